What follows belongs to an exercise in optimizing a design on an open flow for small area; a production flow would make more cautious choices.
At most, simulation tests tie the RTL to the original design; equivalence was not proved.
The runs stand in the order in which they began. Some may have run side by side, so a run need not build on the results above it, and the first need not be the original design.
The series may have gaps, and a smaller design here may also do less where the tests do not look.
The RTL of runs 3 to 6 was laid out without a check of its function.
Power figures rest on the tool's default switching activity, not on a simulated workload.

**flow/config.mk**
```make
export PLATFORM = sky130hd
export DESIGN_NAME = uart_module
export DESIGN_NICKNAME = uart_module
export VERILOG_FILES = /design/flow/design.v
export SDC_FILE = /design/flow/constraint.sdc
export NUM_CORES = 4
export LEC_CHECK = 0
export CAP_MARGIN = 20
export CORE_MARGIN = 2
export CORE_UTILIZATION = 40
export SLEW_MARGIN = 20
```
**flow/run.sh**
```bash
#!/bin/bash
# synth_recipe.tcl (not shown) runs the flow's synth.tcl, then flattens the netlist and writes it again
# the make line also repeats each setting of config.mk as NAME=value (left out here)
make -C /OpenROAD-flow-scripts/flow DESIGN_CONFIG=/design/flow/config.mk WORK_HOME=/design/flow/orfs CLKGATE_MAP_FILE= SYNTH_SCRIPT=/design/flow/synth_recipe.tcl finish
```
**flow/design.v**
```verilog
module counter #(
    parameter logic [19:0] RST_VALUE = 20'd500_000
)(
    input logic clk,
    input logic rst_n,
    input logic enable,
    output logic [19:0] value,
    output logic overflow
);
logic [19:0] value_nxt;
logic overflow_nxt;
always_ff @(posedge clk or negedge rst_n) begin
    if (!rst_n) begin
        value <= 20'b0;
        overflow <= 1'b0;
    end else begin
        value <= value_nxt;
        overflow <= overflow_nxt;
    end
end
always_comb begin
    value_nxt = value;
    overflow_nxt = 1'b0;
    if (enable) begin
        if(value < RST_VALUE) begin
            value_nxt = value + 1;
        end
        else begin
            value_nxt = 20'b0;
            overflow_nxt = 1'b1;
        end
    end
end
endmodule
module fifo #(
    parameter int DATA_WIDTH = 8,
    parameter int ADDR_WIDTH = 4  
)(
    input  logic clk,
    input  logic rst_n,
    input  logic wr,
    input  logic [DATA_WIDTH-1:0] w_data,
    input  logic rd,
    output logic [DATA_WIDTH-1:0] r_data,
    output logic full,
    output logic empty
);
    logic [DATA_WIDTH-1:0] mem [0:(2**ADDR_WIDTH)-1];
    logic [ADDR_WIDTH:0] wr_ptr, wr_ptr_nxt;
    logic [ADDR_WIDTH:0] rd_ptr, rd_ptr_nxt;
    always_ff @(posedge clk, negedge rst_n) begin
        if (!rst_n) begin
            wr_ptr <= '0;
            rd_ptr <= '0;
        end
        else begin
            wr_ptr <= wr_ptr_nxt;
            rd_ptr <= rd_ptr_nxt;
        end
    end
    always_ff @(posedge clk) begin
        if (wr && !full) begin
            mem[wr_ptr[ADDR_WIDTH-1:0]] <= w_data;
        end
    end
    always_comb begin
        wr_ptr_nxt = wr_ptr;
        rd_ptr_nxt = rd_ptr;
        if (wr && !full) begin
            wr_ptr_nxt = wr_ptr + 1'b1;
        end
        if (rd && !empty) begin
            rd_ptr_nxt = rd_ptr + 1'b1;
        end
    end
    assign r_data = mem[rd_ptr[ADDR_WIDTH-1:0]];
    assign empty = (wr_ptr == rd_ptr);
    assign full  = (wr_ptr[ADDR_WIDTH-1:0] == rd_ptr[ADDR_WIDTH-1:0]) &&
                   (wr_ptr[ADDR_WIDTH]     != rd_ptr[ADDR_WIDTH]);
endmodule
module uart_rx #(
    parameter DBIT = 8,  
    parameter SB_TICK = 16  
) (
    input logic clk,
    input logic rst_n,
    input logic rx,
    input logic s_tick,
    output logic rx_done_tick,
    output logic [7:0] dout
);
typedef enum logic [1:0] {
    IDLE,
    START,
    DATA,
    STOP
} state_t;
state_t state, state_nxt;
logic [3:0] s, s_nxt;
logic [2:0] n, n_nxt;
logic [7:0] b, b_nxt;
always_ff @(posedge clk, negedge rst_n) begin
    if (!rst_n) begin
        state <= IDLE;
        s <= 4'b0;
        n <= 3'b0;
        b <= 8'b0;
    end else begin
        state <= state_nxt;
        s <= s_nxt;
        n <= n_nxt;
        b <= b_nxt;
    end
end
always_comb begin
    state_nxt = state;
    s_nxt = s;
    n_nxt = n;
    b_nxt = b;
    case (state)
        IDLE: begin
            if (~rx) begin
                state_nxt = START;
                s_nxt = 0;
            end
        end
        START: begin
            if (s_tick) begin
                if (s == 7) begin
                    state_nxt = DATA;
                    s_nxt = 0;
                    n_nxt = 0;
                end else begin
                    s_nxt = s + 1;
                end
            end
        end
        DATA: begin
            if (s_tick) begin
                if (s == 15) begin
                    s_nxt = 0;
                    b_nxt = {rx, b[7:1]};
                    if (n == (DBIT - 1))
                        state_nxt = STOP;
                    else
                        n_nxt = n + 1;
                end else begin
                    s_nxt = s + 1;
                end
            end
        end
        STOP: begin
            if (s_tick) begin
                if (s == (SB_TICK - 1)) begin
                    state_nxt = IDLE;
                end else begin
                    s_nxt = s + 1;
                end
            end
        end
    endcase
end
always_comb begin
    rx_done_tick = 1'b0;
    dout = b;
    case (state)
        IDLE: ;
        START: ;
        DATA: ;
        STOP: begin
            rx_done_tick = (s_tick && (s == (SB_TICK - 1)));
        end
    endcase
end
endmodule
module uart_tx #(
    parameter DBIT = 8,  
    parameter SB_TICK = 16  
) (
    input logic clk,
    input logic rst_n,
    input logic tx_start,
    input logic s_tick,
    input logic [7:0] din,
    output logic tx_done_tick,
    output logic tx
);
typedef enum logic [1:0] {
    IDLE,
    START,
    DATA,
    STOP
} state_t;
state_t state, state_nxt;
logic [3:0] s, s_nxt;
logic [2:0] n, n_nxt;
logic [7:0] b, b_nxt;
always_ff @(posedge clk, negedge rst_n)
    if (!rst_n) begin
        state <= IDLE;
        s <= 0;
        n <= 0;
        b <= 0;
    end else begin
        state <= state_nxt;
        s <= s_nxt;
        n <= n_nxt;
        b <= b_nxt;
    end
always_comb begin
    state_nxt = state;
    s_nxt = s;
    n_nxt = n;
    b_nxt = b;
    case (state)
        IDLE: begin
            if (tx_start) begin
                state_nxt = START;
                s_nxt = 0;
                b_nxt = din;
            end
        end
        START: begin
            if (s_tick) begin
                if (s == 15) begin
                    state_nxt = DATA;
                    s_nxt = 0;
                    n_nxt = 0;
                end else begin
                    s_nxt = s + 1;
                end
            end
        end
        DATA: begin
            if (s_tick) begin
                if (s == 15) begin
                    s_nxt = 0;
                    b_nxt = b >> 1;
                    if (n == (DBIT - 1)) begin
                        state_nxt = STOP;
                    end else begin
                        n_nxt = n + 1;
                    end
                end else begin
                    s_nxt = s + 1;
                end
            end
        end
        STOP: begin
            if (s_tick) begin
                if (s == (SB_TICK - 1)) begin
                    state_nxt = IDLE;
                end else begin
                    s_nxt = s + 1;
                end
            end
        end
    endcase
end
always_comb begin
    tx_done_tick = 1'b0;
    case (state)
        IDLE: begin
            tx = 1'b1;
        end
        START: begin
            tx = 1'b0;
        end
        DATA: begin
            tx = b[0];
        end
        STOP: begin
            tx = 1'b1;
            if (s_tick) begin
                if (s == (SB_TICK - 1)) begin
                    tx_done_tick = 1'b1;
                end
            end
        end
    endcase
end
endmodule
module uart_module #(
    parameter int BIT_TICKS = 54
)(
    input logic clk,
    input logic rst_n,
    input logic rx,
    input logic rd_uart,
    input logic [7:0] w_data,
    input logic wr_uart,
    output logic tx,
    output logic [7:0] r_data,
    output logic rx_empty,
    output logic tx_full
);
wire logic [7:0] dout;
wire logic rx_done_tick;
wire logic tx_done_tick;
wire logic [7:0] din;
wire logic s_tick_ov;
wire logic tx_fifo_empty;
counter #(.RST_VALUE(BIT_TICKS)) u_baud_rate_generator (
    .clk(clk),
    .rst_n(rst_n),
    .enable(1'b1),
    .overflow(s_tick_ov),
    .value()
);
uart_rx u_reciever (
    .clk(clk),
    .rst_n(rst_n),
    .rx(rx),
    .s_tick(s_tick_ov),
    .dout(dout),
    .rx_done_tick(rx_done_tick)
);
fifo u_reciever_fifo (
    .clk(clk),
    .rst_n(rst_n),
    .w_data(dout),
    .wr(rx_done_tick),
    .r_data(r_data),
    .rd(rd_uart),
    .empty(rx_empty),
    .full()
);
uart_tx u_tranciever (
    .clk(clk),
    .rst_n(rst_n),
    .tx(tx),
    .din(din),
    .s_tick(s_tick_ov),
    .tx_done_tick(tx_done_tick),
    .tx_start(!tx_fifo_empty)
);
fifo u_tranciever_fifo(
    .clk(clk),
    .rst_n(rst_n),
    .w_data(w_data),
    .wr(wr_uart),
    .rd(tx_done_tick),
    .empty(tx_fifo_empty),
    .full(tx_full),
    .r_data(din)
);
endmodule
```
**flow/constraint.sdc**
```tcl
create_clock -name core_clock -period 10.0 [get_ports {clk}]
set_input_delay 2.0000 -clock core_clock [delete_from_list [all_inputs] [get_ports {clk}]]
set_output_delay 2.0000 -clock core_clock [all_outputs]
set_load 0.01 [all_outputs]
```
==> results.txt, run 1 <==
Status
The flow ran to the end and the layout has no timing, DRC or antenna violations.

Worst setup path
The signal on the critical path passes through buf_4 -> mux4_2 -> nor2b_1 -> a211oi_1 -> a21oi_1 -> clkdlybuf4s50_1. The critical path endpoint is r_data[6]. The worst register-to-register path has a setup slack of 6.94 ns. STA puts the critical path data arrival time at 3.23 ns. The worst setup path is of the reg -> out kind. The critical path crosses 6 cells after its start point. STA puts the critical path data required time at about 8.0 ns. Grouping stages by cell kind, the critical path spends the most delay in buffers and inverters. Along the worst path, the maximum fanout reaches 24.

In this run the worst setup path begins at u_reciever_fifo.rd_ptr[0]. The worst register-to-register path ends at u_reciever_fifo.mem[11][1]. On the worst path, the slowest cell contributes a delay of 0.59 ns.

The critical path contains buffers and inverters numbering 2 combined. The launching point of the worst reg2reg path is u_reciever_fifo.rd_ptr[3]. STA classifies the critical path startpoint as a register. Counting cells, the worst reg-to-reg path comes to 5. The capturing element type of the critical path is an output pin. The worst-path cell with the longest stage delay is sky130_fd_sc_hd__dfrtp_2.

Layout
The cell area after layout is ~15000 µm². The final core area utilization is 46.1%. The net count of the finished layout is 869. The antenna cell count is 0. The top cell types in the final layout, fill and taps aside, are 256 x sky130_fd_sc_hd__edfxtp_1, 73 x sky130_fd_sc_hd__dfrtp_1, 56 x sky130_fd_sc_hd__mux4_2, 38 x sky130_fd_sc_hd__mux2i_1, 37 x sky130_fd_sc_hd__clkbuf_16.

The layout has 2900 filler cells. The most common library cell in the layout ignoring fill and taps is sky130_fd_sc_hd__edfxtp_1. The layout overhead on the synthesized area is 13.7%. The multi-input combinational cells in the finished layout cover a total of ~3800 µm².

Across the whole layout, storage elements account for 9570 µm². The number of non-filler instances in the completed layout is between 1k and 1.5k. The share of final-layout standard cells stronger than drive strength 1 is roughly 17%.

Timing
Setup violations remaining at the end of the flow were counted as 0. The final hold violation count came to 0. The part of the cycle the worst path needs is 52.3%. The max-slew violation count was 0. The transition at the pin with the smallest max-transition slack is 1.03 ns. The clock arrives with ~0.021 ns of skew. In this run the tightest slew margin relative to its limit is 31.4%.

The fmax is 0.191 GHz. Setup repair after global routing left no endpoint under its margin. The final-layout setup total negative slack is 0 ns. Subtracting the final worst setup slack from the clock period gives 5.23 ns.

Route
Dividing the detail-routed wire length by the instance count gives ~20 µm. The number of vias after detailed routing is between 6k and 7k. For this run, the detailed router's first-pass iteration total came to 4. For this block, the routed nets add up to around 25000 µm of wire.

In the routed design, unresolved DRC markers number 0. For this block, the initial DRC count from the detailed router was about 470. The residual antenna-violating net count after detailed routing is 0. Dividing the detail-routed via count by the number of cells gives ~5.2.

Floorplan
The effective utilization at floorplan is 40.6%. In this run the standard cell core region covers 33500 µm². Pin placement for this block handled 24 I/O pins. The floorplan has 67 rows. The die covers 35500 µm². The die extent in x is around 190 µm.

The floorplan step set the die height to 188 µm.

Synth
Yosys mapped a number of flops with a built-in enable equal to between 200 and 300. The share of synthesized registers carrying an async set or reset is 22.7%. Counting flops and latches in the post-synthesis netlist gives 331. After synthesis, flip-flops and latches occupy between 70% and 80% of the total area. After technology mapping, the gate count stands at 782. For this run, the leading register cell type out of synthesis is sky130_fd_sc_hd__edfxtp_1. The post-synthesis instance area is approximately 14000 µm². The synthesized area divided by synthesized cell count is 17.4 µm². During synthesis, Yosys emitted a total of 4 warnings. In this run, distinct cell masters in the synthesized netlist total 51.

Power
The completed layout was analyzed and its total power is 4.06 mW. Across the VDD grid, the largest voltage drop is 0.146 mV. The ratio of total power to cell area is 263 nW/µm². The static leakage power is 5.40 nW.

Clocking
The total CTS buffers is 37. TritonCTS built the clock tree. The post-cts hold buffer count is 0. Clock latency on the worst-skew pair, taken at its later pin, is 0.52 ns. CTS saw 331 sinks. The CTS root buffer is sky130_fd_sc_hd__clkbuf_16. The number of buffers between clock root and the deepest sink is 3. The number of levels in the clock H-tree is 2.

The number of resized instances in the post-cts repair step is 0. In this run the post-CTS setup repair buffer count came out at 0. The clock slew seen by the registers of the worst setup and hold paths is 0.05 ns.

Global routing
The number of global-route vias before repair was 6870. Summed over all layers, the global routing overflow is 0. The initial antenna violation count came to 0. Across every metal layer, demand over resource in global routing totals 14.7%. The first global-routing pass estimated 40000 µm of wire. The pin count of the biggest net entering global routing is 76.

Worst hold path
The path category of the worst min-delay check is reg -> reg.

Place
In this run the cell area measured after placement is around 14000 µm². Buffers placed on the I/O ports in this run total 23. Including well taps, the total number of placed cells is around 1.2k.

The detailed-placement wirelength estimate is 15500 µm. The placer's final routability congestion estimate is 0.751.

Run
The number of max-capacitance violations reported is 0.
==> per-stage QoR <==
stage / hold slack [ns] / worst slack, ns
after floorplan: 0.425 / 6.34
after global placement: 0.453 / 5.22
after detailed placement: 0.457 / 5.23
after CTS: 0.464 / 4.68
after global routing: 0.483 / 4.51
final: 0.457 / 4.77
==> layer usage <==
layer / wire length, µm / part of all wire [%] / global-route usage, %
met4: 577 / 2.3 / 4.81
met1: 11200 / 44 / 20.0
met3: 1200 / 4.7 / 2.78
met2: 12500 / 49 / 23.9
met5: 0 / 0 / 0
==> worst min path at each step <==
stage	start	to	slack, ns	cells after the start
after CTS	u_baud_rate_generator.value[0]	u_baud_rate_generator.value[0]	0.46	1
after global routing	u_baud_rate_generator.value[0]	u_baud_rate_generator.value[0]	0.48	1
after detailed placement	u_baud_rate_generator.value[0]	u_baud_rate_generator.value[0]	0.46	1
after global placement	u_baud_rate_generator.value[0]	u_baud_rate_generator.value[0]	0.45	1
final	u_baud_rate_generator.value[0]	u_baud_rate_generator.value[0]	0.46	1
after floorplan	u_baud_rate_generator.value[0]	u_baud_rate_generator.value[0]	0.43	1
==> kinds of logic after synthesis <==
kind of cell             synth area share, %
flip-flops                              70.3
AND/OR/NAND/NOR                         5.24
multiplexers                            13.3
AO/OA/AOI/OAI                           4.39
buffers and inverters                   2.19
XOR/XNOR                                1.93
adder cells (fa/ha/maj)                 2.58
other                                 0.0276
==> report_power, final <==
group | switching (mW) | internal, mW
combinational | 0.467 | 0.446
sequential | 0.169 | 1.69
clock | 0.522 | 0.765
==> worst reg2reg max path, cell delays in order (launching register included) <==
cell and delay (ns):
sky130_fd_sc_hd__dfrtp_1 0.86, sky130_fd_sc_hd__xor2_1 0.23, sky130_fd_sc_hd__nor4_2 0.11, sky130_fd_sc_hd__a211oi_4 0.41, sky130_fd_sc_hd__nand2_1 0.22, sky130_fd_sc_hd__nor2_1 0.83
==> layout make-up <==
| cell class | count | share of cell area (%) |
|---|---|---|
| Timing Repair Buffer | 30 | 1.81 |
| Clock buffer | 48 | 6.51 |
| Tap cell | 448 | 3.63 |
| Inverter | 22 | 0.534 |
| Sequential cell | 331 | 61.9 |
| Multi-Input combinational cell | 406 | 24.6 |
| Clock inverter | 19 | 1.02 |
==> cell usage after synthesis (4+ instances only) <==
master	number	area, µm²
sky130_fd_sc_hd__xor2_1	10	87.6
sky130_fd_sc_hd__and3_1	18	113
sky130_fd_sc_hd__o21ai_0	18	90.1
sky130_fd_sc_hd__a21o_1	5	37.5
sky130_fd_sc_hd__a211oi_1	8	60.1
sky130_fd_sc_hd__edfxtp_1	256	7690
sky130_fd_sc_hd__a22o_1	5	43.8
sky130_fd_sc_hd__nor2_1	35	131
sky130_fd_sc_hd__nand3_1	13	65.1
sky130_fd_sc_hd__nand2_1	23	86.3
sky130_fd_sc_hd__xnor2_1	20	175
sky130_fd_sc_hd__dfrtp_1	75	1880
sky130_fd_sc_hd__mux2i_1	38	380
sky130_fd_sc_hd__buf_4	5	37.5
sky130_fd_sc_hd__mux2_2	15	169
sky130_fd_sc_hd__nor3_1	12	60.1
sky130_fd_sc_hd__o221ai_1	6	52.6
sky130_fd_sc_hd__inv_1	22	82.6
sky130_fd_sc_hd__nand4_1	8	50.1
sky130_fd_sc_hd__a21oi_1	21	105
sky130_fd_sc_hd__mux4_2	56	1260
sky130_fd_sc_hd__ha_1	28	350
sky130_fd_sc_hd__clkbuf_1	11	41.3
sky130_fd_sc_hd__buf_6	6	67.6
sky130_fd_sc_hd__buf_2	13	65.1
sky130_fd_sc_hd__nor2b_1	14	87.6
sky130_fd_sc_hd__a32o_1	4	40.0
==> registers in the layout, summed over array words and instances, names as in the netlist <==
name / count
u_reciever_fifo.rd_ptr: 5
u_tranciever.b: 8
u_tranciever.s: 4
u_tranciever_fifo.wr_ptr: 5
u_tranciever.n: 3
u_reciever.n: 3
u_reciever.state: 2
u_tranciever_fifo.mem: 128
u_tranciever_fifo.rd_ptr: 5
u_reciever_fifo.mem: 128
u_reciever.s: 4
u_baud_rate_generator.value: 20
u_reciever.b: 8
u_tranciever.state: 2
u_reciever_fifo.wr_ptr: 5
u_baud_rate_generator.overflow: 1
==> run 2, diff against run 1 <==
==> flow/design.v (replaced) <==
module counter #(
    parameter int BIT_TICKS = 54
)(
    input  logic clk,
    input  logic rst_n,
    output logic tick
);
logic [5:0] u;
assign tick = (u == 6'(BIT_TICKS + 1));
always_ff @(posedge clk or negedge rst_n) begin
    if (!rst_n)
        u <= 6'd0;
    else if (tick)
        u <= 6'd1;
    else
        u <= u + 6'd1;
end
endmodule
module fifo (
    input  logic       clk,
    input  logic       rst_n,
    input  logic       wr,
    input  logic [7:0] w_data,
    input  logic       rd,
    output logic [7:0] r_data,
    output logic       full,
    output logic       empty
);
logic [7:0] mem [0:15];
logic [4:0] p;
assign empty = p[4];
assign full  = ~p[4] & (&p[3:0]);
wire push = wr & ~full;
wire pop  = rd & ~empty;
always_ff @(posedge clk) begin
    if (push) begin
        mem[0] <= w_data;
        for (int i = 1; i < 16; i++)
            mem[i] <= mem[i-1];
    end
end
always_ff @(posedge clk or negedge rst_n) begin
    if (!rst_n)
        p <= 5'b11111;
    else if (push & ~pop)
        p <= p + 5'd1;
    else if (pop & ~push)
        p <= p - 5'd1;
end
assign r_data = mem[p[3:0]];
endmodule
module uart_rx (
    input  logic       clk,
    input  logic       rst_n,
    input  logic       rx,
    input  logic       s_tick,
    output logic       rx_done_tick,
    output logic [7:0] dout
);
localparam logic [1:0] IDLE = 2'd0, START = 2'd1, DATA = 2'd2, STOP = 2'd3;
logic [1:0] state;
logic [3:0] s;
logic [7:0] b;
wire last = s_tick & (&s);
always_ff @(posedge clk or negedge rst_n) begin
    if (!rst_n)
        state <= IDLE;
    else case (state)
        IDLE:  if (~rx) state <= START;
        START: if (last) state <= DATA;
        DATA:  if (last & b[0]) state <= STOP;
        STOP:  if (last) state <= IDLE;
    endcase
end
always_ff @(posedge clk) begin
    if (state == IDLE)
        s <= 4'd8;
    else if (s_tick)
        s <= s + 4'd1;
end
always_ff @(posedge clk) begin
    if (state == IDLE)
        b <= 8'h80;
    else if (state == DATA && last)
        b <= {rx, b[7:1]};
end
assign rx_done_tick = (state == STOP) & last;
assign dout = b;
endmodule
module uart_tx (
    input  logic       clk,
    input  logic       rst_n,
    input  logic       tx_start,
    input  logic       s_tick,
    input  logic [7:0] din,
    output logic       tx_done_tick,
    output logic       tx
);
localparam logic [1:0] IDLE = 2'd0, START = 2'd1, DATA = 2'd2, STOP = 2'd3;
logic [1:0] state;
logic [6:0] ns;    
wire last = s_tick & (&ns[3:0]);
always_ff @(posedge clk or negedge rst_n) begin
    if (!rst_n)
        state <= IDLE;
    else case (state)
        IDLE:  if (tx_start) state <= START;
        START: if (last) state <= DATA;
        DATA:  if (last & (&ns[6:4])) state <= STOP;
        STOP:  if (last) state <= IDLE;
    endcase
end
always_ff @(posedge clk) begin
    if (state == IDLE)
        ns <= 7'b111_0000;
    else if (s_tick)
        ns <= ns + 7'd1;
end
always_comb begin
    case (state)
        START:   tx = 1'b0;
        DATA:    tx = din[ns[6:4]];
        default: tx = 1'b1;
    endcase
end
assign tx_done_tick = (state == STOP) & last;
endmodule
module uart_module #(
    parameter int BIT_TICKS = 54
)(
    input logic clk,
    input logic rst_n,
    input logic rx,
    input logic rd_uart,
    input logic [7:0] w_data,
    input logic wr_uart,
    output logic tx,
    output logic [7:0] r_data,
    output logic rx_empty,
    output logic tx_full
);
logic s_tick;
logic [7:0] dout;
logic rx_done_tick;
logic tx_done_tick;
logic [7:0] din;
logic tx_fifo_empty;
counter #(.BIT_TICKS(BIT_TICKS)) u_baud_rate_generator (
    .clk(clk),
    .rst_n(rst_n),
    .tick(s_tick)
);
uart_rx u_reciever (
    .clk(clk),
    .rst_n(rst_n),
    .rx(rx),
    .s_tick(s_tick),
    .dout(dout),
    .rx_done_tick(rx_done_tick)
);
fifo u_reciever_fifo (
    .clk(clk),
    .rst_n(rst_n),
    .w_data(dout),
    .wr(rx_done_tick),
    .r_data(r_data),
    .rd(rd_uart),
    .empty(rx_empty),
    .full()
);
uart_tx u_tranciever (
    .clk(clk),
    .rst_n(rst_n),
    .tx(tx),
    .din(din),
    .s_tick(s_tick),
    .tx_done_tick(tx_done_tick),
    .tx_start(!tx_fifo_empty)
);
fifo u_tranciever_fifo (
    .clk(clk),
    .rst_n(rst_n),
    .w_data(w_data),
    .wr(wr_uart),
    .rd(tx_done_tick),
    .empty(tx_fifo_empty),
    .full(tx_full),
    .r_data(din)
);
endmodule
==> results.txt, run 2 <==
Status
The flow ran to the end and the layout has no timing, DRC or antenna violations.

Route
After detailed routing, the number of vias per cell comes to roughly 5.6. The total DRC errors in the routed layout is 0. After detailed routing, the total wire length is between 20000 and 25000 µm. The detail route stage leaves a number of antenna-violating nets equal to 0. The first routing iteration left 828 violations.

The count of TritonRoute iterations in the first routing pass is 5. The routed layout has 7156 vias. Dividing the detail-routed wire length by the instance count gives 19.3 µm.

Synth
The share of the synthesized area in the top cell type is between 60% and 70%. The count of unique library cells instantiated by Yosys is 72. The most frequent cell after synthesis is sky130_fd_sc_hd__edfxtp_1. Counting instances in the post-synthesis netlist gives the leading cell types as 256 x sky130_fd_sc_hd__edfxtp_1, 47 x sky130_fd_sc_hd__nand2_1, 42 x sky130_fd_sc_hd__nor2_1. In the synthesized netlist the async set-or-reset flop fraction comes to 6.78%. The synthesized area divided by synthesized cell count is 14.5 µm². By area the synthesized netlist is led by sky130_fd_sc_hd__edfxtp_1 62%, sky130_fd_sc_hd__dfxtp_1 3.1%, sky130_fd_sc_hd__mux2i_1 2.7%. The leading register cell type out of synthesis is sky130_fd_sc_hd__edfxtp_1. Of all cell types, the one taking the most synthesized area is sky130_fd_sc_hd__edfxtp_1.

The post-synthesis instance area is 12400 µm². The number of synthesized flops with an enable pin is ~260. After synthesis, flip-flops and latches occupy between 60% and 70% of the total area. The number of flip-flops and latches in the synthesized netlist is between 200 and 300. The Yosys step of the flow raised 5 warnings. The gate count of the mapped netlist is 854.

Layout
The cell area after layout is 14100 µm². The repair_antennas step left the layout with diodes totalling 0. Leaving out fill and tap cells, the most frequent cells in the layout are 256 x sky130_fd_sc_hd__edfxtp_1, 47 x sky130_fd_sc_hd__nand2_1, 42 x sky130_fd_sc_hd__nor2_1, 39 x sky130_fd_sc_hd__a21oi_1, 37 x sky130_fd_sc_hd__o21ai_0. The total of fill cells in the finished design is 2700. The library cell used most frequently in the layout, excluding fill and tap cells, is sky130_fd_sc_hd__edfxtp_1. The number of non-filler instances in the completed layout is 1287. Of the cells placed in the final design, the portion with a size suffix greater than 1 is about an eighth. The layout overhead on the synthesized area is 13.9%. For this run, the post-layout net count is 904. Across the whole layout, storage elements account for approximately 8600 µm². Summing all multi-input logic gate instances after layout gives 3480 µm².

Clocking
The CTS root buffer is sky130_fd_sc_hd__clkbuf_16. The clock drives 295 sinks. The total CTS buffers is 34. The number of levels in the clock H-tree is 2. For the worst-skew pair, the clock arrives at the later sink with an insertion delay of 0.51 ns. Clock-pin slew was measured on the worst setup and hold paths at 0.06 ns. The number of buffers between clock root and the deepest sink is 3. The clock tree from TritonCTS is done.

The number of gates resized after CTS was 0. The post-cts hold buffer count is 0. The number of buffers inserted to repair setup after CTS is 0.

Timing
Measured against its own limit, the worst slew margin works out to 33.5%. The minimum hold slack is 0.433 ns. The final hold violation count is 0. The part of the cycle the worst path needs is 56.5%. Setup repair after global routing left no endpoint under its margin.

For the pin with the worst max-slew slack, the measured transition is 0.997 ns. For the final routed database, the setup TNS stands at 0 ns. The max-slew violation count is 0. For the finished layout, the period the worst path requires is between 5 and 6 ns. The fmax is 0.177 GHz. Across the routed clock network, the largest skew measured is 0.0264 ns.

Setup violations remaining at the end of the flow were counted as 0.

Global routing
Global routing used 15.1% of the available tracks across all layers. The global route total overflow is 0. The pin count of the biggest net entering global routing is 81. The number of global-route vias before repair is just under 7k. The first global-routing pass estimated ~39000 µm of wire. The initial antenna violation count was 0.

Place
The detailed-placement wirelength estimate is 15300 µm. The congestion estimate from routability-driven global placement came to between 0.7 and 0.8. Including well taps, the total number of placed cells is 1229. Summing all placed instances gives a cell area of 12900 µm².

In this run the tool buffered the top-level ports with 23 buffer cells.

Worst hold path
The path category of the worst min-delay check is reg -> reg. The worst min-delay path startpoint is u_reciever_fifo.mem[7][7].

Worst setup path
The origin of the worst setup path is u_tranciever_fifo.p[3]. The capturing element type of the critical path is an output pin. The maximum fanout count along the critical path is 34.

The worst setup path is launched from a register. In this run the critical register-to-register path is launched from u_reciever_fifo.p[1]. The critical path class is reg -> out. The endpoint required time on the critical path is 8.00 ns. Data arrives at the worst endpoint at 3.65 ns.

Power
The analysis attributes to cell leakage a power of about 5 nW. The design draws 3.91 mW. The ratio of total power to cell area is 277 nW/µm². The peak supply drop is 0.204 mV.

Floorplan
The total area inside the core boundary comes to 30600 µm². The area enclosed by the die boundary is 32400 µm². From bottom edge to top edge, the die measures 180 µm.

Once the floorplan was initialized, standard cells occupied 40.5% of the core. The die extent in x is 180 µm. The number of top-level pins is 24. The site row count is 64.

Run
The number of max-capacitance violations reported is 0.
-- run 2: worst max-delay path, stage by stage, from the launching register on --
cell and delay, ns:
sky130_fd_sc_hd__dfstp_2 0.77, sky130_fd_sc_hd__buf_4 0.44, sky130_fd_sc_hd__and2b_1 0.31, sky130_fd_sc_hd__a22oi_1 0.12, sky130_fd_sc_hd__a2111oi_0 0.44, sky130_fd_sc_hd__a211oi_1 0.12
sky130_fd_sc_hd__o22a_2 0.25, sky130_fd_sc_hd__o22ai_2 0.13, sky130_fd_sc_hd__clkdlybuf4s50_1 0.56
-- run 2: path summary, 6_finish.rpt --
kind / endpoint / slack (ns) / cells after the start
max: tx / 4.35 / 8
min: u_reciever_fifo.mem[8][7] / 0.43 / 0
max reg2reg: u_reciever_fifo.p[4] / 6.06 / 11
min reg2reg: u_reciever_fifo.mem[8][7] / 0.43 / 0
max in group asynchronous: u_tranciever.state[1] / 7.35 / 1
min in group asynchronous: u_baud_rate_generator.u[3] / 2.05 / 1
-- run 2: kinds of logic (layout without fill, tap and decap cells) --
group,after synthesis,after routing,synth area share [%]
AOI/OAI and AO/OA,180,180,9.93
xor gates and xnor gates,20,20,1.41
adders and majority gates,22,22,2.34
buffers and inverters,69,106,2.87
DFF,295,295,69.2
muxes,62,62,5.84
and+or+nand+nor,206,206,8.37
-- run 2: power by group --
group / internal [mW] / total [mW] / switching [mW]
Clock: 0.871 / 1.35 / 0.475
Sequential: 1.45 / 1.64 / 0.187
Combinational: 0.395 / 0.921 / 0.526
Total: 2.72 / 3.91 / 1.19
-- run 2: final cells by class --
type	count	area share [%]
Inverter	17	0.452
Sequential cell	295	60.8
Clock inverter	17	2.22
Tap cell	396	3.51
Clock buffer	41	6.36
Multi-Input combinational cell	490	24.6
Timing Repair Buffer	31	2.06
-- run 2: layer usage --
metal / vias up / track usage [%] / part of all wire [%]
met5: - / 0 / 0
met4: 0 / 4.65 / 2.2
met3: 39 / 2.53 / 5.1
met2: 206 / 21.5 / 44
met1: 3570 / 23.4 / 49
li1: 3341 / - / -
-- run 2: per-stage QoR --
stage | setup slack, ns | util [%]
after detailed placement | 4.86 | 42.2
after global routing | 4.13 | 46.2
after CTS | 4.33 | 46.2
after floorplan | 0.242 | -
after global placement | 4.93 | 42.2
final | 4.35 | 46.2
==> run 3, diff against run 2 <==
--- a/flow/design.v
+++ b/flow/design.v
@@ -47,7 +47,50 @@
     else if (pop & ~push)
         p <= p - 5'd1;
 end
-assign r_data = mem[p[3:0]];
+logic [15:0] sel;
+always_comb begin
+    for (int i = 0; i < 16; i++)
+        sel[i] = (p[3:0] == 4'(i));
+    r_data = '0;
+    for (int i = 0; i < 16; i++)
+        r_data = r_data | (mem[i] & {8{sel[i]}});
+end
+endmodule
+module fifo_tx (
+    input  logic       clk,
+    input  logic       rst_n,
+    input  logic       wr,
+    input  logic [7:0] w_data,
+    input  logic       rd,
+    output logic [7:0] head,
+    output logic       full,
+    output logic       empty
+);
+logic [7:0]  mem [0:15];
+logic [15:0] v;
+logic [15:0] m;
+assign full  = &v;
+assign empty = ~|v;
+assign head  = mem[0];
+always_comb begin
+    m[0] = ~v[0] | rd;
+    for (int i = 1; i < 16; i++)
+        m[i] = ~v[i] | m[i-1];
+end
+always_ff @(posedge clk) begin
+    for (int i = 0; i < 15; i++)
+        if (m[i]) mem[i] <= mem[i+1];
+    if (m[15]) mem[15] <= w_data;
+end
+always_ff @(posedge clk or negedge rst_n) begin
+    if (!rst_n)
+        v <= '0;
+    else begin
+        for (int i = 0; i < 15; i++)
+            if (m[i]) v[i] <= v[i+1];
+        if (m[15]) v[15] <= wr & ~full;
+    end
+end
 endmodule
 module uart_rx (
     input  logic       clk,
@@ -177,7 +220,7 @@
     .tx_done_tick(tx_done_tick),
     .tx_start(!tx_fifo_empty)
 );
-fifo u_tranciever_fifo (
+fifo_tx u_tranciever_fifo (
     .clk(clk),
     .rst_n(rst_n),
     .w_data(w_data),
@@ -185,6 +228,6 @@
     .rd(tx_done_tick),
     .empty(tx_fifo_empty),
     .full(tx_full),
-    .r_data(din)
-);
-endmodule
+    .head(din)
+);
+endmodule
--- a/flow/config.mk
+++ b/flow/config.mk
@@ -8,4 +8,5 @@
 export CAP_MARGIN = 20
 export CORE_MARGIN = 2
 export CORE_UTILIZATION = 40
+export CTS_BUF_LIST = sky130_fd_sc_hd__clkbuf_4
 export SLEW_MARGIN = 20
==> results.txt, run 3 <==
Global routing
For this run, the total global-route usage over all layers was measured as 13.2%. The pin count of the biggest net entering global routing is 75. The global route total overflow is 0. The initial antenna violation count is 1. The first global-routing pass estimated 31800 µm of wire. The number of global-route vias before repair was 6202.

Synth
During synthesis, Yosys emitted a total of 7 warnings. The number of synthesized flops with an enable pin is between 200 and 300. The synthesized design contains 306 register bits. The synthesized area divided by synthesized cell count is around 17 µm².

The share of the synthesized area in the top cell type is 66.1%. The gate count of the mapped netlist is 691. The most frequent cell after synthesis is sky130_fd_sc_hd__edfxtp_1. The portion of the post-synthesis area used by sequential elements is 76.1%.

The commonest cells after synthesis are 256 x sky130_fd_sc_hd__edfxtp_1, 30 x sky130_fd_sc_hd__mux2i_1, 30 x sky130_fd_sc_hd__nand2_1. The count of unique library cells instantiated by Yosys is 75. In the synthesized netlist the async set-or-reset flop fraction comes to between 10% and 20%. The leading area contributor after synthesis is sky130_fd_sc_hd__edfxtp_1. In this run the cell area of the synthesized design comes to 11600 µm². Ranked by total cell area, the synthesized netlist is headed by sky130_fd_sc_hd__edfxtp_1 66%, sky130_fd_sc_hd__dfrtp_1 5.6%, sky130_fd_sc_hd__dfxtp_1 3.3%. For this run, the leading register cell type out of synthesis is sky130_fd_sc_hd__edfxtp_1.

Clocking
The post-cts hold buffer count is 0. The tree is rooted in a sky130_fd_sc_hd__clkbuf_4. The clock tree from TritonCTS is done. The total clock sinks is 306.

The later-pin clock latency in the skew report is 0.67 ns. The number of buffers inserted to repair setup after CTS is 0. The total CTS buffers is 78.

Clock-pin slew was measured on the worst setup and hold paths at 0.07 ns. The number of buffers between clock root and the deepest sink is 3. In this run, post-CTS repair resized a total of 0 instances. The clock tree synthesis step divided the H-tree into 3 levels.

Route
The residual antenna-violating net count after detailed routing is 0. The detail-routed via count per cell is approximately 5.1. The initial detailed-routing violation count is 487. The total DRC errors in the routed layout is 0.

The average wire per standard cell is ~16 µm. The count of TritonRoute iterations in the first routing pass is 5. Detailed routing inserted a total of about 6k vias. The post-detailed-routing wire length is 19700 µm.

Worst setup path
The critical path arrival is 3.74 ns. The setup path with the least slack is of type reg -> out. The worst setup path is launched from a register.

The capturing element type of the critical path is an output pin. For the worst setup path, the data required time is 8.00 ns. Along the worst path, the maximum fanout reaches 51.

Floorplan
The initial utilization of the core area, before any placement, comes to between 40% and 50%. The site row count is 62. During I/O placement, the number of pins put on the boundary was 24. The floorplan step defined a die boundary enclosing 30400 µm².

The die extent in x is ~170 µm. The area of the core region is 28600 µm². The floorplan die height is 174 µm.

Worst hold path
The tightest min-delay check is of the reg -> reg type.

Power
Summing internal, switching and leakage power gives 2.98 mW. Power spread over the standard cell area amounts to 225 nW/µm². The static leakage power is 4.84 nW. The peak supply drop is a little over 0.09 mV.

Layout
The top cell types in the final layout, fill and taps aside, are 256 x sky130_fd_sc_hd__edfxtp_1, 116 x sky130_fd_sc_hd__clkbuf_4, 30 x sky130_fd_sc_hd__nand2_1, 30 x sky130_fd_sc_hd__mux2i_1, 26 x sky130_fd_sc_hd__dfrtp_1. The share of final-layout standard cells stronger than drive strength 1 is slightly above 20%. Leaving out fill and tap cells, the most frequent cell in the layout is sky130_fd_sc_hd__edfxtp_1. In the final design database the tool counted 794 nets.

The area growth from synthesis to layout is 13.9%.

Timing
The fmax is 0.174 GHz. The worst pin sits at a relative slew slack of 34.0%. The part of the cycle the worst path needs is between 50% and 60%. At the pin with the least slew margin, the transition time is 0.991 ns.

Setup violations remaining at the end of the flow were counted as 0. The clock skew is 0.0289 ns. The final hold violation count was 0.

Setup repair after global routing left no endpoint under its margin. Summed over all failing endpoints, the final setup total negative slack is 0 ns. The max-slew violation count is 0.

Counting I/O delays and the setup requirement, the final critical path takes 5.74 ns.

Place
Once detailed placement completed, the half-perimeter wirelength came to between 10000 and 15000 µm. The congestion estimate from routability-driven global placement came to 0.791. Buffers placed on the I/O ports in this run total 23.

Run
The number of max-capacitance violations reported is 0.

Status
The flow ran to the end and the layout has no timing, DRC or antenna violations.
==> run 3: cell count changes after synthesis, sizes merged, moves of 16 or more <==
cell,previous run,this run
dfrtp,10,26
nor2,42,24
buf,40,20
o21ai,39,17
nand2,48,30
a21oi,39,11
==> run 3: per-layer routing <==
layer | vias to the layer above | share of wire, % | GRT usage [%]
met5 | - | 0 | 0
met4 | 0 | 2.0 | 6.62
met3 | 30 | 4.7 | 3.43
met2 | 149 | 46 | 19.7
met1 | 3038 | 47 | 17.8
li1 | 2881 | - | -
==> run 3: final cells by class <==
| cell class | instances | area, µm² |
|---|---|---|
| diodes | 1 | 2.50 |
| clock buffers | 116 | 871 |
| clock inverters | 20 | 185 |
| fillers | 2477 | 15400 |
| inverters | 16 | 60.1 |
| multi-input cells | 336 | 2540 |
| flip-flops and latches | 306 | 8850 |
| well taps | 384 | 480 |
| repair buffers | 26 | 253 |
==> run 3: stage by stage <==
stage               cell area, µm²  utilization (%)  instances  setup slack [ns]  hold slack (ns)
finish                       13200             46.3       1205              4.26            0.409
global route                 13200             46.3       1205              4.03            0.415
CTS                          13200             46.3       1204              4.23            0.411
detailed placement           12200             42.6       1068              4.99            0.405
global placement             12200             42.6       1068              5.08            0.400
floorplan                    11600                -        691              3.84            0.400
==> run 3: where the power goes <==
group / switching [mW] / internal, mW / total, mW / leakage [nW]
sequential: 0.0932 / 1.40 / 1.50 / 3.01
combinational: 0.204 / 0.171 / 0.375 / 1.22
clock: 0.476 / 0.632 / 1.11 / 0.619
total: 0.773 / 2.21 / 2.98 / 4.84
==> run 3: worst max-delay path, stage by stage (launching register included) <==
cell and delay (ns):
sky130_fd_sc_hd__dfstp_2 1.16, sky130_fd_sc_hd__nor2b_1 0.70, sky130_fd_sc_hd__a21oi_1 0.15, sky130_fd_sc_hd__a221oi_1 0.34
sky130_fd_sc_hd__a2111o_1 0.16, sky130_fd_sc_hd__clkdlybuf4s50_1 0.53
==> run 3: logic make-up after synthesis <==
family                   share of synthesized area [%]
flip-flops                                        76.1
AND/OR/NAND/NOR                                   7.92
AO/OA/AOI/OAI                                     5.69
multiplexers                                      5.20
buffers and inverters                             2.11
adder cells (fa/ha/maj)                           1.89
XOR/XNOR                                          1.05
==> run 3: path summary, 6_finish.rpt <==
check,start,end,slack (ns),cells after the start
hold reg to reg,u_tranciever_fifo.mem[2][2],u_tranciever_fifo.mem[1][2],0.41,0
setup reg to reg,u_baud_rate_generator.u[0],u_reciever_fifo.p[4],5.79,10
min in group asynchronous,rst_n,u_tranciever_fifo.v[7],1.75,2
hold / removal,u_tranciever_fifo.mem[2][2],u_tranciever_fifo.mem[1][2],0.41,0
setup / recovery,u_reciever_fifo.p[3],r_data[3],4.26,5
max in group asynchronous,rst_n,u_tranciever_fifo.v[9],7.93,2
==> run 4, diff against run 3 <==
--- a/flow/config.mk
+++ b/flow/config.mk
@@ -8,5 +8,4 @@
 export CAP_MARGIN = 20
 export CORE_MARGIN = 2
 export CORE_UTILIZATION = 40
-export CTS_BUF_LIST = sky130_fd_sc_hd__clkbuf_4
 export SLEW_MARGIN = 20
==> results.txt, run 4 <==
Status
The flow ran to the end and the layout has no timing, DRC or antenna violations.

Timing
For the pin with the worst max-slew slack, the measured transition is 0.988 ns. Of the available clock period, the critical path in the final layout requires between 50 and 60%. The final hold violation count is 0. The setup violation total in the final timing report is 0. The final critical delay including setup and external delays is 5.57 ns. The worst max-slew margin expressed relative to the limit is 34.1%. The max-slew violation count is 0. The clock skew is roughly 0.011 ns. The final-layout setup total negative slack is 0 ns. Static timing analysis puts the maximum clock frequency at roughly 0.18 GHz. Setup repair after global routing left no endpoint under its margin.

Floorplan
The area enclosed by the die boundary is 30400 µm². 24 I/O pins were placed. Measured along the y axis, the die boundary spans 174 µm. The effective utilization at floorplan is 40.6%. The floorplan has slightly above 60 rows. The die extent in x is 174 µm.

The area of the core region is 28600 µm².

Synth
The largest family of logic cells by synthesized area is simple AND/OR/NAND/NOR gates. Yosys instantiated no cell more often than sky130_fd_sc_hd__edfxtp_1. The commonest cells after synthesis are 256 x sky130_fd_sc_hd__edfxtp_1, 30 x sky130_fd_sc_hd__mux2i_1, 30 x sky130_fd_sc_hd__nand2_1. The cell area that synthesis handed to floorplanning was roughly 12000 µm².

Summed over all instances, the cell type with the most area after synthesis is sky130_fd_sc_hd__edfxtp_1. Among all flip-flop cells after synthesis, the most frequent one is sky130_fd_sc_hd__edfxtp_1. The area fraction in and, or, nand and nor cells after synthesis is 7.92%. The gate count of the mapped netlist is 691. The portion of synthesized area spent on multiplexers is 5.20%.

The share of the synthesized area in the top cell type is 66.1%. The synthesized area divided by synthesized cell count is 16.8 µm². The number of flip-flops and latches in the synthesized netlist is 306. Summing the areas of all xor and xnor instances in the mapped netlist gives 1.05% of the synthesized area. The synthesized netlist devotes 1.89% of its cell area to adder and majority cells.

The count of unique library cells instantiated by Yosys is 75. The Yosys step of the flow raised 7 warnings. Ranked by total cell area, the synthesized netlist is headed by sky130_fd_sc_hd__edfxtp_1 66%, sky130_fd_sc_hd__dfrtp_1 5.6%, sky130_fd_sc_hd__dfxtp_1 3.3%. For this run, asynchronously set or reset flops after synthesis account for 10.1%. Yosys mapped a number of flops with a built-in enable equal to roughly 260. Summing the areas of all compound-gate instances in the mapped netlist gives 5.69% of the synthesized area. Sequential elements use 76.1% of the synthesized area.

Layout
The most common library cell in the layout ignoring fill and taps is sky130_fd_sc_hd__edfxtp_1. After routing the design area is 13300 µm². The number of non-filler instances in the completed layout is 1124. The layout overhead on the synthesized area is 14.3%. Fill cells in the final layout number 2391. The number of antenna diodes in the final layout is 0. In the final layout, the share of cells above drive strength 1 is 12.6%. In the layout the commonest cells are 256 x sky130_fd_sc_hd__edfxtp_1, 35 x sky130_fd_sc_hd__clkbuf_16, 30 x sky130_fd_sc_hd__nand2_1, 30 x sky130_fd_sc_hd__mux2i_1, 26 x sky130_fd_sc_hd__dfrtp_1. The net count of the finished layout is 746. Summing all multi-input logic gate instances after layout gives 2540 µm². The area taken by flip-flops and latches is 8850 µm².

Route
The initial detailed-routing violation count is between 300 and 400. Dividing the detail-routed wire length by the instance count gives 17.1 µm. The detail-routed via count per cell is approximately 5.2.

The first detailed-routing pass ran for 4 iterations. After detailed routing, the number of remaining DRC violations is 0. The number of vias after detailed routing is around 5.8k. The residual antenna-violating net count after detailed routing is 0. The post-detailed-routing wire length is 19200 µm.

Global routing
The initial antenna violation count is 0. Entering global routing, the biggest net connects 75 pins. The global route total overflow is 0. The all-layer global routing usage is 12.5%. The number of global-route vias before repair is approximately 5.7k. The first global-routing pass estimated 30900 µm of wire.

Worst setup path
The critical path arrival is around 3.6 ns. The dominant delay contributor by cell family on the critical path is flip-flops. The endpoint required time on the critical path is about 8 ns. The worst-path cell with the longest stage delay is sky130_fd_sc_hd__dfstp_2.

The signal on the critical path passes through nor2b_1 -> a21oi_1 -> a221oi_1 -> a2111o_1 -> clkdlybuf4s50_1. The worst setup path is captured at an output pin. The worst setup path is launched from a register. The count of buffering cells on the critical path with inverters included is 1.

Of all nets on the critical path, the largest fanout is 51. The delay of the slowest cell on the worst path is 1.16 ns. The critical path is of the reg -> out type.

Power
The part of the total power dissipated in sequential elements is 48.7%. In this run switching power makes up 24.8% of total power. The static leakage power is 4.77 nW. The ratio of total power to cell area is 232 nW/µm². Per report_power, the combinational group accounts for between 10% and 20% of the total. Summed over all nets, the switching power comes to 0.764 mW. The internal portion of the total power is 2.31 mW. The power share of the clock group is 39.2%. VDD sags by at most 0.156 mV.

Clocking
The clock slew seen by the registers of the worst setup and hold paths is 0.06 ns. CTS saw 306 sinks. The post-cts hold buffer count is 0.

The total CTS buffers is 30. The later pin in the worst-skew pair is clocked with a latency of 0.55 ns. The clock tree from TritonCTS is done. In this run the number of H-tree levels came out at 1. The CTS root buffer is sky130_fd_sc_hd__clkbuf_16. The number of resized instances in the post-cts repair step is 0. The clock passes through at most 3 buffers. The number of buffers inserted to repair setup after CTS is 0.

Run
Across the run, the number of max-cap violations was 0.

Place
The placer's final routability congestion estimate is about 0.79. The total instance count after detailed placement is 1068. The instance area after placement is approximately 12000 µm².

The count of buffers from port buffering is 23. Once detailed placement completed, the half-perimeter wirelength came to about 12000 µm.

Worst hold path
In this run the worst hold path is classified as reg -> reg.
## run 4: changes by cell type in the layout (fill, tap and decap cells not counted)
cell,previous run,this run
sky130_fd_sc_hd__clkbuf_16,0,35
sky130_fd_sc_hd__inv_2,1,0
sky130_fd_sc_hd__clkbuf_8,0,1
sky130_fd_sc_hd__inv_4,0,3
sky130_fd_sc_hd__clkinv_1,13,5
sky130_fd_sc_hd__clkbuf_4,116,0
sky130_fd_sc_hd__clkbuf_1,0,1
sky130_fd_sc_hd__clkinv_2,1,5
sky130_fd_sc_hd__diode_2,1,0
sky130_fd_sc_hd__clkinv_8,0,1
## run 4: worst paths after layout
check                                                  from                          end  slack [ns]  cells after the start
worst max register to register   u_baud_rate_generator.u[0]         u_reciever_fifo.p[4]        5.77                     10
min in group asynchronous                             rst_n       u_tranciever_fifo.v[1]        1.87                      2
worst max-delay path                   u_reciever_fifo.p[3]                    r_data[3]        4.43                      5
worst min register to register  u_tranciever_fifo.mem[3][1]  u_tranciever_fifo.mem[2][1]        0.42                      0
worst min-delay path            u_tranciever_fifo.mem[3][1]  u_tranciever_fifo.mem[2][1]        0.42                      0
max in group asynchronous                             rst_n         u_reciever_fifo.p[3]        7.80                      2
## run 4: area by class of cell
cell class,instances,share of cell area [%]
Sequential cell,306,66.6
Multi-Input combinational cell,336,19.1
Clock buffer,37,6.73
Tap cell,384,3.62
Timing Repair Buffer,26,1.90
Clock inverter,19,1.55
Inverter,16,0.452
## run 4: power by group through the flow
stage | Sequential [mW] | Clock (mW) | Combinational (mW)
after CTS | 1.50 | 1.23 | 0.376
after global placement | 1.52 | 0 | 0.361
final | 1.50 | 1.21 | 0.373
after global routing | 1.51 | 1.29 | 0.411
after detailed placement | 1.52 | 0 | 0.374
after floorplan | 1.45 | 0 | 0.321
## run 4: logic make-up (layout without fill, tap and decap cells)
| group | count (synthesis) | in the layout |
|---|---|---|
| buf+inv | 49 | 98 |
| fa+ha+maj | 17 | 17 |
| xor+xnor | 14 | 14 |
| compound gates | 91 | 91 |
| flops | 306 | 306 |
| mux | 50 | 50 |
| simple gates | 164 | 164 |
## run 4: worst reg2reg max path, stage by stage (launching register included)
cell                        delay, ns
sky130_fd_sc_hd__dfrtp_1         0.40
sky130_fd_sc_hd__ha_1            0.35
sky130_fd_sc_hd__nand4_1         0.24
sky130_fd_sc_hd__nor2_1          0.37
sky130_fd_sc_hd__o311a_4         0.94
sky130_fd_sc_hd__ha_1            0.41
sky130_fd_sc_hd__inv_1           0.15
sky130_fd_sc_hd__fa_1            0.49
sky130_fd_sc_hd__a21o_1          0.23
sky130_fd_sc_hd__a2111oi_0       0.42
sky130_fd_sc_hd__o31ai_1         0.15
## run 4: routing by layer
layer	vias to the layer above	part of all wire (%)	track usage, %
met5	-	0	0
met4	0	1.8	3.57
met3	28	4.4	2.08
met2	127	46	19.6
met1	2919	48	18.2
li1	2731	-	-
## run 4: metrics by stage
step / setup slack (ns) / hold slack [ns] / util (%) / power, mW
detailed placement: 4.99 / 0.405 / 42.6 / 1.90
global route: 4.20 / 0.416 / 46.4 / 3.21
finish: 4.43 / 0.416 / 46.4 / 3.08
global placement: 5.08 / 0.400 / 42.6 / 1.88
floorplan: 3.84 / 0.400 / - / 1.77
CTS: 4.41 / 0.416 / 46.4 / 3.11
==> run 5, diff against run 4 <==
--- a/flow/config.mk
+++ b/flow/config.mk
@@ -7,5 +7,8 @@
 export LEC_CHECK = 0
 export CAP_MARGIN = 20
 export CORE_MARGIN = 2
-export CORE_UTILIZATION = 40
+export CORE_UTILIZATION = 70
+export CTS_BUF_LIST = sky130_fd_sc_hd__clkbuf_8
+export CTS_CLUSTER_DIAMETER = 50
+export CTS_CLUSTER_SIZE = 20
 export SLEW_MARGIN = 20
==> results.txt, run 5 <==
Worst setup path
The capturing point of the worst reg2reg path is u_reciever_fifo.p[4]. The startpoint type of the worst setup path is a register. The launching point of the worst reg2reg path is u_baud_rate_generator.u[0]. The critical path arrival is 3.62 ns.

The path depth of the worst reg2reg path is 10. For the worst setup path, the data required time is 8.00 ns. Of all nets on the critical path, the largest fanout is 51. Across all register-to-register paths, the minimum setup slack is 5.92 ns.

The critical path class is reg -> out. The capturing element type of the critical path is an output pin.

Global routing
The initial antenna violation count was 0. The pin count of the biggest net entering global routing is 70. The number of global-route vias before repair is between 5k and 6k. The all-layer global routing usage is 21.2%.

The first global-routing pass estimated 29800 µm of wire. For this run the aggregate overflow at the end of global routing stands at 0.

Place
Detailed placement ended at an HPWL of 11800 µm. The placer's final routability congestion estimate is 0.839. The total instance count after detailed placement is approximately 910.

At the placement stage, the worst setup path has a slack of 5.04 ns. The instance area after placement is 12000 µm². The count of buffers from port buffering is 23.

Clocking
The number of buffers inserted to repair setup after CTS is 0. Clock latency on the worst-skew pair, taken at its later pin, is 0.56 ns. The CTS root buffer is sky130_fd_sc_hd__clkbuf_8.

The number of levels in the clock H-tree is 1. The clock slew seen by the registers of the worst setup and hold paths is 0.11 ns. The clock tree from TritonCTS is done. The total CTS buffers is 25. Buffers inserted to repair hold after CTS numbered 0. The total clock sinks is 306. The number of buffers between clock root and the deepest sink is 3. The number of resized instances in the post-cts repair step is 0.

Synth
Synthesis inferred 306 register bits. Counting flops with an async set or reset pin after synthesis yields a share of just over 10%. The synthesized design contains between 200 and 300 enable-type register cells. For this run, the number of Yosys warnings is 7. After synthesis, the largest family of logic cells by area is simple AND/OR/NAND/NOR gates. Summed over its instances, the top area cell type makes up 66.1% of the synthesized netlist area. The portion of the post-synthesis area used by sequential elements is about three quarters. The count of unique library cells instantiated by Yosys is 75.

The synthesized netlist devotes 5.69% of its cell area to compound gates. By area the synthesized netlist is led by sky130_fd_sc_hd__edfxtp_1 66%, sky130_fd_sc_hd__dfrtp_1 5.6%, sky130_fd_sc_hd__dfxtp_1 3.3%. The cell count after synthesis came out at a little under 700. In the synthesized netlist the dominant register cell turns out to be sky130_fd_sc_hd__edfxtp_1. The biggest area contributor in the post-synthesis netlist is sky130_fd_sc_hd__edfxtp_1. The post-synthesis instance area is 11600 µm². The synthesized area divided by synthesized cell count is 16.8 µm². The synthesized netlist devotes 1.89% of its cell area to adder and majority cells. Summing the areas of all and, or, nand and nor instances in the mapped netlist gives 7.92% of the synthesized area. By count the netlist is led by 256 x sky130_fd_sc_hd__edfxtp_1, 30 x sky130_fd_sc_hd__mux2i_1, 30 x sky130_fd_sc_hd__nand2_1. The most frequent cell after synthesis is sky130_fd_sc_hd__edfxtp_1.

The portion of netlist area occupied by mux cells is 5.20%. The share of the synthesized netlist area taken by xor and xnor gates is under 10%.

Timing
Setup violations remaining at the end of the flow were counted as 0. The final critical delay including setup and external delays is 5.62 ns. Setup repair after global routing left no endpoint under its margin.

The final hold violation count is 0. After routing, the total negative slack on setup checks comes to 0 ns. The minimum hold slack is 0.413 ns. The part of the cycle the worst path needs is 56.2%.

The max-slew violation count was 0. The final critical-path setup slack is 4.38 ns. The fmax is approximately 0.18 GHz. The clock skew is approximately 0.026 ns. For the pin with the worst max-slew slack, the measured transition is slightly below 1 ns. The worst max-slew margin expressed relative to the limit is 35.8%.

Route
The count of nets left with antenna violations once routing finished came out at 0. The total DRC errors in the routed layout is 0. In the routed layout, each cell is associated on average with a via count of between 6 and 7. Before antenna repair, the detailed router went through 5 iterations. In the final routed layout, each cell accounts on average for between 15 and 20 µm. The first routing iteration left 511 violations. The number of vias after detailed routing is 5853. The post-detailed-routing wire length is 18200 µm.

Layout
Leaving out fill and tap cells, the most frequent cells in the layout are 256 x sky130_fd_sc_hd__edfxtp_1, 30 x sky130_fd_sc_hd__nand2_1, 30 x sky130_fd_sc_hd__mux2i_1, 26 x sky130_fd_sc_hd__dfrtp_1, 25 x sky130_fd_sc_hd__clkbuf_8. The final layout contains roughly 740 nets. The cell area after layout is 12500 µm². The total of fill cells in the finished design is 915. The most common library cell in the layout ignoring fill and taps is sky130_fd_sc_hd__edfxtp_1.

The layout overhead on the synthesized area is 7.87%. The final core area utilization is 76.4%. The repair_antennas step left the layout with diodes totalling 0. Cells with a size suffix above 1 make up 11.6% of the layout. The number of non-filler instances in the completed layout is 950.

Worst hold path
The path category of the worst min-delay check is reg -> reg. The count of cells along the worst hold path is 0. The startpoint identified for the worst hold timing path is u_tranciever_fifo.mem[14][5].

The path with the worst hold slack has its endpoint at u_tranciever_fifo.mem[13][5].

Power
VDD sags by at most 0.209 mV. In this run the static leakage power is 4.51 nW. The total power is around 2.6 mW.

The ratio of total power to cell area is between 200 and 250 nW/µm². The power share of the clock group is 27.9%. Registers are responsible for 56.6% of the overall power. Per report_power, the combinational group accounts for about 16% of the total. The internal power contribution is 1.87 mW. In this run switching power makes up 28.1% of total power.

Summed over all nets, the switching power comes to approximately 0.73 mW.

Run
Across the run, the number of max-cap violations was 0.

Floorplan
Measured along the y axis, the die boundary spans approximately 130 µm. The effective utilization at floorplan is between 70 and 80%. Measured along the x axis, the die boundary spans between 100 and 150 µm. The initialized floorplan defines 47 standard-cell rows. The die covers ~18000 µm². In this run the count of I/O pins placed on the die edge is 24.

The core region is ~16000 µm².

Status
The run finished with no timing, DRC or antenna violations.
==> run 5: worst max-delay path, cell delays in order, from the launching register on <==
cell and delay (ns):
sky130_fd_sc_hd__dfstp_2 1.18, sky130_fd_sc_hd__nor2b_1 0.69, sky130_fd_sc_hd__a311o_1 0.27, sky130_fd_sc_hd__a211oi_1 0.05, sky130_fd_sc_hd__o21ai_0 0.28, sky130_fd_sc_hd__clkdlybuf4s50_1 0.59
==> run 5: power by group through the flow <==
| stage | logic [mW] | registers (mW) | clock network, mW |
|---|---|---|---|
| 6_report | 0.402 | 1.47 | 0.723 |
| 4_1_cts | 0.402 | 1.47 | 0.746 |
| 3_3_place_gp | 0.388 | 1.49 | 0 |
| 3_5_place_dp | 0.399 | 1.50 | 0 |
| 5_1_grt | 0.443 | 1.48 | 0.790 |
| 2_1_floorplan | 0.321 | 1.45 | 0 |
==> run 5: cell type report <==
class                           instances  area, µm²  share of cell area [%]
Tap cell                              220        275                    2.20
Sequential cell                       306       8850                    70.6
Clock buffer                           25        344                    2.74
Inverter                               16       60.1                   0.479
Clock inverter                         20        209                    1.67
Timing Repair Buffer                   27        260                    2.08
Multi-Input combinational cell        336       2540                    20.3
==> run 5: how the worst max path moves through the flow <==
stage	start	to	depth (start not counted)
6_report	u_reciever_fifo.p[3]	r_data[5]	5
5_1_grt	u_reciever_fifo.p[3]	r_data[3]	5
4_1_cts	u_reciever_fifo.p[3]	r_data[5]	5
3_5_place_dp	u_reciever_fifo.p[3]	r_data[5]	5
3_3_place_gp	u_reciever_fifo.p[3]	r_data[5]	5
2_1_floorplan	u_baud_rate_generator.u[0]	u_reciever_fifo.p[4]	11
==> run 5: cell families (layout without fill, tap and decap cells) <==
group                      count (synthesis)  count (layout)
DFF                                      306             306
and+or+nand+nor                          164             164
AOI/OAI and AO/OA                         91              91
muxes                                     50              50
buffers and inverters                     49              88
adders and majority gates                 17              17
xor gates and xnor gates                  14              14
==> run 5: per-layer routing <==
layer  global-route usage (%)  routed length, µm  vias up
met4                     4.36                234        0
met3                     4.21               1100       21
met1                     33.7               8470     2922
met5                        0                  0        -
met2                     31.5               8360      190
li1                         -                  -     2720
==> run 6, diff against run 5 <==
--- a/flow/config.mk
+++ b/flow/config.mk
@@ -8,7 +8,7 @@
 export CAP_MARGIN = 20
 export CORE_MARGIN = 2
 export CORE_UTILIZATION = 70
-export CTS_BUF_LIST = sky130_fd_sc_hd__clkbuf_8
-export CTS_CLUSTER_DIAMETER = 50
-export CTS_CLUSTER_SIZE = 20
+export CTS_BUF_LIST = sky130_fd_sc_hd__clkbuf_4
+export CTS_CLUSTER_DIAMETER = 40
+export CTS_CLUSTER_SIZE = 12
 export SLEW_MARGIN = 20
==> results.txt, run 6 <==
Floorplan
The area of the core region is about 16000 µm². In this run the horizontal extent of the chip is 133 µm. Pin placement for this block handled 24 I/O pins. The effective utilization at floorplan is 70.9%.

The site row count is between 40 and 50. The die is 133 µm tall. The floorplan step defined a die boundary enclosing 17700 µm².

Timing
The max-slew violation count is 0. The worst path needs 5.65 ns of the cycle, external delays included. Based on the critical path, the design can be clocked at up to 0.177 GHz. The worst max-slew margin expressed relative to the limit is 35.9%. The part of the cycle the worst path needs is between 50% and 60%. The final hold violation count is 0.

The clock skew is 0.0526 ns. On the final layout, the worst hold slack is 0.414 ns. Across all setup checks in the final design, the least slack found is about 4.3 ns. For the pin with the worst max-slew slack, the measured transition is ~0.96 ns. Setup repair after global routing left no endpoint under its margin. Setup total negative slack on the finished layout was measured at 0 ns. The setup violation total in the final timing report is 0.

Route
For this block, the routed nets add up to between 15000 and 20000 µm of wire. The residual antenna-violating net count after detailed routing is 0. The count of TritonRoute iterations in the first routing pass is 5. The average wire per standard cell is ~19 µm. The number of vias after detailed routing is 5854.

The total DRC errors in the routed layout is 0. Using the TritonRoute via totals, the vias-per-cell ratio works out to between 6 and 7. After the first detailed-routing iteration, the DRC count stood at 449.

Synth
The most used flip-flop cell after synthesis is sky130_fd_sc_hd__edfxtp_1. The post-synthesis instance area is 11600 µm². After Yosys synthesis, XOR and XNOR cells account for 1.05% of the synthesized area.

Summing the sequential cell areas from Yosys gives roughly 76% of the chip area. Yosys mapped a number of flops with a built-in enable equal to about 260. The portion of synthesized area spent on multiplexers is under 10%. Summing the areas of all compound-gate instances in the mapped netlist gives 5.69% of the synthesized area. The total number of yosys warnings is 7. By area the synthesized netlist is led by sky130_fd_sc_hd__edfxtp_1 66%, sky130_fd_sc_hd__dfrtp_1 5.6%, sky130_fd_sc_hd__dfxtp_1 3.3%.

The leading area contributor after synthesis is sky130_fd_sc_hd__edfxtp_1. In this run the biggest area consumer among cell types represents approximately 66% of the synthesized area. The synthesized area divided by synthesized cell count is around 17 µm². Of the total synthesized cell area, the portion taken by AND, OR, NAND and NOR gates is 7.92%. The most frequent cell after synthesis is sky130_fd_sc_hd__edfxtp_1. By area, the combinational part of the netlist is dominated by simple AND/OR/NAND/NOR gates. In the synthesized netlist, the cells that appear most often are 256 x sky130_fd_sc_hd__edfxtp_1, 30 x sky130_fd_sc_hd__mux2i_1, 30 x sky130_fd_sc_hd__nand2_1.

The gate count of the mapped netlist is approximately 700. The share of synthesized registers carrying an async set or reset is between 10% and 20%. After synthesis, the netlist uses 75 different library cells.

The number of flip-flops and latches in the synthesized netlist is about 310. The post-synthesis adder-cell area fraction is 1.89%.

Layout
The layout has roughly 950 filler cells. The net count of the finished layout is 753. In the layout the commonest cells are 256 x sky130_fd_sc_hd__edfxtp_1, 46 x sky130_fd_sc_hd__clkbuf_4, 30 x sky130_fd_sc_hd__nand2_1, 30 x sky130_fd_sc_hd__mux2i_1, 26 x sky130_fd_sc_hd__dfrtp_1. The count of cells in the finished layout, fillers not included, comes to 968. Leaving out fill and tap cells, the most frequent cell in the layout is sky130_fd_sc_hd__edfxtp_1. The layout overhead on the synthesized area is 7.15%. The share of final-layout standard cells stronger than drive strength 1 is 14.1%. The final core area utilization is 75.9%.

Place
Counting tap cells, the placed design contains a total of 905 instances. Detailed placement finished with a half-perimeter wire length of 11800 µm. The placer's final routability congestion estimate is 0.839. The count of buffers from port buffering is 23. The setup slack at placement is 5.04 ns.

Clocking
The number of buffers between clock root and the deepest sink is 3. The number of levels in the clock H-tree is 2. TritonCTS built the clock tree.

The root buffer cell chosen for the clock tree is sky130_fd_sc_hd__clkbuf_4. The number of resized instances in the post-cts repair step is 0. For this design, the sink count on the clock tree is 306. The number of buffers inserted to repair setup after CTS is 0. The clock reaches the later pin of the worst-skew pair after around 0.65 ns. The total CTS buffers is 36. The clock slew seen by the registers of the worst setup and hold paths is around 0.11 ns. The post-cts hold buffer count is 0.

Run
Max-cap violations in this run came to 0.

Power
The peak supply drop is approximately 0.2 mV. For this design the static power due to leakage is between 4 and 5 nW. The ratio of total power to cell area is 202 nW/µm².

Worst setup path
The most critical setup path has its startpoint at u_reciever_fifo.p[3]. The capturing point of the worst reg2reg path is u_reciever_fifo.p[4]. The endpoint required time on the critical path is around 8.0 ns. The path depth of the worst reg2reg path is 10. Grouping stages by cell kind, the critical path spends the most delay in flip-flops. The maximum fanout count along the critical path is 51. The capturing element type of the critical path is an output pin. The count of buffering cells on the critical path with inverters included is 1. The critical path endpoint is r_data[5]. In this run the number of cells on the critical path is 5. Walking the worst path, the cells encountered are nor2b_1 -> a311o_1 -> a211oi_1 -> o21ai_0 -> clkdlybuf4s50_1. The slowest stage of the critical path is the sky130_fd_sc_hd__dfstp_2 cell. The setup check on the worst reg-to-reg path leaves a slack of ~5.9 ns. The largest single stage delay on the critical path is 1.17 ns.

The startpoint type of the worst setup path is a register. The critical path arrival is 3.65 ns. By startpoint and endpoint, the worst setup path is classified as reg -> out. In this run the critical register-to-register path is launched from u_baud_rate_generator.u[0].

Global routing
The initial antenna violation count came to 1. Global routing finished with a remaining overflow of 0. The all-layer global routing usage is between 20% and 30%. The met3 capacity usage during global routing is 3.91%. In the global route stage, met2 resource usage came out at 31.6%.

The number of global-route vias before repair was 5800. Global routing consumed, on the met1 layer, 33.8% of the routing resources. The pin count of the biggest net entering global routing is 70.

The wire length of the first global-routing pass is 29900 µm. The busiest layer in global routing is met1.

Status
The run finished with no timing, DRC or antenna violations.

Worst hold path
The path category of the worst min-delay check is reg -> reg.
-- run 6: how the worst min path moves through the flow --
stage | depth (start not counted) | start | endpoint | slack [ns]
2_1_floorplan | 0 | u_tranciever_fifo.mem[1][0] | u_tranciever_fifo.mem[0][0] | 0.40
3_3_place_gp | 0 | u_tranciever_fifo.mem[4][1] | u_tranciever_fifo.mem[3][1] | 0.40
3_5_place_dp | 0 | u_tranciever_fifo.mem[14][3] | u_tranciever_fifo.mem[13][3] | 0.40
4_1_cts | 0 | u_tranciever_fifo.mem[1][0] | u_tranciever_fifo.mem[0][0] | 0.41
5_1_grt | 0 | u_tranciever_fifo.mem[1][0] | u_tranciever_fifo.mem[0][0] | 0.41
6_report | 0 | u_tranciever_fifo.mem[15][5] | u_tranciever_fifo.mem[14][5] | 0.41
-- run 6: per-layer routing --
metal,share of wire (%),vias to the layer above
met5,0,-
met2,46,188
li1,-,2750
met4,1.9,0
met1,46,2891
met3,6.4,25
-- run 6: cells by family after synthesis --
| group | count (synthesis) |
|---|---|
| AOI/OAI and AO/OA | 91 |
| xor gates and xnor gates | 14 |
| adders and majority gates | 17 |
| buffers and inverters | 49 |
| DFF | 306 |
| muxes | 50 |
| and+or+nand+nor | 164 |
-- run 6: area by class of cell --
cell class	count	area (µm²)	area share, %
flip-flops and latches	306	8850	71.0
clock buffers	46	345	2.77
multi-input cells	336	2540	20.4
well taps	220	275	2.21
inverters	16	60.1	0.482
repair buffers	27	260	2.09
clock inverters	16	121	0.974
diodes	1	2.50	0.0201
-- run 6: report_power, final --
part / switching, mW / internal [mW] / total, mW
sequential: 0.0671 / 1.40 / 1.47
combinational: 0.229 / 0.173 / 0.402
clock: 0.394 / 0.253 / 0.647
total: 0.690 / 1.83 / 2.52
-- run 6: stage by stage --
stage / total power, mW / instance area [µm²]
6_report: 2.52 / 12500
5_1_grt: 2.64 / 12500
4_1_cts: 2.54 / 12500
3_5_place_dp: 1.90 / 12000
3_3_place_gp: 1.88 / 12000
2_1_floorplan: 1.77 / 11600
==> run 7, diff against run 6 <==
--- a/flow/design.v
+++ b/flow/design.v
@@ -28,32 +28,47 @@
 );
 logic [7:0] mem [0:15];
 logic [4:0] p;
+logic [3:0] hp;
+logic       pend;
 assign empty = p[4];
 assign full  = ~p[4] & (&p[3:0]);
 wire push = wr & ~full;
 wire pop  = rd & ~empty;
-always_ff @(posedge clk) begin
-    if (push) begin
-        mem[0] <= w_data;
-        for (int i = 1; i < 16; i++)
-            mem[i] <= mem[i-1];
+wire ins  = pend & ((hp + p[3:0]) == 4'd0);
+always_ff @(posedge clk) begin
+    for (int j = 0; j < 15; j++)
+        mem[j] <= mem[j+1];
+    mem[15] <= ins ? w_data : mem[0];
+end
+always_ff @(posedge clk or negedge rst_n) begin
+    if (!rst_n) begin
+        p    <= 5'b11111;
+        hp   <= 4'd0;
+        pend <= 1'b0;
+    end else begin
+        if (push & ~pop)
+            p <= p + 5'd1;
+        else if (pop & ~push)
+            p <= p - 5'd1;
+        if (!pop)
+            hp <= hp - 4'd1;
+        if (push)
+            pend <= 1'b1;
+        else if (ins)
+            pend <= 1'b0;
     end
 end
-always_ff @(posedge clk or negedge rst_n) begin
-    if (!rst_n)
-        p <= 5'b11111;
-    else if (push & ~pop)
-        p <= p + 5'd1;
-    else if (pop & ~push)
-        p <= p - 5'd1;
-end
+wire        selb = pend & (p == 5'd0);
 logic [15:0] sel;
-always_comb begin
+always_comb
     for (int i = 0; i < 16; i++)
-        sel[i] = (p[3:0] == 4'(i));
-    r_data = '0;
-    for (int i = 0; i < 16; i++)
-        r_data = r_data | (mem[i] & {8{sel[i]}});
+        sel[i] = ~selb & (hp == 4'(i));
+for (genvar j = 0; j < 8; j++) begin : g_col
+    logic [15:0] d;
+    for (genvar i = 0; i < 16; i++) begin : g_bit
+        assign d[i] = mem[i][j];
+    end
+    rd_col u_col (.sel(sel), .d(d), .selb(selb), .b(w_data[j]), .y(r_data[j]));
 end
 endmodule
 module fifo_tx (
@@ -92,6 +107,34 @@
     end
 end
 endmodule
+module rd_col (
+    input  logic [15:0] sel,
+    input  logic [15:0] d,
+    input  logic        selb,
+    input  logic        b,
+    output logic        y
+);
+logic [5:0] t;
+for (genvar g = 0; g < 5; g++) begin : g_aoi
+    aoi222 u (.a0(sel[3*g]),   .b0(d[3*g]),
+              .a1(sel[3*g+1]), .b1(d[3*g+1]),
+              .a2(sel[3*g+2]), .b2(d[3*g+2]), .y(t[g]));
+end
+aoi22 u_last (.a0(sel[15]), .b0(d[15]), .a1(selb), .b1(b), .y(t[5]));
+assign y = ~&t;
+endmodule
+module aoi222 (
+    input  logic a0, b0, a1, b1, a2, b2,
+    output logic y
+);
+assign y = ~((a0 & b0) | (a1 & b1) | (a2 & b2));
+endmodule
+module aoi22 (
+    input  logic a0, b0, a1, b1,
+    output logic y
+);
+assign y = ~((a0 & b0) | (a1 & b1));
+endmodule
 module uart_rx (
     input  logic       clk,
     input  logic       rst_n,
@@ -122,7 +165,7 @@
         s <= s + 4'd1;
 end
 always_ff @(posedge clk) begin
-    if (state == IDLE)
+    if (state == START && last)
         b <= 8'h80;
     else if (state == DATA && last)
         b <= {rx, b[7:1]};
==> flow/flow/run.sh (new file) <==
#!/bin/bash
# Standard layout with two changes: port buffers are buf_1, and the clock
# tree is built from clkbuf_4 with larger sink clusters and no dummy loads.
set -euo pipefail
export BUFFER_PORTS_ARGS="-buffer_cell sky130_fd_sc_hd__buf_1"
export CTS_ARGS="-sink_clustering_enable -repair_clock_nets -dont_use_dummy_load -buf_list sky130_fd_sc_hd__clkbuf_8 -sink_clustering_size 20 -sink_clustering_max_diameter 50"
bash standard.sh > standard_flow.log 2>&1
==> flow/standard.sh (new file) <==
#!/bin/bash
# synth_recipe.tcl (not shown) runs the flow's synth.tcl, then flattens the netlist and writes it again
# the make line also repeats each setting of config.mk as NAME=value (left out here)
make -C /OpenROAD-flow-scripts/flow DESIGN_CONFIG=/design/flow/config.mk WORK_HOME=/design/flow/orfs CLKGATE_MAP_FILE= SYNTH_SCRIPT=/design/flow/synth_recipe.tcl "${@:-finish}"
--- a/flow/config.mk
+++ b/flow/config.mk
@@ -8,7 +8,5 @@
 export CAP_MARGIN = 20
 export CORE_MARGIN = 2
 export CORE_UTILIZATION = 70
-export CTS_BUF_LIST = sky130_fd_sc_hd__clkbuf_4
-export CTS_CLUSTER_DIAMETER = 40
-export CTS_CLUSTER_SIZE = 12
 export SLEW_MARGIN = 20
+export SYNTH_HIERARCHICAL = 1
removed: flow/run.sh
==> results.txt, run 7 <==
Timing
Derived from the worst setup path, the maximum achievable clock frequency is between 0.15 and 0.2 GHz. The max-slew violation count is 0. The setup violation total in the final timing report is 0.

Between clock sinks in the finished design, the worst skew comes to around 0.040 ns. The final hold violation count is 0. The transition at the pin with the smallest max-transition slack is 1.22 ns.

The final-layout setup total negative slack is 0 ns. The worst max-slew margin expressed relative to the limit is 18.1%. Final hold analysis gives a worst-case slack of approximately 0.34 ns. The final critical delay including setup and external delays is approximately 5.2 ns. In the finished design, the share of the clock period the worst path needs comes to 52.4%. Setup repair after global routing left no endpoint under its margin.

Synth
The gate count of the mapped netlist is 642. The total number of yosys warnings is 13. The synthesized area divided by synthesized cell count is approximately 16 µm². The post-synthesis instance area is 10200 µm².

Route
The post-detailed-routing wire length is 16400 µm. After detailed routing, the average wire length per cell comes to 19.0 µm. The first detailed-routing pass took 5 iterations. The residual antenna-violating net count after detailed routing is 0. The total DRC errors in the routed layout is 0.

The detailed router finished its first iteration with 481 violations. The detail-routed via count per cell is 6.11. The number of vias after detailed routing is 5283.

Global routing
The busiest layer in global routing is met2. The global-route met2 utilization is 33.3%. The initial antenna violation count is 0. The pin count of the biggest net entering global routing is 37. Across every metal layer, demand over resource in global routing totals 21.2%. The number of global-route vias before repair is 5316. The global route total overflow is 0. Global routing used 4.51% of the available met3 tracks. The met1 global-route usage is 31.0%.

The first global-routing pass estimated ~26000 µm of wire.

Clocking
The number of resized instances in the post-cts repair step is 0. The total clock sinks is 311. Post-CTS timing repair inserted 0 buffers for setup. The clock tree from TritonCTS is done. The root buffer cell chosen for the clock tree is sky130_fd_sc_hd__clkbuf_8. In this run the number of H-tree levels came out at 1. The number of buffers between clock root and the deepest sink is 3. The later pin in the worst-skew pair is clocked with a latency of 0.53 ns. After clock tree synthesis, the clock-pin slew on the worst setup and hold paths is 0.11 ns.

Clock tree synthesis inserted a total of 22 buffers. In this run, post-CTS hold repair placed 0 buffers.

Worst setup path
At the worst endpoint, the arrival time is 3.24 ns. Tracing the worst setup path back leads to its startpoint at u_reciever_fifo.p[3]. The launching point of the worst reg2reg path is u_baud_rate_generator.u[0]. Walking the worst path, the cells encountered are or4b_1 -> nor3_2 -> buf_4 -> nor3b_1 -> and2_1 -> a222oi_1 -> and4_1 -> nand3_1 -> buf_1. Together, buffers and inverters on the worst path number 2. The delay of the slowest cell on the worst path is 0.54 ns. The slowest stage of the critical path is the sky130_fd_sc_hd__or4b_1 cell. In this run the worst path has a maximum fanout of 15. STA classifies the critical path startpoint as a register. Data on the critical path is required at its endpoint by 8.00 ns.

The critical path class is reg -> out. Broken down by cell family, the worst path's largest delay share belongs to simple AND/OR/NAND/NOR gates. The capturing element type of the critical path is an output pin.

Layout
The number of non-filler instances in the completed layout is 864. Fill cells in the final layout number roughly 880. The share of final-layout standard cells stronger than drive strength 1 is 10.9%. The top cell types in the final layout, fill and taps aside, are 147 x sky130_fd_sc_hd__dfxtp_1, 128 x sky130_fd_sc_hd__edfxtp_1, 40 x sky130_fd_sc_hd__a222oi_1, 31 x sky130_fd_sc_hd__dfrtp_1, 30 x sky130_fd_sc_hd__nand2_1. 0 antenna diodes ended up in the layout. The layout overhead on the synthesized area is 6.09%. The net count of the finished layout is 721.

The area taken by flip-flops and latches is 7690 µm². The most common library cell in the layout ignoring fill and taps is sky130_fd_sc_hd__dfxtp_1. The multi-input logic area is 2430 µm².

Power
For this design the static power due to leakage is 3.89 nW. Of the total power, the share spent switching nets is 25.9%. Power spread over the standard cell area amounts to about 210 nW/µm². Cell internal power was estimated by the tool at between 1.5 and 2 mW. The power share of the clock group is 24.2%. The worst-case IR drop observed on VDD is 0.191 mV. The share of total power dissipated in combinational logic is 13.3%. The switching power is 0.576 mW. Of the total power, registers draw a little over three fifths.

Floorplan
Once the floorplan was initialized, standard cells occupied 71.0% of the core. From bottom edge to top edge, the die measures ~120 µm. The die extent in x is roughly 120 µm.

The site row count is 44. The number of top-level pins is 24. In this run the standard cell core region covers ~14000 µm².

The area enclosed by the die boundary is about 16000 µm².

Place
The congestion estimate from routability-driven global placement came to 0.825. The detailed-placement wirelength estimate is between 10000 and 15000 µm. The total instance count after detailed placement is 842.

The count of buffers from port buffering is 23.

Worst hold path
The worst min-delay path startpoint is u_reciever_fifo.mem[10][1]. The min-delay analysis places its worst path in the category reg -> reg.

Run
The number of max-capacitance violations reported is 0.

Status
The run finished with no timing, DRC or antenna violations.
## run 7: layer usage
metal / wire length [µm] / share of wire (%) / vias up
met2: 7420 / 45 / 135
met5: 0 / 0 / -
li1: - / - / 2495
met4: 281 / 1.7 / 0
met1: 7550 / 46 / 2623
met3: 1120 / 6.8 / 30
## run 7: area by class of cell
type                    count  area share, %
repair buffers             24          0.878
well taps                 184           2.13
flip-flops and latches    311           71.1
clock buffers              22           2.80
inverters                  20          0.693
multi-input cells         303           22.4
## run 7: metrics by stage
stage	utilization [%]	total power, mW	instance area (µm²)	setup slack (ns)
after CTS	75.3	2.23	10800	4.78
after global routing	75.3	2.33	10800	4.57
after global placement	73.2	1.69	10500	5.47
final	75.3	2.23	10800	4.76
after floorplan	-	1.62	10200	5.39
after detailed placement	73.2	1.70	10500	5.37
## run 7: worst paths after layout
kind | endpoint | slack [ns] | depth (start not counted)
setup / recovery | r_data[4] | 4.76 | 9
hold / removal | u_reciever_fifo.mem[9][1] | 0.34 | 0
setup reg to reg | u_reciever_fifo.p[4] | 6.13 | 13
hold reg to reg | u_reciever_fifo.mem[9][1] | 0.34 | 0
max in group asynchronous | u_tranciever_fifo.v[7] | 7.78 | 1
min in group asynchronous | u_tranciever_fifo.v[10] | 1.61 | 1
## run 7: power groups by stage
stage               clock network, mW  registers, mW  logic, mW
detailed placement                  0           1.42      0.288
finish                          0.539           1.39      0.297
global placement                    0           1.41      0.271
CTS                             0.554           1.39      0.290
global route                    0.600           1.40      0.333
floorplan                           0           1.40      0.222
==> run 8, diff against run 7 <==
==> flow/flow/run.sh (replaced) <==
#!/bin/bash
# Standard layout with two changes: port buffers are buf_1, and the clock
# tree is built from clkbuf_4 with larger sink clusters and no dummy loads.
set -euo pipefail
export BUFFER_PORTS_ARGS="-buffer_cell sky130_fd_sc_hd__buf_1"
export CTS_ARGS="-sink_clustering_enable -repair_clock_nets -dont_use_dummy_load -buf_list sky130_fd_sc_hd__clkbuf_4 -sink_clustering_size 12 -sink_clustering_max_diameter 40"
bash standard.sh > standard_flow.log 2>&1
==> results.txt, run 8 <==
Timing
Across all setup checks in the final design, the least slack found is between 4 and 5 ns. The max-slew violation count was 0. The final critical path takes up 53.1% of the cycle. Setup repair after global routing left no endpoint under its margin.

Setup violations remaining at the end of the flow were counted as 0. The fmax is about 0.19 GHz. The final-layout setup total negative slack is 0 ns. The clock skew is 0.0862 ns. Headroom to the max-slew limit came out at around 17%. The final hold violation count is 0.

The transition at the pin with the smallest max-transition slack is 1.24 ns. The final critical delay including setup and external delays is roughly 5.3 ns.

Floorplan
For this design the top-level I/O count stands at 24. The area of the core region is 14400 µm². The floorplan step set the die height to roughly 120 µm.

The effective utilization at floorplan is roughly 70%. The die covers 15600 µm². The die extent in x is 125 µm. After floorplanning, the core was divided into 44 placement rows.

Clocking
In this run the number of H-tree levels came out at 2. Once the clock tree was built, the setup fixing pass inserted 0 buffers. The clock slew seen by the registers of the worst setup and hold paths is 0.11 ns.

The clock tree from TritonCTS is done. In this run, CTS created clock tree buffers numbering 35. CTS placed an instance of sky130_fd_sc_hd__clkbuf_4 at the clock tree root. The number of hold buffers added after CTS was 0.

The number of resized instances in the post-cts repair step is 0. The number of buffers between clock root and the deepest sink is 3. For this design, the sink count on the clock tree is approximately 310. The clock reaches the later pin of the worst-skew pair after 0.64 ns.

Synth
Synthesis produced a netlist whose cell count is 642. The Yosys step of the flow raised 13 warnings. The cell area that synthesis handed to floorplanning was a little over 10000 µm². The average instance in the mapped netlist occupies between 15 and 20 µm².

Run
Max-cap violations in this run came to 0.

Place
Port buffering added 23 buffers. The setup slack at placement is 5.37 ns. The detailed-placement wirelength estimate is 11400 µm.

The instance area after placement is 10500 µm². At the end of routability-driven placement, the weighted congestion stood at around 0.83.

Worst setup path
In this run the critical register-to-register path is launched from u_baud_rate_generator.u[0]. STA classifies the critical path endpoint as an output pin. The path depth of the worst reg2reg path is 13. The critical path class is reg -> out. The setup slack of the most critical reg-to-reg path is 6.10 ns. The startpoint type of the worst setup path is a register. Data on the critical path arrives at its endpoint at between 3 and 4 ns. For the worst setup path, the data required time is 8.00 ns.

The maximum fanout count along the critical path is 15. The worst register-to-register path ends at u_reciever_fifo.p[4].

Layout
With fillers left out, the area of the finished cells amounts to about 11000 µm². The net count of the finished layout is 734. 0 antenna diodes ended up in the layout.

The share of final-layout standard cells stronger than drive strength 1 is about an eighth. The layout has 883 filler cells. For this run, the share of the core covered by cells in the final layout is 75.1%.

The layout overhead on the synthesized area is 5.70%. The most common library cell in the layout ignoring fill and taps is sky130_fd_sc_hd__dfxtp_1. In the layout the commonest cells are 147 x sky130_fd_sc_hd__dfxtp_1, 128 x sky130_fd_sc_hd__edfxtp_1, 40 x sky130_fd_sc_hd__a222oi_1, 35 x sky130_fd_sc_hd__clkbuf_4, 31 x sky130_fd_sc_hd__dfrtp_1.

Worst hold path
The tightest min-delay check is of the reg -> reg type. The count of cells along the worst hold path is 0. The worst hold path begins at u_reciever_fifo.mem[11][4]. The destination of the worst hold path is u_reciever_fifo.mem[10][4].

Global routing
The wire length of the first global-routing pass is about 27000 µm. The all-layer global routing usage is between 20 and 25%. Entering global routing, the biggest net connects 37 pins. The number of global-route vias before repair is about 5.5k. The initial antenna violation count is 0. For this run the aggregate overflow at the end of global routing stands at 0.

Power
For this design the ratio of total power to cell area is roughly 200 nW/µm². The total power is 2.20 mW. VDD sags by at most 0.146 mV. The static leakage power is 3.89 nW.

Route
In the routed layout, each cell is associated on average with a via count of 6.17. The average wire per standard cell is 18.8 µm. Once detail routing completed, the nets flagged for antenna violations numbered 0. The post-detailed-routing wire length is 16500 µm.

The number of vias after detailed routing is ~5.4k. For this block, the initial DRC count from the detailed router was just over 500. The total DRC errors in the routed layout is 0. The count of TritonRoute iterations in the first routing pass is 8.

Status
The flow ran to the end and the layout has no timing, DRC or antenna violations.
run 8: area by class of cell:
type	instances	area, µm²	share of cell area [%]
clock buffers	35	263	2.44
inverters	20	75.1	0.696
multi-input cells	303	2430	22.5
flip-flops and latches	311	7690	71.3
well taps	184	230	2.13
repair buffers	24	95.1	0.882
run 8: where the power goes:
group          total (mW)  leakage [nW]  switching (mW)  internal (mW)
registers            1.39          2.70          0.0476           1.34
clock network       0.513         0.161           0.350          0.163
logic               0.296          1.03           0.187          0.109
run 8: how the worst max path moves through the flow:
stage | start | endpoint | slack, ns | cells after the start
finish | u_reciever_fifo.p[3] | r_data[1] | 4.69 | 9
global route | u_reciever_fifo.p[3] | r_data[1] | 4.49 | 9
CTS | u_reciever_fifo.p[3] | r_data[4] | 4.70 | 9
detailed placement | u_reciever_fifo.p[3] | r_data[1] | 5.37 | 9
global placement | u_reciever_fifo.p[3] | r_data[4] | 5.47 | 9
floorplan | u_reciever_fifo.p[3] | r_data[0] | 5.39 | 7
run 8: per-stage QoR:
| step | cells | hold slack, ns |
|---|---|---|
| finish | 877 | 0.310 |
| global route | 877 | 0.297 |
| CTS | 877 | 0.306 |
| detailed placement | 842 | 0.336 |
| global placement | 842 | 0.331 |
| floorplan | 642 | 0.330 |
run 8: critical path: stages (launching register included):
cell and delay, ns:
sky130_fd_sc_hd__dfstp_2 0.39, sky130_fd_sc_hd__or4b_1 0.54, sky130_fd_sc_hd__nor3_2 0.11, sky130_fd_sc_hd__buf_4 0.29, sky130_fd_sc_hd__nor3b_1 0.13, sky130_fd_sc_hd__and2_1 0.34
sky130_fd_sc_hd__a222oi_1 0.40, sky130_fd_sc_hd__and4_1 0.26, sky130_fd_sc_hd__nand3_1 0.09, sky130_fd_sc_hd__buf_1 0.15
run 8: per-layer routing:
metal | wire length (µm) | track usage, %
met5 | 0 | 0
met4 | 293 | 7.34
met3 | 977 | 5.24
met2 | 7570 | 33.4
met1 | 7690 | 31.3
==> run 9, diff against run 8 <==
==> flow/flow/run.sh (replaced) <==
#!/bin/bash
# Standard layout with two changes: port buffers are buf_1, and the clock
# tree is built from clkbuf_4 with larger sink clusters and no dummy loads.
set -euo pipefail
export BUFFER_PORTS_ARGS="-buffer_cell sky130_fd_sc_hd__buf_1"
export CTS_ARGS="-sink_clustering_enable -repair_clock_nets -dont_use_dummy_load -buf_list \"sky130_fd_sc_hd__clkbuf_2 sky130_fd_sc_hd__clkbuf_4\" -sink_clustering_size 10 -sink_clustering_max_diameter 35"
bash standard.sh > standard_flow.log 2>&1
==> results.txt, run 9 <==
Floorplan
The floorplan step defined a die boundary enclosing 15600 µm². The area of the core region is 14400 µm². The floorplan step set the die width to 125 µm.

Once the floorplan was initialized, standard cells occupied 71.0% of the core. The floorplan step set the die height to 125 µm. The number of top-level pins is 24.

The floorplan has 44 rows.

Place
The total instance count after detailed placement is 842. The placer's final routability congestion estimate is 0.825. Summed over all nets, the half-perimeter wirelength after detailed placement is 11400 µm. The count of buffers from port buffering is 23.

Route
In the final routing, the length of wire on met1 measures 7420 µm. The total DRC errors in the routed layout is 0. After the first detailed-routing iteration, the DRC count stood at about 430. In the detailed route, the total length drawn on met2 is 7520 µm. The average wire per standard cell is 18.7 µm.

In the routed layout, each cell is associated on average with a via count of between 6 and 7. Detailed routing placed a total of 1230 µm of wire on met3. The post-detailed-routing wire length is 16500 µm. The residual antenna-violating net count after detailed routing is 0. The count of TritonRoute iterations in the first routing pass is 7.

The highest layer touched by signal routing is met4. Summing over every cut layer, the via total after detailed routing is between 5k and 6k.

Clocking
The number of clock buffers added by TritonCTS is 42. The CTS root buffer is sky130_fd_sc_hd__clkbuf_4. The H-tree was split into 2 levels.

The number of buffers between clock root and the deepest sink is 3. The total clock sinks is 311. The post-cts hold buffer count is 0.

For the worst-skew pair, the clock arrives at the later sink with an insertion delay of 0.65 ns. Clock-pin slew was measured on the worst setup and hold paths at 0.10 ns. The clock tree from TritonCTS is done. After clock tree synthesis, the setup repair step added 0 buffers.

After clock tree synthesis, the repair step resized 0 gates.

Timing
Setup repair after global routing left no endpoint under its margin. The max-slew violation count is 0. The final-layout setup total negative slack is 0 ns. Across all hold checks on the routed design, the worst slack comes to 0.312 ns. The fmax is about 0.19 GHz. The setup violation total in the final timing report is 0.

The transition at the pin with the smallest max-transition slack is 1.19 ns. The final critical delay including setup and external delays is about 5.3 ns. Measured against its own limit, the worst slew margin works out to 20.2%. After layout, the worst path uses 52.9% of the clock period.

The final hold violation count came to 0. Between clock sinks in the finished design, the worst skew comes to 0.103 ns.

Worst setup path
The maximum fanout count along the critical path is 15. Data on the critical path is required at its endpoint by 8.00 ns. The capturing element type of the critical path is an output pin. The critical path arrival is 3.29 ns.

The worst register-to-register path begins at u_baud_rate_generator.u[0]. The startpoint type of the worst setup path is a register. The critical path is of the reg -> out type.

In this run the worst setup path begins at u_reciever_fifo.p[3].

Layout
The share of final-layout standard cells stronger than drive strength 1 is a little over an eighth. The finished layout holds 884 standard cells, fillers aside. The total of fill cells in the finished design is ~900. The most common library cell in the layout ignoring fill and taps is sky130_fd_sc_hd__dfxtp_1. The top cell types in the final layout, fill and taps aside, are 147 x sky130_fd_sc_hd__dfxtp_1, 128 x sky130_fd_sc_hd__edfxtp_1, 42 x sky130_fd_sc_hd__clkbuf_4, 40 x sky130_fd_sc_hd__a222oi_1, 31 x sky130_fd_sc_hd__dfrtp_1.

The layout overhead on the synthesized area is 6.22%. 0 antenna diodes ended up in the layout. The net count of the finished layout is 741.

Worst hold path
The startpoint identified for the worst hold timing path is u_reciever_fifo.mem[11][4]. The path category of the worst min-delay check is reg -> reg.

Status
The flow ran to the end and the layout has no timing, DRC or antenna violations.

Power
The total power is 2.24 mW. The peak supply drop is ~0.15 mV. The static leakage power is 3.93 nW. The ratio of total power to cell area is between 200 and 250 nW/µm².

Global routing
The first global-routing pass estimated between 20000 and 30000 µm of wire. The initial antenna violation count is 0. The global route total overflow is 0. The number of global-route vias before repair is between 5k and 6k. The pin count of the biggest net entering global routing is 37. Global routing consumed, over all layers together, 21.8% of the routing resources.

Synth
The gate count of the mapped netlist is roughly 640. The synthesized area divided by synthesized cell count is between 15 and 20 µm². For this run, the number of Yosys warnings is 13. The post-synthesis instance area is 10200 µm².

Run
Across the run, the number of max-cap violations was 0.
==> run 9: power by group <==
part	leakage, nW	internal [mW]	switching (mW)
clock network	0.193	0.194	0.361
registers	2.70	1.34	0.0472
logic	1.03	0.109	0.186
total	3.93	1.65	0.594
==> run 9: layout make-up <==
| class | instances | area (µm²) | share of cell area (%) |
|---|---|---|---|
| repair buffers | 24 | 95.1 | 0.877 |
| clock buffers | 42 | 315 | 2.91 |
| flip-flops and latches | 311 | 7690 | 71.0 |
| inverters | 20 | 75.1 | 0.693 |
| well taps | 184 | 230 | 2.12 |
| multi-input cells | 303 | 2430 | 22.4 |
==> run 9: per-layer routing <==
| metal | up-vias | track usage, % |
|---|---|---|
| met5 | - | 0 |
| met4 | 0 | 7.87 |
| met3 | 36 | 5.84 |
| met2 | 152 | 33.0 |
| met1 | 2656 | 30.9 |
| li1 | 2547 | - |
==> run 9: final timing paths <==
| check | to | slack, ns | cells after the start |
|---|---|---|---|
| worst max-delay path | r_data[1] | 4.71 | 9 |
| worst min register to register | u_reciever_fifo.mem[10][4] | 0.31 | 0 |
| worst min-delay path | u_reciever_fifo.mem[10][4] | 0.31 | 0 |
| worst max register to register | u_reciever_fifo.p[4] | 6.10 | 13 |
| min in group asynchronous | u_baud_rate_generator.u[5] | 1.47 | 1 |
| max in group asynchronous | u_tranciever_fifo.v[6] | 7.83 | 1 |
==> run 9: critical path: stages, from the launching register on <==
cell and delay (ns):
sky130_fd_sc_hd__dfstp_2 0.39, sky130_fd_sc_hd__or4b_1 0.54, sky130_fd_sc_hd__nor3_2 0.11, sky130_fd_sc_hd__buf_4 0.28, sky130_fd_sc_hd__nor3b_1 0.13, sky130_fd_sc_hd__and2_1 0.34, sky130_fd_sc_hd__a222oi_1 0.39, sky130_fd_sc_hd__and4_1 0.26
sky130_fd_sc_hd__nand3_1 0.09, sky130_fd_sc_hd__buf_1 0.15
==> run 9: per-stage QoR <==
| step | instance area [µm²] | utilization (%) | worst slack, ns |
|---|---|---|---|
| after floorplan | 10200 | - | 5.39 |
| after global placement | 10500 | 73.2 | 5.47 |
| after detailed placement | 10500 | 73.2 | 5.37 |
| after CTS | 10800 | 75.4 | 4.70 |
| after global routing | 10800 | 75.4 | 4.48 |
| final | 10800 | 75.4 | 4.71 |
==> run 10, diff against run 9 <==
--- a/flow/design.v
+++ b/flow/design.v
@@ -1,19 +1,15 @@
-module counter #(
-    parameter int BIT_TICKS = 54
-)(
+module counter (
     input  logic clk,
     input  logic rst_n,
     output logic tick
 );
 logic [5:0] u;
-assign tick = (u == 6'(BIT_TICKS + 1));
-always_ff @(posedge clk or negedge rst_n) begin
-    if (!rst_n)
-        u <= 6'd0;
-    else if (tick)
-        u <= 6'd1;
+assign tick = (u == 6'd20);
+always_ff @(posedge clk or negedge rst_n) begin
+    if (!rst_n)
+        u <= 6'd52;
     else
-        u <= u + 6'd1;
+        u <= {u[4:0], u[5] ^ u[4] ^ tick};
 end
 endmodule
 module fifo (
@@ -231,7 +227,7 @@
 logic tx_done_tick;
 logic [7:0] din;
 logic tx_fifo_empty;
-counter #(.BIT_TICKS(BIT_TICKS)) u_baud_rate_generator (
+counter u_baud_rate_generator (
     .clk(clk),
     .rst_n(rst_n),
     .tick(s_tick)
==> flow/flow/run.sh (replaced) <==
#!/bin/bash
# Standard layout with two changes: port buffers are buf_1, and the clock
# tree is built from clkbuf_4 with larger sink clusters and no dummy loads.
set -euo pipefail
export BUFFER_PORTS_ARGS="-buffer_cell sky130_fd_sc_hd__buf_1"
export CTS_ARGS="-sink_clustering_enable -repair_clock_nets -dont_use_dummy_load -buf_list sky130_fd_sc_hd__clkbuf_4 -sink_clustering_size 12 -sink_clustering_max_diameter 40"
bash standard.sh > standard_flow.log 2>&1
==> results.txt, run 10 <==
Worst hold path
The worst hold path terminates at u_reciever_fifo.mem[11][7]. The path category of the worst min-delay check is reg -> reg. The worst min-delay path startpoint is u_reciever_fifo.mem[12][7]. The worst hold path was traced through 0 stages.

Global routing
The initial antenna violation count is 1. The pin count of the biggest net entering global routing is 37. The number of global-route vias before repair was 5478. The global route total overflow is 0. The all-layer global routing usage is 22.0%.

The wire length of the first global-routing pass is 27100 µm.

Route
The initial detailed-routing violation count is 448. The count of TritonRoute iterations in the first routing pass is 6. The number of vias after detailed routing is 5288. After detailed routing, the number of vias per cell comes to about 6.1. The total DRC errors in the routed layout is 0. The routed design has 16400 µm of wire. The residual antenna-violating net count after detailed routing is 0. The average wire per standard cell is ~19 µm.

Timing
Setup repair after global routing left no endpoint under its margin. Hold timing on the final database bottoms out at a slack of around 0.33 ns. After routing, the total negative slack on setup checks comes to 0 ns. The part of the cycle the worst path needs is 53.0%. The max-slew violation count is 0. The final critical delay including setup and external delays is approximately 5.3 ns. In this run the tightest slew margin relative to its limit is a little over a fifth. Derived from the worst setup path, the maximum achievable clock frequency is 0.189 GHz. The final hold violation count came to 0. The clock arrives with 0.0538 ns of skew. The transition at the pin with the smallest max-transition slack is 1.16 ns. Setup violations remaining at the end of the flow were counted as 0.

Floorplan
The number of top-level pins is 24. The total area inside the core boundary comes to 14000 µm². Measured along the y axis, the die boundary spans approximately 120 µm. The die covers 15500 µm². From left edge to right edge, the die measures roughly 120 µm. For this configuration, the core starts out at a cell density of ~72%. The site row count is 43.

Layout
The final core area utilization is between 70% and 80%. The number of non-filler instances in the completed layout is 861. From synthesis to final layout, the design area changed by 5.68%. The net count of the finished layout is 721. The multi-input logic area is 2350 µm². The antenna cell count is 0.

The layout has 883 filler cells. The most common library cell in the layout ignoring fill and taps is sky130_fd_sc_hd__dfxtp_1. The sequential cells in the finished layout cover a total of 7700 µm². The post-route netlist has 13.2% of its cells at a drive strength greater than 1. In the layout the commonest cells are 147 x sky130_fd_sc_hd__dfxtp_1, 128 x sky130_fd_sc_hd__edfxtp_1, 40 x sky130_fd_sc_hd__a222oi_1, 36 x sky130_fd_sc_hd__clkbuf_4.

Clocking
In this run, post-CTS hold repair placed 0 buffers. TritonCTS built the clock tree. After clock tree synthesis, the setup repair step added 0 buffers.

The clock slew seen by the registers of the worst setup and hold paths is 0.11 ns. The clock net in this run drives a total of 311 sinks. The number of buffers between clock root and the deepest sink is 3. The number of gates resized after CTS was 0. The total CTS buffers is 36. The tree is rooted in a sky130_fd_sc_hd__clkbuf_4.

The number of levels in the clock H-tree is 2. The later-pin clock latency in the skew report is 0.62 ns.

Worst setup path
The startpoint type of the worst setup path is a register. STA puts the critical path data arrival time at 3.30 ns. The launching point of the worst reg2reg path is u_baud_rate_generator.u[2]. The capturing element type of the critical path is an output pin. Across all register-to-register paths, the minimum setup slack is 6.26 ns. For the worst flop-to-flop path, the logic depth is 11.

The maximum fanout count along the critical path is 15. The endpoint identified for the worst register-to-register timing path is u_reciever_fifo.p[4]. STA puts the critical path data required time at 8.00 ns. The critical path class is reg -> out.

Synth
After synthesis the cells add up to 10100 µm². After synthesis, the mean cell area works out to 16.1 µm². The gate count of the mapped netlist is 629. The total number of yosys warnings is 13.

Power
In this run the static leakage power is 3.85 nW. The ratio of total power to cell area is 205 nW/µm². The peak supply drop is 0.156 mV. The total power is 2.20 mW.

Place
Routability-driven placement finished with a final weighted congestion of ~0.89. Summed over all nets, the half-perimeter wirelength after detailed placement is between 10000 and 15000 µm. The number of placed instances, taps included, is 825. In this run the tool buffered the top-level ports with 23 buffer cells.

Status
The flow ran to the end and the layout has no timing, DRC or antenna violations.

Run
Max-cap violations in this run came to 0.
## run 10: cell count changes in the layout (fill, tap and decap cells not counted), moves of 2 or more
cell / delta
sky130_fd_sc_hd__nand2_1: -2
sky130_fd_sc_hd__dfrtp_1: -3
sky130_fd_sc_hd__nor2_1: -2
sky130_fd_sc_hd__xor2_1: -2
sky130_fd_sc_hd__nand2b_1: +2
sky130_fd_sc_hd__nand3_1: -2
sky130_fd_sc_hd__clkbuf_4: -6
sky130_fd_sc_hd__dfstp_2: +3
## run 10: per-stage QoR
step	instance area, µm²	setup slack (ns)
finish	10700	4.70
global route	10700	4.53
CTS	10700	4.72
detailed placement	10400	5.38
global placement	10400	5.43
floorplan	10100	5.39
## run 10: area by class of cell
type | count | area share (%)
repair buffers | 24 | 0.888
multi-input cells | 291 | 21.9
well taps | 180 | 2.10
inverters | 19 | 0.666
clock buffers | 36 | 2.52
flip-flops and latches | 311 | 71.9
## run 10: report_power, final
part | total [mW] | switching, mW | internal [mW]
registers | 1.39 | 0.0473 | 1.34
clock network | 0.518 | 0.351 | 0.167
logic | 0.289 | 0.180 | 0.108
total | 2.20 | 0.579 | 1.62
## run 10: layer usage
| metal | global-route usage, % | vias to the layer above | share of wire [%] |
|---|---|---|---|
| li1 | - | 2493 | - |
| met1 | 31.1 | 2581 | 44 |
| met2 | 34.0 | 175 | 46 |
| met3 | 5.28 | 37 | 7.2 |
| met4 | 7.47 | 2 | 2.1 |
| met5 | 0 | - | 0.079 |
## run 10: worst max-delay path by stage
stage,startpoint,endpoint
after floorplan,u_reciever_fifo.p[3],r_data[0]
after global placement,u_reciever_fifo.p[3],r_data[4]
after detailed placement,u_reciever_fifo.p[3],r_data[4]
after CTS,u_reciever_fifo.p[3],r_data[4]
after global routing,u_reciever_fifo.p[3],r_data[4]
final,u_reciever_fifo.p[3],r_data[4]
## run 10: worst max-delay path, cell delays in order (launching register included)
cell and delay, ns:
sky130_fd_sc_hd__dfstp_2 0.39, sky130_fd_sc_hd__or4b_1 0.54, sky130_fd_sc_hd__nor3_2 0.12, sky130_fd_sc_hd__buf_4 0.27
sky130_fd_sc_hd__nor3b_1 0.13, sky130_fd_sc_hd__and2_1 0.31, sky130_fd_sc_hd__a222oi_1 0.37, sky130_fd_sc_hd__and4_1 0.25
sky130_fd_sc_hd__nand3_1 0.15, sky130_fd_sc_hd__buf_1 0.17
==> run 11, diff against run 10 <==
==> flow/flow/run.sh (replaced) <==
#!/bin/bash
# Standard layout with three changes: after floorplan every cell gets the
# smallest size of its family (flow/downsize.tcl); port buffers are buf_1;
# the clock tree is built from clkbuf_4 with larger sink clusters and no
# dummy loads.
set -euo pipefail
export POST_FLOORPLAN_TCL="$PWD/flow/downsize.tcl"
export BUFFER_PORTS_ARGS="-buffer_cell sky130_fd_sc_hd__buf_1"
export CTS_ARGS="-sink_clustering_enable -repair_clock_nets -dont_use_dummy_load -buf_list sky130_fd_sc_hd__clkbuf_4 -sink_clustering_size 12 -sink_clustering_max_diameter 40"
bash standard.sh > standard_flow.log 2>&1
==> flow/flow/downsize.tcl (new file) <==
set db [ord::get_db]
set block [ord::get_db_block]
set dont_use {}
if { [info exists ::env(DONT_USE_CELLS)] } {
  set dont_use $::env(DONT_USE_CELLS)
}
array set fam {}
foreach lib [$db getLibs] {
  foreach m [$lib getMasters] {
    set n [$m getName]
    if { [regexp {^(sky130_fd_sc_hd__[a-z0-9]+)_([0-9]+)$} $n -> base sz] } {
      if { [lsearch -exact $dont_use $n] < 0 } {
        lappend fam($base) $m
      }
    }
  }
}
set swapped 0
set saved 0
foreach inst [$block getInsts] {
  set m [$inst getMaster]
  set n [$m getName]
  if { ![regexp {^(sky130_fd_sc_hd__[a-z0-9]+)_([0-9]+)$} $n -> base sz] } {
    continue
  }
  if { ![info exists fam($base)] } {
    continue
  }
  set best $m
  set bw [$m getWidth]
  foreach c $fam($base) {
    if { [$c getWidth] < $bw } {
      set best $c
      set bw [$c getWidth]
    }
  }
  if { $best ne $m } {
    set saved [expr { $saved + [$m getWidth] - $bw }]
    $inst swapMaster $best
    incr swapped
  }
}
puts "downsize: swapped $swapped cells, saved width [expr { $saved / 1000.0 }] um"
==> results.txt, run 11 <==
Status
The run finished with no timing, DRC or antenna violations.

Power
Of the total power, the clock network draws 23.3%. The switching power is 0.583 mW. The share of power burned in combinational logic is 13.2%. IR analysis of the VDD net gives a maximum drop of 0.215 mV. Sequential cells account for between 60 and 70% of the total power.

The switching share of power is 26.5%. Summed over all cells, the static leakage comes to 3.81 nW. The internal power contribution is 1.61 mW. Power spread over the standard cell area amounts to ~210 nW/µm².

Global routing
The initial antenna violation count came to 0. The global route total overflow is 0. The wire length of the first global-routing pass is 26800 µm. The pin count of the biggest net entering global routing is 37.

For this run, the total global-route usage over all layers was measured as 22.1%. The number of global-route vias before repair is 5371.

Route
The routed design has 16500 µm of wire. The count of nets left with antenna violations once routing finished came out at 0. After the first detailed-routing iteration, the DRC count stood at 573.

The total DRC errors in the routed layout is 0. The first detailed-routing pass took 6 iterations. In the final routed layout, each cell accounts on average for 19.2 µm. The number of vias after detailed routing is 5262. Dividing the detail-routed via count by the number of cells gives approximately 6.1.

Synth
Summing every instance area after synthesis gives about 10000 µm². Each instance of the synthesized netlist takes up on average 16.1 µm². The total number of yosys warnings is 13. The gate count of the mapped netlist is 629.

Timing
The final hold violation count is 0. The max-slew violation count is 0. The part of the cycle the worst path needs is 53.8%.

The final critical-path setup slack is 4.62 ns. The setup violation total in the final timing report is 0. For this run, the top clock speed supported by timing is 0.186 GHz.

Setup repair after global routing left no endpoint under its margin. The worst max-slew margin expressed relative to the limit is about 28%. For the final database, setup skew stands at roughly 0.053 ns. For the final routed database, the setup TNS stands at 0 ns. Subtracting the final worst setup slack from the clock period gives 5.38 ns. The transition at the pin with the smallest max-transition slack is about 1.1 ns.

Worst setup path
At the worst endpoint, the required time is roughly 8.0 ns. STA puts the critical path data arrival time at 3.38 ns. The startpoint type of the worst setup path is a register. The maximum fanout count along the critical path is 15.

The capturing element type of the critical path is an output pin. The setup path with the least slack is of type reg -> out.

Floorplan
The die extent in x is roughly 120 µm. The number of top-level pins is 24. The effective utilization at floorplan is 72.4%. The area of the core region is between 10000 and 15000 µm². After floorplanning, the core was divided into 43 placement rows. The die is 124 µm tall.

The area enclosed by the die boundary is 15500 µm².

Clocking
The number of resized instances in the post-cts repair step is 0. The post-cts hold buffer count is 0. For this design, the sink count on the clock tree is 311. TritonCTS built the clock tree. At the later pin of the worst-skew pair, clock insertion delay measures 0.63 ns. The CTS root buffer is sky130_fd_sc_hd__clkbuf_4. Buffers added to address setup during post-CTS repair amount to 0. Counting along the longest clock path gives a buffer depth of 3.

The total CTS buffers is 35. The clock slew seen by the registers of the worst setup and hold paths is 0.12 ns. The clock tree synthesis step divided the H-tree into 2 levels.

Layout
The antenna cell count is 0. The layout overhead on the synthesized area is 4.59%. Fill cells in the final layout number 850. The net count of the finished layout is 720. The most common library cell in the layout ignoring fill and taps is sky130_fd_sc_hd__dfxtp_1.

In the final layout, flip-flops and latches occupy around 7700 µm². The multi-input combinational cells in the finished layout cover a total of 2250 µm². In the layout the commonest cells are 147 x sky130_fd_sc_hd__dfxtp_1, 128 x sky130_fd_sc_hd__edfxtp_1, 40 x sky130_fd_sc_hd__a222oi_1, 35 x sky130_fd_sc_hd__clkbuf_4. Of the cells placed in the final design, the portion with a size suffix greater than 1 is 9.41%.

Worst hold path
The path category of the worst min-delay check is reg -> reg.

Place
At the placement stage, the worst setup path has a slack of 5.37 ns. The placer's final routability congestion estimate is approximately 0.8. The count of buffers added on input and output ports is 23. The detailed-placement wirelength estimate is 11400 µm.

Run
The number of max-capacitance violations reported is 0.
[run 11: cell types whose count changed in the layout (fill, tap and decap cells not counted), sizes merged]
cell    previous run  this run
clkbuf            37        36
[run 11: power groups by stage]
stage	Sequential, mW	Combinational, mW	Clock, mW
CTS	1.39	0.280	0.528
finish	1.39	0.291	0.511
detailed placement	1.42	0.279	0
global placement	1.41	0.260	0
global route	1.40	0.323	0.576
floorplan	1.40	0.222	0
[run 11: cell type report]
class	instances	share of cell area, %
Timing Repair Buffer	24	0.897
Multi-Input combinational cell	291	21.2
Inverter	19	0.673
Tap cell	180	2.12
Sequential cell	311	72.6
Clock buffer	35	2.48
[run 11: path summary, 6_finish.rpt]
check | start | end | slack (ns) | cells past startpoint
max | u_reciever_fifo.p[3] | r_data[2] | 4.62 | 9
min | u_reciever_fifo.mem[15][5] | u_reciever_fifo.mem[14][5] | 0.33 | 0
max reg2reg | u_baud_rate_generator.u[2] | u_reciever_fifo.p[4] | 5.94 | 11
min reg2reg | u_reciever_fifo.mem[15][5] | u_reciever_fifo.mem[14][5] | 0.33 | 0
max in group asynchronous | rst_n | u_baud_rate_generator.u[0] | 7.92 | 1
min in group asynchronous | rst_n | u_reciever_fifo.hp[1] | 1.47 | 1
[run 11: worst max-delay path, cell delays in order (launching register included)]
cell and delay (ns):
sky130_fd_sc_hd__dfstp_2 0.41, sky130_fd_sc_hd__or4b_1 0.51, sky130_fd_sc_hd__nor3_1 0.16, sky130_fd_sc_hd__buf_4 0.30, sky130_fd_sc_hd__nor3b_1 0.12, sky130_fd_sc_hd__and2_1 0.35
sky130_fd_sc_hd__a222oi_1 0.38, sky130_fd_sc_hd__and4_1 0.25, sky130_fd_sc_hd__nand3_1 0.10, sky130_fd_sc_hd__buf_1 0.15
[run 11: metal layers]
metal	vias up	GRT usage (%)	routed length, µm
met5	-	0	0
met4	0	6.01	269
met3	28	6.01	1240
met2	179	33.7	7540
met1	2576	32.1	7450
li1	2479	-	-
[run 11: stage by stage]
| step | hold WS, ns | std cells | area (µm²) | power, mW | util, % |
|---|---|---|---|---|---|
| finish | 0.328 | 860 | 10600 | 2.20 | 75.8 |
| global route | 0.327 | 860 | 10600 | 2.30 | 75.8 |
| CTS | 0.322 | 860 | 10600 | 2.20 | 75.5 |
| detailed placement | 0.336 | 825 | 10300 | 1.70 | 73.6 |
| global placement | 0.332 | 825 | 10300 | 1.67 | 73.6 |
| floorplan | 0.330 | 629 | 10100 | 1.62 | - |
==> run 12, diff against run 11 <==
--- a/flow/flow/run.sh
+++ b/flow/flow/run.sh
@@ -6,5 +6,5 @@
 set -euo pipefail
 export POST_FLOORPLAN_TCL="$PWD/flow/downsize.tcl"
 export BUFFER_PORTS_ARGS="-buffer_cell sky130_fd_sc_hd__buf_1"
-export CTS_ARGS="-sink_clustering_enable -repair_clock_nets -dont_use_dummy_load -buf_list sky130_fd_sc_hd__clkbuf_4 -sink_clustering_size 12 -sink_clustering_max_diameter 40"
+export CTS_ARGS="-sink_clustering_enable -repair_clock_nets -dont_use_dummy_load -buf_list sky130_fd_sc_hd__clkbuf_4 -root_buf sky130_fd_sc_hd__clkbuf_2 -tree_buf sky130_fd_sc_hd__clkbuf_2 -sink_clustering_size 12 -sink_clustering_max_diameter 40"
 bash standard.sh > standard_flow.log 2>&1
==> results.txt, run 12 <==
Global routing
The all-layer global routing usage is between 20 and 25%. The wire length of the first global-routing pass is 26800 µm. The number of global-route vias before repair is 5368. The initial antenna violation count is 0. The pin count of the biggest net entering global routing is 37.

Summed over all layers, the global routing overflow is 0.

Floorplan
The die is 124 µm tall. The area of the core region is 14000 µm². The area enclosed by the die boundary is between 15000 and 20000 µm². Pin placement for this block handled 24 I/O pins. The effective utilization at floorplan is 72.4%. Row generation in the floorplan step produced 43 rows. In this run the horizontal extent of the chip is ~120 µm.

Clocking
In this run, post-CTS hold repair placed 0 buffers. The clock slew seen by the registers of the worst setup and hold paths is 0.11 ns. The clock drives 311 sinks. CTS built an H-tree with a depth of 2. The total CTS buffers is 35. Once the clock tree was built, the setup fixing pass inserted 0 buffers.

The clock tree from TritonCTS is done. The number of resized instances in the post-cts repair step is 0. The number of buffers between clock root and the deepest sink is 3.

CTS placed an instance of sky130_fd_sc_hd__clkbuf_2 at the clock tree root. The clock reaches the later pin of the worst-skew pair after 0.75 ns.

Route
The initial detailed-routing violation count is 578. The total DRC errors in the routed layout is 0. The detail-routed via count per cell is 6.14.

Detailed routing inserted a total of 5280 vias. The residual antenna-violating net count after detailed routing is 0. The count of TritonRoute iterations in the first routing pass is 5. The average wire per standard cell is 19.1 µm. The post-detailed-routing wire length is 16500 µm.

Power
Across the VDD grid, the largest voltage drop is 0.212 mV. For this design the ratio of total power to cell area is between 200 and 250 nW/µm². Summed over all cells, the static leakage comes to 3.81 nW.

Worst setup path
The startpoint type of the worst setup path is a register. The maximum fanout count along the critical path is 15. The endpoint required time on the critical path is 8.00 ns. The setup slack of the most critical reg-to-reg path is 5.97 ns.

STA classifies the critical path endpoint as an output pin. The critical path class is reg -> out. At the worst endpoint, the arrival time is 3.49 ns.

Layout
Relative to the synthesized area, the layout overhead comes to 4.47%. 0 antenna diodes ended up in the layout. Leaving out fill and tap cells, the most frequent cells in the layout are 147 x sky130_fd_sc_hd__dfxtp_1, 128 x sky130_fd_sc_hd__edfxtp_1, 40 x sky130_fd_sc_hd__a222oi_1, 30 x sky130_fd_sc_hd__clkbuf_4. The library cell used most frequently in the layout, excluding fill and tap cells, is sky130_fd_sc_hd__dfxtp_1. In the final layout, the share of cells above drive strength 1 is 9.41%. The net count of the finished layout is 720.

Run
The number of max-capacitance violations reported is 0.

Timing
At the pin with the least slew margin, the transition time is 1.07 ns. The worst pin sits at a relative slew slack of 28.2%. Setup violations remaining at the end of the flow were counted as 0.

The final critical delay including setup and external delays is ~5.5 ns. The fmax is 0.182 GHz. Setup repair after global routing left no endpoint under its margin. The final hold violation count is 0. The final-layout setup total negative slack is 0 ns.

Setup slack on the critical path of the routed design comes to 4.51 ns. The max-slew violation count is 0. The part of the cycle the worst path needs is a little over half. The tightest hold path in the finished design has a slack of 0.326 ns. The clock skew is 0.0761 ns.

Synth
The total number of yosys warnings is 13. Synthesis handed over a netlist of 629 instances. The post-synthesis instance area is a little over 10000 µm². Each instance of the synthesized netlist takes up on average approximately 16 µm².

Place
Detailed placement finished with a half-perimeter wire length of 11400 µm. The count of buffers from port buffering is 23. The setup slack at placement is 5.37 ns. The placer's final routability congestion estimate is slightly above 0.8.

Status
The run finished with no timing, DRC or antenna violations.

Worst hold path
The tightest min-delay check is of the reg -> reg type.
## run 12: power breakdown
| group | internal [mW] | total [mW] | leakage [nW] | switching [mW] |
|---|---|---|---|---|
| Sequential | 1.34 | 1.39 | 2.71 | 0.0516 |
| Clock | 0.150 | 0.498 | 0.159 | 0.348 |
| Combinational | 0.107 | 0.290 | 0.945 | 0.183 |
## run 12: area by class of cell
class	instances	area, µm²
tap	180	225
clock buffer	35	250
multi-input combinational	291	2250
inverter	19	71.3
fill	854	3400
sequential	311	7700
timing repair buffer	24	95.1
## run 12: per-layer routing
metal,wire (µm),share of wire [%],track usage [%]
met5,0,0,0
met4,291,1.8,5.82
met3,1300,7.9,5.84
met2,7490,46,33.7
met1,7370,45,32.2
## run 12: stage by stage
stage	power (mW)	util (%)	instance area, µm²	instances
final	2.18	75.7	10600	860
after global routing	2.29	75.7	10600	860
after CTS	2.18	75.4	10600	860
after detailed placement	1.70	73.6	10300	825
after global placement	1.67	73.6	10300	825
after floorplan	1.62	-	10100	629
## run 12: worst paths after layout
check,start,end,cells past startpoint
max,u_reciever_fifo.p[3],r_data[7],9
min,u_reciever_fifo.mem[15][0],u_reciever_fifo.mem[14][0],0
max reg2reg,u_baud_rate_generator.u[2],u_reciever_fifo.p[4],11
min reg2reg,u_reciever_fifo.mem[15][0],u_reciever_fifo.mem[14][0],0
max in group asynchronous,rst_n,u_baud_rate_generator.u[0],1
min in group asynchronous,rst_n,u_baud_rate_generator.u[3],1
## run 12: critical path, stage by stage (launching register included)
cell and delay [ns]:
sky130_fd_sc_hd__dfstp_2 0.41, sky130_fd_sc_hd__or4b_1 0.51, sky130_fd_sc_hd__nor3_1 0.16, sky130_fd_sc_hd__buf_4 0.29, sky130_fd_sc_hd__nor3b_1 0.12, sky130_fd_sc_hd__and2_1 0.36
sky130_fd_sc_hd__a222oi_1 0.38, sky130_fd_sc_hd__and4_1 0.26, sky130_fd_sc_hd__nand3_1 0.11, sky130_fd_sc_hd__buf_1 0.16
==> run 13, diff against run 12 <==
--- a/flow/design.v
+++ b/flow/design.v
@@ -30,7 +30,7 @@
 assign full  = ~p[4] & (&p[3:0]);
 wire push = wr & ~full;
 wire pop  = rd & ~empty;
-wire ins  = pend & ((hp + p[3:0]) == 4'd0);
+wire ins  = pend & (hp == 4'(-p[3:0]));
 always_ff @(posedge clk) begin
     for (int j = 0; j < 15; j++)
         mem[j] <= mem[j+1];
@@ -46,8 +46,7 @@
             p <= p + 5'd1;
         else if (pop & ~push)
             p <= p - 5'd1;
-        if (!pop)
-            hp <= hp - 4'd1;
+        hp <= hp - {3'b000, ~pop};
         if (push)
             pend <= 1'b1;
         else if (ins)
@@ -116,7 +115,7 @@
               .a1(sel[3*g+1]), .b1(d[3*g+1]),
               .a2(sel[3*g+2]), .b2(d[3*g+2]), .y(t[g]));
 end
-aoi22 u_last (.a0(sel[15]), .b0(d[15]), .a1(selb), .b1(b), .y(t[5]));
+assign t[5] = ~((sel[15] & d[15]) | (selb & b));
 assign y = ~&t;
 endmodule
 module aoi222 (
@@ -124,12 +123,6 @@
     output logic y
 );
 assign y = ~((a0 & b0) | (a1 & b1) | (a2 & b2));
-endmodule
-module aoi22 (
-    input  logic a0, b0, a1, b1,
-    output logic y
-);
-assign y = ~((a0 & b0) | (a1 & b1));
 endmodule
 module uart_rx (
     input  logic       clk,
@@ -157,8 +150,8 @@
 always_ff @(posedge clk) begin
     if (state == IDLE)
         s <= 4'd8;
-    else if (s_tick)
-        s <= s + 4'd1;
+    else
+        s <= s + {3'd0, s_tick};
 end
 always_ff @(posedge clk) begin
     if (state == START && last)
==> results.txt, run 13 <==
Worst setup path
The number of cells on the worst reg-to-reg path is 13. The worst-path cell with the longest stage delay is sky130_fd_sc_hd__nor3_1. The worst setup path is captured at an output pin. The delay of the slowest cell on the worst path is 0.84 ns. The startpoint type of the worst setup path is a register. At the worst endpoint, the required time is 8.00 ns. The cell family contributing the most delay on the critical path is simple AND/OR/NAND/NOR gates. At the worst endpoint, the arrival time is between 3 and 4 ns.

The number of gates on the worst path with buffers counted is 11. Together, buffers and inverters on the worst path number 3. The critical path class is reg -> out. The maximum fanout count along the critical path is 12.

The critical path goes through inv_1 -> ha_1 -> nand2_1 -> nor4_1 -> buf_4 -> nand3b_1 -> nor3_1 -> a222oi_1 -> nand3_1 -> or3_1 -> buf_1.

Timing
The setup violation total in the final timing report is 0. The fmax is 0.173 GHz. The final hold violation count came to 0. Counting I/O delays and the setup requirement, the final critical path takes 5.79 ns.

The final-layout setup total negative slack is 0 ns. For the pin with the worst max-slew slack, the measured transition is 1.04 ns. The clock skew is 0.0513 ns.

The max-slew violation count was 0. The part of the cycle the worst path needs is between 50 and 60%. The worst max-slew margin expressed relative to the limit is 30.1%.

Setup repair after global routing left no endpoint under its margin. The minimum hold slack is just over 0.3 ns.

Layout
The share of final-layout standard cells stronger than drive strength 1 is 8.70%. The area taken by flip-flops and latches is 7700 µm². The multi-input logic area is 2040 µm². The most common library cell in the layout ignoring fill and taps is sky130_fd_sc_hd__dfxtp_1.

From synthesis to final layout, the design area changed by 4.42%. The library cells used most frequently in the layout, excluding fill and tap cells, are 147 x sky130_fd_sc_hd__dfxtp_1, 128 x sky130_fd_sc_hd__edfxtp_1, 40 x sky130_fd_sc_hd__a222oi_1, 31 x sky130_fd_sc_hd__nand2_1, 29 x sky130_fd_sc_hd__clkbuf_4. The total of fill cells in the finished design is between 800 and 900.

The net count of the finished layout is 703.

Clocking
The clock tree from TritonCTS is done. The post-cts hold buffer count is 0. The number of levels in the clock H-tree is 2.

The number of resized instances in the post-cts repair step is 0. Counting every sink on the clock net gives 311. The number of setup buffers added after CTS is 0. Clock tree synthesis selected as its root buffer the cell sky130_fd_sc_hd__clkbuf_2. Clock-pin slew was measured on the worst setup and hold paths at 0.12 ns. The later-pin clock latency in the skew report is around 0.73 ns.

In this run the deepest clock path goes through 3 buffers. The total CTS buffers is 34.

Synth
The post-synthesis instance area is 9950 µm². For this run, the number of Yosys warnings is 13. The gate count of the mapped netlist is 612. In this run the mean area of a mapped cell was 16.3 µm².

Route
The residual antenna-violating net count after detailed routing is 0. In the final routed layout, each cell accounts on average for 20.0 µm. The pre-antenna-repair detailed-routing pass consisted of 5 iterations. Dividing the detail-routed via count by the number of cells gives between 6 and 7.

After detailed routing, the total wire length is 16900 µm. The initial detailed-routing violation count is 624. The routed layout has 5114 vias. The total DRC errors in the routed layout is 0.

Power
The ratio of total power to cell area is around 200 nW/µm². The part of the total power dissipated in sequential elements is roughly two thirds. The clock network is responsible for 23.1% of the overall power.

The internal power contribution is 1.58 mW. The switching power is 0.544 mW. The peak supply drop is 0.136 mV. In this run the static leakage power is 3.90 nW. Net switching is 25.6% of the power.

The share of power burned in combinational logic is 11.6%.

Global routing
Global routing consumed, over all layers together, between 20% and 30% of the routing resources. The global route total overflow is 0. The first global-routing pass estimated 26400 µm of wire.

The number of global-route vias before repair is 5177. The initial antenna violation count is 2. Entering global routing, the biggest net connects 37 pins.

Status
The flow ran to the end and the layout has no timing, DRC or antenna violations.

Worst hold path
The path category of the worst min-delay check is reg -> reg. The worst hold path passes through 0 cells.

Place
The placer's final routability congestion estimate is 0.927. The count of buffers added on input and output ports is 23. The detailed-placement wirelength estimate is between 10000 and 15000 µm.

Floorplan
Once the floorplan was initialized, standard cells occupied 71.7% of the core. After floorplanning, the core was divided into 43 placement rows. The number of top-level pins is 24. The die extent in x is 123 µm. The area enclosed by the die boundary is 15200 µm². The area of the core region is ~14000 µm². Measured along the y axis, the die boundary spans about 120 µm.

Run
The tool flagged a number of max-cap violations equal to 0.
## run 13: cell count changes in the layout (fill, tap and decap cells not counted), moves of 4 or more
cell / previous run / this run
sky130_fd_sc_hd__and2_1: 11 / 3
sky130_fd_sc_hd__and4_1: 11 / 2
sky130_fd_sc_hd__nand3_1: 22 / 16
sky130_fd_sc_hd__a22oi_1: 8 / 2
sky130_fd_sc_hd__a22o_1: 0 / 15
sky130_fd_sc_hd__or3_1: 1 / 11
sky130_fd_sc_hd__nor2_1: 21 / 28
sky130_fd_sc_hd__a21oi_1: 15 / 6
sky130_fd_sc_hd__nor4_4: 4 / 0
## run 13: worst paths after layout
path	endpoint	startpoint	slack, ns
setup / recovery	r_data[3]	u_reciever_fifo.p[0]	4.21
hold / removal	u_reciever_fifo.mem[10][4]	u_reciever_fifo.mem[11][4]	0.31
setup reg to reg	u_reciever_fifo.p[4]	u_baud_rate_generator.u[2]	6.67
hold reg to reg	u_reciever_fifo.mem[10][4]	u_reciever_fifo.mem[11][4]	0.31
max in group asynchronous	u_baud_rate_generator.u[0]	rst_n	8.03
min in group asynchronous	u_reciever_fifo.hp[0]	rst_n	1.38
## run 13: cell type report
| cell class | count | area share, % |
|---|---|---|
| diodes | 1 | 0.0241 |
| clock buffers | 34 | 2.34 |
| inverters | 21 | 0.759 |
| well taps | 180 | 2.17 |
| flip-flops and latches | 311 | 74.1 |
| multi-input cells | 276 | 19.6 |
| repair buffers | 25 | 0.988 |
## run 13: power groups by stage
stage                     Combinational [mW]  Clock (mW)  Sequential (mW)
after floorplan                        0.195           0             1.39
after global placement                 0.220           0             1.41
after detailed placement               0.238           0             1.41
after CTS                              0.242       0.508             1.38
after global routing                   0.273       0.559             1.39
final                                  0.246       0.491             1.39
## run 13: per-layer routing
metal  part of all wire [%]  global-route usage [%]  vias up
met5                      0                       0        -
met2                     45                    35.3      182
li1                       -                       -     2423
met1                     45                    33.5     2484
met3                    8.3                    7.01       25
met4                    1.7                    7.24        0
## run 13: stage by stage
stage / instance area, µm² / setup slack, ns / power, mW / cells / utilization, %
after floorplan: 9950 / 5.27 / 1.59 / 612 / -
after global placement: 10100 / 5.14 / 1.63 / 813 / 73.0
after detailed placement: 10100 / 5.00 / 1.65 / 813 / 73.0
after CTS: 10400 / 4.26 / 2.14 / 847 / 74.8
after global routing: 10400 / 3.96 / 2.22 / 848 / 74.8
final: 10400 / 4.21 / 2.12 / 848 / 74.8
==> run 14, diff against run 13 <==
--- a/flow/design.v
+++ b/flow/design.v
@@ -72,35 +72,86 @@
     input  logic       wr,
     input  logic [7:0] w_data,
     input  logic       rd,
-    output logic [7:0] head,
+    input  logic       clr_head,
+    output logic [7:0] q0,
+    output logic       at_x,
     output logic       full,
     output logic       empty
 );
-logic [7:0]  mem [0:15];
-logic [15:0] v;
-logic [15:0] m;
-assign full  = &v;
-assign empty = ~|v;
-assign head  = mem[0];
+logic [7:0] st [0:15];
+logic [7:0] d  [0:15];
+logic [4:0] p;
+logic [3:0] hp, tp;
+logic       init;
+assign empty = p[4];
+assign full  = ~p[4] & (&p[3:0]);
+assign at_x  = (hp == 4'd0);
+assign q0    = st[0];
+wire push = wr & ~full;
+wire pop  = rd;
+wire clr  = init | (clr_head & (hp == 4'd1));
+logic [15:0] ins;
+wire  [3:0] tq = tp - 4'd1;
+logic [3:0] lo, hi;
 always_comb begin
-    m[0] = ~v[0] | rd;
-    for (int i = 1; i < 16; i++)
-        m[i] = ~v[i] | m[i-1];
-end
-always_ff @(posedge clk) begin
-    for (int i = 0; i < 15; i++)
-        if (m[i]) mem[i] <= mem[i+1];
-    if (m[15]) mem[15] <= w_data;
-end
-always_ff @(posedge clk or negedge rst_n) begin
-    if (!rst_n)
-        v <= '0;
-    else begin
-        for (int i = 0; i < 15; i++)
-            if (m[i]) v[i] <= v[i+1];
-        if (m[15]) v[15] <= wr & ~full;
-    end
-end
+    for (int k = 0; k < 4; k++) begin
+        lo[k] = push & (tq[1:0] == 2'(k));
+        hi[k] = (tq[3:2] == 2'(k));
+    end
+    for (int j = 0; j < 16; j++)
+        ins[j] = lo[j % 4] & hi[j / 4];
+end
+wire [7:0] w_n = ~w_data;
+for (genvar k = 0; k < 8; k++) begin : g_x
+    oai22 u (.a1(st[1][k]), .a2(clr), .b1(~ins[0]), .b2(w_n[k]), .y(d[0][k]));
+end
+for (genvar j = 1; j < 16; j++) begin : g_pos
+    for (genvar k = 0; k < 8; k++) begin : g_bit
+        if (j % 2 == 1) begin : g_inv
+            aoi21 u (.a1(ins[j]), .a2(w_data[k]), .b1(st[(j+1)%16][k]), .y(d[j][k]));
+        end else begin : g_true
+            oai21 u (.a1(~ins[j]), .a2(w_n[k]), .b1(st[j+1][k]), .y(d[j][k]));
+        end
+    end
+end
+always_ff @(posedge clk)
+    for (int j = 0; j < 16; j++)
+        st[j] <= d[j];
+always_ff @(posedge clk or negedge rst_n) begin
+    if (!rst_n) begin
+        p    <= 5'b11111;
+        hp   <= 4'd1;
+        tp   <= 4'd1;
+        init <= 1'b1;
+    end else begin
+        if (push & ~pop)
+            p <= p + 5'd1;
+        else if (pop & ~push)
+            p <= p - 5'd1;
+        hp <= hp - {3'b000, ~pop};
+        tp <= tp - {3'b000, ~push};
+        if (hp == 4'd2)
+            init <= 1'b0;
+    end
+end
+endmodule
+module aoi21 (
+    input  logic a1, a2, b1,
+    output logic y
+);
+assign y = ~((a1 & a2) | b1);
+endmodule
+module oai21 (
+    input  logic a1, a2, b1,
+    output logic y
+);
+assign y = ~((a1 | a2) & b1);
+endmodule
+module oai22 (
+    input  logic a1, a2, b1, b2,
+    output logic y
+);
+assign y = ~((a1 | a2) & (b1 | b2));
 endmodule
 module rd_col (
     input  logic [15:0] sel,
@@ -168,6 +219,8 @@
     input  logic       tx_start,
     input  logic       s_tick,
     input  logic [7:0] din,
+    input  logic       at_x,
+    output logic       stop,
     output logic       tx_done_tick,
     output logic       tx
 );
@@ -181,23 +234,31 @@
     else case (state)
         IDLE:  if (tx_start) state <= START;
         START: if (last) state <= DATA;
-        DATA:  if (last & (&ns[6:4])) state <= STOP;
+        DATA:  if (last & (ns[6:4] == 3'd0)) state <= STOP;
         STOP:  if (last) state <= IDLE;
     endcase
 end
 always_ff @(posedge clk) begin
     if (state == IDLE)
-        ns <= 7'b111_0000;
+        ns <= 7'd0;
     else if (s_tick)
         ns <= ns + 7'd1;
+end
+logic nb, txd;
+always_ff @(posedge clk) begin
+    if (at_x)
+        nb <= din[ns[6:4]];
+    if (last)
+        txd <= nb;
 end
 always_comb begin
     case (state)
         START:   tx = 1'b0;
-        DATA:    tx = din[ns[6:4]];
+        DATA:    tx = txd;
         default: tx = 1'b1;
     endcase
 end
+assign stop = (state == STOP);
 assign tx_done_tick = (state == STOP) & last;
 endmodule
 module uart_module #(
@@ -220,6 +281,8 @@
 logic tx_done_tick;
 logic [7:0] din;
 logic tx_fifo_empty;
+logic at_x;
+logic tx_stop;
 counter u_baud_rate_generator (
     .clk(clk),
     .rst_n(rst_n),
@@ -248,6 +311,8 @@
     .rst_n(rst_n),
     .tx(tx),
     .din(din),
+    .at_x(at_x),
+    .stop(tx_stop),
     .s_tick(s_tick),
     .tx_done_tick(tx_done_tick),
     .tx_start(!tx_fifo_empty)
@@ -258,8 +323,10 @@
     .w_data(w_data),
     .wr(wr_uart),
     .rd(tx_done_tick),
+    .clr_head(tx_stop),
+    .q0(din),
+    .at_x(at_x),
     .empty(tx_fifo_empty),
-    .full(tx_full),
-    .head(din)
-);
-endmodule
+    .full(tx_full)
+);
+endmodule
==> results.txt, run 14 <==
Timing
After layout, the worst path uses between 50% and 60% of the clock period. Setup violations remaining at the end of the flow were counted as 0. The max-slew violation count is 0. Setup repair after global routing left no endpoint under its margin. The smallest clock period supported by the final layout is computed as 5.65 ns. The clock skew is ~0.16 ns.

The fmax is 0.177 GHz. After routing, the total negative slack on setup checks comes to 0 ns. The transition at the pin with the smallest max-transition slack is 1.23 ns. In this run the tightest slew margin relative to its limit is 17.6%.

The final hold violation count came to 0.

Power
The share of power burned in combinational logic is 18.6%. The part of the total power dissipated in sequential elements is 61.5%. The clock network burns 19.9% of the power. The peak supply drop is between 0.15 and 0.2 mV. The total power is 2.58 mW.

The switching power is slightly below 0.8 mW. Dividing total power by cell area gives a power density of 254 nW/µm². For this design the static power due to leakage is 4.12 nW. The internal power of the cells totals about 1.8 mW. The switching share of power is 30.2%.

Worst setup path
For the worst setup path, the data required time is 8.00 ns. The capturing element type of the critical path is an output pin. The critical path class is reg -> out. The capturing point of the worst reg2reg path is u_reciever_fifo.p[4]. Along the worst path, the maximum fanout reaches 12. The setup slack of the most critical reg-to-reg path is approximately 6.6 ns. The delay of the slowest cell on the worst path is 0.95 ns.

Walking the worst path, the cells encountered are inv_1 -> ha_1 -> nand2_1 -> nor4_4 -> nor2_1 -> nand2_1 -> nor3_1 -> a222oi_1 -> nand3_1 -> or3_1 -> buf_1. Data arrives at the worst endpoint at 3.65 ns. The launching point of the worst reg2reg path is u_baud_rate_generator.u[2]. The most numerous cell type found on the critical path is sky130_fd_sc_hd__nand2_1. The largest individual stage delay along the critical path comes from the cell sky130_fd_sc_hd__nor3_1. The path depth of the worst reg2reg path is 13. STA classifies the critical path startpoint as a register.

Route
Before antenna repair, the detailed router went through 8 iterations. The detail-routed via count per cell is approximately 6.1. The average wire per standard cell is just under 20 µm.

The post-detailed-routing wire length is 19700 µm. In this run the remaining antenna-violating nets after routing total 0. In the routed design, unresolved DRC markers number 0. Summing over every cut layer, the via total after detailed routing is 6204. After the first detailed-routing iteration, the DRC count stood at 681.

Layout
The net count of the finished layout is 885. In the final layout, the share of cells above drive strength 1 is 9.39%. The library cells used most frequently in the layout, excluding fill and tap cells, are 275 x sky130_fd_sc_hd__dfxtp_1, 70 x sky130_fd_sc_hd__a21oi_1, 57 x sky130_fd_sc_hd__o21ai_1, 40 x sky130_fd_sc_hd__a222oi_1, 39 x sky130_fd_sc_hd__inv_1. Leaving out fill and tap cells, the most frequent cell in the layout is sky130_fd_sc_hd__dfxtp_1.

The area growth from synthesis to layout is 2.86%. The repair_antennas step left the layout with diodes totalling 0.

Clocking
The clock tree from TritonCTS is done. The total CTS buffers is 36. In this run the clock root is driven by a sky130_fd_sc_hd__clkbuf_2. CTS saw 311 sinks. The H-tree was split into 2 levels. The number of resized instances in the post-cts repair step is 0. The later-pin clock latency in the skew report is roughly 0.8 ns. The number of setup buffers added after CTS is 0.

The clock slew seen by the registers of the worst setup and hold paths is 0.11 ns. Buffers inserted to repair hold after CTS numbered 0. The longest clock path from root to sink contains 3 buffers.

Global routing
The number of global-route vias before repair is 6144. The first global-routing pass estimated 31400 µm of wire. Entering global routing, the biggest net connects 35 pins. The initial antenna violation count is 0. Summed over all layers, the global routing overflow is 0.

Across every metal layer, demand over resource in global routing totals a little over a quarter.

Floorplan
The area enclosed by the die boundary is around 15000 µm². The die is 123 µm wide. The number of top-level pins is 24.

The effective utilization at floorplan is 71.3%. The region available for standard cell placement spans ~14000 µm². The floorplan die height is roughly 120 µm.

The site row count is 43.

Synth
The post-synthesis instance area is 9860 µm². The synthesized area divided by synthesized cell count is 12.5 µm². The gate count of the mapped netlist is 786. The total number of yosys warnings is 15.

Worst hold path
The startpoint identified for the worst hold timing path is u_reciever_fifo.mem[4][0]. For hold timing, the worst endpoint is u_reciever_fifo.mem[3][0]. The tightest min-delay check is of the reg -> reg type.

The count of cells along the worst hold path is 0.

Place
The count of buffers from port buffering is 23. Detailed placement finished with a half-perimeter wire length of 13300 µm. The placer's final routability congestion estimate is 0.866.

Run
The number of max-capacitance violations reported is 0.

Status
The run finished with no timing, DRC or antenna violations.
-- run 14: worst max-delay path, delay by kind of cell (launching register included) --
kind	cells	cell delay [ns]
flip-flops	1	0.59
AND/OR/NAND/NOR	7	1.67
adder cells (fa/ha/maj)	1	0.22
buffers and inverters	2	0.23
AO/OA/AOI/OAI	1	0.26
-- run 14: power groups by stage --
stage | logic [mW] | clock network (mW) | registers [mW]
CTS | 0.475 | 0.526 | 1.58
floorplan | 0.409 | 0 | 1.58
detailed placement | 0.472 | 0 | 1.61
finish | 0.479 | 0.513 | 1.59
global route | 0.537 | 0.574 | 1.61
global placement | 0.441 | 0 | 1.60
-- run 14: worst max path at each step --
stage / start / end / slack (ns) / depth (start not counted)
floorplan: u_reciever_fifo.p[0] / r_data[0] / 5.27 / 9
CTS: u_reciever_fifo.p[0] / r_data[6] / 4.09 / 10
finish: u_reciever_fifo.p[0] / r_data[6] / 4.35 / 11
global route: u_reciever_fifo.p[0] / r_data[6] / 4.20 / 10
global placement: u_reciever_fifo.p[0] / r_data[0] / 5.05 / 10
detailed placement: u_reciever_fifo.p[0] / r_data[6] / 4.83 / 10
-- run 14: area by class of cell --
type	instances	area (µm²)
flip-flops and latches	311	6440
well taps	180	225
fillers	981	3690
inverters	41	154
multi-input cells	425	2940
repair buffers	28	125
clock buffers	36	258
-- run 14: per-stage QoR --
step	hold slack, ns	utilization [%]	setup slack [ns]	area [µm²]	instances
floorplan	0.330	-	5.27	9860	786
global placement	0.336	71.3	5.05	9860	985
detailed placement	0.336	71.3	4.83	9860	985
CTS	0.260	73.2	4.09	10100	1021
global route	0.266	73.3	4.20	10100	1021
finish	0.263	73.3	4.35	10100	1021
-- run 14: metal layers --
| layer | GRT usage, % | routed length, µm |
|---|---|---|
| met2 | 46.5 | 9650 |
| met3 | 4.74 | 1100 |
| met4 | 10.3 | 521 |
| met1 | 33.8 | 8410 |
| met5 | 0 | 0 |
==> run 15, diff against run 14 <==
--- a/flow/design.v
+++ b/flow/design.v
@@ -183,7 +183,7 @@
     output logic       rx_done_tick,
     output logic [7:0] dout
 );
-localparam logic [1:0] IDLE = 2'd0, START = 2'd1, DATA = 2'd2, STOP = 2'd3;
+localparam logic [1:0] IDLE = 2'b00, START = 2'b01, DATA = 2'b11, STOP = 2'b10;
 logic [1:0] state;
 logic [3:0] s;
 logic [7:0] b;
@@ -224,7 +224,7 @@
     output logic       tx_done_tick,
     output logic       tx
 );
-localparam logic [1:0] IDLE = 2'd0, START = 2'd1, DATA = 2'd2, STOP = 2'd3;
+localparam logic [1:0] IDLE = 2'b00, START = 2'b01, DATA = 2'b11, STOP = 2'b10;
 logic [1:0] state;
 logic [6:0] ns;    
 wire last = s_tick & (&ns[3:0]);
==> results.txt, run 15 <==
Status
The run finished with no timing, DRC or antenna violations.

Place
The instance area after placement is a little under 10000 µm². Prior to clock tree synthesis, the placed netlist has a worst setup slack of between 4 and 5 ns. During placement, the flow inserted port buffers numbering 23.

The detailed-placement wirelength estimate is between 10000 and 15000 µm. The placer's final routability congestion estimate is 0.842.

Layout
In the final design database the tool counted approximately 870 nets. In the layout the commonest cells are 275 x sky130_fd_sc_hd__dfxtp_1, 71 x sky130_fd_sc_hd__a21oi_1, 56 x sky130_fd_sc_hd__o21ai_1, 41 x sky130_fd_sc_hd__nand2_1, 40 x sky130_fd_sc_hd__a222oi_1. The layout overhead on the synthesized area is 2.55%. The most common library cell in the layout ignoring fill and taps is sky130_fd_sc_hd__dfxtp_1. Cells with a size suffix above 1 make up 9.09% of the layout. Summing all multi-input logic gate instances after layout gives 2840 µm².

The total of fill cells in the finished design is ~1000. The area taken by flip-flops and latches is 6440 µm². The finished cells cover between 10000 and 15000 µm².

Clocking
The number of resized instances in the post-cts repair step is 0. The total CTS buffers is 34. The H-tree was split into 2 levels. For this design, the CTS-stage hold fixing added 0 buffers. TritonCTS built the clock tree. Clock-pin slew was measured on the worst setup and hold paths at between 0.1 and 0.15 ns. Buffers added to address setup during post-CTS repair amount to 0. For the worst-skew pair, the clock arrives at the later sink with an insertion delay of between 0.7 and 0.8 ns.

The CTS root buffer is sky130_fd_sc_hd__clkbuf_2. The total clock sinks is 311. The number of buffers between clock root and the deepest sink is 3.

Route
Dividing the detail-routed wire length by the instance count gives 19.4 µm. The detailed router finished its first iteration with 640 violations. The post-detailed-routing wire length is 19700 µm. The pre-antenna-repair detailed-routing pass consisted of 6 iterations. The total DRC errors in the routed layout is 0. The number of vias after detailed routing is 6225. The residual antenna-violating net count after detailed routing is 0. The detail-routed via count per cell is approximately 6.1.

Global routing
The first global-routing pass estimated approximately 31000 µm of wire. The initial antenna violation count is 1. Across every metal layer, demand over resource in global routing totals 27.4%. The number of global-route vias before repair was about 6.2k. Global routing finished with a remaining overflow of 0.

The pin count of the biggest net entering global routing is 35.

Power
The analysis attributes to cell leakage a power of slightly above 4 nW. The ratio of total power to cell area is 248 nW/µm². Across the VDD grid, the largest voltage drop is 0.146 mV.

Timing
The final hold violation count is 0. The transition at the pin with the smallest max-transition slack is 1.23 ns. The worst max-slew margin expressed relative to the limit is about 17%. The worst path meets setup with between 4 and 5 ns of slack. The max-slew violation count was 0.

Hold is met by just under 0.3 ns. The final critical delay including setup and external delays is between 5 and 6 ns. The fmax is 0.171 GHz. Setup repair after global routing left no endpoint under its margin. The clock skew is 0.106 ns.

The part of the cycle the worst path needs is 58.4%. The final-layout setup total negative slack is 0 ns. Setup violations remaining at the end of the flow were counted as 0.

Floorplan
The die covers 14900 µm². In this run the horizontal extent of the chip is 122 µm. The effective utilization at floorplan is a little under three quarters. The area of the core region is 13800 µm². The site row count is 43.

The floorplan die height is about 120 µm. During I/O placement, the number of pins put on the boundary was 24.

Worst setup path
Data on the critical path is required at its endpoint by 8.00 ns. The capturing element type of the critical path is an output pin. The critical path arrival is 3.84 ns. The critical path is of the reg -> out type. In this run the worst path has a maximum fanout of 12.

STA classifies the critical path startpoint as a register.

Worst hold path
In this run the worst hold path is classified as reg -> reg.

Run
Across the run, the number of max-cap violations was 0.

Synth
The post-synthesis instance area is 9760 µm². The total number of yosys warnings is 15. The gate count of the mapped netlist is 785. The synthesized area divided by synthesized cell count is about 12 µm².
-- run 15: critical path, cell delays in order, from the launching register on --
cell and delay (ns):
sky130_fd_sc_hd__dfstp_2 0.60, sky130_fd_sc_hd__inv_1 0.09, sky130_fd_sc_hd__ha_1 0.23, sky130_fd_sc_hd__nand2_1 0.06
sky130_fd_sc_hd__nor4_1 0.04, sky130_fd_sc_hd__buf_4 0.17, sky130_fd_sc_hd__or3_1 0.37, sky130_fd_sc_hd__nor3_1 0.85
sky130_fd_sc_hd__a222oi_1 0.33, sky130_fd_sc_hd__nand2_1 0.13, sky130_fd_sc_hd__or3_1 0.13, sky130_fd_sc_hd__buf_1 0.15
-- run 15: worst paths after layout --
| path | startpoint | endpoint | slack (ns) | depth (start not counted) |
|---|---|---|---|---|
| hold / removal | u_reciever_fifo.mem[13][2] | u_reciever_fifo.mem[12][2] | 0.29 | 0 |
| setup reg to reg | u_baud_rate_generator.u[2] | u_reciever_fifo.p[4] | 5.79 | 13 |
| max in group asynchronous | rst_n | u_tranciever.state[0] | 8.07 | 1 |
| min in group asynchronous | rst_n | u_reciever.state[1] | 1.36 | 1 |
| setup / recovery | u_reciever_fifo.p[0] | r_data[3] | 4.16 | 11 |
| hold reg to reg | u_reciever_fifo.mem[13][2] | u_reciever_fifo.mem[12][2] | 0.29 | 0 |
-- run 15: metrics by stage --
stage | utilization (%) | power (mW) | instances
floorplan | - | 1.91 | 785
global placement | 70.8 | 1.96 | 981
detailed placement | 70.8 | 1.99 | 981
CTS | 72.6 | 2.49 | 1015
global route | 72.7 | 2.61 | 1017
finish | 72.7 | 2.48 | 1017
-- run 15: final cells by class --
cell class | instances | share of cell area, %
flip-flops and latches | 311 | 64.3
well taps | 180 | 2.25
clock buffers | 34 | 2.43
repair buffers | 28 | 1.23
diodes | 1 | 0.0250
inverters | 37 | 1.39
multi-input cells | 426 | 28.4
-- run 15: routing by layer --
layer | GRT usage (%) | vias up | wire, µm
li1 | - | 2952 | -
met1 | 37.9 | 2989 | 8780
met5 | 0 | - | 0
met2 | 42.4 | 242 | 8860
met3 | 6.79 | 42 | 1580
met4 | 9.63 | 0 | 472
-- run 15: power breakdown --
group          internal (mW)  switching (mW)  leakage, nW  total, mW
registers               1.44           0.119         2.67       1.55
clock network          0.146           0.355        0.154      0.501
logic                  0.158           0.266         1.20      0.423
==> run 16, diff against run 15 <==
==> flow/flow/run.sh (replaced) <==
#!/bin/bash
# Standard layout with three changes: after floorplan every cell gets the
# smallest size of its family (flow/downsize.tcl); port buffers are buf_1;
# the clock tree is built from clkbuf_4 with larger sink clusters and no
# dummy loads.
set -euo pipefail
export POST_FLOORPLAN_TCL="$PWD/flow/downsize.tcl"
export BUFFER_PORTS_ARGS="-buffer_cell sky130_fd_sc_hd__buf_1"
export CTS_ARGS="-sink_clustering_enable -repair_clock_nets -dont_use_dummy_load -buf_list sky130_fd_sc_hd__clkbuf_4 -root_buf sky130_fd_sc_hd__clkbuf_2 -tree_buf sky130_fd_sc_hd__clkbuf_2 -sink_clustering_size 11 -sink_clustering_max_diameter 35"
bash standard.sh > standard_flow.log 2>&1
==> results.txt, run 16 <==
Status
The run finished with no timing, DRC or antenna violations.

Global routing
The all-layer global routing usage is 27.4%. After global routing, the most crowded layer is met2. The wire length of the first global-routing pass is 31400 µm. The initial antenna violation count came to 1.

Entering global routing, the biggest net connects 35 pins. For this run the aggregate overflow at the end of global routing stands at 0. For met3 alone, demand over resource in global routing was 6.69%.

In the global route stage, met2 resource usage came out at 42.2%. The number of global-route vias before repair came to 6303. For met1 alone, demand over resource in global routing was 37.8%.

Clocking
The number of levels in the clock H-tree is 2. The number of resized instances in the post-cts repair step is 0. Clock-pin slew was measured on the worst setup and hold paths at 0.10 ns.

The number of buffers between clock root and the deepest sink is 3. The total clock sinks is a little over 300. Hold repair after CTS inserted 0 buffers. The later-pin clock latency in the skew report is 0.79 ns. The CTS root buffer is sky130_fd_sc_hd__clkbuf_2. The number of buffers inserted to repair setup after CTS is 0. The clock tree from TritonCTS is done. Counting the buffers created by CTS gives 40.

Floorplan
The site row count is between 40 and 50. The die covers 14900 µm². The number of top-level pins is 24. The floorplan step set the die height to 122 µm.

Once the floorplan was initialized, standard cells occupied between 70% and 80% of the core. The area of the core region is around 14000 µm². The die is around 120 µm wide.

Place
The count of buffers added on input and output ports is 23. The placer's final routability congestion estimate is between 0.8 and 0.9. Including well taps, the total number of placed cells is 981. Detailed placement ended at an HPWL of 13300 µm.

Layout
Leaving out fill and tap cells, the most frequent cell in the layout is sky130_fd_sc_hd__dfxtp_1. The layout overhead on the synthesized area is 3.01%. After the flow finishes, the layout carries non-filler instances totaling 1023. In the layout the commonest cells are 275 x sky130_fd_sc_hd__dfxtp_1, 71 x sky130_fd_sc_hd__a21oi_1, 56 x sky130_fd_sc_hd__o21ai_1, 41 x sky130_fd_sc_hd__nand2_1, 40 x sky130_fd_sc_hd__a222oi_1. The post-route netlist has around a tenth of its cells at a drive strength greater than 1. Counting the fill cells in the layout gives about 1k. The final layout contains between 800 and 900 nets.

Power
The peak supply drop is 0.154 mV. The ratio of total power to cell area is 250 nW/µm². The total power is approximately 2.5 mW. Net switching is 29.7% of the power. For this design the total switching power over the nets is about 0.74 mW. The static leakage power is 4.06 nW. The part of the total power dissipated in sequential elements is 61.9%. Combinational logic is responsible for 16.9% of the overall power. Cell internal power was estimated by the tool at 1.77 mW. Of the total power, the clock network draws 21.3%.

Timing
The transition at the pin with the smallest max-transition slack is between 1 and 1.5 ns. Of the available clock period, the critical path in the final layout requires 58.2%. Setup repair after global routing left no endpoint under its margin. The clock skew is 0.0878 ns. The final hold violation count came to 0. Summed over all failing endpoints, the final setup total negative slack is 0 ns. The max-slew violation count is 0. The routed design could run at a clock period as short as slightly below 6 ns. The setup violation total in the final timing report is 0. For this run, the top clock speed supported by timing is 0.172 GHz. The worst max-slew margin expressed relative to the limit is 20.3%.

Worst setup path
STA classifies the critical path startpoint as a register. The setup slack of the most critical reg-to-reg path is 5.83 ns. The maximum fanout count along the critical path is 12.

The endpoint required time on the critical path is 8.00 ns. For the worst setup path, the data arrival time is around 3.8 ns. STA classifies the critical path endpoint as an output pin. The critical path class is reg -> out.

Route
In the routed design, unresolved DRC markers number 0. For this block, the via count after detailed routing is roughly 6.2k. The initial detailed-routing violation count is 626. Using the TritonRoute via totals, the vias-per-cell ratio works out to approximately 6. After detailed routing, the average wire length per cell comes to 19.2 µm. After detailed routing, the total wire length is ~20000 µm. The detail route stage leaves a number of antenna-violating nets equal to 0.

The count of TritonRoute iterations in the first routing pass is 8.

Worst hold path
The tightest min-delay check is of the reg -> reg type.

Synth
Counting every instance in the synthesized netlist gives slightly below 800. Averaged over all synthesized cells, the footprint is 12.4 µm². During synthesis, Yosys emitted a total of 15 warnings. The post-synthesis instance area is 9760 µm².

Run
The number of max-capacitance violations reported is 0.
run 16: cell types whose count changed in the layout (fill, tap and decap cells not counted):
cell | before | now
sky130_fd_sc_hd__clkbuf_4 | 29 | 35
run 16: per-stage QoR:
| stage | area (µm²) | hold WS (ns) | util, % | setup slack [ns] |
|---|---|---|---|---|
| after floorplan | 9760 | 0.330 | - | 5.27 |
| after global placement | 9750 | 0.332 | 70.8 | 5.09 |
| after detailed placement | 9750 | 0.337 | 70.8 | 4.96 |
| after CTS | 10000 | 0.254 | 72.9 | 4.15 |
| after global routing | 10100 | 0.267 | 73.0 | 3.93 |
| final | 10100 | 0.269 | 73.0 | 4.18 |
run 16: routing by layer:
layer / share of wire, % / wire, µm
met1: 45 / 8890
met2: 45 / 8790
met3: 8.0 / 1570
met4: 2.2 / 424
met5: 0 / 0
run 16: worst paths after layout:
path,startpoint,to,cells after the start
min in group asynchronous,rst_n,u_reciever_fifo.hp[2],1
worst min-delay path,u_reciever_fifo.mem[13][7],u_reciever_fifo.mem[12][7],0
worst max register to register,u_baud_rate_generator.u[2],u_reciever_fifo.p[4],13
max in group asynchronous,rst_n,u_reciever_fifo.pend,1
worst min register to register,u_reciever_fifo.mem[13][7],u_reciever_fifo.mem[12][7],0
worst max-delay path,u_reciever_fifo.p[0],r_data[3],11
run 16: area by class of cell:
class	instances	area [µm²]	share of cell area, %
sequential	311	6440	64.0
multi-input combinational	426	2840	28.3
clock buffer	40	288	2.86
tap	180	225	2.24
inverter	37	139	1.38
timing repair buffer	28	123	1.22
antenna	1	2.50	0.0249
run 16: critical path, stage by stage, from the launching register on:
cell	delay, ns
sky130_fd_sc_hd__dfstp_2	0.59
sky130_fd_sc_hd__inv_1	0.09
sky130_fd_sc_hd__ha_1	0.23
sky130_fd_sc_hd__nand2_1	0.06
sky130_fd_sc_hd__nor4_1	0.04
sky130_fd_sc_hd__buf_4	0.17
sky130_fd_sc_hd__or3_1	0.37
sky130_fd_sc_hd__nor3_1	0.82
sky130_fd_sc_hd__a222oi_1	0.32
sky130_fd_sc_hd__nand2_1	0.13
sky130_fd_sc_hd__or3_1	0.13
sky130_fd_sc_hd__buf_1	0.15
run 16: power by group through the flow:
stage	Sequential (mW)	Clock [mW]	Combinational, mW
after global placement	1.57	0	0.394
after detailed placement	1.57	0	0.415
after CTS	1.55	0.549	0.420
after global routing	1.57	0.600	0.477
final	1.55	0.534	0.423
after floorplan	1.55	0	0.366
==> run 17, diff against run 16 <==
==> flow/flow/run.sh (replaced) <==
#!/bin/bash
# Standard layout with three changes: after floorplan every cell gets the
# smallest size of its family (flow/downsize.tcl); port buffers are buf_1;
# the clock tree is built from clkbuf_4 with larger sink clusters and no
# dummy loads.
set -euo pipefail
export POST_FLOORPLAN_TCL="$PWD/flow/downsize.tcl"
export BUFFER_PORTS_ARGS="-buffer_cell sky130_fd_sc_hd__buf_1"
export CTS_ARGS="-sink_clustering_enable -repair_clock_nets -dont_use_dummy_load -buf_list sky130_fd_sc_hd__clkbuf_4 -root_buf sky130_fd_sc_hd__clkbuf_2 -tree_buf sky130_fd_sc_hd__clkbuf_2 -sink_clustering_size 12 -sink_clustering_max_diameter 40"
bash standard.sh > standard_flow.log 2>&1
--- a/flow/config.mk
+++ b/flow/config.mk
@@ -7,6 +7,6 @@
 export LEC_CHECK = 0
 export CAP_MARGIN = 20
 export CORE_MARGIN = 2
-export CORE_UTILIZATION = 70
+export CORE_UTILIZATION = 80
 export SLEW_MARGIN = 20
 export SYNTH_HIERARCHICAL = 1
==> results.txt, run 17 <==
Status
The flow ran to the end and the layout has no timing, DRC or antenna violations.

Worst setup path
Walking the worst path, the cells encountered are inv_1 -> ha_1 -> nand2_1 -> nor4_1 -> buf_4 -> or3_1 -> nor3_1 -> a222oi_1 -> nand2_1 -> or3_1 -> buf_1. The launching point of the worst reg2reg path is u_baud_rate_generator.u[2]. Among cell families on the critical path, the largest total delay comes from simple AND/OR/NAND/NOR gates. The worst-path cell with the longest stage delay is sky130_fd_sc_hd__nor3_1.

STA classifies the critical path startpoint as a register. Counting buffers and inverters, the worst setup path is 11 cells deep. The critical path arrival is 3.75 ns.

The endpoint required time on the critical path is 8.00 ns. The capturing point of the worst reg2reg path is u_reciever_fifo.p[4]. Counting both buffers and inverters, the worst setup path holds a total of 3. Setup slack on the worst reg-to-reg path comes out at 5.96 ns. For this run, the slowest stage of the critical path takes 0.78 ns. In this run the worst path has a maximum fanout of 12. STA classifies the critical path endpoint as an output pin.

The path depth of the worst reg2reg path is 13. The critical path class is reg -> out. The origin of the worst setup path is u_reciever_fifo.p[0].

Floorplan
The number of top-level pins is 24. The floorplan step defined a die boundary enclosing 13100 µm². The effective utilization at floorplan is about 82%.

The floorplan step defined a core boundary enclosing 12000 µm². The die extent in x is 114 µm. The floorplan die height is roughly 110 µm.

The site row count is 40.

Run
The number of max-capacitance violations reported is 0.

Worst hold path
The tightest min-delay check is of the reg -> reg type. The count of cells along the worst hold path is 0. The destination of the worst hold path is u_reciever_fifo.mem[6][0]. The worst min-delay path startpoint is u_reciever_fifo.mem[7][0].

Clocking
Gates resized during post-CTS repair numbered 0. The CTS root buffer is sky130_fd_sc_hd__clkbuf_2. After clock tree synthesis, the clock-pin slew on the worst setup and hold paths is 0.12 ns.

The later-pin clock latency in the skew report is roughly 0.74 ns. The number of buffers between clock root and the deepest sink is 3. The clock tree from TritonCTS is done.

The total clock sinks is a little over 300. The number of buffers inserted to repair setup after CTS is 0. The number of levels in the clock H-tree is 2. TritonCTS created 35 clock buffers. The post-cts hold buffer count is 0.

Place
Detailed placement finished with a half-perimeter wire length of between 10000 and 15000 µm. During placement, the flow inserted port buffers numbering 23. The total instance count after detailed placement is 946. Routability-driven placement finished with a final weighted congestion of around 0.86.

Layout
After the last flow step, the layout net total stands at just under 900. The share of final-layout standard cells stronger than drive strength 1 is 9.23%. The number of non-filler instances in the completed layout is 981.

The library cells used most frequently in the layout, excluding fill and tap cells, are 275 x sky130_fd_sc_hd__dfxtp_1, 71 x sky130_fd_sc_hd__a21oi_1, 56 x sky130_fd_sc_hd__o21ai_1, 41 x sky130_fd_sc_hd__nand2_1, 40 x sky130_fd_sc_hd__a222oi_1. Compared with the post-synthesis result, the final layout area differs by 2.14%. The repair_antennas step left the layout with diodes totalling 0. The most common library cell in the layout ignoring fill and taps is sky130_fd_sc_hd__dfxtp_1.

Global routing
The first global-routing pass estimated 31400 µm of wire. Entering global routing, the biggest net connects 35 pins. The initial antenna violation count is 0. Global routing used 30.6% of the available tracks across all layers.

The number of global-route vias before repair is 6406. The global route total overflow is 0.

Timing
Setup repair after global routing left no endpoint under its margin. For the finished layout, the period the worst path requires is 5.75 ns. Setup total negative slack on the finished layout was measured at 0 ns. Setup violations remaining at the end of the flow were counted as 0.

At the pin with the least slew margin, the transition time is ~1.1 ns. The final hold violation count is 0. Between clock sinks in the finished design, the worst skew comes to 0.0593 ns. For this run, the top clock speed supported by timing is approximately 0.17 GHz. The part of the cycle the worst path needs is 57.5%. The worst max-slew margin expressed relative to the limit is between 20 and 30%. The max-slew violation count is 0.

Route
The detail-routed via count per cell is around 6.4. After the first detailed-routing iteration, the DRC count stood at 514. After detailed routing, the number of remaining DRC violations is 0.

The post-detailed-routing wire length is 19200 µm. The average wire per standard cell is 19.5 µm. The count of TritonRoute iterations in the first routing pass is 5.

The residual antenna-violating net count after detailed routing is 0. Detailed routing inserted a total of 6296 vias.

Power
Dividing total power by cell area gives a power density of 249 nW/µm². Overall power consumption after layout is estimated at roughly 2.5 mW. The analysis attributes to cell leakage a power of 4.02 nW.

Across the VDD grid, the largest voltage drop is 0.191 mV.

Synth
The synthesized area divided by synthesized cell count is between 10 and 15 µm². In this run the cell area of the synthesized design comes to 9760 µm². For this run, the number of Yosys warnings is 15. The gate count of the mapped netlist is 785.
-- run 17: changes by cell type in the layout (fill, tap and decap cells not counted) --
cell,previous run,this run
sky130_fd_sc_hd__nor3_2,0,2
sky130_fd_sc_hd__buf_2,1,0
sky130_fd_sc_hd__diode_2,1,0
sky130_fd_sc_hd__nor4_2,2,3
sky130_fd_sc_hd__nor3_1,10,8
sky130_fd_sc_hd__nor4_1,6,5
sky130_fd_sc_hd__clkbuf_4,35,30
sky130_fd_sc_hd__buf_4,4,2
-- run 17: through the flow --
step | util (%) | instance area (µm²) | setup WS, ns | hold WS (ns)
finish | 83.3 | 9970 | 4.25 | 0.331
global route | 83.3 | 9970 | 3.97 | 0.308
CTS | 83.2 | 9950 | 4.16 | 0.333
detailed placement | 81.1 | 9700 | 4.94 | 0.337
global placement | 81.1 | 9700 | 5.14 | 0.331
floorplan | - | 9760 | 5.27 | 0.330
-- run 17: how the worst max path moves through the flow --
stage | slack, ns | endpoint
after floorplan | 5.27 | r_data[0]
after global placement | 5.14 | r_data[5]
after detailed placement | 4.94 | r_data[2]
after CTS | 4.16 | r_data[2]
after global routing | 3.97 | r_data[2]
final | 4.25 | r_data[2]
-- run 17: power by group --
part           switching, mW  internal (mW)
logic                  0.267          0.157
clock network          0.349          0.151
registers              0.119           1.44
total                  0.735           1.74
-- run 17: layout make-up --
cell class / instances / area, µm²
clock buffers: 35 / 250
well taps: 147 / 184
repair buffers: 25 / 103
multi-input cells: 426 / 2860
flip-flops and latches: 311 / 6440
inverters: 37 / 139
fillers: 673 / 1990
-- run 17: per-layer routing --
metal	GRT usage [%]	up-vias	routed length, µm
met5	0	-	0
met4	11.5	0	366
li1	-	2951	-
met2	52.1	210	9650
met3	6.35	33	1290
met1	38.9	3102	7860
==> run 18, diff against run 17 <==
--- a/flow/design.v
+++ b/flow/design.v
@@ -85,18 +85,17 @@
 logic       init;
 assign empty = p[4];
 assign full  = ~p[4] & (&p[3:0]);
-assign at_x  = (hp == 4'd0);
+assign at_x  = (hp == 4'd15);
 assign q0    = st[0];
 wire push = wr & ~full;
 wire pop  = rd;
-wire clr  = init | (clr_head & (hp == 4'd1));
+wire clr  = init | (clr_head & (hp == 4'd0));
 logic [15:0] ins;
-wire  [3:0] tq = tp - 4'd1;
 logic [3:0] lo, hi;
 always_comb begin
     for (int k = 0; k < 4; k++) begin
-        lo[k] = push & (tq[1:0] == 2'(k));
-        hi[k] = (tq[3:2] == 2'(k));
+        lo[k] = push & (tp[1:0] == 2'(k));
+        hi[k] = (tp[3:2] == 2'(k));
     end
     for (int j = 0; j < 16; j++)
         ins[j] = lo[j % 4] & hi[j / 4];
@@ -120,8 +119,8 @@
 always_ff @(posedge clk or negedge rst_n) begin
     if (!rst_n) begin
         p    <= 5'b11111;
-        hp   <= 4'd1;
-        tp   <= 4'd1;
+        hp   <= 4'd0;
+        tp   <= 4'd0;
         init <= 1'b1;
     end else begin
         if (push & ~pop)
@@ -130,7 +129,7 @@
             p <= p - 5'd1;
         hp <= hp - {3'b000, ~pop};
         tp <= tp - {3'b000, ~push};
-        if (hp == 4'd2)
+        if (hp == 4'd1)
             init <= 1'b0;
     end
 end
--- a/flow/config.mk
+++ b/flow/config.mk
@@ -7,6 +7,6 @@
 export LEC_CHECK = 0
 export CAP_MARGIN = 20
 export CORE_MARGIN = 2
-export CORE_UTILIZATION = 80
+export CORE_UTILIZATION = 70
 export SLEW_MARGIN = 20
 export SYNTH_HIERARCHICAL = 1
==> results.txt, run 18 <==
Power
IR analysis of the VDD net gives a maximum drop of roughly 0.17 mV. The share of power burned in combinational logic is about 17%. Net switching is around 29% of the power.

The power share of the clock group is 20.9%. The ratio of total power to cell area is between 200 and 250 nW/µm². The switching power is about 0.71 mW. The static leakage power is 4.05 nW.

The internal power contribution is 1.75 mW. Overall power consumption after layout is estimated at roughly 2.5 mW. The part of the total power dissipated in sequential elements is 62.6%.

Worst setup path
Of all nets on the critical path, the largest fanout is 8. The capturing element type of the critical path is an output pin. Walking the worst path, the cells encountered are inv_1 -> ha_1 -> nor4b_1 -> nand2_1 -> nand3_1 -> nor3_1 -> a222oi_1 -> nand2_1 -> or3_1 -> buf_1. Setup slack on the worst reg-to-reg path comes out at 5.99 ns.

The critical path arrival is 3.55 ns. The count of buffering cells on the critical path with inverters included is 2. The worst register-to-register path ends at u_reciever_fifo.p[4]. Counting cells, the worst reg-to-reg path comes to 13. The most numerous cell type found on the critical path is sky130_fd_sc_hd__nand2_1.

The startpoint type of the worst setup path is a register. At the worst endpoint, the required time is approximately 8 ns. The critical path class is reg -> out.

In this design, the stage delay of the slowest critical-path cell is 0.76 ns. For this design, the slowest cell found on the critical path is sky130_fd_sc_hd__nor3_1. The launching point of the worst reg2reg path is u_baud_rate_generator.u[2]. The kind of cell with the highest combined delay along the critical path is simple AND/OR/NAND/NOR gates.

Route
After the first detailed-routing iteration, the DRC count stood at 625. The count of TritonRoute iterations in the first routing pass is 8. The average wire per standard cell is 19.0 µm.

After detailed routing, the number of remaining DRC violations is 0. In this run the remaining antenna-violating nets after routing total 0. The routed design has roughly 19000 µm of wire. The routed layout has between 6k and 7k vias. Dividing the detail-routed via count by the number of cells gives 6.10.

Place
The wire-length estimate of the detail-placed layout is 13400 µm. The total instance count after detailed placement is 975. At the end of routability-driven placement, the weighted congestion stood at 0.914.

The count of buffers from port buffering is 23. The instance area after placement is 9660 µm². The setup slack at placement is 5.24 ns.

Layout
The net count of the finished layout is 869. Leaving out fill and tap cells, the most frequent cell in the layout is sky130_fd_sc_hd__dfxtp_1. Counting the fill cells in the layout gives 993. The finished layout holds 1012 standard cells, fillers aside. The share of final-layout standard cells stronger than drive strength 1 is 8.05%. After routing the design area is roughly 9900 µm².

Cells fill roughly 72% of the core in the end. The top cell types in the final layout, fill and taps aside, are 275 x sky130_fd_sc_hd__dfxtp_1, 73 x sky130_fd_sc_hd__a21oi_1, 56 x sky130_fd_sc_hd__o21ai_1, 45 x sky130_fd_sc_hd__nand2_1, 40 x sky130_fd_sc_hd__a222oi_1. The multi-input logic area is 2790 µm².

The layout overhead on the synthesized area is 2.03%. The number of antenna diodes in the final layout is 0. The sequential cells in the finished layout cover a total of 6430 µm².

Status
The run finished with no timing, DRC or antenna violations.

Floorplan
The die is 122 µm wide. The site row count is 43. The area of the core region is 13700 µm². The effective utilization at floorplan is 70.9%. During I/O placement, the number of pins put on the boundary was 24. The floorplan die height is 122 µm. The floorplan step defined a die boundary enclosing 14900 µm².

Worst hold path
Along the worst hold path, the cell count comes to 0. The worst hold path belongs to the class reg -> reg. The path with the worst hold slack has its endpoint at u_reciever_fifo.mem[9][2]. The startpoint identified for the worst hold timing path is u_reciever_fifo.mem[10][2].

Timing
Based on the critical path, the design can be clocked at up to ~0.18 GHz. Setup repair after global routing left no endpoint under its margin. The worst pin sits at a relative slew slack of 33.9%. The final hold violation count is 0. The part of the cycle the worst path needs is 55.5%.

The minimum hold slack is 0.315 ns. In the final timing run, aggregate negative setup slack is 0 ns. The transition at the pin with the smallest max-transition slack is 0.984 ns.

In the post-route analysis, the smallest setup slack over all paths is 4.45 ns. Setup violations remaining at the end of the flow were counted as 0. The max-slew violation count was 0. After layout, the minimum clock period comes to 5.55 ns. The clock arrives with 0.0657 ns of skew.

Clocking
The number of buffers inserted to repair setup after CTS is 0. TritonCTS built the clock tree. In this run the clock root is driven by a sky130_fd_sc_hd__clkbuf_2. The number of levels in the clock H-tree is 2. The number of buffers between clock root and the deepest sink is 3. Counting the buffers created by CTS gives 37. After clock tree synthesis, the repair step resized 0 gates. The total clock sinks is 311. The later pin in the worst-skew pair is clocked with a latency of around 0.76 ns. Buffers inserted to repair hold after CTS numbered 0. The clock slew seen by the registers of the worst setup and hold paths is 0.11 ns.

Global routing
The global route total overflow is 0. The number of global-route vias before repair is 6278. The first global-routing pass estimated slightly above 30000 µm of wire.

The all-layer global routing usage is 27.2%. Entering global routing, the biggest net connects 35 pins. The initial antenna violation count is 0.

Synth
The gate count of the mapped netlist is 782. The cell area that synthesis handed to floorplanning was 9730 µm². The synthesized area divided by synthesized cell count is 12.4 µm². The total number of yosys warnings is 15.

Run
The number of max-capacitance violations reported is 0.
==> run 18: final cells by class <==
| type | instances | area share (%) |
|---|---|---|
| repair buffers | 23 | 0.882 |
| clock buffers | 37 | 2.67 |
| well taps | 180 | 2.27 |
| inverters | 33 | 1.25 |
| flip-flops and latches | 311 | 64.8 |
| multi-input cells | 428 | 28.1 |
==> run 18: worst reg2reg max path, delay by kind of cell (launching register included) <==
kind / cells / cell delay, ns
and+or+nand+nor: 6 / 2.00
adders and majority gates: 2 / 0.59
DFF: 1 / 0.53
AOI/OAI and AO/OA: 2 / 0.34
muxes: 1 / 0.24
xor gates and xnor gates: 1 / 0.15
buffers and inverters: 1 / 0.11
==> run 18: worst max path at each step <==
stage	start	to	slack [ns]	cells after the start
after global routing	u_reciever_fifo.p[0]	r_data[0]	4.18	10
after CTS	u_reciever_fifo.p[0]	r_data[4]	4.46	10
final	u_reciever_fifo.p[0]	r_data[0]	4.45	10
after floorplan	u_reciever_fifo.p[0]	r_data[0]	5.87	9
after global placement	u_reciever_fifo.p[0]	r_data[5]	5.41	10
after detailed placement	u_reciever_fifo.p[0]	r_data[4]	5.24	10
==> run 18: power groups by stage <==
stage	clock network, mW	logic [mW]	registers [mW]
after floorplan	0	0.362	1.55
after global placement	0	0.379	1.56
after detailed placement	0	0.403	1.57
after CTS	0.529	0.408	1.54
after global routing	0.579	0.460	1.56
final	0.514	0.406	1.54
==> run 18: routing by layer <==
| metal | track usage (%) | wire length [µm] |
|---|---|---|
| met5 | 0 | 0 |
| met4 | 9.91 | 495 |
| met3 | 6.27 | 1380 |
| met2 | 45.5 | 9420 |
| met1 | 34.7 | 7980 |
==> run 19, diff against run 18 <==
--- a/flow/design.v
+++ b/flow/design.v
@@ -83,6 +83,8 @@
 logic [4:0] p;
 logic [3:0] hp, tp;
 logic       init;
+logic [7:0] wd;
+logic       dpush;
 assign empty = p[4];
 assign full  = ~p[4] & (&p[3:0]);
 assign at_x  = (hp == 4'd15);
@@ -90,45 +92,49 @@
 wire push = wr & ~full;
 wire pop  = rd;
 wire clr  = init | (clr_head & (hp == 4'd0));
-logic [15:0] ins;
-logic [3:0] lo, hi;
-always_comb begin
-    for (int k = 0; k < 4; k++) begin
-        lo[k] = push & (tp[1:0] == 2'(k));
-        hi[k] = (tp[3:2] == 2'(k));
-    end
-    for (int j = 0; j < 16; j++)
-        ins[j] = lo[j % 4] & hi[j / 4];
-end
-wire [7:0] w_n = ~w_data;
+wire       ins_en = (push & ~tp[0]) | dpush;
+wire [7:0] src    = dpush ? wd : w_data;
+wire [7:0] src_n  = ~src;
+logic [7:0] ins;
+always_comb
+    for (int m = 0; m < 8; m++)
+        ins[m] = ins_en & (tp[3:1] == 3'(m));
 for (genvar k = 0; k < 8; k++) begin : g_x
-    oai22 u (.a1(st[1][k]), .a2(clr), .b1(~ins[0]), .b2(w_n[k]), .y(d[0][k]));
+    oai22 u (.a1(st[1][k]), .a2(clr), .b1(~ins[0]), .b2(src_n[k]), .y(d[0][k]));
 end
 for (genvar j = 1; j < 16; j++) begin : g_pos
-    for (genvar k = 0; k < 8; k++) begin : g_bit
-        if (j % 2 == 1) begin : g_inv
-            aoi21 u (.a1(ins[j]), .a2(w_data[k]), .b1(st[(j+1)%16][k]), .y(d[j][k]));
-        end else begin : g_true
-            oai21 u (.a1(~ins[j]), .a2(w_n[k]), .b1(st[j+1][k]), .y(d[j][k]));
+    if (j % 2 == 1) begin : g_wire
+        assign d[j] = st[(j+1)%16];
+    end else if (j % 4 == 2) begin : g_inv
+        for (genvar k = 0; k < 8; k++) begin : g_bit
+            aoi21 u (.a1(ins[j/2]), .a2(src[k]), .b1(st[j+1][k]), .y(d[j][k]));
+        end
+    end else begin : g_true
+        for (genvar k = 0; k < 8; k++) begin : g_bit
+            oai21 u (.a1(~ins[j/2]), .a2(src_n[k]), .b1(st[j+1][k]), .y(d[j][k]));
         end
     end
 end
-always_ff @(posedge clk)
+always_ff @(posedge clk) begin
     for (int j = 0; j < 16; j++)
         st[j] <= d[j];
+    wd <= w_data;
+end
 always_ff @(posedge clk or negedge rst_n) begin
     if (!rst_n) begin
-        p    <= 5'b11111;
-        hp   <= 4'd0;
-        tp   <= 4'd0;
-        init <= 1'b1;
+        p     <= 5'b11111;
+        hp    <= 4'd0;
+        tp    <= 4'd0;
+        init  <= 1'b1;
+        dpush <= 1'b0;
     end else begin
         if (push & ~pop)
             p <= p + 5'd1;
         else if (pop & ~push)
             p <= p - 5'd1;
-        hp <= hp - {3'b000, ~pop};
-        tp <= tp - {3'b000, ~push};
+        hp    <= hp - {3'b000, ~pop};
+        tp    <= tp - {3'b000, ~push};
+        dpush <= push & tp[0];
         if (hp == 4'd1)
             init <= 1'b0;
     end
==> results.txt, run 19 <==
Status
The flow ran to the end and the layout has no timing, DRC or antenna violations.

Worst setup path
The endpoint required time on the critical path is 8.00 ns. The count of buffering cells on the critical path with inverters included is 3. In this design, the largest share of critical-path delay is due to simple AND/OR/NAND/NOR gates. STA classifies the critical path endpoint as an output pin.

The critical path class is reg -> out. The critical path goes through inv_1 -> ha_1 -> nand2_1 -> nor4_1 -> buf_4 -> nand3b_1 -> nor3_1 -> a222oi_1 -> nand3_1 -> or3_1 -> buf_1. On the worst path, the slowest cell contributes a delay of 0.74 ns. The maximum fanout count along the critical path is 12.

The critical path arrival is 3.47 ns. The worst-path cell with the longest stage delay is sky130_fd_sc_hd__nor3_1. The startpoint type of the worst setup path is a register.

Clocking
In this run the deepest clock path goes through 3 buffers. The total clock sinks is 320. The clock tree from TritonCTS is done. The post-cts hold buffer count is 0.

The later-pin clock latency in the skew report is 0.71 ns. The total CTS buffers is 35. The number of resized instances in the post-cts repair step is 0. The number of buffers inserted to repair setup after CTS is 0. In this run the number of H-tree levels came out at 2. The clock slew seen by the registers of the worst setup and hold paths is 0.11 ns. The CTS root buffer is sky130_fd_sc_hd__clkbuf_2.

Route
After detailed routing, the number of remaining DRC violations is 0. For this run, the detailed router's first-pass iteration total came to 7. After detailed routing, the average wire length per cell comes to 17.6 µm. Summed over all layers, the routed wires come to 16900 µm.

Across all layers, the routed design uses approximately 5.5k vias. The detail-routed via count per cell is 5.79. The initial detailed-routing violation count is roughly 430. The residual antenna-violating net count after detailed routing is 0.

Timing
Setup repair after global routing left no endpoint under its margin. Setup violations remaining at the end of the flow were counted as 0. The clock skew is 0.0927 ns. The max-slew violation count is 0. The worst max-slew margin expressed relative to the limit is 38.0%. The final critical delay including setup and external delays is between 5 and 6 ns. The transition at the pin with the smallest max-transition slack is 0.923 ns. The final hold violation count is 0. In the finished design, the share of the clock period the worst path needs comes to 54.7%. The fmax is 0.183 GHz.

The final-layout setup total negative slack is 0 ns.

Power
The share of power burned in combinational logic is 15.6%. The switching share of power is 28.3%. In this run the static leakage power is 4.15 nW. The power share of the clock group is 20.5%. Power spread over the standard cell area amounts to 249 nW/µm². The switching power is approximately 0.7 mW. The peak supply drop is about 0.21 mV. Registers are responsible for about 64% of the overall power. The internal power contribution is 1.77 mW.

Global routing
The first global-routing pass estimated 27700 µm of wire. The initial antenna violation count was 2. Entering global routing, the biggest net connects 36 pins.

After global routing the overflow that remains totals 0. The number of global-route vias before repair was 5757. Global routing used 24.1% of the available tracks.

Synth
The synthesized area divided by synthesized cell count is between 10 and 15 µm². The total number of yosys warnings is 16. The gate count of the mapped netlist is 728. In this run the cell area of the synthesized design comes to 9550 µm².

Layout
Cells with a size suffix above 1 make up 8.72% of the layout. Cells fill 74.5% of the core in the end. Summing all non-filler instances in the final layout gives an area of 9910 µm².

The area growth from synthesis to layout is 3.77%. In the final design database the tool counted 818 nets. The library cells used most frequently in the layout, excluding fill and tap cells, are 283 x sky130_fd_sc_hd__dfxtp_1, 42 x sky130_fd_sc_hd__a21oi_1, 40 x sky130_fd_sc_hd__a222oi_1, 39 x sky130_fd_sc_hd__inv_1, 38 x sky130_fd_sc_hd__nand2_1. The most common library cell in the layout ignoring fill and taps is sky130_fd_sc_hd__dfxtp_1.

Floorplan
Row generation in the floorplan step produced 42 rows. The die is roughly 120 µm tall. The area of the core region is 13300 µm². The die covers 14600 µm². 24 I/O pins were placed.

The die is 121 µm wide. The effective utilization at floorplan is 71.8%.

Run
The number of max-capacitance violations reported is 0.

Worst hold path
The min-delay analysis places its worst path in the category reg -> reg.

Place
The instance area after placement is 9640 µm². At the end of routability-driven placement, the weighted congestion stood at 0.801. Once detailed placement completed, the half-perimeter wirelength came to 11800 µm. Buffers placed on the I/O ports in this run total 23.
[run 19: layout make-up]
cell class              instances  area [µm²]
well taps                     176         220
multi-input cells             359        2550
fillers                       910        3390
clock buffers                  35         250
inverters                      39         146
flip-flops and latches        320        6620
repair buffers                 27         118
diodes                          1        2.50
[run 19: metrics by stage]
stage                     power, mW  setup WS (ns)  hold WS (ns)  instances
after floorplan                1.88           5.27         0.310        728
after global placement         1.96           5.12         0.311        921
after detailed placement       1.98           4.87         0.312        921
after CTS                      2.48           4.15         0.303        956
after global routing           2.61           4.29         0.297        957
final                          2.47           4.53         0.299        957
[run 19: metal layers]
layer,GRT usage (%),share of wire (%),wire [µm]
met5,0,0,0
met4,8.50,2.1,346
met3,4.48,4.1,691
met2,41.3,50,8410
met1,30.6,44,7410
[run 19: worst register-to-register path, delay by kind of cell, from the launching register on]
kind                     cells  cell delay, ns
adder cells (fa/ha/maj)      2            0.54
flip-flops                   1            0.53
AO/OA/AOI/OAI                2            0.34
XOR/XNOR                     1            0.14
AND/OR/NAND/NOR              6            1.49
buffers and inverters        1            0.12
multiplexers                 1            0.23
[run 19: path summary, 6_finish.rpt]
kind | to | cells after the start | from | slack, ns
worst max-delay path | r_data[7] | 11 | u_reciever_fifo.p[0] | 4.53
worst min-delay path | u_tranciever_fifo.st[1][4] | 0 | u_tranciever_fifo.st[2][4] | 0.30
worst max register to register | u_reciever_fifo.p[4] | 13 | u_baud_rate_generator.u[2] | 6.52
worst min register to register | u_tranciever_fifo.st[1][4] | 0 | u_tranciever_fifo.st[2][4] | 0.30
max in group asynchronous | u_tranciever_fifo.hp[0] | 1 | rst_n | 8.01
min in group asynchronous | u_tranciever_fifo.tp[2] | 1 | rst_n | 1.40
[run 19: power by group through the flow]
stage	Combinational [mW]	Sequential, mW	Clock [mW]
4_1_cts	0.386	1.58	0.521
2_1_floorplan	0.328	1.55	0
5_1_grt	0.432	1.60	0.574
3_5_place_dp	0.382	1.60	0
3_3_place_gp	0.361	1.60	0
6_report	0.385	1.58	0.507
==> run 20, diff against run 19 <==
==> flow/flow/run.sh (replaced) <==
#!/bin/bash
# Standard layout with three changes: after floorplan every cell gets the
# smallest size of its family (flow/downsize.tcl); port buffers are buf_1;
# the clock tree is built from clkbuf_4 with larger sink clusters and no
# dummy loads.
set -euo pipefail
export POST_FLOORPLAN_TCL="$PWD/flow/downsize.tcl"
export BUFFER_PORTS_ARGS="-buffer_cell sky130_fd_sc_hd__buf_1"
export CTS_ARGS="-sink_clustering_enable -repair_clock_nets -dont_use_dummy_load -buf_list sky130_fd_sc_hd__clkbuf_4 -root_buf sky130_fd_sc_hd__clkbuf_1 -tree_buf sky130_fd_sc_hd__clkbuf_1 -sink_clustering_size 12 -sink_clustering_max_diameter 40"
bash standard.sh > standard_flow.log 2>&1
==> results.txt, run 20 <==
Status
The run finished with no timing, DRC or antenna violations.

Synth
After technology mapping, the gate count stands at 728. The total number of yosys warnings is 16. Each instance of the synthesized netlist takes up on average 13.1 µm².

The post-synthesis instance area is between 9000 and 10000 µm².

Power
The peak supply drop is between 0.2 and 0.25 mV. Registers are responsible for between 60% and 70% of the overall power. For this design the ratio of total power to cell area is 249 nW/µm². The clock network burns 20.3% of the power. In this run switching power makes up 28.4% of total power. The switching power is 0.701 mW. The internal power contribution is 1.76 mW. Combinational cells account for roughly 16% of the total power. In this run the static leakage power is 4.13 nW.

Route
For this run, design rule violations remaining after detail routing come to 0. The final layout contains routed wiring with a total length of roughly 17000 µm. The count of TritonRoute iterations in the first routing pass is 5. The first routing iteration left 412 violations. The detail-routed via count per cell is 5.78. The routed layout has between 5k and 6k vias. The detail route stage leaves a number of antenna-violating nets equal to 0. The average wire per standard cell is 17.7 µm.

Timing
The max-slew violation count came to 0. Setup repair after global routing left no endpoint under its margin. The transition at the pin with the smallest max-transition slack is 0.941 ns. The worst max-slew margin expressed relative to the limit is a little under two fifths. Adding up every negative setup slack in the final design gives 0 ns. The clock skew is 0.153 ns.

The final critical delay including setup and external delays is 5.80 ns. The worst path meets setup with around 4.2 ns of slack. The final hold violation count is 0.

The part of the cycle the worst path needs is 58.0%. The setup violation total in the final timing report is 0. Static timing analysis puts the maximum clock frequency at ~0.17 GHz.

Clocking
The clock passes through at most 3 buffers. The number of clock buffers added by TritonCTS is 35. TritonCTS built the clock tree. Clock latency on the worst-skew pair, taken at its later pin, is approximately 1.1 ns.

CTS saw 320 sinks. The number of levels in the clock H-tree is 2. The CTS root buffer is sky130_fd_sc_hd__clkbuf_1. Post-CTS timing repair inserted 0 buffers for setup. In this run, post-CTS repair resized a total of 0 instances. The post-cts hold buffer count is 0. After clock tree synthesis, the clock-pin slew on the worst setup and hold paths is about 0.12 ns.

Worst setup path
STA classifies the critical path startpoint as a register. The dominant delay contributor by cell family on the critical path is simple AND/OR/NAND/NOR gates. Traced cell by cell, the critical path runs through inv_1 -> ha_1 -> nand2_1 -> nor4_1 -> buf_4 -> nand3b_1 -> nor3_1 -> a222oi_1 -> nand3_1 -> or3_1 -> buf_1. The delay of the slowest cell on the worst path is 0.75 ns. The critical path class is reg -> out. Among all stages on the critical path, the largest delay is contributed by sky130_fd_sc_hd__nor3_1.

The maximum fanout count along the critical path is 12. The critical path arrival is 3.80 ns. STA classifies the critical path endpoint as an output pin.

Together, buffers and inverters on the worst path number 3. The endpoint required time on the critical path is roughly 8.0 ns.

Layout
In the layout the commonest cells are 283 x sky130_fd_sc_hd__dfxtp_1, 42 x sky130_fd_sc_hd__a21oi_1, 40 x sky130_fd_sc_hd__a222oi_1, 39 x sky130_fd_sc_hd__inv_1, 38 x sky130_fd_sc_hd__nand2_1. For this run, the post-layout net count is 818. Once layout is complete, the cells apart from fillers number 957. Summing all multi-input logic gate instances after layout gives 2550 µm².

The post-route netlist has 8.08% of its cells at a drive strength greater than 1. Fill cells in the final layout number approximately 910. Measured on the finished design, the core utilization comes to approximately 74%.

Leaving out fill and tap cells, the most frequent cell in the layout is sky130_fd_sc_hd__dfxtp_1. Across the whole layout, storage elements account for 6620 µm². The layout overhead on the synthesized area is 3.71%.

Global routing
The number of global-route vias before repair is 5765. Global routing used between 20% and 30% of the available tracks. The initial antenna violation count is 2. Global routing finished with a remaining overflow of 0. The wire length of the first global-routing pass is 27800 µm. The pin count of the biggest net entering global routing is 36.

Floorplan
The initial utilization of the core area, before any placement, comes to 71.8%. The number of top-level pins is 24. The die extent in x is 121 µm. The area of the core region is 13300 µm². The floorplan step set the die height to 121 µm. The area enclosed by the die boundary is 14600 µm².

The site row count is between 40 and 50.

Place
The total instance count after detailed placement is between 900 and 1k. The setup slack at placement is between 4 and 5 ns. At the end of routability-driven placement, the weighted congestion stood at about 0.80.

The count of buffers from port buffering is 23. The detailed-placement wirelength estimate is 11800 µm.

Run
The tool flagged a number of max-cap violations equal to 0.

Worst hold path
The min-delay analysis places its worst path in the category reg -> reg.
-- run 20: final timing paths --
check                                           start                    endpoint  slack [ns]  depth (start not counted)
min in group asynchronous                       rst_n     u_tranciever_fifo.tp[2]        1.05                          1
min reg2reg                u_tranciever_fifo.st[2][4]  u_tranciever_fifo.st[1][4]        0.27                          0
min                        u_tranciever_fifo.st[2][4]  u_tranciever_fifo.st[1][4]        0.27                          0
max reg2reg                u_baud_rate_generator.u[2]        u_reciever_fifo.p[4]        6.49                         13
max in group asynchronous                       rst_n        u_reciever_fifo.pend        8.34                          1
max                              u_reciever_fifo.p[0]                   r_data[7]        4.20                         11
-- run 20: stage by stage --
stage | hold WS (ns) | cell area, µm² | total power, mW
5_1_grt | 0.244 | 9900 | 2.60
6_report | 0.268 | 9900 | 2.47
2_1_floorplan | 0.310 | 9550 | 1.88
4_1_cts | 0.250 | 9890 | 2.48
3_3_place_gp | 0.311 | 9640 | 1.96
3_5_place_dp | 0.312 | 9640 | 1.98
-- run 20: final cells by class --
cell class | count | area share [%]
Tap cell | 176 | 2.22
Antenna cell | 1 | 0.0253
Clock buffer | 35 | 2.46
Inverter | 39 | 1.48
Timing Repair Buffer | 27 | 1.19
Multi-Input combinational cell | 359 | 25.8
Sequential cell | 320 | 66.9
-- run 20: power groups by stage --
stage,logic [mW],registers (mW),clock network [mW]
6_report,0.386,1.58,0.501
3_3_place_gp,0.361,1.60,0
5_1_grt,0.433,1.60,0.568
2_1_floorplan,0.328,1.55,0
4_1_cts,0.386,1.58,0.516
3_5_place_dp,0.382,1.60,0
-- run 20: metal layers --
layer	wire (µm)	GRT usage (%)	up-vias
met1	7500	30.5	2686
li1	-	-	2693
met4	334	8.94	0
met3	651	4.48	23
met5	0	0	-
met2	8440	41.4	126
==> run 21, diff against run 20 <==
==> flow/flow/run.sh (replaced) <==
#!/bin/bash
# Standard layout with three changes: after floorplan every cell gets the
# smallest size of its family (flow/downsize.tcl); port buffers are buf_1;
# the clock tree is built from clkbuf_4 with larger sink clusters and no
# dummy loads.
set -euo pipefail
export POST_FLOORPLAN_TCL="$PWD/flow/downsize.tcl"
export BUFFER_PORTS_ARGS="-buffer_cell sky130_fd_sc_hd__buf_1"
export CTS_ARGS="-sink_clustering_enable -repair_clock_nets -dont_use_dummy_load -buf_list sky130_fd_sc_hd__clkbuf_4 -root_buf sky130_fd_sc_hd__clkbuf_2 -tree_buf sky130_fd_sc_hd__clkbuf_2 -sink_clustering_size 12 -sink_clustering_max_diameter 40"
bash standard.sh > standard_flow.log 2>&1
--- a/flow/config.mk
+++ b/flow/config.mk
@@ -7,6 +7,6 @@
 export LEC_CHECK = 0
 export CAP_MARGIN = 20
 export CORE_MARGIN = 2
-export CORE_UTILIZATION = 70
+export CORE_UTILIZATION = 75
 export SLEW_MARGIN = 20
 export SYNTH_HIERARCHICAL = 1
==> results.txt, run 21 <==
Status
The run finished with no timing, DRC or antenna violations.

Route
In the final routed layout, each cell accounts on average for 17.6 µm. The post-detailed-routing wire length is 16700 µm. The initial detailed-routing violation count is 456. The count of TritonRoute iterations in the first routing pass is 5. The detail-routed via count per cell is 5.83. The total DRC errors in the routed layout is 0. The detail route stage leaves a number of antenna-violating nets equal to 0. The number of vias after detailed routing is 5559.

Synth
The average instance in the mapped netlist occupies 13.1 µm². The gate count of the mapped netlist is between 700 and 800. The total number of yosys warnings is 16.

The synthesized netlist occupies a cell area of 9550 µm².

Clocking
The number of resized instances in the post-cts repair step is 0. The post-cts hold buffer count is 0. The total clock sinks is 320. Clock latency on the worst-skew pair, taken at its later pin, is 0.80 ns. The number of buffers inserted to repair setup after CTS is 0. The H-tree generated during clock tree synthesis spans 2 levels. The clock tree from TritonCTS is done. The total CTS buffers is 37. Clock-pin slew was measured on the worst setup and hold paths at 0.11 ns. The cell sitting at the root of the clock tree is a sky130_fd_sc_hd__clkbuf_2. The number of buffers between clock root and the deepest sink is 3.

Floorplan
The initialized floorplan defines 41 standard-cell rows. Measured along the x axis, the die boundary spans between 100 and 150 µm. The area enclosed by the die boundary is 13600 µm².

The effective utilization at floorplan is between 70% and 80%. The area of the core region is 12500 µm². Pin placement for this block handled 24 I/O pins.

The floorplan die height is 117 µm.

Layout
The library cell used most frequently in the layout, excluding fill and tap cells, is sky130_fd_sc_hd__dfxtp_1. The net count of the finished layout is between 800 and 900. The share of final-layout standard cells stronger than drive strength 1 is 8.71%. 0 antenna diodes ended up in the layout. Leaving out fill and tap cells, the most frequent cells in the layout are 283 x sky130_fd_sc_hd__dfxtp_1, 42 x sky130_fd_sc_hd__a21oi_1, 40 x sky130_fd_sc_hd__a222oi_1, 39 x sky130_fd_sc_hd__inv_1, 38 x sky130_fd_sc_hd__nand2_1. The area growth from synthesis to layout is 3.72%.

Place
The setup slack at placement is 5.05 ns. Input and output buffers added on the ports amount to 23. The detailed-placement wirelength estimate is 11600 µm. At the end of routability-driven placement, the weighted congestion stood at 0.834.

Timing
The part of the cycle the worst path needs is 56.9%. The final critical-path setup slack is 4.31 ns. The final hold violation count came to 0. Based on the critical path, the design can be clocked at up to 0.176 GHz. The max-slew violation count is 0. Setup repair after global routing left no endpoint under its margin.

The transition at the pin with the smallest max-transition slack is 0.976 ns. The setup violation total in the final timing report is 0. Across the routed clock network, the largest skew measured is 0.138 ns. The final critical delay including setup and external delays is 5.69 ns. Headroom to the max-slew limit came out at about 34%. The final-layout setup total negative slack is 0 ns.

Power
The clock network burns a little over a fifth of the power. The part of the total power dissipated in sequential elements is between 60% and 70%. Net switching is 28.3% of the power. The peak supply drop is roughly 0.21 mV. The internal power contribution is 1.78 mW.

The share of power burned in combinational logic is 15.4%. For this design the static power due to leakage is 4.15 nW. For this design the total switching power over the nets is 0.703 mW. Power spread over the standard cell area amounts to 251 nW/µm².

Worst setup path
STA classifies the critical path startpoint as a register. Data on the critical path is required at its endpoint by 8.00 ns. The startpoint identified for the worst register-to-register timing path is u_baud_rate_generator.u[2].

Along the worst path, the maximum fanout reaches 12. In this run the worst setup path terminates at r_data[0]. The origin of the worst setup path is u_reciever_fifo.p[0].

The setup slack of the most critical reg-to-reg path is around 6.5 ns. The capturing point of the worst reg2reg path is u_tranciever_fifo.p[4]. Data on the critical path arrives at its endpoint at 3.69 ns.

The setup path with the least slack is of type reg -> out. For the worst flop-to-flop path, the logic depth is 11. The capturing element type of the critical path is an output pin.

Worst hold path
The worst hold path belongs to the class reg -> reg. The worst hold path begins at u_reciever_fifo.mem[4][1].

Global routing
Global routing used between 20% and 30% of the available tracks. The global route total overflow is 0. The wire length of the first global-routing pass is 27400 µm. The number of global-route vias before repair is 5596.

The initial antenna violation count was 0. Entering global routing, the biggest net connects 36 pins.

Run
Max-cap violations in this run came to 0.
-- run 21: cell count changes in the layout (fill, tap and decap cells not counted), sizes merged --
cell and change:
clkbuf +2, buf -1, diode -1
-- run 21: worst min-delay path by stage --
stage                                        endpoint  slack, ns  depth (start not counted)
final                       u_reciever_fifo.mem[3][1]       0.23                          0
after CTS                   u_reciever_fifo.mem[3][1]       0.23                          0
after global routing        u_reciever_fifo.mem[3][1]       0.24                          0
after detailed placement  u_tranciever_fifo.st[13][3]       0.31                          0
after floorplan           u_tranciever_fifo.st[11][0]       0.31                          0
after global placement     u_tranciever_fifo.st[1][6]       0.31                          0
-- run 21: layout make-up --
class / count / area, µm²
fill: 802 / 2620
multi-input combinational: 359 / 2550
inverter: 39 / 146
timing repair buffer: 26 / 110
sequential: 320 / 6620
clock buffer: 37 / 265
tap: 172 / 215
-- run 21: per-layer routing --
metal | global-route usage (%) | wire [µm] | up-vias
li1 | - | - | 2693
met1 | 33.3 | 7270 | 2680
met2 | 42.9 | 8280 | 150
met3 | 5.36 | 764 | 36
met4 | 10.6 | 422 | 0
met5 | 0 | 0 | -
-- run 21: power groups by stage --
| stage | sequential, mW | combinational, mW | clock (mW) |
|---|---|---|---|
| final | 1.58 | 0.382 | 0.523 |
| after detailed placement | 1.60 | 0.380 | 0 |
| after global placement | 1.59 | 0.356 | 0 |
| after floorplan | 1.55 | 0.328 | 0 |
| after CTS | 1.58 | 0.383 | 0.540 |
| after global routing | 1.60 | 0.430 | 0.587 |
-- run 21: per-stage QoR --
stage | hold WS [ns] | total power [mW] | util, % | cells | area (µm²)
2_1_floorplan | 0.310 | 1.88 | - | 728 | 9550
3_3_place_gp | 0.311 | 1.95 | 76.9 | 916 | 9630
3_5_place_dp | 0.312 | 1.98 | 77.0 | 916 | 9640
4_1_cts | 0.226 | 2.50 | 79.1 | 953 | 9900
5_1_grt | 0.238 | 2.61 | 79.1 | 953 | 9900
6_report | 0.233 | 2.48 | 79.1 | 953 | 9900
-- run 21: critical path, cell delays in order, from the launching register on --
cell                       delay [ns]
sky130_fd_sc_hd__dfstp_2         0.59
sky130_fd_sc_hd__inv_1           0.10
sky130_fd_sc_hd__ha_1            0.23
sky130_fd_sc_hd__nand2_1         0.06
sky130_fd_sc_hd__nor4_1          0.04
sky130_fd_sc_hd__buf_4           0.17
sky130_fd_sc_hd__or3_1           0.37
sky130_fd_sc_hd__nor3_1          0.77
sky130_fd_sc_hd__a222oi_1        0.29
sky130_fd_sc_hd__nand2_1         0.14
sky130_fd_sc_hd__or3_1           0.12
sky130_fd_sc_hd__buf_1           0.14
==> run 22, diff against run 21 <==
==> flow/flow/run.sh (replaced) <==
#!/bin/bash
# Standard layout with three changes: after floorplan every cell gets the
# smallest size of its family (flow/downsize.tcl); port buffers are buf_1;
# the clock tree is built from clkbuf_4 with larger sink clusters and no
# dummy loads.
set -euo pipefail
export POST_FLOORPLAN_TCL="$PWD/flow/downsize.tcl"
export BUFFER_PORTS_ARGS="-buffer_cell sky130_fd_sc_hd__buf_1"
export CTS_ARGS="-sink_clustering_enable -repair_clock_nets -dont_use_dummy_load -buf_list sky130_fd_sc_hd__clkbuf_4 -root_buf sky130_fd_sc_hd__clkbuf_2 -tree_buf sky130_fd_sc_hd__clkbuf_2 -sink_clustering_size 12 -sink_clustering_max_diameter 45"
bash standard.sh > standard_flow.log 2>&1
--- a/flow/config.mk
+++ b/flow/config.mk
@@ -7,6 +7,6 @@
 export LEC_CHECK = 0
 export CAP_MARGIN = 20
 export CORE_MARGIN = 2
-export CORE_UTILIZATION = 75
+export CORE_UTILIZATION = 70
 export SLEW_MARGIN = 20
 export SYNTH_HIERARCHICAL = 1
==> results.txt, run 22 <==
Status
The flow ran to the end and the layout has no timing, DRC or antenna violations.

Worst setup path
The largest individual stage delay along the critical path comes from the cell sky130_fd_sc_hd__nor3_1. The worst setup path is captured at an output pin. The setup path with the least slack is of type reg -> out. The maximum fanout count along the critical path is 12. Data on the critical path is required at its endpoint by 8.00 ns.

The number of buffers and inverters on the critical path is 3. The delay of the slowest cell on the worst path is 0.75 ns. Walking the worst path, the cells encountered are inv_1 -> ha_1 -> nand2_1 -> nor4_1 -> buf_4 -> nand3b_1 -> nor3_1 -> a222oi_1 -> nand3_1 -> or3_1 -> buf_1. The critical path arrival is about 3.6 ns.

The dominant delay contributor by cell family on the critical path is simple AND/OR/NAND/NOR gates. The startpoint type of the worst setup path is a register.

Layout
Compared with the post-synthesis result, the final layout area differs by 3.70%. The library cells used most frequently in the layout, excluding fill and tap cells, are 283 x sky130_fd_sc_hd__dfxtp_1, 42 x sky130_fd_sc_hd__a21oi_1, 40 x sky130_fd_sc_hd__a222oi_1, 39 x sky130_fd_sc_hd__inv_1, 38 x sky130_fd_sc_hd__nand2_1. The multi-input combinational cells in the finished layout cover a total of between 2000 and 3000 µm². Once layout is complete, the utilization of the core stands at 74.5%. At the end of the flow, the number of nets in the layout was around 800. After routing the design area is 9900 µm². Fill cells in the final layout number ~900. Cells with a size suffix above 1 make up 8.60% of the layout.

Once layout is complete, the cells apart from fillers number roughly 960. The most common library cell in the layout ignoring fill and taps is sky130_fd_sc_hd__dfxtp_1. The sequential cells in the finished layout cover a total of 6620 µm².

Global routing
The number of global-route vias before repair is 5744. Entering global routing, the biggest net connects 36 pins. The global route total overflow is 0. Across every metal layer, demand over resource in global routing totals 24.1%. The initial antenna violation count was 1. The wire length of the first global-routing pass is 27700 µm.

Timing
The worst max-slew margin expressed relative to the limit is 36.7%. For the finished layout, the period the worst path requires is ~5.6 ns. The part of the cycle the worst path needs is a little under three fifths. Setup repair after global routing left no endpoint under its margin. After routing, the total negative slack on setup checks comes to 0 ns. The minimum hold slack is 0.258 ns. The worst path meets setup with 4.42 ns of slack. At the pin with the least slew margin, the transition time is 0.943 ns. Across the routed clock network, the largest skew measured is 0.127 ns. The max-slew violation count is 0.

The final hold violation count is 0. Derived from the worst setup path, the maximum achievable clock frequency is about 0.18 GHz. The setup violation total in the final timing report is 0.

Floorplan
The die covers between 10000 and 15000 µm². The effective utilization at floorplan is 71.8%. After floorplanning, the core was divided into 42 placement rows. The number of top-level pins is 24. The area of the core region is 13300 µm². The die extent in x is 121 µm.

Measured along the y axis, the die boundary spans 121 µm.

Place
At the placement stage, the worst setup path has a slack of 4.87 ns. The instance area after placement is roughly 9600 µm². The total instance count after detailed placement is 921. The placer's final routability congestion estimate is ~0.8. The count of buffers added on input and output ports is 23. The detailed-placement wirelength estimate is 11800 µm.

Power
The ratio of total power to cell area is 249 nW/µm². For this design the static power due to leakage is 4.14 nW. IR analysis of the VDD net gives a maximum drop of between 0.15 and 0.2 mV. The design draws 2.47 mW.

Worst hold path
The path category of the worst min-delay check is reg -> reg.

Route
The detail-routed via count per cell is 5.76. After detailed routing, the total wire length is 16900 µm. For this run, design rule violations remaining after detail routing come to 0. The detailed router placed 5502 vias in this run. In the final routed layout, each cell accounts on average for 17.7 µm. The residual antenna-violating net count after detailed routing is 0. For this run, the detailed router's first-pass iteration total came to 6. The initial detailed-routing violation count is 388.

Synth
The total number of yosys warnings is 16. The post-synthesis instance area is 9550 µm². The synthesized area divided by synthesized cell count is 13.1 µm². Synthesis handed over a netlist of 728 instances.

Clocking
The CTS root buffer is sky130_fd_sc_hd__clkbuf_2. CTS built an H-tree with a depth of 2. The total clock sinks is 320. TritonCTS created 34 clock buffers. The later-pin clock latency in the skew report is approximately 0.78 ns. The number of buffers between clock root and the deepest sink is 3. Post-CTS timing repair inserted 0 buffers for setup.

The number of resized instances in the post-cts repair step is 0. The clock slew seen by the registers of the worst setup and hold paths is about 0.11 ns. TritonCTS built the clock tree. The post-cts hold buffer count is 0.

Run
Max-cap violations in this run came to 0.
[run 22: power by group]
group | total, mW | internal (mW) | switching [mW]
clock | 0.505 | 0.146 | 0.359
sequential | 1.58 | 1.47 | 0.107
combinational | 0.385 | 0.148 | 0.237
total | 2.47 | 1.77 | 0.702
[run 22: routing by layer]
layer / wire length [µm] / part of all wire (%) / global-route usage, %
met1: 7520 / 44 / 30.8
met2: 8360 / 49 / 41.3
met3: 668 / 4.0 / 4.01
met4: 354 / 2.1 / 9.23
met5: 0 / 0 / 0
[run 22: final timing paths]
check	from	endpoint	slack [ns]	cells after the start
max reg2reg	u_baud_rate_generator.u[2]	u_tranciever_fifo.p[4]	6.49	11
min reg2reg	u_tranciever_fifo.st[2][4]	u_tranciever_fifo.st[1][4]	0.26	0
min	u_tranciever_fifo.st[2][4]	u_tranciever_fifo.st[1][4]	0.26	0
max in group asynchronous	rst_n	u_tranciever_fifo.hp[0]	8.00	1
min in group asynchronous	rst_n	u_baud_rate_generator.u[3]	1.41	1
max	u_reciever_fifo.p[0]	r_data[7]	4.42	11
[run 22: area by class of cell]
| class | instances | share of cell area [%] |
|---|---|---|
| diodes | 1 | 0.0253 |
| clock buffers | 34 | 2.45 |
| inverters | 39 | 1.48 |
| multi-input cells | 359 | 25.8 |
| flip-flops and latches | 320 | 66.9 |
| well taps | 176 | 2.22 |
| repair buffers | 27 | 1.19 |

[port drivers added, routing unchanged]
No port has a modelled driver above. Below, the same layouts with a new extraction and two added sets of constraints. Step 1 (the two cells are an assumption about what drives the block):
set clk [get_ports {clk}]
set_driving_cell -lib_cell sky130_fd_sc_hd__clkbuf_16 $clk
set_driving_cell -lib_cell sky130_fd_sc_hd__buf_2 [delete_from_list [all_inputs] $clk]
Step 2 moves the port delays by t, midway between the first and last clock arrival at a register: inputs arrive t later, outputs are due t later. That takes back most of the time a late clock gives input paths. Three values: no drivers, after step 1, after step 2; two values: the first two.
run	t, ns	setup slack, ns	worst setup path after step 2	latest minus earliest clock arrival (ns)
run 1	0.560	4.767 / 4.715 / 5.275	register to output	0.022 / 0.022
run 2	0.546	4.348 / 4.300 / 4.846	register to output	0.027 / 0.027
run 3	0.697	4.260 / 4.215 / 4.912	register to output	0.030 / 0.030
run 4	0.595	4.425 / 4.376 / 4.972	register to output	0.013 / 0.013
run 5	0.585	4.379 / 4.340 / 4.925	register to output	0.029 / 0.029
run 6	0.664	4.346 / 4.307 / 4.971	register to output	0.052 / 0.053
run 7	0.551	4.763 / 4.724 / 5.276	register to output	0.041 / 0.041
run 8	0.636	4.685 / 4.651 / 5.287	register to output	0.094 / 0.094
run 9	0.639	4.710 / 4.674 / 5.313	register to output	0.110 / 0.109
run 10	0.639	4.700 / 4.665 / 5.303	register to output	0.068 / 0.067
run 11	0.645	4.618 / 4.580 / 5.225	register to output	0.059 / 0.059
run 12	0.754	4.506 / 4.469 / 5.223	register to output	0.078 / 0.079
run 13	0.738	4.207 / 4.172 / 4.910	register to output	0.055 / 0.056
run 14	0.756	4.349 / 4.313 / 5.068	register to output	0.156 / 0.155
run 15	0.752	4.164 / 4.131 / 4.883	register to output	0.114 / 0.113
run 16	0.778	4.179 / 4.147 / 4.925	register to output	0.093 / 0.093
run 17	0.751	4.255 / 4.218 / 4.969	register to output	0.062 / 0.062
run 18	0.759	4.446 / 4.411 / 5.170	register to output	0.068 / 0.068
run 19	0.720	4.527 / 4.494 / 5.214	register to output	0.137 / 0.138
run 20	1.066	4.197 / 4.163 / 5.229	register to output	0.200 / 0.200
run 21	0.768	4.307 / 4.273 / 5.041	register to output	0.138 / 0.138
run 22	0.756	4.423 / 4.387 / 5.144	register to output	0.127 / 0.127
After both steps every run listed still meets setup and hold.
